Source: an optimization exercise on an open RTL-to-GDS flow (aim: small area). Production flows keep margins and buffers that such runs may drop. Where RTL was checked, it was by simulation tests only, not by an equivalence proof against the original. The runs stand in the order in which they began. Some may have run side by side, so a run need not build on the results above it, and the first need not be the original design. Not every run is shown, and edits may drop behaviour that the tests do not exercise. For runs 3, 10, 12 and 14 to 16, only the layout was checked, not whether the RTL still works. In runs 23 to 26 the design's own scripts or RTL, not TritonCTS, make the clock network. No driver is modelled on the clock port, so clock power and skew are understated where the tree is cut down; a real chip needs a root buffer or a tree. Power is estimated from default activity; no workload was simulated.

<file path="flow/design.v">
module adder32b (a, b, clk, s);
	input [31:0] a;
	input [31:0] b;
	input clk;
	output [31:0] s;
	assign s = a + b;
endmodule
module counter1 (filesize,enable,pause,clk,count,done);
        input [31:0] filesize;
        input enable, clk, pause;
        output [31:0] count;
        output done;
reg[15:0] cnt;
reg done;
assign count = {16'b0, cnt};
always @(posedge clk)
begin
        if (enable)
        begin
                if (cnt != filesize[15:0] - 16'd1)
                begin
                        if (!pause)
                        begin
                                if (cnt == 0)
                                begin
                                        cnt <= 1;
                                        done <= 0;
                                end else
                                begin
                                        done <= 0;
                                        cnt <= cnt + 1;
                                end
                        end else
                        begin
                                cnt <= cnt;
                                done <= 0;
                        end
                end else
                begin
                        cnt <= cnt;
                        done <= 1;
                end
        end else
        begin
                cnt <= 0;
                done <= 0;
        end
end
endmodule
module filt_address_calc (offset, filesize, enable, pause, clk, addr, done);
	input [31:0] offset, filesize;
	input enable, pause, clk;
	output [31:0] addr;
	output done;
	wire [31:0] count;
	counter1 counter (.filesize(filesize),.enable(enable), .pause(pause), .clk(clk),.count(count), .done(done));
	adder32b adder (.a(offset), .b(count), .clk(clk), .s(addr));
endmodule
module addr_calc_top (offset, filesize, fft_enable, fir_enable, fft_read_pause, fir_read_pause, fft_write_pause, fir_write_pause, clk, addr, fft_read_done, fft_write_done, fir_read_done, fir_write_done);
    input [31:0] offset, filesize;
	input fir_enable, fft_enable, fft_read_pause, fir_read_pause, fft_write_pause, fir_write_pause, clk;
	output [31:0] addr;
	output fft_read_done, fft_write_done, fir_read_done, fir_write_done;
	wire [31:0] fft_read_addr, fft_write_addr, fir_read_addr, fir_write_addr;
	wire [31:0] filesize_plus;
	reg to_fft_go, from_fft_go, to_fir_go, from_fir_go;
assign filesize_plus = filesize + 1 ;
filt_address_calc fft_read_calc (.offset(offset), .filesize(filesize), .enable(fft_enable), .pause(fft_read_pause), .clk(clk), .addr(fft_read_addr), .done(fft_read_done));
filt_address_calc fft_write_calc (.offset(offset), .filesize(filesize), .enable(fft_enable), .pause(fft_write_pause), .clk(clk), .addr(fft_write_addr), .done(fft_write_done));
filt_address_calc fir_read_calc (.offset(offset), .filesize(filesize_plus), .enable(fir_enable), .pause(fir_read_pause), .clk(clk), .addr(fir_read_addr), .done(fir_read_done));
filt_address_calc fir_write_calc (.offset(offset), .filesize(filesize_plus), .enable(fir_enable), .pause(fir_write_pause), .clk(clk), .addr(fir_write_addr), .done(fir_write_done));
always @(*)
begin
	{to_fft_go, from_fft_go, to_fir_go, from_fir_go} = 4'b0000;
	if (fft_enable)
	begin
		case ({fft_read_pause, fft_write_pause})
		2'b01: {to_fft_go, from_fft_go} = 2'b10;
		2'b10: {to_fft_go, from_fft_go} = 2'b01;
		default: {to_fft_go, from_fft_go} = 2'b00;
		endcase
	end
	else if (fir_enable)
	begin
		case ({fir_read_pause, fir_write_pause})
		2'b01: {to_fir_go, from_fir_go} = 2'b10;
		2'b10: {to_fir_go, from_fir_go} = 2'b01;
		default: {to_fir_go, from_fir_go} = 2'b00;
		endcase
	end
end
assign addr = to_fft_go ? fft_read_addr :
              from_fft_go ? fft_write_addr :
              to_fir_go ? fir_read_addr :
              from_fir_go ? fir_write_addr : 32'b0;
endmodule
module pla_top (instruction, fft_read_done, fft_write_done, fir_read_done, fir_write_done, fft_enable, fir_enable, acc_done, clk, reset);
input clk, reset, fft_read_done, fft_write_done, fir_read_done, fir_write_done;
input [31:0] instruction;
output fft_enable, fir_enable, acc_done;
reg fft_enable, fir_enable, acc_done;
reg [31:0] instruction_prev;
reg instruction_valid_reg;
reg acc_done_reg;
wire instruction_changed;
wire fft_finished, fir_finished;
wire instruction_valid;
assign instruction_changed = (instruction != instruction_prev);
assign fft_finished = fft_read_done & fft_write_done;
assign fir_finished = fir_read_done & fir_write_done;
assign instruction_valid = instruction_changed | (instruction_valid_reg & !(fft_finished | fir_finished));
always @(posedge clk)
begin
	instruction_prev <= instruction;
	if (reset)
	begin
		instruction_valid_reg <= 0;
		acc_done_reg <= 0;
	end
	else
	begin
		instruction_valid_reg <= instruction_valid;
		acc_done_reg <= acc_done;
	end
end
always @(*)
begin
	fft_enable = 0;
	fir_enable = 0;
	acc_done = acc_done_reg;
	if (!reset)
	begin
		if (instruction == 2'b01 & instruction_valid == 1)
		begin
			fft_enable = !fft_finished;
			acc_done = fft_finished;
		end
		else if (instruction == 2'b10 & instruction_valid == 1)
		begin
			fir_enable = !fir_finished;
			acc_done = fir_finished;
		end
		if (fft_finished | fir_finished)
			acc_done = 1;
	end
	else
	begin
		acc_done = 0;
	end
end
endmodule
module data_bus_controller (data_bus_in, data_bus_out, fft_data_in, fir_data_in, fft_data_out, fir_data_out, to_fft_empty, to_fft_full, from_fft_empty, from_fft_full, to_fir_empty, to_fir_full, from_fir_empty, from_fir_full, data_to_fft, data_from_fft, data_to_fir, data_from_fir, fft_enable, fir_enable, fft_put_req, fft_get_req, fir_put_req, fir_get_req, ram_read_enable, ram_write_enable, clk, reset);
input [31:0] data_bus_in;
output [31:0] data_bus_out;
input [31:0] fft_data_in, fir_data_in;
input to_fft_empty, to_fft_full, from_fft_empty, from_fft_full, to_fir_empty, to_fir_full, from_fir_empty, from_fir_full, fft_enable, fir_enable, clk, reset;
output [31:0] fft_data_out, fir_data_out;
output data_to_fft, data_from_fft, data_to_fir, data_from_fir, fft_put_req, fft_get_req, fir_put_req, fir_get_req, ram_read_enable, ram_write_enable;
reg data_to_fft, data_from_fft, data_to_fir, data_from_fir, fft_put_req, fft_get_req, fir_put_req, fir_get_req, ram_read_enable, ram_write_enable;
reg fft_to, fft_from, fir_to, fir_from;
always @(*)
begin
	case ({to_fft_empty, to_fft_full, from_fft_empty, from_fft_full})
	4'b0000: {fft_to, fft_from} = 2'b01;
	4'b0001: {fft_to, fft_from} = 2'b01;
	4'b0010: {fft_to, fft_from} = 2'b10;
	4'b0100: {fft_to, fft_from} = 2'b01;
	4'b0101: {fft_to, fft_from} = 2'b01;
	4'b0110: {fft_to, fft_from} = 2'b00;
	4'b1000: {fft_to, fft_from} = 2'b10;
	4'b1001: {fft_to, fft_from} = 2'b01;
	4'b1010: {fft_to, fft_from} = 2'b10;
	default: {fft_to, fft_from} = 2'b00;
	endcase
	case ({to_fir_empty, to_fir_full, from_fir_empty, from_fir_full})
	4'b0000: {fir_to, fir_from} = 2'b01;
	4'b0001: {fir_to, fir_from} = 2'b01;
	4'b0010: {fir_to, fir_from} = 2'b10;
	4'b0100: {fir_to, fir_from} = 2'b01;
	4'b0101: {fir_to, fir_from} = 2'b01;
	4'b0110: {fir_to, fir_from} = 2'b00;
	4'b1000: {fir_to, fir_from} = 2'b10;
	4'b1001: {fir_to, fir_from} = 2'b01;
	4'b1010: {fir_to, fir_from} = 2'b10;
	default: {fir_to, fir_from} = 2'b00;
	endcase
end
always @(*)
begin
	{data_to_fft, data_from_fft, data_to_fir, data_from_fir} = 4'b0000;
	{fft_put_req, fft_get_req, fir_put_req, fir_get_req} = 4'b0000;
	{ram_read_enable, ram_write_enable} = 2'b00;
	if (fft_enable)
	begin
		{data_to_fft, data_from_fft} = {fft_to, fft_from};
		if (data_to_fft == 1)
		begin
			{fft_put_req, fft_get_req} = 2'b10;
			{ram_read_enable, ram_write_enable} = 2'b10;
		end
		else if (data_from_fft == 1)
		begin
			{fft_put_req, fft_get_req} = 2'b01;
			{ram_read_enable, ram_write_enable} = 2'b01;
		end
	end
	else if (fir_enable)
	begin
		{data_to_fir, data_from_fir} = {fir_to, fir_from};
		if (data_to_fir == 1)
		begin
			{fir_put_req, fir_get_req} = 2'b10;
			{ram_read_enable, ram_write_enable} = 2'b10;
		end
		else if (data_from_fir == 1)
		begin
			{fir_put_req, fir_get_req} = 2'b01;
			{ram_read_enable, ram_write_enable} = 2'b01;
		end
	end
end
	assign data_bus_out = data_from_fft ? fft_data_in : (data_from_fir ? fir_data_in : 32'b0);
	assign fft_data_out = (data_to_fft ? data_bus_in : 32'b0);
	assign fir_data_out = (data_to_fir ? data_bus_in : 32'b0);
endmodule
module dc_router_top (clk, reset, instruction, offset, filesize, acc_done, fft_enable, fir_enable, data_bus_in, data_bus_out, fft_data_in, fir_data_in, fft_data_out, fir_data_out, to_fft_empty, to_fft_full, from_fft_empty, from_fft_full, to_fir_empty, to_fir_full, from_fir_empty, from_fir_full, fft_put_req, fft_get_req, fir_put_req, fir_get_req, ram_read_enable, ram_write_enable, addr);
input clk, reset, to_fft_full, to_fft_empty, from_fft_full, from_fft_empty, to_fir_full, to_fir_empty, from_fir_full, from_fir_empty;
input [31:0] instruction, offset, filesize;
input [31:0] fft_data_in, fir_data_in;
output acc_done, fft_enable, fir_enable, fft_put_req, fft_get_req, fir_put_req, fir_get_req, ram_read_enable, ram_write_enable;
output [31:0] addr;
output [31:0] fft_data_out, fir_data_out;
input [31:0] data_bus_in;
output [31:0] data_bus_out;
wire fft_read_pause, fft_write_pause, fir_read_pause, fir_write_pause, data_to_fft, data_from_fft, data_to_fir, data_from_fir, fft_read_done, fft_write_done, fir_read_done, fir_write_done;
wire fft_put_req_reg, fft_get_req_reg, fir_put_req_reg, fir_get_req_reg, ram_read_enable_reg, ram_write_enable_reg;
reg ram_read_enable, ram_write_enable, fft_put_req, fft_get_req, fir_put_req, fir_get_req;
assign fft_read_pause = !data_to_fft;
assign fft_write_pause = !data_from_fft;
assign fir_read_pause = !data_to_fir;
assign fir_write_pause = !data_from_fir;
pla_top pla_top (.instruction(instruction), .fft_read_done(fft_read_done), .fft_write_done(fft_write_done), .fir_read_done(fir_read_done), .fir_write_done(fir_write_done), .fft_enable(fft_enable), .fir_enable(fir_enable), .acc_done(acc_done), .clk(clk), .reset(reset));
addr_calc_top addr_calc (.offset(offset), .filesize(filesize), .fft_enable(fft_enable), .fir_enable(fir_enable), .fft_read_pause(fft_read_pause), .fir_read_pause(fir_read_pause), .fft_write_pause(fft_write_pause), .fir_write_pause(fir_write_pause), .clk(clk), .addr(addr), .fft_read_done(fft_read_done), .fft_write_done(fft_write_done), .fir_read_done(fir_read_done), .fir_write_done(fir_write_done));
data_bus_controller data_cntl (.data_bus_in(data_bus_in), .data_bus_out(data_bus_out), .fft_data_in(fft_data_in), .fir_data_in(fir_data_in), .fft_data_out(fft_data_out), .fir_data_out(fir_data_out), .to_fft_empty(to_fft_empty), .to_fft_full(to_fft_full), .from_fft_empty(from_fft_empty), .from_fft_full(from_fft_full), .to_fir_empty(to_fir_empty), .to_fir_full(to_fir_full), .from_fir_empty(from_fir_empty), .from_fir_full(from_fir_full), .data_to_fft(data_to_fft), .data_from_fft(data_from_fft), .data_to_fir(data_to_fir), .data_from_fir(data_from_fir), .fft_enable(fft_enable), .fir_enable(fir_enable), .fft_put_req(fft_put_req_reg), .fft_get_req(fft_get_req_reg), .fir_put_req(fir_put_req_reg), .fir_get_req(fir_get_req_reg), .ram_read_enable(ram_read_enable_reg), .ram_write_enable(ram_write_enable_reg), .clk(clk), .reset(reset));
always @ (*)
begin
	if (fft_enable & fft_read_done)
	begin
		ram_read_enable = 0;
		ram_write_enable = ram_write_enable_reg;
		fft_put_req = 0;
		fft_get_req = fft_get_req_reg;
		fir_put_req = 0;
		fir_get_req = 0;
	end
	else if (fft_enable & fft_write_done)
	begin
		ram_read_enable = 0;
		ram_write_enable = 0;
		fft_put_req = 0;
		fft_get_req = 0;
		fir_put_req = 0;
		fir_get_req = 0;
	end
	else if (fft_enable & !fft_read_done & !fft_write_done)
	begin
		ram_read_enable = ram_read_enable_reg;
		ram_write_enable = ram_write_enable_reg;
		fft_put_req = fft_put_req_reg;
		fft_get_req = fft_get_req_reg;
		fir_put_req = 0;
		fir_get_req = 0;
	end
	else if (fir_enable & fir_read_done)
	begin
		ram_read_enable = 0;
		ram_write_enable = ram_write_enable_reg;
		fir_put_req = 0;
		fir_get_req = fir_get_req_reg;
		fft_put_req = 0;
		fft_get_req = 0;
	end
	else if (fir_enable & fir_write_done)
	begin
		ram_read_enable = 0;
		ram_write_enable = 0;
		fir_put_req = 0;
		fir_get_req = 0;
		fft_put_req = 0;
		fft_get_req = 0;
	end
	else if (fir_enable & !fir_read_done & !fft_write_done)
	begin
		ram_read_enable = ram_read_enable_reg;
		ram_write_enable = ram_write_enable_reg;
		fir_put_req = fir_put_req_reg;
		fir_get_req = fir_get_req_reg;
		fft_put_req = 0;
		fft_get_req = 0;
	end
	else
	begin
		ram_read_enable = 0;
		ram_write_enable = 0;
		fft_put_req = 0;
		fft_get_req = 0;
		fir_put_req = 0;
		fir_get_req = 0;
	end
end
endmodule
</file>
<file path="flow/run.sh">
#!/bin/bash
# synth_recipe.tcl (not shown) runs the flow's synth.tcl, then flattens the netlist and writes it again
# the make line also repeats each setting of config.mk as NAME=value (left out here)
make -C /OpenROAD-flow-scripts/flow DESIGN_CONFIG=/design/flow/config.mk WORK_HOME=/design/flow/orfs CLKGATE_MAP_FILE= SYNTH_SCRIPT=/design/flow/synth_recipe.tcl finish
</file>
<file path="flow/config.mk">
export PLATFORM = sky130hd
export DESIGN_NAME = dc_router_top
export DESIGN_NICKNAME = dc_router_top
export VERILOG_FILES = /design/flow/design.v
export SDC_FILE = /design/flow/constraint.sdc
export NUM_CORES = 4
export LEC_CHECK = 0
export CAP_MARGIN = 20
export CORE_MARGIN = 2
export CORE_UTILIZATION = 40
export SLEW_MARGIN = 20
</file>
<file path="flow/constraint.sdc">
create_clock -name core_clock -period 10.0 [get_ports {clk}]
set_input_delay 2.0000 -clock core_clock [delete_from_list [all_inputs] [get_ports {clk}]]
set_output_delay 2.0000 -clock core_clock [all_outputs]
set_load 0.01 [all_outputs]
</file>
==> results of run 1 <==
tightest hold or removal path, stage by stage, from the launching register on:
cell and delay [ns]:
dfxtp_1 0.30, o21ai_0 0.10, a31oi_1 0.09
stage by stage:
step / utilization, % / worst slack [ns] / hold WS [ns]
after CTS: 54.1 / 1.73 / 0.535
after global routing: 54.1 / 1.36 / 0.613
after detailed placement: 53.0 / 1.74 / 0.521
after global placement: 53.0 / 1.76 / 0.511
final: 54.1 / 1.69 / 0.541
after floorplan: - / 3.34 / 0.481
cell families after synthesis:
group           after synthesis
buf+inv                     122
flops                       102
fa+ha+maj                    77
simple gates                546
compound gates              413
mux                           6
xor+xnor                    191
worst paths after layout:
check	startpoint	to	slack, ns	depth (start not counted)
worst max-delay path	instruction[23]	addr[27]	1.69	13
worst min-delay path	pla_top.acc_done_reg	pla_top.acc_done_reg	0.54	2
worst max register to register	pla_top.instruction_prev[23]	addr_calc.fft_write_calc.counter.cnt[12]	6.86	10
worst min register to register	pla_top.acc_done_reg	pla_top.acc_done_reg	0.54	2
per-layer routing:
metal	track usage (%)	vias up	part of all wire (%)
li1	-	5917	-
met2	51.5	541	48
met4	12.7	0	3.9
met5	0	-	0
met1	34.9	5572	40
met3	4.77	94	7.5
placed cells by master (no fill, tap or decap), drive strengths merged, types with 16 or more instances in the layout:
master           n
nor3            41
or3             33
dfxtp          102
a22o            35
xnor3           17
ha              73
and2            72
nand4           23
xor2            79
nor2           112
and3            28
inv             42
xnor2           95
nand2           89
o21a            16
a21o            22
clkdlybuf4s50  322
nor4            39
nand3           40
a21oi          129
o21ai           88
area by class of cell:
class,instances,area [um^2],area share [%]
Timing Repair Buffer,337,3340,22.3
Sequential cell,102,2040,13.7
Antenna cell,2,5.00,0.0335
Clock inverter,6,53.8,0.360
Inverter,40,150,1.00
Clock buffer,10,239,1.60
Tap cell,378,473,3.16
Multi-Input combinational cell,1233,8650,57.9
where the power goes:
group | leakage [nW] | internal (mW) | switching, mW
registers | 0.834 | 0.413 | 0.00279
clock network | 0.146 | 0.180 | 0.178
logic | 4.69 | 0.112 | 0.0947
==> run_results.csv, run 1 <==
group,metric,value,unit
cts,cts_tree,"yes",
critical_path,cp.arrival,6.31,ns
global_route,grt_max_degree,53,
timing,finalSetupViolations,0,
synthesis,ys_ff_latch,102,
cells_and_area,stdcell_area,14900,um^2
critical_path,critPathKind,"input pin to output pin",
cts,htree_levels,3,
cells_and_area,regMostFlops,"pla_top.instruction_prev",
timing,finalHoldViolCount,0,
worst_hold_path,hp-class,"flop to flop",
synthesis,async_flop_share,0,%
power,finalPower,0.982,mW
timing,fmax,120,MHz
synthesis,synth_compound_area_share,24.1,%
critical_path,end_kind,"output pin",
floorplan,core,27600,um^2
synthesis,syn-instance-count,1457,
timing,worst_pin_slew,0.893,ns
power,vdd_drop_max,100,uV
critical_path,path_delay_family,"simple AND/OR/NAND/NOR gates",
synthesis,synthFlopType,"dfxtp_1",
place,place.gp.congestion,0.923,
timing,timing.final.crit_share,83.1,%
cts,clk_latency,0.37,ns
cells_and_area,largest_register_ffs,32,
critical_path,required,8.00,ns
detailed_routing,vias,12100,
synthesis,synthXorXnorAreaFrac,17.1,%
floorplan,die_h,171,um
timing,rsz0062_at_grt,"no",
place,place_area,14600,um^2
power,powerDensity,65.7,nW/um^2
detailed_routing,vias_per_cell,5.75,
critical_path,critPathMaxStageDelay,0.64,ns
critical_path,slowest_stage,"clkdlybuf4s50_1",
critical_path,cp-start-kind,"input pin",
synthesis,synth_nets,1736,
timing,maxSlewHeadroom,40.1,%
detailed_routing,drcViolationCount,0,
critical_path,crit_buf_inv,4,
synthesis,yosysUniqueCellTypes,76,
cts,cts_sinks,102,
cells_and_area,syn_to_final_growth,34.1,%
cts,clk_pin_slew,0.08,ns
synthesis,yosysTopAreaCell,"dfxtp_1",
synthesis,synth-simple-area-share,26.7,%
cts,holdBufCountCts,0,
global_route,antenna_found_initial,2,
detailed_routing,first_pass_iters,5,
cells_and_area,final_nets,2002,
floorplan,io_pins,339,
place,dp.cells,2090,
detailed_routing,drtIter0Drc,818,
global_route,grt_pass1_wl,65200,um
cts,clk_path_buf_depth,2,
timing,tns,0,ns
global_route,grt_util_all_layers,29.2,%
critical_path,crit_fanout,47,
place,hpwlAfterDp,35200,um
synthesis,synth_fa_ha_area_share,8.91,%
synthesis,synthMuxAreaShare,0.550,%
flow_run,max_cap_violations,0,
synthesis,ys.warnings.count,5,
timing,period_needed,8.31,ns
synthesis,synth_top_family_by_area,"simple AND/OR/NAND/NOR gates",
global_route,grt_pass1_vias,11400,
cts,cts-buffers-inserted,9,
floorplan,row_count,61,
floorplan,initial_utilization,40.3,%
cells_and_area,drive_gt1_share,3.36,%
cts,cts.repair.resized,0,
cells_and_area,fill_cells,2693,
floorplan,dieWidth,171,um
power,p_leak,5.67,nW
cts,post_cts.repair.setup_buffers,0,
synthesis,avgSynthCellArea,7.65,um^2
detailed_routing,wl,43700,um
cells_and_area,final_cells,2108,
synthesis,synth_edf_count,0,
synthesis,synth_top_area_share,18.3,%
detailed_routing,detail_route.wl_per_cell,20.7,um
synthesis,yosysSeqAreaShare,18.3,%
timing,slew_violations,0,
synthesis,netlist_top_cells_count,"a21oi_1, nor2_1, dfxtp_1, xnor2_1, nand2_1",
critical_path,worstPathCellList,"clkdlybuf4s50_1, nor4_1, nand4_1, nor2_1, o31ai_1, buf_4, nor3_2, buf_4, nand3_1, or3b_2, o21ai_0, a2111oi_0, clkdlybuf4s50_1",
synthesis,syn-cell-area,11100,um^2
cts,cts_root_buf,"clkbuf_16",
synthesis,yosysMostFrequentCell,"a21oi_1",
global_route,grt_overflow,0,
floorplan,die-area,29200,um^2
detailed_routing,ant_nets,0,
status,outcome,"no timing/DRC/antenna violations",
synthesis,synthTopCellsByArea,"dfxtp_1, ha_1, xnor2_1",
timing,fin_skew,0.00920,ns
place,io_buffers,322,
==> inputs of run 2 (changes only) <==
==> flow/design.v (replaced) <==
module dc_router_top (clk, reset, instruction, offset, filesize, acc_done, fft_enable, fir_enable, data_bus_in, data_bus_out, fft_data_in, fir_data_in, fft_data_out, fir_data_out, to_fft_empty, to_fft_full, from_fft_empty, from_fft_full, to_fir_empty, to_fir_full, from_fir_empty, from_fir_full, fft_put_req, fft_get_req, fir_put_req, fir_get_req, ram_read_enable, ram_write_enable, addr);
input clk, reset, to_fft_full, to_fft_empty, from_fft_full, from_fft_empty, to_fir_full, to_fir_empty, from_fir_full, from_fir_empty;
input [31:0] instruction, offset, filesize;
input [31:0] fft_data_in, fir_data_in;
output acc_done, fft_enable, fir_enable, fft_put_req, fft_get_req, fir_put_req, fir_get_req, ram_read_enable, ram_write_enable;
output [31:0] addr;
output [31:0] fft_data_out, fir_data_out;
input [31:0] data_bus_in;
output [31:0] data_bus_out;
reg prev1, prev2;           
reg valid_reg, acc_done_reg;
reg sel_fir_q;              
reg [15:0] rcnt, wcnt;      
reg rdone, wdone;           
wire hi_zero = ~|instruction[31:2];
wire is1 = hi_zero & ~instruction[1] & instruction[0];
wire is2 = hi_zero & instruction[1] & ~instruction[0];
wire fft_read_done  = rdone & ~sel_fir_q;
wire fft_write_done = wdone & ~sel_fir_q;
wire fir_read_done  = rdone & sel_fir_q;
wire fir_write_done = wdone & sel_fir_q;
wire fft_finished = fft_read_done & fft_write_done;
wire fir_finished = fir_read_done & fir_write_done;
wire finished = rdone & wdone;
wire changed = (is1 & ~prev1) | (is2 & ~prev2);
wire valid = changed | (valid_reg & ~finished);
assign fft_enable = ~reset & is1 & valid & ~fft_finished;
assign fir_enable = ~reset & is2 & valid & ~fir_finished;
assign acc_done = ~reset & (finished | (acc_done_reg & ~(valid & (is1 | is2))));
reg fft_to, fft_from, fir_to, fir_from;
always @(*)
begin
	case ({to_fft_empty, to_fft_full, from_fft_empty, from_fft_full})
	4'b0000: {fft_to, fft_from} = 2'b01;
	4'b0001: {fft_to, fft_from} = 2'b01;
	4'b0010: {fft_to, fft_from} = 2'b10;
	4'b0100: {fft_to, fft_from} = 2'b01;
	4'b0101: {fft_to, fft_from} = 2'b01;
	4'b1000: {fft_to, fft_from} = 2'b10;
	4'b1001: {fft_to, fft_from} = 2'b01;
	4'b1010: {fft_to, fft_from} = 2'b10;
	default: {fft_to, fft_from} = 2'b00;
	endcase
	case ({to_fir_empty, to_fir_full, from_fir_empty, from_fir_full})
	4'b0000: {fir_to, fir_from} = 2'b01;
	4'b0001: {fir_to, fir_from} = 2'b01;
	4'b0010: {fir_to, fir_from} = 2'b10;
	4'b0100: {fir_to, fir_from} = 2'b01;
	4'b0101: {fir_to, fir_from} = 2'b01;
	4'b1000: {fir_to, fir_from} = 2'b10;
	4'b1001: {fir_to, fir_from} = 2'b01;
	4'b1010: {fir_to, fir_from} = 2'b10;
	default: {fir_to, fir_from} = 2'b00;
	endcase
end
wire data_to_fft   = fft_enable & fft_to;
wire data_from_fft = fft_enable & fft_from;
wire data_to_fir   = fir_enable & fir_to;
wire data_from_fir = fir_enable & fir_from;
assign fft_put_req = data_to_fft & ~fft_read_done & ~fft_write_done;
assign fft_get_req = data_from_fft & (fft_read_done | ~fft_write_done);
assign fir_put_req = data_to_fir & ~fir_read_done & ~fir_write_done & ~fft_write_done;
assign fir_get_req = data_from_fir & (fir_read_done | (~fir_write_done & ~fft_write_done));
assign ram_read_enable = fft_put_req | fir_put_req;
assign ram_write_enable = fft_get_req | fir_get_req;
assign fft_data_out = data_to_fft ? data_bus_in : 32'b0;
assign fir_data_out = data_to_fir ? data_bus_in : 32'b0;
assign data_bus_out = data_from_fft ? fft_data_in : (data_from_fir ? fir_data_in : 32'b0);
wire enabled = fft_enable | fir_enable;
wire go_read = data_to_fft | data_to_fir;
wire go_write = data_from_fft | data_from_fir;
wire same = ~(fir_enable ^ sel_fir_q);
wire [15:0] rcur = same ? rcnt : 16'b0;
wire [15:0] wcur = same ? wcnt : 16'b0;
wire [15:0] target = filesize[15:0] - {15'b0, fft_enable};
wire req = (rcur == target);
wire weq = (wcur == target);
wire [15:0] cur = go_read ? rcur : wcur;
wire [15:0] inc = cur + 16'd1;
assign addr = (go_read | go_write) ? offset + {16'b0, cur} : 32'b0;
always @(posedge clk)
begin
	prev1 <= is1;
	prev2 <= is2;
	valid_reg <= ~reset & valid;
	acc_done_reg <= acc_done;
	sel_fir_q <= fir_enable;
	rdone <= enabled & req;
	wdone <= enabled & weq;
	rcnt <= ~enabled ? 16'b0 : ((go_read & ~req) ? inc : rcur);
	wcnt <= ~enabled ? 16'b0 : ((go_write & ~weq) ? inc : wcur);
end
endmodule
==> run_results.csv, run 2 <==
group,metric,value,unit
critical_path,reg2reg_to,"rcnt[2]",
floorplan,dieWidth,126,um
timing,worst_slack,0.524,ns
synthesis,syn-instance-count,808,
power,vdd_drop_max,55.6,uV
critical_path,r2r_start,"sel_fir_q",
power,p_leak,3.48,nW
critical_path,required,8.00,ns
floorplan,row_count,44,
cts,clk_pin_slew,0.06,ns
timing,timing.final.crit_share,94.8,%
critical_path,crit_buf_inv,2,
critical_path,end_kind,"output pin",
detailed_routing,wl,26100,um
critical_path,cp-start-kind,"input pin",
synthesis,yosysMostFrequentCell,"nand2_1",
place,io_buffers,322,
critical_path,cp_common_cell,"a21oi_1",
cts,clk_latency,0.29,ns
critical_path,critPathKind,"input pin to output pin",
cells_and_area,syn_to_final_growth,60.0,%
critical_path,reg2regPathDepth,15,
floorplan,io_pins,339,
detailed_routing,drcViolationCount,0,
critical_path,crit_fanout,10,
detailed_routing,vias,7273,
cts,cts_sinks,39,
timing,worst_pin_slew,0.983,ns
cts,htree_levels,2,
cells_and_area,fill_cells,1333,
synthesis,synthMuxAreaShare,4.34,%
global_route,antenna_found_initial,1,
floorplan,die-area,15800,um^2
detailed_routing,first_pass_iters,5,
worst_hold_path,hold_end,"acc_done_reg",
worst_hold_path,hold_depth,2,
global_route,grt_util_all_layers,31.6,%
cells_and_area,layout_common_cells,"clkdlybuf4s50_1, nand2_1, nor2_1",
cells_and_area,layout_commonest_cell,"clkdlybuf4s50_1",
synthesis,synth_edf_count,0,
cts,cts-buffers-inserted,5,
synthesis,syn-cell-area,5930,um^2
cts,clk_path_buf_depth,2,
synthesis,synthFlopType,"dfxtp_1",
cells_and_area,final_nets,1334,
worst_hold_path,holdCritStartpoint,"acc_done_reg",
synthesis,netlist_top_cells_count,"nand2_1, nor2_1, and2_1, a21oi_1, dfxtp_1",
synthesis,synthTopCellsByArea,"dfxtp_1, and2_1, nand2_1",
place,place_ws,0.591,ns
synthesis,yosysTopAreaCell,"dfxtp_1",
flow_run,max_cap_violations,0,
synthesis,synthXorXnorAreaFrac,12.3,%
detailed_routing,detail_route.wl_per_cell,20.2,um
floorplan,initial_utilization,40.8,%
timing,maxSlewHeadroom,34.4,%
synthesis,synth_top_family_by_area,"simple AND/OR/NAND/NOR gates",
critical_path,crit_start,"instruction[1]",
detailed_routing,ant_nets,0,
cells_and_area,reg.largest.list,"rcnt (16), wcnt (16)",
critical_path,worstPathCellList,"clkdlybuf4s50_1, nand2b_1, or4_1, o22ai_1, nand2_1, nand2_1, a21oi_1, ha_1, fa_1, nand3_1, a21oi_1, o21bai_1, a21oi_1, o2111ai_1, a211oi_1, nor2_1, o21ai_0, a21oi_1, clkdlybuf4s50_1",
cts,cts_root_buf,"clkbuf_16",
floorplan,core,14500,um^2
critical_path,critPathMaxStageDelay,0.63,ns
synthesis,synth-simple-area-share,36.6,%
timing,tns,0,ns
timing,fin_skew,0.00444,ns
critical_path,path_delay_family,"compound AO/OA/AOI/OAI gates",
synthesis,synth_nets,1034,
synthesis,synth_top_area_share,13.2,%
cts,post_cts.repair.setup_buffers,0,
critical_path,slowest_stage,"or4_1",
synthesis,ys.warnings.count,1,
synthesis,ys_ff_latch,39,
place,hpwlAfterDp,21100,um
cells_and_area,seqCellArea,781,um^2
synthesis,avgSynthCellArea,7.34,um^2
timing,fmax,106,MHz
timing,rsz0062_at_grt,"no",
synthesis,yosysUniqueCellTypes,86,
global_route,grt_pass1_vias,6912,
worst_hold_path,hp-class,"flop to flop",
detailed_routing,drtIter0Drc,655,
cells_and_area,multi_input_area,4910,um^2
synthesis,synth_fa_ha_area_share,5.19,%
status,outcome,"no timing/DRC/antenna violations",
global_route,grt_overflow,0,
place,place.gp.congestion,0.897,
timing,finalHoldViolCount,0,
cells_and_area,drive_gt1_share,6.13,%
detailed_routing,vias_per_cell,5.62,
power,powerDensity,49.9,nW/um^2
synthesis,async_flop_share,0,%
floorplan,die_h,126,um
cts,cts.repair.resized,0,
global_route,grt_max_degree,36,
timing,period_needed,9.48,ns
cts,cts_tree,"yes",
critical_path,r2r_setup_slack,4.84,ns
timing,slew_violations,0,
global_route,grt_pass1_wl,40000,um
synthesis,yosysSeqAreaShare,13.2,%
synthesis,synth_compound_area_share,23.9,%
cts,holdBufCountCts,0,
critical_path,cp.arrival,7.48,ns
timing,finalSetupViolations,0,
[run 2: changes by cell type in the layout (fill, tap and decap cells not counted), moves of 17 or more]
cell / previous run / this run
a21oi_1: 129 / 39
dfxtp_1: 102 / 39
ha_1: 73 / 23
inv_1: 40 / 13
nand3_1: 40 / 23
nor2_1: 112 / 75
nor4_1: 38 / 16
o21ai_0: 84 / 36
or3_1: 33 / 11
xnor2_1: 95 / 35
xor2_1: 79 / 22
[run 2: layout make-up]
type / instances / share of cell area [%]
Tap cell: 184 / 2.42
Antenna cell: 1 / 0.0264
Inverter: 13 / 0.514
Clock buffer: 6 / 1.46
Clock inverter: 2 / 0.369
Timing Repair Buffer: 338 / 35.2
Sequential cell: 39 / 8.22
Multi-Input combinational cell: 711 / 51.8
[run 2: worst min-delay path: cells and delay by family, from the launching register on]
family / cells / cell delay (ns)
compound gates: 2 / 0.15
flops: 1 / 0.29
[run 2: through the flow]
stage	instance area [um^2]	utilization (%)	total power, mW	std cells	hold WS (ns)
2_1_floorplan	5930	-	0.198	808	0.464
3_3_place_gp	9320	64.1	0.286	1285	0.488
3_5_place_dp	9320	64.1	0.287	1285	0.493
4_1_cts	9490	65.3	0.475	1293	0.501
5_1_grt	9490	65.3	0.490	1293	0.537
6_report	9490	65.3	0.474	1294	0.505
[run 2: metal layers]
layer | global-route usage, % | vias to the layer above | wire length, um
li1 | - | 3556 | -
met1 | 42.7 | 3332 | 11100
met2 | 50.2 | 356 | 11600
met4 | 6.79 | 0 | 442
met3 | 9.56 | 29 | 2910
met5 | 0 | - | 0
[run 2: kinds of logic (layout without fill, tap and decap cells)]
logic type               Yosys count  after routing
AND/OR/NAND/NOR                  404            404
XOR/XNOR                          67             67
adder cells (fa/ha/maj)           24             24
AO/OA/AOI/OAI                    192            192
other                              0              1
buffers and inverters             58            359
multiplexers                      24             24
flip-flops                        39             39
[run 2: worst max path at each step]
stage | slack (ns) | cells past startpoint | to
after floorplan | 1.89 | 18 | addr[25]
after global placement | 0.60 | 19 | addr[28]
after detailed placement | 0.59 | 19 | addr[22]
after CTS | 0.55 | 19 | addr[28]
after global routing | 0.01 | 19 | addr[24]
final | 0.52 | 19 | addr[28]
[run 2: where the power goes]
| group | switching (mW) | internal, mW |
|---|---|---|
| clock network | 0.0647 | 0.124 |
| registers | 0.0000000000160 | 0.155 |
| logic | 0.0457 | 0.0841 |
| total | 0.110 | 0.364 |
==> inputs of run 3 (changes only) <==
--- a/flow/design.v
+++ b/flow/design.v
@@ -70,14 +70,21 @@
 wire go_read = data_to_fft | data_to_fir;
 wire go_write = data_from_fft | data_from_fir;
 wire same = ~(fir_enable ^ sel_fir_q);
-wire [15:0] rcur = same ? rcnt : 16'b0;
-wire [15:0] wcur = same ? wcnt : 16'b0;
 wire [15:0] target = filesize[15:0] - {15'b0, fft_enable};
-wire req = (rcur == target);
-wire weq = (wcur == target);
-wire [15:0] cur = go_read ? rcur : wcur;
+wire target_zero = ~|target;
+wire req = same ? (rcnt == target) : target_zero;
+wire weq = same ? (wcnt == target) : target_zero;
+wire sel_r = go_read & same;
+wire sel_w = go_write & same;
+wire [15:0] cur = ({16{sel_r}} & rcnt) | ({16{sel_w}} & wcnt);
 wire [15:0] inc = cur + 16'd1;
-assign addr = (go_read | go_write) ? offset + {16'b0, cur} : 32'b0;
+wire inc_r = go_read & ~req;
+wire inc_w = go_write & ~weq;
+wire keep_r = enabled & same & ~inc_r;
+wire keep_w = enabled & same & ~inc_w;
+wire go = go_read | go_write;
+wire [31:0] offset_g = offset & {32{go}};
+assign addr = offset_g + {16'b0, cur};
 always @(posedge clk)
 begin
 	prev1 <= is1;
@@ -87,7 +94,7 @@
 	sel_fir_q <= fir_enable;
 	rdone <= enabled & req;
 	wdone <= enabled & weq;
-	rcnt <= ~enabled ? 16'b0 : ((go_read & ~req) ? inc : rcur);
-	wcnt <= ~enabled ? 16'b0 : ((go_write & ~weq) ? inc : wcur);
+	rcnt <= ({16{inc_r}} & inc) | ({16{keep_r}} & rcnt);
+	wcnt <= ({16{inc_w}} & inc) | ({16{keep_w}} & wcnt);
 end
 endmodule
==> flow/flow/run.sh (new file) <==
#!/bin/bash
# Standard layout, with the smallest buffer on the ports instead of the
# default delay buffer. Each step's output goes to a log file of its own.
set -euo pipefail
bash standard.sh synth > synth.log 2>&1
bash standard.sh "BUFFER_PORTS_ARGS=-buffer_cell sky130_fd_sc_hd__buf_1" finish > finish.log 2>&1
==> flow/standard.sh (new file) <==
#!/bin/bash
# synth_recipe.tcl (not shown) runs the flow's synth.tcl, then flattens the netlist and writes it again
# the make line also repeats each setting of config.mk as NAME=value (left out here)
make -C /OpenROAD-flow-scripts/flow DESIGN_CONFIG=/design/flow/config.mk WORK_HOME=/design/flow/orfs CLKGATE_MAP_FILE= SYNTH_SCRIPT=/design/flow/synth_recipe.tcl "${@:-finish}"
--- a/flow/config.mk
+++ b/flow/config.mk
@@ -5,6 +5,7 @@
 export SDC_FILE = /design/flow/constraint.sdc
 export NUM_CORES = 4
 export LEC_CHECK = 0
+export ABC_AREA = 1
 export CAP_MARGIN = 20
 export CORE_MARGIN = 2
 export CORE_UTILIZATION = 40
removed: flow/run.sh
==> run_results.csv, run 3 <==
group,metric,value,unit
detailed_routing,vias_per_cell,4.90,
critical_path,crit_fanout,33,
critical_path,cp-start-kind,"input pin",
synthesis,synthXorXnorAreaFrac,9.65,%
synthesis,synth_compound_area_share,7.34,%
synthesis,synth-simple-area-share,50.2,%
detailed_routing,vias,6979,
timing,fin_skew,0.00570,ns
cells_and_area,fill_cells,1479,
timing,timing.final.crit_share,89.8,%
global_route,grt_pass1_vias,6118,
power,finalPower,0.413,mW
cells_and_area,reg.largest.list,"rcnt (16), wcnt (16)",
cts,cts-buffers-inserted,5,
critical_path,cp_common_cell,"nand2_1",
synthesis,yosysUniqueCellTypes,44,
floorplan,io_pins,339,
critical_path,reg2regPathDepth,23,
synthesis,syn-instance-count,944,
synthesis,yosysMostFrequentCell,"nand2_1",
cts,post_cts.repair.setup_buffers,0,
synthesis,synthFlopType,"dfxtp_1",
floorplan,core,12700,um^2
global_route,grt_overflow,0,
floorplan,row_count,41,
worst_hold_path,hold_depth,2,
critical_path,crit_buf_inv,4,
synthesis,synth_top_family_by_area,"simple AND/OR/NAND/NOR gates",
timing,finalSetupViolations,0,
flow_run,max_cap_violations,0,
synthesis,ys.warnings.count,1,
cts,htree_levels,2,
cts,cts_root_buf,"clkbuf_16",
detailed_routing,wl,22400,um
critical_path,crit_cells,28,
cells_and_area,layout_commonest_cell,"buf_1",
detailed_routing,detail_route.wl_per_cell,15.7,um
synthesis,yosysSeqAreaShare,14.9,%
timing,period_needed,8.98,ns
power,p_leak,3.26,nW
critical_path,required,8.00,ns
cells_and_area,layout_common_cells,"buf_1, nand2_1, nor2_1",
place,place.gp.congestion,0.943,
synthesis,synth_top_area_share,17.8,%
detailed_routing,drcViolationCount,0,
power,powerDensity,61.3,nW/um^2
global_route,grt_pass1_wl,33600,um
synthesis,synth_fa_ha_area_share,4.91,%
status,outcome,"no timing/DRC/antenna violations",
global_route,grt_max_degree,35,
critical_path,critPathMaxStageDelay,0.49,ns
critical_path,end_kind,"output pin",
cts,clk_pin_slew,0.06,ns
synthesis,avgSynthCellArea,5.57,um^2
timing,maxSlewHeadroom,35.0,%
floorplan,die_h,119,um
critical_path,slowest_stage,"nand2_2",
timing,whs,0.460,ns
cts,clk_path_buf_depth,2,
detailed_routing,ant_nets,0,
synthesis,ys_ff_latch,39,
timing,tns,0,ns
synthesis,synth_nets,1166,
critical_path,cp.arrival,6.98,ns
place,hpwlAfterDp,18800,um
detailed_routing,first_pass_iters,5,
synthesis,synth_edf_count,0,
synthesis,async_flop_share,0,%
floorplan,die-area,14100,um^2
cts,holdBufCountCts,0,
timing,finalHoldViolCount,0,
synthesis,netlist_top_cells_count,"nand2_1, nor2_1, inv_1, nand3_1, xor2_1",
synthesis,synthTopCellsByArea,"nand2_1, dfxtp_1, nor2_1",
cts,cts_tree,"yes",
timing,fmax,111,MHz
floorplan,dieWidth,119,um
place,io_buffers,322,
cts,cts_sinks,39,
critical_path,path_delay_family,"simple AND/OR/NAND/NOR gates",
global_route,grt_util_all_layers,30.3,%
cells_and_area,syn_to_final_growth,28.3,%
synthesis,syn-cell-area,5250,um^2
cts,clk_latency,0.29,ns
cells_and_area,final_nets,1472,
cts,cts.repair.resized,0,
power,vdd_drop_max,54.2,uV
worst_hold_path,hp-class,"flop to flop",
global_route,antenna_found_initial,2,
timing,rsz0062_at_grt,"no",
synthesis,synthMuxAreaShare,0,%
synthesis,yosysTopAreaCell,"nand2_1",
cells_and_area,drive_gt1_share,5.04,%
timing,slew_violations,0,
detailed_routing,drtIter0Drc,466,
critical_path,critPathKind,"input pin to output pin",
floorplan,initial_utilization,41.3,%
timing,worst_pin_slew,0.974,ns
-- run 3: cell types whose count changed after synthesis, moves of 33 or more --
| cell | before | now |
|---|---|---|
| nor2_1 | 76 | 163 |
| a22o_1 | 33 | 0 |
| nand2_1 | 89 | 249 |
| nand3_1 | 23 | 100 |
| inv_1 | 13 | 138 |
| and2_1 | 69 | 0 |
-- run 3: report_power, final --
group / internal (mW) / total [mW] / switching, mW
combinational: 0.0253 / 0.0652 / 0.0398
clock: 0.124 / 0.193 / 0.0684
sequential: 0.155 / 0.155 / 0.00000000000314
total: 0.305 / 0.413 / 0.108
-- run 3: worst paths after layout --
path / from / endpoint / slack (ns)
setup reg to reg: rdone / wcnt[11] / 6.02
setup / recovery: instruction[17] / addr[30] / 1.02
hold reg to reg: rcnt[15] / rcnt[15] / 0.46
hold / removal: rcnt[15] / rcnt[15] / 0.46
-- run 3: through the flow --
step           area, um^2  cells  setup slack (ns)  utilization [%]
2_1_floorplan        5250    944              2.18                -
3_3_place_gp         6560   1415              1.07             51.6
3_5_place_dp         6560   1415              1.09             51.6
4_1_cts              6740   1423              1.06             53.0
5_1_grt              6740   1425             0.407             53.0
6_report             6740   1425              1.02             53.0
-- run 3: cells by family (layout without fill, tap and decap cells) --
kind of cell,count (synthesis),in the layout
buf+inv,173,480
other cells,0,2
compound gates,67,67
flops,39,39
simple gates,588,588
xor+xnor,57,57
fa+ha+maj,20,20
-- run 3: routing by layer --
| metal | wire [um] | vias to the layer above | GRT usage [%] |
|---|---|---|---|
| li1 | - | 3564 | - |
| met1 | 9240 | 3078 | 39.2 |
| met2 | 10400 | 295 | 48.3 |
| met3 | 2080 | 40 | 8.25 |
| met4 | 606 | 2 | 9.38 |
| met5 | 72 | - | 4.04 |
-- run 3: final cells by class --
cell class	count	area, um^2	area share, %
Antenna cell	2	5.00	0.0742
Inverter	147	552	8.18
Tap cell	172	215	3.19
Timing Repair Buffer	325	1230	18.3
Multi-Input combinational cell	732	3780	56.1
Clock buffer	6	139	2.06
Clock inverter	2	35.0	0.520
Sequential cell	39	781	11.6
-- run 3: worst register-to-register path: cells and delay by family, from the launching register on --
kind | cells | cell delay (ns)
adders and majority gates | 2 | 0.42
xor gates and xnor gates | 2 | 0.44
and+or+nand+nor | 16 | 2.17
buffers and inverters | 3 | 0.52
DFF | 1 | 0.33
==> inputs of run 4 (changes only) <==
--- a/flow/design.v
+++ b/flow/design.v
@@ -69,22 +69,34 @@
 wire enabled = fft_enable | fir_enable;
 wire go_read = data_to_fft | data_to_fir;
 wire go_write = data_from_fft | data_from_fir;
-wire same = ~(fir_enable ^ sel_fir_q);
-wire [15:0] target = filesize[15:0] - {15'b0, fft_enable};
+wire go = go_read | go_write;
+wire same = is1 ^ sel_fir_q;
+wire dir_read = sel_fir_q ? fir_to : fft_to;
+wire [15:0] sel_cnt = dir_read ? rcnt : wcnt;
+wire [15:0] target = filesize[15:0] - {15'b0, is1};
 wire target_zero = ~|target;
 wire req = same ? (rcnt == target) : target_zero;
 wire weq = same ? (wcnt == target) : target_zero;
-wire sel_r = go_read & same;
-wire sel_w = go_write & same;
-wire [15:0] cur = ({16{sel_r}} & rcnt) | ({16{sel_w}} & wcnt);
-wire [15:0] inc = cur + 16'd1;
+wire [15:0] inc = same ? sel_cnt + 16'd1 : 16'd1;
 wire inc_r = go_read & ~req;
 wire inc_w = go_write & ~weq;
 wire keep_r = enabled & same & ~inc_r;
 wire keep_w = enabled & same & ~inc_w;
-wire go = go_read | go_write;
-wire [31:0] offset_g = offset & {32{go}};
-assign addr = offset_g + {16'b0, cur};
+wire [16:0] sum_lo = {1'b0, offset[15:0]} + {1'b0, sel_cnt};
+wire carry = same & sum_lo[16];
+wire [15:0] prop;
+genvar i;
+generate
+	for (i = 0; i < 16; i = i + 1) begin : g_prop
+		if (i == 0) begin : g0
+			assign prop[i] = carry;
+		end else begin : gi
+			assign prop[i] = carry & (&offset[15+i:16]);
+		end
+	end
+endgenerate
+wire [15:0] sum_hi = offset[31:16] ^ prop;
+assign addr = go ? {sum_hi, same ? sum_lo[15:0] : offset[15:0]} : 32'b0;
 always @(posedge clk)
 begin
 	prev1 <= is1;
==> flow/flow/run.sh (replaced) <==
#!/bin/bash
# Standard synthesis; then the combinational logic re-mapped for area by ABC
# with a few scripts, keeping the smallest netlist whose pre-layout timing
# has some slack left (flip-flops untouched); then the standard layout with
# the smallest buffer on the ports. Each tool run logs to a file of its own.
set -euo pipefail
HERE=$(pwd)
PLAT=$FLOW_HOME/platforms/$FLOW_PLATFORM
RES=$HERE/orfs/results/$FLOW_PLATFORM/dc_router_top/base
YOSYS=$FLOW_HOME/../tools/install/yosys/bin/yosys
export LIB=$PLAT/lib/sky130_fd_sc_hd__tt_025C_1v80.lib
export TECH_LEF=$PLAT/lef/sky130_fd_sc_hd.tlef
export SC_LEF=$PLAT/lef/sky130_fd_sc_hd_merged.lef
export TOP=$FLOW_TOP
export SDC=$HERE/constraint.sdc
export DONT_USE=$(awk '/^export DONT_USE_CELLS/{f=1} f{print} f && !/\\$/{f=0}' $PLAT/config.mk | sed 's/export DONT_USE_CELLS *+\?= *//' | tr -d '\\' | tr '\n' ' ')
MARGIN=0.4

bash standard.sh synth > synth.log 2>&1
cp $RES/1_2_yosys.v $HERE/std_synth.v

mkdir -p $HERE/resynth
best=""; best_area=""; best_slack=""
for s in $HERE/flow/abc_*.script; do
  n=$(basename $s .script)
  IN_V=$HERE/std_synth.v OUT_V=$HERE/resynth/$n.v ABC_SCRIPT=$s STAT=$HERE/resynth/$n.stat \
    $YOSYS -c $HERE/flow/resynth.tcl > $HERE/resynth_$n.log 2>&1 || continue
  NET=$HERE/resynth/$n.v openroad -no_init -exit $HERE/flow/sta.tcl > $HERE/sta_$n.log 2>&1 || continue
  area=$(sed -n 's/.*Chip area for module .*: *//p' $HERE/resynth/$n.stat | head -1)
  slack=$(sed -n 's/^SLACK *//p' $HERE/sta_$n.log | tail -1)
  echo "$n area $area slack $slack" >> $HERE/resynth_choice.txt
  if [[ -z "$best" ]] || python3 -c "
import sys
a,s,ba,bs,m=map(float,sys.argv[1:])
ok,bok=s>=m,bs>=m
sys.exit(0 if (ok and (not bok or a<ba)) or (not ok and not bok and s>bs) else 1)" "$area" "$slack" "$best_area" "$best_slack" "$MARGIN"; then
    best=$n; best_area=$area; best_slack=$slack
  fi
done
echo "chosen $best area $best_area slack $best_slack" >> $HERE/resynth_choice.txt
if [[ -n "$best" ]]; then
  cp $HERE/resynth/$best.v $RES/1_2_yosys.v
  rm -f $RES/1_synth.odb $RES/1_synth.sdc
fi
bash standard.sh "BUFFER_PORTS_ARGS=-buffer_cell sky130_fd_sc_hd__buf_1" finish > finish.log 2>&1
==> flow/flow/abc_a3.script (new file) <==
strash
dch
amap
==> flow/flow/abc_c1.script (new file) <==
strash
balance; rewrite; refactor; balance; rewrite; rewrite -z; balance; refactor -z; rewrite -z; balance
dch -f
amap
==> flow/flow/abc_c4.script (new file) <==
strash
dch
amap
topo
mfs2
strash
dch
amap
topo
mfs2
strash
dch
amap
==> flow/flow/abc_c5.script (new file) <==
strash
dch -f
amap
topo
mfs2
strash
dch -f
amap
topo
mfs2
strash
dch -f
amap
==> flow/flow/abc_c6.script (new file) <==
strash
balance; rewrite; refactor; balance; rewrite; rewrite -z; balance; refactor -z; rewrite -z; balance
dch
amap
topo
mfs2
strash
dch
amap
topo
mfs2
strash
dch
amap
==> flow/flow/abc_c7.script (new file) <==
strash
dch
amap
topo
mfs2 -W 8 -M 5000
strash
dch
amap
topo
mfs2 -W 8 -M 5000
strash
dch
amap
topo
mfs2 -W 8 -M 5000
strash
dch
amap
==> flow/flow/resynth.tcl (new file) <==
# Re-map the standard synthesis's combinational logic for area. The flip-flops
# are kept as they are (same cells, same instance names).
set lib $::env(LIB)
yosys read_liberty -overwrite -ignore_miss_func $lib
yosys blackbox sky130_fd_sc_hd__df* sky130_fd_sc_hd__sdf* sky130_fd_sc_hd__edf* sky130_fd_sc_hd__dl*
yosys read_verilog $::env(IN_V)
yosys hierarchy -top $::env(TOP)
yosys flatten
yosys opt -purge
set du {}
foreach c $::env(DONT_USE) { lappend du -dont_use $c }
yosys abc -liberty $lib {*}$du -script $::env(ABC_SCRIPT)
yosys opt_clean -purge
yosys hilomap -singleton -hicell sky130_fd_sc_hd__conb_1 HI -locell sky130_fd_sc_hd__conb_1 LO
yosys splitnets
yosys opt_clean -purge
yosys insbuf -buf sky130_fd_sc_hd__buf_1 A X
yosys tee -o $::env(STAT) stat -liberty $lib
yosys write_verilog -noattr -noexpr -nohex -nodec $::env(OUT_V)
==> flow/flow/sta.tcl (new file) <==
# Quick pre-layout timing of a candidate netlist (no wires; ports driven and
# loaded through the smallest buffer, as the layout will be).
read_lef $::env(TECH_LEF)
read_lef $::env(SC_LEF)
read_liberty $::env(LIB)
read_verilog $::env(NET)
link_design $::env(TOP)
read_sdc $::env(SDC)
set_driving_cell -lib_cell sky130_fd_sc_hd__buf_1 [delete_from_list [all_inputs] [get_ports clk]]
set_load [expr 0.01 + [[get_lib_pins sky130_fd_sc_hd__buf_1/A] capacitance]] [all_outputs]
report_checks -path_delay max -fields {fanout cap slew}
puts "SLACK [sta::worst_slack -max]"
--- a/flow/config.mk
+++ b/flow/config.mk
@@ -9,4 +9,7 @@
 export CAP_MARGIN = 20
 export CORE_MARGIN = 2
 export CORE_UTILIZATION = 40
+export CTS_BUF_LIST = sky130_fd_sc_hd__clkbuf_8
+export CTS_CLUSTER_DIAMETER = 200
+export CTS_CLUSTER_SIZE = 40
 export SLEW_MARGIN = 20
==> run_results.csv, run 4 <==
group,metric,value,unit
critical_path,slowest_stage,"nand2_2",
floorplan,initial_utilization,40.7,%
power,finalPower,0.439,mW
synthesis,synth_top_area_share,18.2,%
critical_path,cp-start-kind,"input pin",
cts,cts.repair.resized,0,
power,p_leak,3.57,nW
global_route,grt_pass1_wl,35200,um
cts,cts_sinks,39,
critical_path,cp.arrival,6.22,ns
synthesis,syn-instance-count,1101,
timing,fmax,122,MHz
status,outcome,"no timing/DRC/antenna violations",
critical_path,path_delay_family,"simple AND/OR/NAND/NOR gates",
worst_hold_path,holdCritStartpoint,"rcnt[5]",
synthesis,synth_edf_count,0,
cts,cts_root_buf,"clkbuf_8",
critical_path,critPathKind,"input pin to output pin",
critical_path,end_kind,"output pin",
timing,maxSlewHeadroom,31.4,%
detailed_routing,vias_per_cell,4.92,
synthesis,synth_nets,1324,
cells_and_area,reg.largest.list,"rcnt (16), wcnt (16)",
cells_and_area,layout_common_cells,"buf_1, nand2_1, nor2_1",
cells_and_area,multi_input_area,4560,um^2
synthesis,async_flop_share,0,%
cts,clk_latency,0.31,ns
flow_run,max_cap_violations,0,
floorplan,row_count,45,
cts,clk_path_buf_depth,2,
timing,finalSetupViolations,0,
detailed_routing,vias,7795,
cells_and_area,fill_cells,1704,
global_route,grt_overflow,0,
cts,holdBufCountCts,0,
detailed_routing,wl,23800,um
synthesis,ys.warnings.count,1,
critical_path,required,8.00,ns
cts,clk_pin_slew,0.09,ns
synthesis,syn-cell-area,6160,um^2
critical_path,critPathMaxStageDelay,0.50,ns
worst_hold_path,hp-class,"flop to flop",
synthesis,avgSynthCellArea,5.59,um^2
timing,rsz0062_at_grt,"no",
place,hpwlAfterDp,19300,um
synthesis,yosysSeqAreaShare,12.7,%
cts,post_cts.repair.setup_buffers,0,
floorplan,io_pins,339,
place,io_buffers,322,
floorplan,dieWidth,128,um
cts,cts-buffers-inserted,5,
cells_and_area,final_nets,1616,
floorplan,core,15100,um^2
floorplan,die_h,128,um
critical_path,crit_buf_inv,5,
synthesis,synthTopCellsByArea,"nand2_1, dfxtp_1, nor2_1",
synthesis,yosysUniqueCellTypes,51,
cells_and_area,seqCellArea,781,um^2
detailed_routing,drtIter0Drc,343,
timing,worst_pin_slew,1.03,ns
detailed_routing,ant_nets,0,
detailed_routing,wl_met3,2060,um
critical_path,cp_common_cell,"nand2_1",
synthesis,yosysTopAreaCell,"nand2_1",
cts,cts_tree,"yes",
detailed_routing,drcViolationCount,0,
synthesis,synthFlopType,"dfxtp_1",
critical_path,worstPathCellList,"buf_1, nor2_1, nor3_4, nand2_1, nand2_2, nand2_1, o21ai_2, ha_1, inv_1, fa_1, inv_1, nand3_1, nand2_1, nand3_1, nand2_1, nand3_1, a21oi_2, nand2_1, nor3_4, nand4_1, nand2_1, inv_1, nor2_1, buf_1",
detailed_routing,wl_met2,10700,um
global_route,antenna_found_initial,3,
floorplan,die-area,16400,um^2
critical_path,crit_start,"to_fft_empty",
timing,timing.final.crit_share,82.2,%
detailed_routing,detail_route.wl_per_cell,15.0,um
critical_path,r2r_start,"sel_fir_q",
cells_and_area,layout_commonest_cell,"buf_1",
timing,fin_skew,0.0135,ns
place,place.gp.congestion,0.915,
detailed_routing,routed.top_layer,"met5",
timing,slew_violations,0,
timing,tns,0,ns
cells_and_area,postLayoutCoreUtil,49.8,%
detailed_routing,first_pass_iters,5,
cells_and_area,drive_gt1_share,7.32,%
global_route,grt_pass1_vias,6797,
power,powerDensity,58.3,nW/um^2
global_route,grt_util_all_layers,27.2,%
synthesis,ys_ff_latch,39,
cells_and_area,syn_to_final_growth,22.4,%
cts,htree_levels,2,
timing,period_needed,8.22,ns
synthesis,netlist_top_cells_count,"nand2_1, nor2_1, inv_1, nand3_1, nand4_1",
critical_path,crit_fanout,21,
global_route,grt_max_degree,38,
timing,finalHoldViolCount,0,
detailed_routing,wl_met1,10200,um
power,vdd_drop_max,45.2,uV
synthesis,yosysMostFrequentCell,"nand2_1",
run 4: cell types whose count changed after synthesis, sizes merged, moves of 5 or more:
cell / before / now
xor2: 41 / 17
o22ai: 8 / 2
nand2: 265 / 307
nand3b: 3 / 8
nor3: 6 / 14
nand3: 104 / 126
o21ai: 25 / 41
a21oi: 23 / 37
inv: 145 / 161
nand4: 24 / 44
nor2: 176 / 211
buf: 13 / 25
run 4: per-stage QoR:
| stage | cell area (um^2) | hold slack [ns] | cells | worst slack (ns) |
|---|---|---|---|---|
| after floorplan | 6160 | 0.437 | 1101 | 3.22 |
| after global placement | 7380 | 0.449 | 1573 | 1.81 |
| after detailed placement | 7390 | 0.454 | 1574 | 1.76 |
| after CTS | 7530 | 0.467 | 1582 | 1.75 |
| after global routing | 7540 | 0.493 | 1582 | 1.29 |
| final | 7540 | 0.464 | 1583 | 1.78 |
run 4: path summary, 6_finish.rpt:
kind,to,slack (ns),cells after the start
max reg2reg,wcnt[10],6.90,13
min,rcnt[5],0.46,2
max,addr[30],1.78,24
min reg2reg,rcnt[5],0.46,2
run 4: logic make-up (layout without fill, tap and decap cells):
kind of cell	Yosys count	after routing	share of synthesized area, %
AO/OA/AOI/OAI	89	89	8.39
buffers and inverters	199	492	13.4
adder cells (fa/ha/maj)	21	21	4.39
multiplexers	2	2	0.325
AND/OR/NAND/NOR	722	722	55.8
other	0	1	0
flip-flops	39	39	12.7
XOR/XNOR	29	29	5.04
run 4: cell type report:
class	instances	area share, %
tap	188	3.12
inverter	161	8.02
multi-input combinational	863	60.5
sequential	39	10.4
antenna	1	0.0332
clock buffer	5	0.913
timing repair buffer	323	16.2
clock inverter	3	0.896
run 4: layer usage:
layer,GRT usage (%),up-vias
li1,-,4078
met1,34.9,3374
met2,43.5,299
met3,6.93,38
met4,11.2,6
met5,0,-
run 4: where the power goes:
group	leakage, nW	switching, mW	total (mW)	internal (mW)
clock network	0.0644	0.0641	0.164	0.0996
registers	0.314	0.00000000000274	0.155	0.155
logic	3.19	0.0747	0.120	0.0458
total	3.57	0.139	0.439	0.300
run 4: worst register-to-register path: stages, from the launching register on:
cell	delay, ns
dfxtp_1	0.47
inv_2	0.10
nand2_1	0.40
nand2_2	0.42
o21ai_2	0.40
ha_1	0.25
inv_1	0.07
nor2_2	0.24
nand4_1	0.14
nand2_1	0.07
inv_1	0.04
nor2_1	0.24
nand4_1	0.14
nand2_1	0.10
==> inputs of run 5 (changes only) <==
--- a/flow/flow/sta.tcl
+++ b/flow/flow/sta.tcl
@@ -7,6 +7,6 @@
 link_design $::env(TOP)
 read_sdc $::env(SDC)
 set_driving_cell -lib_cell sky130_fd_sc_hd__buf_1 [delete_from_list [all_inputs] [get_ports clk]]
-set_load [expr 0.01 + [[get_lib_pins sky130_fd_sc_hd__buf_1/A] capacitance]] [all_outputs]
+set_load 0.012 [all_outputs]
 report_checks -path_delay max -fields {fanout cap slew}
 puts "SLACK [sta::worst_slack -max]"
==> run_results.csv, run 5 <==
group,metric,value,unit
cts,clk_latency,0.31,ns
cts,clk_pin_slew,0.08,ns
place,hpwlAfterDp,18900,um
timing,worst_pin_slew,0.881,ns
critical_path,cp.arrival,6.56,ns
floorplan,core,10300,um^2
cells_and_area,layout_common_cells,"buf_1, nor2_1, clkinv_1",
timing,finalSetupViolations,0,
cts,cts.repair.resized,0,
detailed_routing,vias,6603,
cells_and_area,syn_to_final_growth,38.2,%
floorplan,io_pins,339,
synthesis,ys.warnings.count,1,
floorplan,dieWidth,107,um
status,outcome,"no timing/DRC/antenna violations",
global_route,grt_pass1_vias,5664,
detailed_routing,drcViolationCount,0,
cells_and_area,layout_commonest_cell,"buf_1",
cts,post_cts.repair.setup_buffers,0,
global_route,grt_max_degree,35,
place,io_buffers,322,
floorplan,die-area,11400,um^2
cells_and_area,stdcell_area,5840,um^2
worst_hold_path,hp-class,"flop to flop",
critical_path,critPathKind,"input pin to output pin",
timing,tns,0,ns
timing,fmax,117,MHz
cts,cts-buffers-inserted,5,
power,vdd_drop_max,47.1,uV
critical_path,cp-endpoint,"addr[27]",
cts,cts_root_buf,"clkbuf_8",
critical_path,crit_fanout,17,
detailed_routing,vias_per_cell,5.61,
power,powerDensity,65.7,nW/um^2
critical_path,required,8.00,ns
critical_path,crit_start,"from_fft_full",
detailed_routing,ant_nets,0,
global_route,antenna_found_initial,3,
synthesis,syn-cell-area,4230,um^2
detailed_routing,wl,22200,um
floorplan,die_h,107,um
detailed_routing,drtIter0Drc,667,
critical_path,reg2reg_to,"wcnt[15]",
cells_and_area,drive_gt1_share,2.40,%
critical_path,end_kind,"output pin",
cts,htree_levels,2,
synthesis,syn-instance-count,697,
cts,cts_sinks,39,
critical_path,r2r_start,"sel_fir_q",
cts,holdBufCountCts,0,
timing,finalHoldViolCount,0,
floorplan,row_count,37,
flow_run,max_cap_violations,0,
cells_and_area,reg.largest.list,"rcnt (16), wcnt (16)",
critical_path,cp-start-kind,"input pin",
detailed_routing,first_pass_iters,5,
global_route,grt_overflow,0,
critical_path,reg2regPathDepth,19,
timing,fin_skew,0.00540,ns
synthesis,avgSynthCellArea,6.06,um^2
timing,rsz0062_at_grt,"no",
synthesis,synth_nets,899,
cells_and_area,postLayoutCoreUtil,56.8,%
power,p_leak,1.86,nW
global_route,grt_util_all_layers,37.4,%
place,place_area,5720,um^2
timing,period_needed,8.56,ns
cells_and_area,final_nets,1241,
cts,cts_tree,"yes",
cts,clk_path_buf_depth,2,
floorplan,initial_utilization,41.1,%
timing,slew_violations,0,
critical_path,r2r_setup_slack,5.52,ns
place,place.gp.congestion,1.06,
timing,maxSlewHeadroom,40.9,%
detailed_routing,detail_route.wl_per_cell,18.9,um
timing,timing.final.crit_share,85.6,%
global_route,grt_pass1_wl,32000,um
[run 5: area by class of cell]
cell class                 instances  area (um^2)
antenna                            2         5.00
clock buffer                       5         68.8
clock inverter                     3         43.8
fill                            1147         4440
inverter                         116          435
multi-input combinational        542         3030
sequential                        39          781
tap                              136          170
timing repair buffer             335         1310
[run 5: how the worst min path moves through the flow]
stage | start | end | slack, ns | depth (start not counted)
2_1_floorplan | wcnt[0] | wcnt[0] | 0.48 | 2
3_3_place_gp | acc_done_reg | acc_done_reg | 0.46 | 2
3_5_place_dp | acc_done_reg | acc_done_reg | 0.46 | 2
4_1_cts | acc_done_reg | acc_done_reg | 0.48 | 2
5_1_grt | acc_done_reg | acc_done_reg | 0.50 | 2
6_report | acc_done_reg | acc_done_reg | 0.49 | 2
[run 5: stage by stage]
stage / hold WS, ns / setup WS (ns) / cells / power [mW]
after global routing: 0.497 / 0.841 / 1176 / 0.403
after CTS: 0.475 / 1.52 / 1176 / 0.382
after global placement: 0.459 / 1.59 / 1168 / 0.247
after detailed placement: 0.462 / 1.53 / 1168 / 0.247
after floorplan: 0.477 / 0.948 / 697 / 0.198
final: 0.486 / 1.44 / 1178 / 0.384
[run 5: report_power, final]
| group | switching [mW] | total (mW) | leakage [nW] | internal [mW] |
|---|---|---|---|---|
| Combinational | 0.0571 | 0.0907 | 1.49 | 0.0336 |
| Clock | 0.0636 | 0.138 | 0.0581 | 0.0744 |
| Sequential | 0.00000000000269 | 0.155 | 0.314 | 0.155 |
[run 5: metal layers]
| layer | global-route usage (%) | vias to the layer above | routed length (um) |
|---|---|---|---|
| met1 | 43.6 | 2992 | 8430 |
| met4 | 12.7 | 2 | 814 |
| met2 | 63.8 | 329 | 10300 |
| met5 | 0 | - | 11 |
| met3 | 12.8 | 45 | 2640 |
| li1 | - | 3235 | - |
[run 5: critical path: stages]
cell      delay [ns]
buf_1           0.08
nor2_1          0.09
o21ai_0         0.24
o22ai_2         0.23
buf_4           0.29
clkinv_1        0.10
buf_4           0.21
o22ai_1         0.24
clkinv_1        0.18
a21oi_1         0.22
nor2_1          0.07
nand2_1         0.09
nand3_1         0.08
o21ai_0         0.17
clkinv_1        0.17
a21oi_1         0.38
nor3_1          0.08
o41ai_1         0.51
nor3_1          0.19
nand4b_1        0.22
clkinv_1        0.13
and3_1          0.19
nor3_1          0.19
buf_1           0.20
==> inputs of run 6 (changes only) <==
--- a/flow/design.v
+++ b/flow/design.v
@@ -82,21 +82,8 @@
 wire inc_w = go_write & ~weq;
 wire keep_r = enabled & same & ~inc_r;
 wire keep_w = enabled & same & ~inc_w;
-wire [16:0] sum_lo = {1'b0, offset[15:0]} + {1'b0, sel_cnt};
-wire carry = same & sum_lo[16];
-wire [15:0] prop;
-genvar i;
-generate
-	for (i = 0; i < 16; i = i + 1) begin : g_prop
-		if (i == 0) begin : g0
-			assign prop[i] = carry;
-		end else begin : gi
-			assign prop[i] = carry & (&offset[15+i:16]);
-		end
-	end
-endgenerate
-wire [15:0] sum_hi = offset[31:16] ^ prop;
-assign addr = go ? {sum_hi, same ? sum_lo[15:0] : offset[15:0]} : 32'b0;
+wire [31:0] sum = offset + {16'b0, sel_cnt};
+assign addr = go ? (same ? sum : offset) : 32'b0;
 always @(posedge clk)
 begin
 	prev1 <= is1;
==> flow/flow/run.sh (replaced) <==
#!/bin/bash
# Standard synthesis, then the combinational logic re-mapped for area (flip-flops
# untouched), then the standard layout with the smallest buffer on the ports.
# Each tool's output goes to a log file of its own in this folder.
set -euo pipefail
HERE=$(pwd)
RES=$HERE/orfs/results/$FLOW_PLATFORM/dc_router_top/base
bash standard.sh synth > synth.log 2>&1
cp $RES/1_2_yosys.v $HERE/std_synth.v
DONT_USE=$(awk '/^export DONT_USE_CELLS/{f=1} f{print} f && !/\\$/{f=0}' $FLOW_HOME/platforms/$FLOW_PLATFORM/config.mk | sed 's/export DONT_USE_CELLS *+\?= *//' | tr -d '\\' | tr '\n' ' ')
LIB=$FLOW_HOME/platforms/$FLOW_PLATFORM/lib/sky130_fd_sc_hd__tt_025C_1v80.lib \
IN_V=$HERE/std_synth.v OUT_V=$RES/1_2_yosys.v TOP=$FLOW_TOP \
ABC_SCRIPT=$HERE/flow/area.abc STAT=$HERE/resynth_stat.txt DONT_USE="$DONT_USE" \
  $FLOW_HOME/../tools/install/yosys/bin/yosys -c $HERE/flow/resynth.tcl > resynth.log 2>&1
rm -f $RES/1_synth.odb $RES/1_synth.sdc
bash standard.sh "BUFFER_PORTS_ARGS=-buffer_cell sky130_fd_sc_hd__buf_1" finish > finish.log 2>&1
==> flow/flow/area.abc (new file) <==
strash
dch
amap
removed: flow/flow/abc_a3.script
removed: flow/flow/abc_c1.script
removed: flow/flow/abc_c4.script
removed: flow/flow/abc_c5.script
removed: flow/flow/abc_c6.script
removed: flow/flow/abc_c7.script
removed: flow/flow/sta.tcl
==> run_results.csv, run 6 <==
group,metric,value,unit
status,outcome,"no timing/DRC/antenna violations",
cts,cts_tree,"yes",
cts,post_cts.repair.setup_buffers,0,
floorplan,row_count,37,
power,powerDensity,59.2,nW/um^2
floorplan,initial_utilization,41.3,%
global_route,grt_max_degree,36,
timing,timing.final.crit_share,92.8,%
critical_path,critPathMaxStageDelay,0.36,ns
power,vdd_drop_max,39.9,uV
floorplan,dieWidth,107,um
cells_and_area,layout_commonest_cell,"buf_1",
timing,slew_violations,0,
synthesis,syn-cell-area,4280,um^2
power,p_leak,1.79,nW
floorplan,die_h,107,um
critical_path,crit_fanout,17,
place,hpwlAfterDp,17200,um
cells_and_area,multi_input_area,3060,um^2
place,io_buffers,322,
detailed_routing,detail_route.wl_per_cell,17.7,um
cells_and_area,fill_cells,1166,
global_route,grt_util_all_layers,34.9,%
floorplan,core,10400,um^2
detailed_routing,drcViolationCount,0,
cts,cts_root_buf,"clkbuf_8",
cts,clk_pin_slew,0.08,ns
cts,cts_sinks,39,
cts,clk_latency,0.30,ns
floorplan,die-area,11500,um^2
timing,period_needed,9.28,ns
critical_path,cp_common_cell,"nor2_1",
global_route,antenna_found_initial,2,
cells_and_area,syn_to_final_growth,37.3,%
cts,htree_levels,2,
timing,finalHoldViolCount,0,
timing,fin_skew,0.00435,ns
detailed_routing,wl,20900,um
critical_path,cp-start-kind,"input pin",
flow_run,max_cap_violations,0,
synthesis,synth_nets,901,
worst_hold_path,hp-class,"flop to flop",
cts,holdBufCountCts,0,
synthesis,avgSynthCellArea,6.12,um^2
timing,rsz0062_at_grt,"no",
global_route,grt_overflow,0,
detailed_routing,vias,6570,
timing,maxSlewHeadroom,44.2,%
detailed_routing,first_pass_iters,5,
detailed_routing,drtIter0Drc,677,
cts,cts-buffers-inserted,5,
synthesis,ys.warnings.count,1,
critical_path,critPathKind,"input pin to output pin",
timing,worst_pin_slew,0.831,ns
place,place.gp.congestion,1.01,
global_route,grt_pass1_vias,5527,
cells_and_area,reg.largest.list,"rcnt (16), wcnt (16)",
critical_path,slowest_stage,"or3_1",
place,place_ws,0.571,ns
timing,whs,0.476,ns
global_route,grt_pass1_wl,31200,um
detailed_routing,vias_per_cell,5.56,
cells_and_area,layout_common_cells,"buf_1, nor2_1, clkinv_1",
timing,worst_slack,0.715,ns
cells_and_area,seqCellArea,781,um^2
cells_and_area,final_nets,1243,
timing,finalSetupViolations,0,
timing,tns,0,ns
cts,clk_path_buf_depth,2,
cells_and_area,drive_gt1_share,2.50,%
timing,fmax,108,MHz
critical_path,required,8.00,ns
critical_path,cp.arrival,7.28,ns
critical_path,end_kind,"output pin",
detailed_routing,ant_nets,0,
floorplan,io_pins,339,
synthesis,syn-instance-count,699,
-- run 6: metal layers --
layer | wire length, um | share of wire [%] | vias up | track usage (%)
li1 | - | - | 3264 | -
met1 | 9190 | 44 | 2950 | 49.9
met2 | 9350 | 45 | 324 | 53.8
met3 | 1750 | 8.4 | 32 | 4.78
met4 | 629 | 3.0 | 0 | 11.6
met5 | 0 | 0 | - | 0
-- run 6: metrics by stage --
| step | instance area [um^2] | utilization (%) | cells | total power [mW] |
|---|---|---|---|---|
| global placement | 5770 | 55.7 | 1170 | 0.243 |
| finish | 5870 | 56.6 | 1181 | 0.348 |
| detailed placement | 5770 | 55.7 | 1170 | 0.243 |
| CTS | 5850 | 56.4 | 1178 | 0.347 |
| global route | 5870 | 56.6 | 1180 | 0.368 |
| floorplan | 4280 | - | 699 | 0.198 |
-- run 6: worst max-delay path: cells and delay by family --
| family | cells | cell delay (ns) |
|---|---|---|
| AND/OR/NAND/NOR | 14 | 2.45 |
| AO/OA/AOI/OAI | 12 | 2.29 |
| buffers and inverters | 3 | 0.55 |
-- run 6: path summary, 6_finish.rpt --
path                   from           end  slack, ns  cells past startpoint
max          from_fir_empty      addr[31]       0.72                     29
min            acc_done_reg  acc_done_reg       0.48                      2
max reg2reg       sel_fir_q      wcnt[15]       5.83                     20
min reg2reg    acc_done_reg  acc_done_reg       0.48                      2
-- run 6: what timing repair did --
item,CTS,global route
gates resized for setup,0,3
endpoints found under the setup margin,0,3
hold endpoints to repair,0,0
-- run 6: where the power goes --
part	internal, mW	total, mW	switching [mW]
Combinational	0.0325	0.0866	0.0541
Sequential	0.155	0.155	0.00000000000291
Clock	0.0470	0.106	0.0591
-- run 6: area by class of cell --
cell class                 count  share of cell area (%)
antenna                        3                   0.128
clock buffer                   5                    1.17
clock inverter                 3                   0.213
inverter                     124                    7.93
multi-input combinational    536                    52.1
sequential                    39                    13.3
tap                          136                    2.90
timing repair buffer         335                    22.2
==> inputs of run 7 (changes only) <==
--- a/flow/design.v
+++ b/flow/design.v
@@ -82,8 +82,21 @@
 wire inc_w = go_write & ~weq;
 wire keep_r = enabled & same & ~inc_r;
 wire keep_w = enabled & same & ~inc_w;
-wire [31:0] sum = offset + {16'b0, sel_cnt};
-assign addr = go ? (same ? sum : offset) : 32'b0;
+wire [16:0] sum_lo = {1'b0, offset[15:0]} + {1'b0, sel_cnt};
+wire carry = same & sum_lo[16];
+wire [15:0] prop;
+genvar i;
+generate
+	for (i = 0; i < 16; i = i + 1) begin : g_prop
+		if (i == 0) begin : g0
+			assign prop[i] = carry;
+		end else begin : gi
+			assign prop[i] = carry & (&offset[15+i:16]);
+		end
+	end
+endgenerate
+wire [15:0] sum_hi = offset[31:16] ^ prop;
+assign addr = go ? {sum_hi, same ? sum_lo[15:0] : offset[15:0]} : 32'b0;
 always @(posedge clk)
 begin
 	prev1 <= is1;
==> flow/flow/run.sh (replaced) <==
#!/bin/bash
# Standard synthesis; then the combinational logic re-mapped for area by ABC
# with a few scripts, keeping the smallest netlist whose pre-layout timing
# has some slack left (flip-flops untouched); then the standard layout with
# the smallest buffer on the ports. Each tool run logs to a file of its own.
set -euo pipefail
HERE=$(pwd)
PLAT=$FLOW_HOME/platforms/$FLOW_PLATFORM
RES=$HERE/orfs/results/$FLOW_PLATFORM/dc_router_top/base
YOSYS=$FLOW_HOME/../tools/install/yosys/bin/yosys
export LIB=$PLAT/lib/sky130_fd_sc_hd__tt_025C_1v80.lib
export TECH_LEF=$PLAT/lef/sky130_fd_sc_hd.tlef
export SC_LEF=$PLAT/lef/sky130_fd_sc_hd_merged.lef
export TOP=$FLOW_TOP
export SDC=$HERE/constraint.sdc
export DONT_USE=$(awk '/^export DONT_USE_CELLS/{f=1} f{print} f && !/\\$/{f=0}' $PLAT/config.mk | sed 's/export DONT_USE_CELLS *+\?= *//' | tr -d '\\' | tr '\n' ' ')
MARGIN=0.1

bash standard.sh synth > synth.log 2>&1
cp $RES/1_2_yosys.v $HERE/std_synth.v

mkdir -p $HERE/resynth
best=""; best_area=""; best_slack=""
for s in $HERE/flow/abc_*.script; do
  n=$(basename $s .script)
  IN_V=$HERE/std_synth.v OUT_V=$HERE/resynth/$n.v ABC_SCRIPT=$s STAT=$HERE/resynth/$n.stat \
    $YOSYS -c $HERE/flow/resynth.tcl > $HERE/resynth_$n.log 2>&1 || continue
  NET=$HERE/resynth/$n.v openroad -no_init -exit $HERE/flow/sta.tcl > $HERE/sta_$n.log 2>&1 || continue
  area=$(sed -n 's/.*Chip area for module .*: *//p' $HERE/resynth/$n.stat | head -1)
  slack=$(sed -n 's/^SLACK *//p' $HERE/sta_$n.log | tail -1)
  echo "$n area $area slack $slack" >> $HERE/resynth_choice.txt
  if [[ -z "$best" ]] || python3 -c "
import sys
a,s,ba,bs,m=map(float,sys.argv[1:])
ok,bok=s>=m,bs>=m
sys.exit(0 if (ok and (not bok or a<ba)) or (not ok and not bok and s>bs) else 1)" "$area" "$slack" "$best_area" "$best_slack" "$MARGIN"; then
    best=$n; best_area=$area; best_slack=$slack
  fi
done
echo "chosen $best area $best_area slack $best_slack" >> $HERE/resynth_choice.txt
if [[ -n "$best" ]]; then
  cp $HERE/resynth/$best.v $RES/1_2_yosys.v
  rm -f $RES/1_synth.odb $RES/1_synth.sdc
fi
bash standard.sh "BUFFER_PORTS_ARGS=-buffer_cell sky130_fd_sc_hd__buf_1" finish > finish.log 2>&1
==> flow/flow/abc_a3.script (new file) <==
strash
dch
amap
==> flow/flow/abc_c1.script (new file) <==
strash
balance; rewrite; refactor; balance; rewrite; rewrite -z; balance; refactor -z; rewrite -z; balance
dch -f
amap
==> flow/flow/abc_c4.script (new file) <==
strash
dch
amap
topo
mfs2
strash
dch
amap
topo
mfs2
strash
dch
amap
==> flow/flow/abc_c5.script (new file) <==
strash
dch -f
amap
topo
mfs2
strash
dch -f
amap
topo
mfs2
strash
dch -f
amap
==> flow/flow/abc_c6.script (new file) <==
strash
balance; rewrite; refactor; balance; rewrite; rewrite -z; balance; refactor -z; rewrite -z; balance
dch
amap
topo
mfs2
strash
dch
amap
topo
mfs2
strash
dch
amap
==> flow/flow/abc_c7.script (new file) <==
strash
dch
amap
topo
mfs2 -W 8 -M 5000
strash
dch
amap
topo
mfs2 -W 8 -M 5000
strash
dch
amap
topo
mfs2 -W 8 -M 5000
strash
dch
amap
==> flow/flow/abc_f1.script (new file) <==
strash
dch
amap
topo
mfs3 -a
strash
dch
amap
==> flow/flow/abc_f3.script (new file) <==
strash
dc2
dch
amap
topo
mfs2
strash
dc2
dch
amap
==> flow/flow/abc_f4.script (new file) <==
strash
dch -x
amap -F 2 -A 4
topo
mfs2
strash
dch -x
amap
==> flow/flow/abc_f5.script (new file) <==
strash
dch
amap
topo
mfs2
strash
dch
amap
topo
mfs2
strash
dch
amap
topo
mfs2
strash
dch
amap
topo
mfs2
strash
dch
amap
==> flow/flow/sta.tcl (new file) <==
# Quick pre-layout timing of a candidate netlist (no wires; ports driven and
# loaded through the smallest buffer, as the layout will be).
read_lef $::env(TECH_LEF)
read_lef $::env(SC_LEF)
read_liberty $::env(LIB)
read_verilog $::env(NET)
link_design $::env(TOP)
read_sdc $::env(SDC)
set_driving_cell -lib_cell sky130_fd_sc_hd__buf_1 [delete_from_list [all_inputs] [get_ports clk]]
set_load 0.012 [all_outputs]
report_checks -path_delay max -fields {fanout cap slew}
puts "SLACK [sta::worst_slack -max]"
removed: flow/flow/area.abc
==> run_results.csv, run 7 <==
group,metric,value,unit
flow_run,max_cap_violations,0,
detailed_routing,drcViolationCount,0,
cells_and_area,reg.largest.list,"rcnt (16), wcnt (16)",
worst_hold_path,holdCritStartpoint,"wcnt[2]",
cells_and_area,antennaDiodeCount,0,
critical_path,cp-start-kind,"input pin",
place,hpwlAfterDp,17600,um
floorplan,core,9330,um^2
floorplan,dieWidth,103,um
cts,holdBufCountCts,0,
cells_and_area,final_cells,1105,
critical_path,end_kind,"output pin",
critical_path,crit_buf_inv,3,
critical_path,reg2regPathDepth,20,
detailed_routing,wl,21100,um
status,outcome,"no timing/DRC/antenna violations",
cts,cts_tree,"yes",
critical_path,required,8.00,ns
place,place.gp.congestion,1.06,
timing,finalSetupViolations,0,
cts,clk_pin_slew,0.08,ns
critical_path,r2r_setup_slack,5.22,ns
critical_path,reg2reg_to,"rcnt[11]",
timing,maxSlewHeadroom,44.2,%
timing,worst_slack,0.584,ns
floorplan,die_h,103,um
global_route,grt_max_degree,35,
global_route,grt_overflow,0,
timing,timing.final.crit_share,94.2,%
cells_and_area,final_nets,1177,
timing,period_needed,9.42,ns
synthesis,syn-instance-count,632,
cells_and_area,drive_gt1_share,3.79,%
timing,slew_violations,0,
timing,finalHoldViolCount,0,
timing,rsz0062_at_grt,"no",
timing,worst_pin_slew,0.837,ns
timing,fmax,106,MHz
global_route,grt_util_all_layers,38.4,%
cts,clk_path_buf_depth,2,
worst_hold_path,hold_depth,2,
cells_and_area,layout_common_cells,"buf_1, nor2_1, clkinv_1",
place,place_ws,0.0421,ns
cts,cts_sinks,39,
worst_hold_path,hp-class,"flop to flop",
critical_path,critPathMaxStageDelay,0.39,ns
place,io_buffers,322,
synthesis,ys.warnings.count,1,
synthesis,syn-cell-area,3890,um^2
cells_and_area,syn_to_final_growth,42.5,%
power,powerDensity,66.1,nW/um^2
cts,cts-buffers-inserted,5,
cts,cts_root_buf,"clkbuf_8",
detailed_routing,vias,6266,
cells_and_area,layout_commonest_cell,"buf_1",
global_route,antenna_found_initial,0,
timing,tns,0,ns
critical_path,critPathKind,"input pin to output pin",
floorplan,row_count,35,
detailed_routing,vias_per_cell,5.67,
timing,fin_skew,0.00934,ns
global_route,grt_pass1_wl,30200,um
detailed_routing,first_pass_iters,6,
worst_hold_path,hold_end,"wcnt[2]",
synthesis,synth_nets,834,
global_route,grt_pass1_vias,5512,
synthesis,avgSynthCellArea,6.15,um^2
critical_path,slowest_stage,"or3_1",
place,dp.cells,1094,
critical_path,path_delay_family,"simple AND/OR/NAND/NOR gates",
cts,clk_latency,0.29,ns
critical_path,cp.arrival,7.42,ns
critical_path,r2r_start,"sel_fir_q",
floorplan,die-area,10500,um^2
power,p_leak,1.75,nW
detailed_routing,drtIter0Drc,545,
floorplan,initial_utilization,41.7,%
floorplan,io_pins,339,
power,vdd_drop_max,49.8,uV
detailed_routing,detail_route.wl_per_cell,19.1,um
detailed_routing,ant_nets,0,
critical_path,crit_fanout,16,
cts,htree_levels,2,
power,finalPower,0.366,mW
critical_path,cp_common_cell,"and3_1",
-- run 7: worst register-to-register path: stages, from the launching register on --
cell       delay, ns
dfxtp_1         0.40
clkinv_1        0.16
o22ai_1         0.11
buf_4           0.27
clkinv_1        0.13
o2111ai_1       0.12
a221oi_1        0.25
o221ai_1        0.17
a221oi_1        0.23
o221ai_1        0.16
a2111oi_0       0.47
o21ai_0         0.15
a2111oi_0       0.33
o221a_1         0.25
o221a_1         0.17
o221ai_1        0.11
nand2b_1        0.16
nor2b_1         0.14
o21ai_0         0.12
nand2b_1        0.49
o22ai_1         0.32
-- run 7: worst max path at each step --
stage | cells after the start | startpoint | slack, ns | end
3_5_place_dp | 28 | to_fir_empty | 0.04 | addr[30]
3_3_place_gp | 28 | to_fir_empty | 0.15 | addr[30]
6_report | 28 | to_fir_empty | 0.58 | addr[30]
2_1_floorplan | 25 | to_fir_full | 0.50 | addr[31]
4_1_cts | 28 | to_fir_empty | 0.03 | addr[30]
5_1_grt | 30 | to_fir_empty | 0.07 | addr[30]
-- run 7: report_power, final --
part,internal [mW],switching (mW)
Sequential,0.155,0.00000000000217
Clock,0.0628,0.0598
Combinational,0.0323,0.0560
Total,0.250,0.116
-- run 7: per-layer routing --
| metal | global-route usage [%] | share of wire [%] | wire length [um] |
|---|---|---|---|
| met3 | 16.9 | 15 | 3160 |
| met5 | 4.81 | 0.31 | 65 |
| met4 | 9.95 | 2.2 | 469 |
| met2 | 54.7 | 42 | 8840 |
| met1 | 52.5 | 41 | 8580 |
-- run 7: area by class of cell --
class	count	area, um^2
timing repair buffer	336	1330
fill	1010	3790
clock buffer	7	96.3
inverter	114	428
multi-input combinational	479	2740
tap	129	161
sequential	39	781
clock inverter	1	7.51
-- run 7: repair_timing --
| action | 4_1_cts | 5_1_grt |
|---|---|---|
| setup endpoints to repair | 0 | 5 |
| resized for setup | 0 | 14 |
| buffers inserted | 0 | 3 |
-- run 7: through the flow --
step | area, um^2 | hold WS (ns) | util, %
2_1_floorplan | 3890 | 0.459 | -
3_3_place_gp | 5370 | 0.470 | 57.5
3_5_place_dp | 5370 | 0.482 | 57.5
4_1_cts | 5470 | 0.496 | 58.6
5_1_grt | 5540 | 0.509 | 59.4
6_report | 5540 | 0.493 | 59.4
==> inputs of run 8 (changes only) <==
--- a/flow/flow/run.sh
+++ b/flow/flow/run.sh
@@ -42,4 +42,6 @@
   cp $HERE/resynth/$best.v $RES/1_2_yosys.v
   rm -f $RES/1_synth.odb $RES/1_synth.sdc
 fi
-bash standard.sh "BUFFER_PORTS_ARGS=-buffer_cell sky130_fd_sc_hd__buf_1" finish > finish.log 2>&1
+bash standard.sh "BUFFER_PORTS_ARGS=-buffer_cell sky130_fd_sc_hd__buf_1" \
+  "CTS_ARGS=-sink_clustering_enable -repair_clock_nets -dont_use_dummy_load -buf_list sky130_fd_sc_hd__clkbuf_8 -sink_clustering_size 40 -sink_clustering_max_diameter 200" \
+  finish > finish.log 2>&1
==> flow/config.mk (replaced) <==
export PLATFORM = sky130hd
export DESIGN_NAME = dc_router_top
export DESIGN_NICKNAME = dc_router_top
export VERILOG_FILES = /design/flow/design.v
export SDC_FILE = /design/flow/constraint.sdc
export NUM_CORES = 4
export LEC_CHECK = 0
export ABC_AREA = 1
export CAP_MARGIN = 5
export CORE_MARGIN = 2
export CORE_UTILIZATION = 40
export SLEW_MARGIN = 5
==> run_results.csv, run 8 <==
group,metric,value,unit
status,outcome,"no timing/DRC/antenna violations",
critical_path,cp.arrival,7.45,ns
critical_path,reg2reg_to,"rcnt[11]",
synthesis,synth_nets,834,
detailed_routing,first_pass_iters,7,
synthesis,syn-cell-area,3890,um^2
detailed_routing,drcViolationCount,0,
place,place_area,5370,um^2
cells_and_area,fill_cells,1014,
timing,timing.final.crit_share,94.5,%
cts,cts_root_buf,"clkbuf_8",
cts,cts_sinks,39,
cells_and_area,drive_gt1_share,3.49,%
power,vdd_drop_max,44.7,uV
critical_path,crit_fanout,16,
place,io_buffers,322,
cells_and_area,stdcell_area,5510,um^2
worst_hold_path,holdCritStartpoint,"wcnt[2]",
timing,period_needed,9.45,ns
worst_hold_path,hold_end,"wcnt[2]",
global_route,antenna_found_initial,0,
flow_run,max_cap_violations,0,
critical_path,reg2regPathDepth,20,
place,place_ws,0.0421,ns
floorplan,die_h,103,um
floorplan,die-area,10500,um^2
cells_and_area,antennaDiodeCount,0,
timing,tns,0,ns
cts,clk_latency,0.29,ns
critical_path,cp-start-kind,"input pin",
cells_and_area,reg.largest.list,"rcnt (16), wcnt (16)",
cts,clk_pin_slew,0.07,ns
place,place.gp.congestion,1.06,
critical_path,critPathMaxStageDelay,0.39,ns
cts,clk_path_buf_depth,2,
cts,cts_tree,"yes",
cells_and_area,layout_commonest_cell,"buf_1",
critical_path,r2r_setup_slack,5.18,ns
floorplan,io_pins,339,
detailed_routing,wl,21100,um
power,p_leak,1.73,nW
cts,cts-buffers-inserted,5,
critical_path,cp_common_cell,"and3_1",
synthesis,avgSynthCellArea,6.15,um^2
cells_and_area,layout_common_cells,"buf_1, nor2_1, clkinv_1",
synthesis,ys.warnings.count,1,
timing,finalHoldViolCount,0,
timing,worst_pin_slew,0.855,ns
cts,htree_levels,2,
timing,slew_violations,0,
floorplan,dieWidth,103,um
global_route,grt_overflow,0,
cells_and_area,final_nets,1177,
critical_path,required,8.00,ns
critical_path,path_delay_family,"simple AND/OR/NAND/NOR gates",
detailed_routing,ant_nets,0,
detailed_routing,detail_route.wl_per_cell,19.1,um
critical_path,critPathKind,"input pin to output pin",
power,powerDensity,62.0,nW/um^2
critical_path,end_kind,"output pin",
timing,fin_skew,0.0191,ns
global_route,grt_pass1_vias,5509,
global_route,grt_max_degree,35,
critical_path,crit_buf_inv,3,
timing,rsz0062_at_grt,"no",
timing,whs,0.492,ns
detailed_routing,vias,6322,
detailed_routing,drtIter0Drc,515,
floorplan,core,9330,um^2
cells_and_area,syn_to_final_growth,41.6,%
critical_path,r2r_start,"sel_fir_q",
floorplan,initial_utilization,41.7,%
place,hpwlAfterDp,17600,um
timing,fmax,106,MHz
power,finalPower,0.342,mW
global_route,grt_util_all_layers,38.2,%
worst_hold_path,hp-class,"flop to flop",
timing,worst_slack,0.550,ns
critical_path,crit_start,"to_fir_empty",
floorplan,row_count,35,
critical_path,slowest_stage,"or3_1",
detailed_routing,vias_per_cell,5.74,
timing,finalSetupViolations,0,
worst_hold_path,hold_depth,2,
synthesis,syn-instance-count,632,
timing,maxSlewHeadroom,42.6,%
global_route,grt_pass1_wl,30100,um
## run 8: metrics by stage
stage / util (%) / std cells
6_report: 59.0 / 1102
5_1_grt: 59.0 / 1102
3_3_place_gp: 57.5 / 1094
2_1_floorplan: - / 632
3_5_place_dp: 57.5 / 1094
4_1_cts: 58.3 / 1099
## run 8: per-layer routing
metal / part of all wire, % / vias to the layer above / track usage, %
met3: 15 / 37 / 17.2
met4: 2.1 / 2 / 9.64
li1: - / 2990 / -
met5: 0.31 / - / 4.81
met2: 42 / 372 / 54.8
met1: 41 / 2921 / 51.9
## run 8: how the worst max path moves through the flow
stage	end	slack, ns	cells past startpoint
after floorplan	addr[31]	0.50	25
after global placement	addr[30]	0.15	28
after detailed placement	addr[30]	0.04	28
after CTS	addr[30]	0.03	28
after global routing	addr[30]	0.08	30
final	addr[30]	0.55	28
## run 8: worst register-to-register path, delay by kind of cell (launching register included)
kind / cells / cell delay (ns)
buffers and inverters: 3 / 0.56
DFF: 1 / 0.39
AOI/OAI and AO/OA: 14 / 2.99
and+or+nand+nor: 3 / 0.79
## run 8: power by group
part           internal, mW  total [mW]    switching [mW]  leakage [nW]
Clock                0.0450      0.0982            0.0531        0.0359
Combinational        0.0323      0.0883            0.0560          1.38
Sequential            0.155       0.155  0.00000000000211         0.314
## run 8: area by class of cell
class | count | area [um^2] | area share (%)
Timing Repair Buffer | 336 | 1330 | 24.1
Clock buffer | 5 | 68.8 | 1.25
Inverter | 114 | 428 | 7.77
Sequential cell | 39 | 781 | 14.2
Tap cell | 129 | 161 | 2.93
Multi-Input combinational cell | 479 | 2740 | 49.8
## run 8: repair_timing
item / CTS / global route
resized for setup: 0 / 14
buffers inserted: 0 / 3
endpoints found under the setup margin: 0 / 5
hold buffers: 0 / 0
==> inputs of run 9 (changes only) <==
--- a/flow/flow/run.sh
+++ b/flow/flow/run.sh
@@ -43,5 +43,5 @@
   rm -f $RES/1_synth.odb $RES/1_synth.sdc
 fi
 bash standard.sh "BUFFER_PORTS_ARGS=-buffer_cell sky130_fd_sc_hd__buf_1" \
-  "CTS_ARGS=-sink_clustering_enable -repair_clock_nets -dont_use_dummy_load -buf_list sky130_fd_sc_hd__clkbuf_8 -sink_clustering_size 40 -sink_clustering_max_diameter 200" \
+  "CTS_ARGS=-sink_clustering_enable -repair_clock_nets -dont_use_dummy_load -buf_list {sky130_fd_sc_hd__clkbuf_4 sky130_fd_sc_hd__clkbuf_8} -sink_clustering_size 40 -sink_clustering_max_diameter 200" \
   finish > finish.log 2>&1
--- a/flow/config.mk
+++ b/flow/config.mk
@@ -6,7 +6,10 @@
 export NUM_CORES = 4
 export LEC_CHECK = 0
 export ABC_AREA = 1
-export CAP_MARGIN = 5
+export CAP_MARGIN = 20
 export CORE_MARGIN = 2
 export CORE_UTILIZATION = 40
-export SLEW_MARGIN = 5
+export CTS_BUF_LIST = sky130_fd_sc_hd__clkbuf_8
+export CTS_CLUSTER_DIAMETER = 200
+export CTS_CLUSTER_SIZE = 40
+export SLEW_MARGIN = 20
==> run_results.csv, run 9 <==
group,metric,value,unit
status,outcome,"no timing/DRC/antenna violations",
critical_path,crit_fanout,16,
timing,timing.final.crit_share,94.5,%
cts,cts_sinks,39,
critical_path,cp-start-kind,"input pin",
timing,fin_skew,0.0191,ns
cts,clk_path_buf_depth,2,
detailed_routing,drtIter0Drc,515,
detailed_routing,first_pass_iters,7,
floorplan,core,9330,um^2
global_route,grt_max_degree,35,
critical_path,end_kind,"output pin",
power,powerDensity,62.0,nW/um^2
detailed_routing,vias_per_cell,5.74,
critical_path,required,8.00,ns
power,finalPower,0.342,mW
cts,holdBufCountCts,0,
timing,period_needed,9.45,ns
global_route,grt_use_met3,17.2,%
critical_path,r2r_start,"sel_fir_q",
floorplan,dieWidth,103,um
timing,maxSlewHeadroom,42.6,%
critical_path,critPathKind,"input pin to output pin",
place,hpwlAfterDp,17600,um
place,place_area,5370,um^2
global_route,busiest_layer,"met2",
global_route,antenna_found_initial,0,
floorplan,die-area,10500,um^2
worst_hold_path,holdCritStartpoint,"wcnt[2]",
global_route,grt_pass1_wl,30100,um
worst_hold_path,hp-class,"flop to flop",
timing,rsz0062_at_grt,"no",
floorplan,initial_utilization,41.7,%
cells_and_area,layout_common_cells,"buf_1, nor2_1, clkinv_1",
place,dp.cells,1094,
global_route,grt_util_all_layers,38.2,%
timing,finalSetupViolations,0,
cells_and_area,antennaDiodeCount,0,
detailed_routing,ant_nets,0,
critical_path,crit_start,"to_fir_empty",
timing,whs,0.492,ns
detailed_routing,drcViolationCount,0,
synthesis,ys.warnings.count,1,
global_route,grtUsageMet1,51.9,%
floorplan,io_pins,339,
timing,slew_violations,0,
cts,cts-buffers-inserted,5,
flow_run,max_cap_violations,0,
cells_and_area,layout_commonest_cell,"buf_1",
cts,cts_tree,"yes",
cells_and_area,final_cells,1102,
global_route,grt.met2_usage,54.8,%
synthesis,syn-cell-area,3890,um^2
floorplan,die_h,103,um
cts,clk_latency,0.29,ns
power,p_leak,1.73,nW
place,io_buffers,322,
cts,cts_root_buf,"clkbuf_8",
synthesis,syn-instance-count,632,
cts,clk_pin_slew,0.07,ns
timing,worst_pin_slew,0.855,ns
power,vdd_drop_max,44.7,uV
synthesis,synth_nets,834,
timing,fmax,106,MHz
floorplan,row_count,35,
cells_and_area,stdcell_area,5510,um^2
global_route,grt_overflow,0,
detailed_routing,wl,21100,um
timing,finalHoldViolCount,0,
detailed_routing,detail_route.wl_per_cell,19.1,um
critical_path,cp.arrival,7.45,ns
detailed_routing,vias,6322,
synthesis,avgSynthCellArea,6.15,um^2
timing,tns,0,ns
cells_and_area,syn_to_final_growth,41.6,%
cells_and_area,drive_gt1_share,3.49,%
cells_and_area,final_nets,1177,
global_route,grt_pass1_vias,5509,
cts,htree_levels,2,
place,place.gp.congestion,1.06,
cells_and_area,reg.largest.list,"rcnt (16), wcnt (16)",
-- run 9: worst paths after layout --
check	endpoint	slack, ns	cells after the start
max reg2reg	rcnt[11]	5.18	20
max	addr[30]	0.55	28
min	wcnt[2]	0.49	2
min reg2reg	wcnt[2]	0.49	2
-- run 9: area by class of cell --
class | count | area [um^2]
fillers | 1014 | 3820
well taps | 129 | 161
inverters | 114 | 428
multi-input cells | 479 | 2740
clock buffers | 5 | 68.8
repair buffers | 336 | 1330
flip-flops and latches | 39 | 781
-- run 9: per-stage QoR --
| step | setup WS, ns | utilization [%] |
|---|---|---|
| 6_report | 0.550 | 59.0 |
| 5_1_grt | 0.0754 | 59.0 |
| 4_1_cts | 0.0252 | 58.3 |
| 3_5_place_dp | 0.0421 | 57.5 |
| 3_3_place_gp | 0.151 | 57.5 |
| 2_1_floorplan | 0.505 | - |
-- run 9: what timing repair did --
| item | in CTS | in global routing |
|---|---|---|
| endpoints found under the setup margin | 0 | 5 |
| hold endpoints to repair | 0 | 0 |
| buffers inserted | 0 | 3 |
| resized for setup | 0 | 14 |
-- run 9: report_power, final --
part / switching (mW) / internal [mW] / leakage, nW
clock: 0.0531 / 0.0450 / 0.0359
combinational: 0.0560 / 0.0323 / 1.38
sequential: 0.00000000000211 / 0.155 / 0.314
total: 0.109 / 0.233 / 1.73
-- run 9: critical path: stages --
cell	delay, ns
buf_1	0.15
nor2_1	0.07
or3_1	0.39
o22ai_4	0.18
buf_12	0.18
o22ai_1	0.13
o21ai_0	0.31
o21a_1	0.21
a21oi_1	0.10
nor2_1	0.10
nor2_1	0.09
nor3_2	0.15
nor3_1	0.10
nor4_2	0.33
nor2_2	0.11
nor4_2	0.21
nor4_1	0.11
a311oi_1	0.37
and3_1	0.25
and3_1	0.20
and3_1	0.20
and3_1	0.20
and3_1	0.21
and3_4	0.24
and3_2	0.24
nor2_1	0.06
a211oi_2	0.34
clkbuf_2	0.20
-- run 9: per-layer routing --
metal  up-vias  part of all wire [%]
li1       2990                     -
met1      2921                    41
met2       372                    42
met3        37                    15
met4         2                   2.1
met5         -                  0.31
==> inputs of run 10 (changes only) <==
--- a/flow/design.v
+++ b/flow/design.v
@@ -84,18 +84,8 @@
 wire keep_w = enabled & same & ~inc_w;
 wire [16:0] sum_lo = {1'b0, offset[15:0]} + {1'b0, sel_cnt};
 wire carry = same & sum_lo[16];
-wire [15:0] prop;
-genvar i;
-generate
-	for (i = 0; i < 16; i = i + 1) begin : g_prop
-		if (i == 0) begin : g0
-			assign prop[i] = carry;
-		end else begin : gi
-			assign prop[i] = carry & (&offset[15+i:16]);
-		end
-	end
-endgenerate
-wire [15:0] sum_hi = offset[31:16] ^ prop;
+wire [15:0] hi_inc = offset[31:16] + 16'd1;
+wire [15:0] sum_hi = carry ? hi_inc : offset[31:16];
 assign addr = go ? {sum_hi, same ? sum_lo[15:0] : offset[15:0]} : 32'b0;
 always @(posedge clk)
 begin
--- a/flow/flow/run.sh
+++ b/flow/flow/run.sh
@@ -43,5 +43,5 @@
   rm -f $RES/1_synth.odb $RES/1_synth.sdc
 fi
 bash standard.sh "BUFFER_PORTS_ARGS=-buffer_cell sky130_fd_sc_hd__buf_1" \
-  "CTS_ARGS=-sink_clustering_enable -repair_clock_nets -dont_use_dummy_load -buf_list {sky130_fd_sc_hd__clkbuf_4 sky130_fd_sc_hd__clkbuf_8} -sink_clustering_size 40 -sink_clustering_max_diameter 200" \
+  "CTS_ARGS=-sink_clustering_enable -repair_clock_nets -dont_use_dummy_load -buf_list sky130_fd_sc_hd__clkbuf_8 -sink_clustering_size 40 -sink_clustering_max_diameter 200" \
   finish > finish.log 2>&1
==> run_results.csv, run 10 <==
group,metric,value,unit
detailed_routing,ant_nets,0,
floorplan,row_count,36,
detailed_routing,first_pass_iters,5,
synthesis,syn-instance-count,632,
power,powerDensity,60.6,nW/um^2
floorplan,die-area,10600,um^2
worst_hold_path,hp-class,"flop to flop",
cts,clk_latency,0.30,ns
detailed_routing,drtIter0Drc,427,
timing,finalHoldViolCount,0,
place,place_ws,0.177,ns
timing,maxSlewHeadroom,18.5,%
critical_path,end_kind,"output pin",
global_route,grt_overflow,0,
place,place.gp.congestion,0.948,
cts,cts_root_buf,"clkbuf_8",
cts,cts-buffers-inserted,5,
power,vdd_drop_max,47.1,uV
cells_and_area,final_nets,1175,
cells_and_area,final_cells,1112,
critical_path,required,8.00,ns
floorplan,io_pins,339,
detailed_routing,detail_route.wl_per_cell,18.1,um
detailed_routing,wl,20100,um
critical_path,cp.arrival,7.53,ns
cells_and_area,syn_to_final_growth,41.0,%
timing,timing.final.crit_share,95.3,%
cts,clk_pin_slew,0.08,ns
timing,period_needed,9.53,ns
synthesis,synth_nets,834,
critical_path,critPathMaxStageDelay,0.37,ns
cells_and_area,layout_commonest_cell,"buf_1",
cts,cts_tree,"yes",
global_route,antenna_found_initial,8,
floorplan,core,9640,um^2
cells_and_area,drive_gt1_share,2.78,%
synthesis,ys.warnings.count,1,
timing,fin_skew,0.0182,ns
power,p_leak,1.71,nW
global_route,grt_util_all_layers,35.3,%
timing,whs,0.508,ns
synthesis,avgSynthCellArea,6.20,um^2
cells_and_area,reg.largest.list,"rcnt (16), wcnt (16)",
cells_and_area,stdcell_area,5530,um^2
timing,slew_violations,0,
place,io_buffers,322,
critical_path,cp-start-kind,"input pin",
timing,worst_pin_slew,1.21,ns
detailed_routing,vias_per_cell,5.67,
timing,fmax,105,MHz
floorplan,dieWidth,103,um
critical_path,crit_buf_inv,6,
cts,htree_levels,2,
power,finalPower,0.335,mW
place,place_area,5370,um^2
timing,tns,0,ns
critical_path,path_delay_family,"simple AND/OR/NAND/NOR gates",
critical_path,crit_fanout,6,
flow_run,max_cap_violations,0,
status,outcome,"no timing/DRC/antenna violations",
global_route,grt_pass1_wl,27900,um
place,hpwlAfterDp,16700,um
cells_and_area,layout_common_cells,"buf_1, nor2_1, clkinv_1",
cells_and_area,postLayoutCoreUtil,57.3,%
critical_path,slowest_stage,"or3_1",
timing,finalSetupViolations,0,
synthesis,syn-cell-area,3920,um^2
cts,cts_sinks,39,
cts,clk_path_buf_depth,2,
place,dp.cells,1095,
detailed_routing,drcViolationCount,0,
timing,worst_slack,0.470,ns
critical_path,critPathKind,"input pin to output pin",
floorplan,initial_utilization,40.7,%
global_route,grt_max_degree,35,
critical_path,cp_common_cell,"and3_1",
floorplan,die_h,103,um
cts,holdBufCountCts,0,
global_route,grt_pass1_vias,5419,
detailed_routing,vias,6309,
==> run 10: routing by layer <==
metal	track usage, %	part of all wire (%)	vias up
met5	0	0.080	-
met4	21.4	5.0	2
met3	9.08	10	53
met2	58.7	48	334
met1	40.7	37	2899
li1	-	-	3021
==> run 10: tightest hold or removal path, stage by stage, from the launching register on <==
cell      delay, ns
dfxtp_1        0.33
clkinv_1       0.06
o32ai_1        0.07
==> run 10: repair_timing <==
item | CTS | global route
resized for setup | 0 | 8
setup buffers | 0 | 4
endpoints found under the setup margin | 0 | 6
==> run 10: worst paths after layout <==
path	start	end	slack (ns)	cells past startpoint
hold reg to reg	rcnt[13]	rcnt[13]	0.51	2
hold / removal	rcnt[13]	rcnt[13]	0.51	2
setup / recovery	from_fir_empty	addr[31]	0.47	33
setup reg to reg	sel_fir_q	rcnt[5]	5.18	16
==> run 10: final cells by class <==
class	count	area, um^2
sequential	39	781
timing repair buffer	334	1300
tap	133	166
antenna	8	20.0
clock buffer	5	68.8
multi-input combinational	469	2720
inverter	124	465
fill	1057	4110
==> run 10: power breakdown <==
group          internal [mW]    switching (mW)
Sequential             0.155  0.00000000000233
Combinational         0.0320            0.0497
Clock                 0.0450            0.0528
==> inputs of run 11 (changes only) <==
--- a/flow/design.v
+++ b/flow/design.v
@@ -84,8 +84,18 @@
 wire keep_w = enabled & same & ~inc_w;
 wire [16:0] sum_lo = {1'b0, offset[15:0]} + {1'b0, sel_cnt};
 wire carry = same & sum_lo[16];
-wire [15:0] hi_inc = offset[31:16] + 16'd1;
-wire [15:0] sum_hi = carry ? hi_inc : offset[31:16];
+wire [15:0] prop;
+genvar i;
+generate
+	for (i = 0; i < 16; i = i + 1) begin : g_prop
+		if (i == 0) begin : g0
+			assign prop[i] = carry;
+		end else begin : gi
+			assign prop[i] = carry & (&offset[15+i:16]);
+		end
+	end
+endgenerate
+wire [15:0] sum_hi = offset[31:16] ^ prop;
 assign addr = go ? {sum_hi, same ? sum_lo[15:0] : offset[15:0]} : 32'b0;
 always @(posedge clk)
 begin
==> run_results.csv, run 11 <==
group,metric,value,unit
critical_path,required,8.00,ns
timing,rsz0062_at_grt,"no",
cts,htree_levels,2,
critical_path,end_kind,"output pin",
floorplan,io_pins,339,
detailed_routing,wl_met3,3110,um
place,io_buffers,322,
cells_and_area,final_nets,1177,
detailed_routing,drtIter0Drc,515,
timing,fin_skew,0.0191,ns
cells_and_area,final_cells,1102,
place,hpwlAfterDp,17600,um
timing,maxSlewHeadroom,42.6,%
detailed_routing,wl,21100,um
floorplan,dieWidth,103,um
timing,tns,0,ns
cells_and_area,layout_common_cells,"buf_1, nor2_1, clkinv_1",
timing,finalHoldViolCount,0,
detailed_routing,routed.top_layer,"met5",
detailed_routing,drcViolationCount,0,
power,vdd_drop_max,44.7,uV
power,swShare,31.9,%
floorplan,core,9330,um^2
critical_path,cp.arrival,7.45,ns
place,dp.cells,1094,
timing,worst_pin_slew,0.855,ns
cts,cts_tree,"yes",
power,powerDensity,62.0,nW/um^2
timing,period_needed,9.45,ns
power,p_clk_share,28.7,%
flow_run,max_cap_violations,0,
cells_and_area,reg.largest.list,"rcnt (16), wcnt (16)",
floorplan,die_h,103,um
cells_and_area,syn_to_final_growth,41.6,%
global_route,grt_pass1_vias,5509,
cts,clk_path_buf_depth,2,
power,seq_power_share,45.4,%
timing,fmax,106,MHz
critical_path,slowest_stage,"or3_1",
global_route,antenna_found_initial,0,
timing,timing.final.crit_share,94.5,%
synthesis,ys.warnings.count,1,
cts,clk_latency,0.29,ns
global_route,grt_max_degree,35,
detailed_routing,first_pass_iters,7,
detailed_routing,vias_per_cell,5.74,
cells_and_area,fill_cells,1014,
place,place.gp.congestion,1.06,
power,finalPower,0.342,mW
global_route,grt_util_all_layers,38.2,%
critical_path,crit_fanout,16,
critical_path,crit_buf_inv,3,
cts,cts-buffers-inserted,5,
synthesis,syn-instance-count,632,
cts,cts_sinks,39,
critical_path,cp-start-kind,"input pin",
global_route,grt_overflow,0,
global_route,grt_pass1_wl,30100,um
critical_path,cp_common_cell,"and3_1",
power,p_leak,1.73,nW
cts,holdBufCountCts,0,
detailed_routing,wl_met1,8650,um
synthesis,avgSynthCellArea,6.15,um^2
status,outcome,"no timing/DRC/antenna violations",
cts,cts_root_buf,"clkbuf_8",
detailed_routing,vias,6322,
cts,clk_pin_slew,0.07,ns
synthesis,syn-cell-area,3890,um^2
timing,slew_violations,0,
floorplan,die-area,10500,um^2
cells_and_area,antennaDiodeCount,0,
detailed_routing,wl_met2,8830,um
critical_path,critPathMaxStageDelay,0.39,ns
detailed_routing,detail_route.wl_per_cell,19.1,um
cells_and_area,drive_gt1_share,3.49,%
synthesis,synth_nets,834,
power,combinationalPowerShare,25.8,%
critical_path,critPathKind,"input pin to output pin",
floorplan,row_count,35,
critical_path,path_delay_family,"simple AND/OR/NAND/NOR gates",
power,p_sw,0.109,mW
worst_hold_path,hp-class,"flop to flop",
timing,finalSetupViolations,0,
power,p_int,0.233,mW
floorplan,initial_utilization,41.7,%
cells_and_area,layout_commonest_cell,"buf_1",
detailed_routing,ant_nets,0,
run 11: cell types whose count changed in the layout (fill, tap and decap cells not counted), moves of 3 or more:
cell,change
o32ai_1,-31
o22ai_1,+20
clkinv_1,-11
o21ai_0,+11
diode_2,-8
a31oi_1,-5
and3_1,+3
nor2b_1,+3
nor4_1,-3
o22ai_2,-3
run 11: worst min-delay path: cells and delay by family, from the launching register on:
kind	cells	cell delay (ns)
DFF	1	0.33
buffers and inverters	1	0.06
AOI/OAI and AO/OA	1	0.06
run 11: worst paths after layout:
check | start | to | slack (ns) | cells after the start
worst max-delay path | to_fir_empty | addr[30] | 0.55 | 28
worst min-delay path | wcnt[2] | wcnt[2] | 0.49 | 2
worst max register to register | sel_fir_q | rcnt[11] | 5.18 | 20
worst min register to register | wcnt[2] | wcnt[2] | 0.49 | 2
run 11: stage by stage:
stage	setup WS, ns	cell area [um^2]	utilization (%)	hold slack [ns]
final	0.550	5510	59.0	0.492
after global routing	0.0754	5510	59.0	0.508
after CTS	0.0252	5440	58.3	0.494
after detailed placement	0.0421	5370	57.5	0.482
after global placement	0.151	5370	57.5	0.470
after floorplan	0.505	3890	-	0.459
run 11: cell type report:
class	instances	area, um^2	area share (%)
multi-input combinational	479	2740	49.8
timing repair buffer	336	1330	24.1
sequential	39	781	14.2
inverter	114	428	7.77
tap	129	161	2.93
clock buffer	5	68.8	1.25
run 11: layer usage:
metal | vias up | GRT usage, %
li1 | 2990 | -
met1 | 2921 | 51.9
met2 | 372 | 54.8
met3 | 37 | 17.2
met4 | 2 | 9.64
met5 | - | 4.81
run 11: power by group through the flow:
stage          Clock, mW  Sequential [mW]  Combinational, mW
6_report          0.0982            0.155             0.0883
5_1_grt            0.103            0.155             0.0967
4_1_cts           0.0983            0.155             0.0837
3_5_place_dp           0            0.159             0.0832
3_3_place_gp           0            0.159             0.0817
2_1_floorplan          0            0.159             0.0355
run 11: what timing repair did:
action | in CTS | in global routing
resized for setup | 0 | 14
setup endpoints to repair | 0 | 5
buffers inserted | 0 | 3
==> inputs of run 12 (changes only) <==
--- a/flow/design.v
+++ b/flow/design.v
@@ -70,10 +70,11 @@
 wire go_read = data_to_fft | data_to_fir;
 wire go_write = data_from_fft | data_from_fir;
 wire go = go_read | go_write;
-wire same = is1 ^ sel_fir_q;
+wire ins_fft = instruction[0];
+wire same = ins_fft ^ sel_fir_q;
 wire dir_read = sel_fir_q ? fir_to : fft_to;
 wire [15:0] sel_cnt = dir_read ? rcnt : wcnt;
-wire [15:0] target = filesize[15:0] - {15'b0, is1};
+wire [15:0] target = filesize[15:0] - {15'b0, ins_fft};
 wire target_zero = ~|target;
 wire req = same ? (rcnt == target) : target_zero;
 wire weq = same ? (wcnt == target) : target_zero;
@@ -82,21 +83,22 @@
 wire inc_w = go_write & ~weq;
 wire keep_r = enabled & same & ~inc_r;
 wire keep_w = enabled & same & ~inc_w;
-wire [16:0] sum_lo = {1'b0, offset[15:0]} + {1'b0, sel_cnt};
-wire carry = same & sum_lo[16];
-wire [15:0] prop;
+wire [15:0] cnt_g = same ? sel_cnt : 16'b0;
+wire [16:0] cy;
+wire [16:0] hc;
+assign cy[0] = 1'b0;
+assign hc[0] = cy[16];
 genvar i;
 generate
-	for (i = 0; i < 16; i = i + 1) begin : g_prop
-		if (i == 0) begin : g0
-			assign prop[i] = carry;
-		end else begin : gi
-			assign prop[i] = carry & (&offset[15+i:16]);
-		end
+	for (i = 0; i < 16; i = i + 1) begin : g_lo
+		assign cy[i+1] = (offset[i] & cnt_g[i]) | (cy[i] & (offset[i] | cnt_g[i]));
+		assign addr[i] = go & (offset[i] ^ cnt_g[i] ^ cy[i]);
+	end
+	for (i = 0; i < 16; i = i + 1) begin : g_hi
+		assign hc[i+1] = hc[i] & offset[16+i];
+		assign addr[16+i] = go & (offset[16+i] ^ hc[i]);
 	end
 endgenerate
-wire [15:0] sum_hi = offset[31:16] ^ prop;
-assign addr = go ? {sum_hi, same ? sum_lo[15:0] : offset[15:0]} : 32'b0;
 always @(posedge clk)
 begin
 	prev1 <= is1;
--- a/flow/flow/run.sh
+++ b/flow/flow/run.sh
@@ -14,7 +14,7 @@
 export TOP=$FLOW_TOP
 export SDC=$HERE/constraint.sdc
 export DONT_USE=$(awk '/^export DONT_USE_CELLS/{f=1} f{print} f && !/\\$/{f=0}' $PLAT/config.mk | sed 's/export DONT_USE_CELLS *+\?= *//' | tr -d '\\' | tr '\n' ' ')
-MARGIN=0.1
+MARGIN=-0.5
 
 bash standard.sh synth > synth.log 2>&1
 cp $RES/1_2_yosys.v $HERE/std_synth.v
==> run_results.csv, run 12 <==
group,metric,value,unit
critical_path,end_kind,"output pin",
synthesis,avgSynthCellArea,5.97,um^2
cells_and_area,final_nets,1179,
synthesis,ys.warnings.count,1,
critical_path,crit_fanout,4,
power,p_int,0.235,mW
power,p_leak,1.81,nW
floorplan,die-area,10100,um^2
cells_and_area,stdcell_area,5470,um^2
cells_and_area,layout_common_cells,"buf_1, nor2_1, clkinv_1",
cts,cts_sinks,39,
timing,maxSlewHeadroom,29.0,%
critical_path,cp-start-kind,"input pin",
place,hpwlAfterDp,17100,um
timing,fin_skew,0.0108,ns
detailed_routing,vias_per_cell,5.69,
cells_and_area,reg.largest.list,"rcnt (16), wcnt (16)",
timing,worst_pin_slew,1.06,ns
global_route,grt_max_degree,35,
global_route,grt_pass1_vias,5323,
worst_hold_path,hp-class,"flop to flop",
power,combinationalPowerShare,26.1,%
floorplan,row_count,35,
cts,clk_pin_slew,0.07,ns
floorplan,io_pins,339,
place,io_buffers,322,
synthesis,syn-instance-count,622,
cts,cts_root_buf,"clkbuf_8",
cells_and_area,layout_commonest_cell,"buf_1",
timing,finalSetupViolations,0,
timing,slew_violations,0,
cts,clk_path_buf_depth,2,
power,p_sw,0.108,mW
timing,period_needed,9.55,ns
power,powerDensity,62.6,nW/um^2
timing,fmax,105,MHz
critical_path,critPathKind,"input pin to output pin",
flow_run,max_cap_violations,0,
place,place_area,5250,um^2
critical_path,path_delay_family,"simple AND/OR/NAND/NOR gates",
global_route,antenna_found_initial,2,
global_route,grt_use_met3,13.4,%
detailed_routing,vias,6195,
critical_path,cp.arrival,7.55,ns
cts,cts_tree,"yes",
critical_path,required,8.00,ns
detailed_routing,first_pass_iters,5,
power,vdd_drop_max,50.9,uV
cells_and_area,drive_gt1_share,6.46,%
cells_and_area,syn_to_final_growth,47.3,%
cts,holdBufCountCts,0,
cts,htree_levels,2,
detailed_routing,drcViolationCount,0,
floorplan,die_h,100,um
global_route,busiest_layer,"met2",
timing,whs,0.500,ns
global_route,grt.met2_usage,56.5,%
power,p_clk_share,28.6,%
synthesis,synth_nets,824,
global_route,grt_pass1_wl,28900,um
global_route,grt_util_all_layers,37.8,%
critical_path,cp_common_cell,"nor2_1",
critical_path,crit_buf_inv,3,
detailed_routing,drtIter0Drc,501,
critical_path,slowest_stage,"nor3_1",
detailed_routing,detail_route.wl_per_cell,18.8,um
cts,clk_latency,0.29,ns
critical_path,critPathMaxStageDelay,0.30,ns
global_route,grtUsageMet1,52.6,%
global_route,grt_overflow,0,
detailed_routing,ant_nets,0,
place,place.gp.congestion,1.01,
timing,finalHoldViolCount,0,
power,swShare,31.5,%
floorplan,initial_utilization,40.8,%
floorplan,core,9110,um^2
floorplan,dieWidth,100,um
synthesis,syn-cell-area,3710,um^2
timing,timing.final.crit_share,95.5,%
detailed_routing,wl,20500,um
power,seq_power_share,45.3,%
cts,cts-buffers-inserted,5,
status,outcome,"no timing/DRC/antenna violations",
-- run 12: area by class of cell --
type | count | area (um^2)
fillers | 991 | 3640
well taps | 111 | 139
diodes | 3 | 7.51
flip-flops and latches | 39 | 781
clock buffers | 5 | 68.8
inverters | 122 | 459
repair buffers | 348 | 1410
multi-input cells | 461 | 2610
-- run 12: repair_timing --
action / 4_1_cts / 5_1_grt
resized for setup: 7 / 34
endpoints found under the setup margin: 4 / 12
pin swaps: 2 / 8
buffers inserted: 1 / 3
-- run 12: power by group through the flow --
stage	sequential, mW	clock (mW)	combinational (mW)
after floorplan	0.159	0	0.0351
after global placement	0.159	0	0.0812
after detailed placement	0.159	0	0.0831
after CTS	0.155	0.0966	0.0843
after global routing	0.155	0.102	0.0981
final	0.155	0.0981	0.0893
-- run 12: tightest hold or removal path, cell delays in order (launching register included) --
cell,delay (ns)
dfxtp_1,0.33
clkinv_1,0.05
o22ai_1,0.07
-- run 12: worst paths after layout --
check | cells after the start | end | from | slack [ns]
min | 2 | rcnt[4] | rcnt[4] | 0.50
min reg2reg | 2 | rcnt[4] | rcnt[4] | 0.50
max | 44 | addr[28] | to_fir_full | 0.45
max reg2reg | 18 | wcnt[6] | sel_fir_q | 4.73
-- run 12: routing by layer --
layer  vias up  wire [um]
met5         -          0
met4         0        436
met3        41       2680
met2       367       8750
met1      2846       8590
li1       2941          -
-- run 12: per-stage QoR --
stage / utilization [%] / total power, mW / TNS (ns) / worst slack (ns) / instances
after floorplan: - / 0.194 / 0 / 0.0492 / 622
final: 60.1 / 0.343 / 0 / 0.453 / 1089
after CTS: 58.7 / 0.336 / 0 / 0.0205 / 1083
after global routing: 60.0 / 0.355 / -0.132 / -0.0662 / 1088
after detailed placement: 57.6 / 0.242 / -0.271 / -0.124 / 1077
after global placement: 57.6 / 0.240 / 0 / 0.0650 / 1077
==> inputs of run 13 (changes only) <==
--- a/flow/design.v
+++ b/flow/design.v
@@ -78,12 +78,12 @@
 wire target_zero = ~|target;
 wire req = same ? (rcnt == target) : target_zero;
 wire weq = same ? (wcnt == target) : target_zero;
-wire [15:0] inc = same ? sel_cnt + 16'd1 : 16'd1;
 wire inc_r = go_read & ~req;
 wire inc_w = go_write & ~weq;
 wire keep_r = enabled & same & ~inc_r;
 wire keep_w = enabled & same & ~inc_w;
 wire [15:0] cnt_g = same ? sel_cnt : 16'b0;
+wire [15:0] inc = cnt_g + 16'd1;
 wire [16:0] cy;
 wire [16:0] hc;
 assign cy[0] = 1'b0;
==> flow/flow/run.sh (replaced) <==
#!/bin/bash
set -euo pipefail
HERE=$(pwd)
PLAT=$FLOW_HOME/platforms/$FLOW_PLATFORM
RES=$HERE/orfs/results/$FLOW_PLATFORM/dc_router_top/base
export YOSYS=$FLOW_HOME/../tools/install/yosys/bin/yosys
export LIB=$PLAT/lib/sky130_fd_sc_hd__tt_025C_1v80.lib
export TECH_LEF=$PLAT/lef/sky130_fd_sc_hd.tlef
export SC_LEF=$PLAT/lef/sky130_fd_sc_hd_merged.lef
export TOP=$FLOW_TOP
export SDC=$HERE/constraint.sdc
export DONT_USE=$(awk '/^export DONT_USE_CELLS/{f=1} f{print} f && !/\\$/{f=0}' $PLAT/config.mk | sed 's/export DONT_USE_CELLS *+\?= *//' | tr -d '\\' | tr '\n' ' ')

bash standard.sh synth > synth.log 2>&1
cp $RES/1_2_yosys.v $HERE/std_synth.v

mkdir -p $HERE/resynth $HERE/abcpool
python3 $HERE/flow/abc_pool.py $HERE/abcpool
ls $HERE/abcpool/*.abc | xargs -P ${NUM_CORES:-4} -I{} bash $HERE/flow/try_one.sh {} $HERE > $HERE/resynth_results.txt 2> $HERE/resynth_errors.log || true
best=$(awk '$2 > 0 && $3 > -90 { d = 0.2 - $3; if (d < 0) d = 0; c = $2 + 400 * d; print c, $1, $2, $3 }' $HERE/resynth_results.txt | sort -n | head -1)
echo "chosen: $best" > $HERE/resynth_choice.txt
n=$(echo "$best" | awk '{print $2}')
if [[ -n "$n" ]]; then
  cp $HERE/resynth/$n.v $RES/1_2_yosys.v
  rm -f $RES/1_synth.odb $RES/1_synth.sdc
fi
bash standard.sh "BUFFER_PORTS_ARGS=-buffer_cell sky130_fd_sc_hd__buf_1" \
  "CTS_ARGS=-sink_clustering_enable -repair_clock_nets -dont_use_dummy_load -buf_list sky130_fd_sc_hd__clkbuf_8 -sink_clustering_size 40 -sink_clustering_max_diameter 200" \
  finish > finish.log 2>&1
==> flow/flow/abc_pool.py (new file) <==
# Writes the ABC scripts that the flow tries when re-mapping the logic for area:
# combinations of pre-optimisation, choice computation and amap/mfs passes.
import sys, os
out = sys.argv[1]
os.makedirs(out, exist_ok=True)
pre = ["strash", "strash\ndc2",
       "strash\nbalance\nrewrite\nrefactor\nbalance\nrewrite\nrewrite -z\nbalance\nrefactor -z\nrewrite -z\nbalance",
       "strash\ndrw\ndrf\ndc2", "strash\nifraig\ndc2"]
ch = ["dch", "dch -f", "dch -p"]
post = ["", "topo\nmfs2\nstrash\n{ch}\namap", "topo\nmfs2\nstrash\ndc2\n{ch}\namap",
        "topo\nmfs3\nstrash\n{ch}\namap",
        "topo\nmfs2\nstrash\n{ch}\namap\ntopo\nmfs2\nstrash\n{ch}\namap"]
n = 0
for p in pre:
    for c in ch:
        for q in post:
            n += 1
            s = p + "\n" + c + "\namap\n" + (q.format(ch=c) + "\n" if q else "")
            with open(os.path.join(out, "s%02d.abc" % n), "w") as f:
                f.write(s)
==> flow/flow/try_one.sh (new file) <==
#!/bin/bash
# Re-map the standard netlist with one ABC script and time it; prints
# "name area slack". Logs go to resynth/NAME.*.log.
s=$1; HERE=$2
n=$(basename $s .abc)
R=$HERE/resynth
IN_V=$HERE/std_synth.v OUT_V=$R/$n.v ABC_SCRIPT=$s STAT=$R/$n.stat \
  timeout 300 $YOSYS -c $HERE/flow/resynth.tcl > $R/$n.yosys.log 2>&1 || { echo "$n 0 -99"; exit 0; }
NET=$R/$n.v timeout 300 openroad -no_init -exit $HERE/flow/sta.tcl > $R/$n.sta.log 2>&1 || { echo "$n 0 -99"; exit 0; }
a=$(sed -n 's/.*Chip area for module .*: *//p' $R/$n.stat | head -1)
sl=$(sed -n 's/^SLACK *//p' $R/$n.sta.log | tail -1)
echo "$n ${a:-0} ${sl:--99}"
removed: flow/flow/abc_a3.script
removed: flow/flow/abc_c1.script
removed: flow/flow/abc_c4.script
removed: flow/flow/abc_c5.script
removed: flow/flow/abc_c6.script
removed: flow/flow/abc_c7.script
removed: flow/flow/abc_f1.script
removed: flow/flow/abc_f3.script
removed: flow/flow/abc_f4.script
removed: flow/flow/abc_f5.script
==> run_results.csv, run 13 <==
group,metric,value,unit
timing,worst_pin_slew,0.866,ns
cells_and_area,reg.largest.list,"rcnt (16), wcnt (16)",
timing,maxSlewHeadroom,41.9,%
cts,cts_sinks,39,
detailed_routing,ant_nets,0,
critical_path,required,8.00,ns
cts,cts_tree,"yes",
global_route,grt_overflow,0,
critical_path,end_kind,"output pin",
detailed_routing,drcViolationCount,0,
floorplan,io_pins,339,
cts,cts_root_buf,"clkbuf_8",
cells_and_area,layout_commonest_cell,"buf_1",
detailed_routing,detail_route.wl_per_cell,18.4,um
synthesis,syn-cell-area,3790,um^2
detailed_routing,wl,20200,um
flow_run,max_cap_violations,0,
global_route,grt_pass1_vias,5359,
cells_and_area,final_nets,1172,
synthesis,avgSynthCellArea,6.02,um^2
critical_path,critPathMaxStageDelay,0.27,ns
cts,htree_levels,2,
power,vdd_drop_max,73.6,uV
cts,clk_latency,0.30,ns
detailed_routing,vias,5998,
critical_path,cp-start-kind,"input pin",
worst_hold_path,hp-class,"flop to flop",
cts,clk_pin_slew,0.07,ns
global_route,antenna_found_initial,1,
place,place.gp.congestion,0.966,
floorplan,die-area,10300,um^2
cts,cts-buffers-inserted,5,
timing,tns,0,ns
place,hpwlAfterDp,17100,um
synthesis,syn-instance-count,630,
global_route,grt_pass1_wl,28800,um
cells_and_area,layout_common_cells,"buf_1, clkinv_1, nor2_1",
status,outcome,"no timing/DRC/antenna violations",
synthesis,synth_nets,832,
floorplan,die_h,101,um
power,p_leak,1.65,nW
critical_path,cp_common_cell,"nand2_1",
critical_path,crit_fanout,5,
floorplan,initial_utilization,41.0,%
critical_path,cp.arrival,7.44,ns
cts,clk_path_buf_depth,2,
cells_and_area,drive_gt1_share,3.00,%
place,io_buffers,322,
timing,period_needed,9.44,ns
floorplan,core,9240,um^2
global_route,grt_max_degree,35,
synthesis,ys.warnings.count,1,
critical_path,slowest_stage,"o221ai_1",
floorplan,row_count,35,
floorplan,dieWidth,101,um
timing,fmax,106,MHz
timing,rsz0062_at_grt,"no",
detailed_routing,drtIter0Drc,450,
timing,timing.final.crit_share,94.4,%
power,powerDensity,63.1,nW/um^2
critical_path,path_delay_family,"compound AO/OA/AOI/OAI gates",
detailed_routing,first_pass_iters,5,
critical_path,critPathKind,"input pin to output pin",
timing,slew_violations,0,
timing,finalSetupViolations,0,
critical_path,crit_buf_inv,2,
timing,finalHoldViolCount,0,
detailed_routing,vias_per_cell,5.46,
cells_and_area,syn_to_final_growth,41.9,%
timing,fin_skew,0.0182,ns
cells_and_area,postLayoutCoreUtil,58.2,%
global_route,grt_util_all_layers,37.0,%
-- run 13: changes by cell type in the layout (fill, tap and decap cells not counted), sizes merged, moves of 8 or more --
| cell | change |
|---|---|
| o22ai | -22 |
| o21ai | +14 |
| and3 | -9 |
| a211oi | +8 |
| nor2 | -11 |
| nor4 | -8 |
| buf | -14 |
| o221ai | +17 |
| clkinv | +28 |
-- run 13: worst min-delay path: stages, from the launching register on --
cell      delay [ns]
dfxtp_1         0.33
clkinv_1        0.06
o22ai_1         0.06
-- run 13: repair_timing --
| item | in CTS | in global routing |
|---|---|---|
| gates resized for setup | 0 | 13 |
| setup endpoints to repair | 0 | 10 |
| buffers inserted | 0 | 1 |
| hold buffers | 0 | 0 |
-- run 13: final timing paths --
check	startpoint	end	slack [ns]	depth (start not counted)
min	wcnt[2]	wcnt[2]	0.50	2
max	to_fft_full	addr[31]	0.56	30
min reg2reg	wcnt[2]	wcnt[2]	0.50	2
max reg2reg	sel_fir_q	wcnt[15]	4.79	34
-- run 13: per-stage QoR --
stage / total power [mW] / worst slack (ns) / instance area [um^2] / hold WS, ns / instances
final: 0.339 / 0.556 / 5380 / 0.496 / 1098
after global routing: 0.356 / 0.0387 / 5380 / 0.517 / 1098
after CTS: 0.337 / 0.153 / 5320 / 0.493 / 1096
after detailed placement: 0.239 / 0.185 / 5250 / 0.483 / 1091
after global placement: 0.237 / 0.362 / 5250 / 0.475 / 1091
after floorplan: 0.194 / 0.672 / 3790 / 0.460 / 630
-- run 13: metal layers --
metal  vias to the layer above  GRT usage, %  share of wire [%]
met2                       334          56.0                 43
met1                      2687          50.9                 44
met5                         -             0                  0
met3                        45          8.42                9.7
li1                       2932             -                  -
met4                         0          15.3                4.1
-- run 13: final cells by class --
cell class                 count  area (um^2)
antenna                        1         2.50
clock buffer                   5         68.8
fill                         992         3860
inverter                     149          559
multi-input combinational    442         2520
sequential                    39          781
tap                          129          161
timing repair buffer         333         1290
-- run 13: power by group --
group | leakage, nW | switching (mW) | internal (mW)
registers | 0.314 | 0.00000000000263 | 0.155
logic | 1.30 | 0.0528 | 0.0316
clock network | 0.0360 | 0.0545 | 0.0451
==> inputs of run 14 (changes only) <==
--- a/flow/design.v
+++ b/flow/design.v
@@ -78,14 +78,14 @@
 wire target_zero = ~|target;
 wire req = same ? (rcnt == target) : target_zero;
 wire weq = same ? (wcnt == target) : target_zero;
+wire [15:0] inc = same ? sel_cnt + 16'd1 : 16'd1;
 wire inc_r = go_read & ~req;
 wire inc_w = go_write & ~weq;
 wire keep_r = enabled & same & ~inc_r;
 wire keep_w = enabled & same & ~inc_w;
 wire [15:0] cnt_g = same ? sel_cnt : 16'b0;
-wire [15:0] inc = cnt_g + 16'd1;
 wire [16:0] cy;
-wire [16:0] hc;
+wire [0:0] hc;
 assign cy[0] = 1'b0;
 assign hc[0] = cy[16];
 genvar i;
@@ -94,11 +94,9 @@
 		assign cy[i+1] = (offset[i] & cnt_g[i]) | (cy[i] & (offset[i] | cnt_g[i]));
 		assign addr[i] = go & (offset[i] ^ cnt_g[i] ^ cy[i]);
 	end
-	for (i = 0; i < 16; i = i + 1) begin : g_hi
-		assign hc[i+1] = hc[i] & offset[16+i];
-		assign addr[16+i] = go & (offset[16+i] ^ hc[i]);
-	end
 endgenerate
+wire [15:0] hi_inc = offset[31:16] + 16'd1;
+assign addr[31:16] = go ? (hc[0] ? hi_inc : offset[31:16]) : 16'b0;
 always @(posedge clk)
 begin
 	prev1 <= is1;
==> run_results.csv, run 14 <==
group,metric,value,unit
cells_and_area,drive_gt1_share,3.60,%
timing,finalSetupViolations,0,
timing,period_needed,9.37,ns
timing,fin_skew,0.0126,ns
detailed_routing,wl_met3,2150,um
worst_hold_path,hp-class,"flop to flop",
floorplan,dieWidth,101,um
floorplan,io_pins,339,
cts,holdBufCountCts,0,
detailed_routing,routed.top_layer,"met4",
cts,cts_sinks,39,
cts,clk_latency,0.30,ns
flow_run,max_cap_violations,0,
timing,whs,0.499,ns
timing,finalHoldViolCount,0,
floorplan,row_count,35,
place,hpwlAfterDp,16500,um
critical_path,cp-start-kind,"input pin",
synthesis,syn-instance-count,629,
power,powerDensity,62.7,nW/um^2
critical_path,critPathMaxStageDelay,0.32,ns
global_route,grt_util_all_layers,36.7,%
detailed_routing,first_pass_iters,5,
synthesis,synth_nets,831,
critical_path,end_kind,"output pin",
detailed_routing,vias,6066,
floorplan,initial_utilization,41.0,%
critical_path,crit_fanout,6,
detailed_routing,wl_met2,8740,um
synthesis,avgSynthCellArea,5.99,um^2
critical_path,cp.arrival,7.37,ns
global_route,antenna_found_initial,1,
place,io_buffers,322,
status,outcome,"no timing/DRC/antenna violations",
detailed_routing,drtIter0Drc,453,
cells_and_area,reg.largest.list,"rcnt (16), wcnt (16)",
cts,cts_tree,"yes",
detailed_routing,wl_met1,8290,um
timing,tns,0,ns
cts,htree_levels,2,
power,p_leak,1.72,nW
floorplan,die-area,10200,um^2
cells_and_area,final_cells,1083,
critical_path,critPathKind,"input pin to output pin",
detailed_routing,drcViolationCount,0,
cells_and_area,layout_common_cells,"buf_1, nor2_1, clkinv_1",
global_route,grt_pass1_vias,5309,
place,place.gp.congestion,1.06,
power,finalPower,0.336,mW
cells_and_area,syn_to_final_growth,42.3,%
place,place_ws,0.0175,ns
timing,slew_violations,0,
timing,timing.final.crit_share,93.7,%
synthesis,syn-cell-area,3770,um^2
detailed_routing,ant_nets,0,
timing,fmax,107,MHz
global_route,grt_overflow,0,
cells_and_area,final_nets,1175,
cts,clk_pin_slew,0.08,ns
global_route,grt_max_degree,35,
detailed_routing,wl,19600,um
timing,worst_slack,0.632,ns
floorplan,core,9200,um^2
floorplan,die_h,101,um
cells_and_area,layout_commonest_cell,"buf_1",
detailed_routing,vias_per_cell,5.60,
cts,cts-buffers-inserted,5,
place,dp.cells,1075,
cts,clk_path_buf_depth,2,
global_route,grt_pass1_wl,28600,um
cts,cts_root_buf,"clkbuf_8",
critical_path,slowest_stage,"o22ai_2",
power,vdd_drop_max,46.7,uV
detailed_routing,detail_route.wl_per_cell,18.1,um
critical_path,required,8.00,ns
synthesis,ys.warnings.count,1,
timing,maxSlewHeadroom,44.9,%
timing,worst_pin_slew,0.826,ns
run 14: cell types whose count changed in the layout (fill, tap and decap cells not counted), moves of 5 or more:
cell	previous run	this run
nand2_1	23	31
o22ai_1	45	69
clkinv_1	149	120
a221oi_1	7	2
or4_1	7	0
o21ai_0	41	34
nor2_1	147	162
nor4_1	4	11
and2_0	1	6
o221ai_1	25	6
run 14: worst paths after layout:
check | start | to | slack, ns | cells past startpoint
min reg2reg | rcnt[4] | rcnt[4] | 0.50 | 2
max reg2reg | sel_fir_q | wcnt[2] | 5.25 | 18
max | to_fft_full | addr[29] | 0.63 | 34
min | rcnt[4] | rcnt[4] | 0.50 | 2
run 14: cell type report:
class / count / area, um^2
clock buffer: 5 / 68.8
fill: 1009 / 3830
multi-input combinational: 469 / 2590
antenna: 1 / 2.50
inverter: 121 / 455
timing repair buffer: 337 / 1320
tap: 111 / 139
sequential: 39 / 781
run 14: timing repair:
item,4_1_cts,5_1_grt
resized for setup,1,11
endpoints found under the setup margin,2,13
pin swaps,0,3
setup buffers,0,2
run 14: power breakdown:
group,internal (mW),switching [mW],leakage [nW],total (mW)
Clock,0.0451,0.0551,0.0360,0.100
Sequential,0.155,0.00000000000283,0.314,0.155
Combinational,0.0311,0.0500,1.37,0.0811
run 14: worst max-delay path: cells and delay by family:
kind            cells  cell delay, ns
simple gates       17            2.56
compound gates     14            2.27
buf+inv             3            0.53
run 14: per-layer routing:
| metal | global-route usage, % | up-vias |
|---|---|---|
| met4 | 10.2 | 0 |
| met2 | 56.7 | 361 |
| li1 | - | 2936 |
| met5 | 0 | - |
| met1 | 51.2 | 2733 |
| met3 | 8.11 | 36 |
run 14: stage by stage:
stage	area (um^2)	util, %
4_1_cts	5310	57.7
3_5_place_dp	5240	56.9
5_1_grt	5360	58.3
2_1_floorplan	3770	-
3_3_place_gp	5240	56.9
6_report	5360	58.3
==> inputs of run 15 (changes only) <==
--- a/flow/config.mk
+++ b/flow/config.mk
@@ -8,8 +8,5 @@
 export ABC_AREA = 1
 export CAP_MARGIN = 20
 export CORE_MARGIN = 2
-export CORE_UTILIZATION = 40
-export CTS_BUF_LIST = sky130_fd_sc_hd__clkbuf_8
-export CTS_CLUSTER_DIAMETER = 200
-export CTS_CLUSTER_SIZE = 40
+export CORE_UTILIZATION = 60
 export SLEW_MARGIN = 20
==> run_results.csv, run 15 <==
group,metric,value,unit
floorplan,dieWidth,83.2,um
synthesis,syn-instance-count,629,
synthesis,avgSynthCellArea,5.99,um^2
floorplan,initial_utilization,62.9,%
status,failed_stage,"3_2_place_iop",
status,outcome,"aborted with a tool error",
synthesis,ys.warnings.count,1,
floorplan,row_count,28,
synthesis,syn-cell-area,3770,um^2
floorplan,die_h,83.2,um
status,error_line,"[ERROR PPL-0024] Number of IO pins (339) exceeds maximum number of available positions (292). Increase the die perimeter from 332.96um to 461.04um.",
synthesis,synth_nets,831,
==> inputs of run 16 (changes only) <==
--- a/flow/flow/run.sh
+++ b/flow/flow/run.sh
@@ -24,6 +24,9 @@
   cp $HERE/resynth/$n.v $RES/1_2_yosys.v
   rm -f $RES/1_synth.odb $RES/1_synth.sdc
 fi
-bash standard.sh "BUFFER_PORTS_ARGS=-buffer_cell sky130_fd_sc_hd__buf_1" \
+# The resizer's repair buffers: at most buf_2 (the platform's don't-use list
+# plus the larger plain buffers).
+LAYOUT_DONT_USE="$DONT_USE sky130_fd_sc_hd__buf_4 sky130_fd_sc_hd__buf_6 sky130_fd_sc_hd__buf_8 sky130_fd_sc_hd__buf_12 sky130_fd_sc_hd__buf_16"
+bash standard.sh "BUFFER_PORTS_ARGS=-buffer_cell sky130_fd_sc_hd__buf_1" "DONT_USE_CELLS=$LAYOUT_DONT_USE" \
   "CTS_ARGS=-sink_clustering_enable -repair_clock_nets -dont_use_dummy_load -buf_list sky130_fd_sc_hd__clkbuf_8 -sink_clustering_size 40 -sink_clustering_max_diameter 200" \
   finish > finish.log 2>&1
--- a/flow/config.mk
+++ b/flow/config.mk
@@ -8,5 +8,8 @@
 export ABC_AREA = 1
 export CAP_MARGIN = 20
 export CORE_MARGIN = 2
-export CORE_UTILIZATION = 60
+export CORE_UTILIZATION = 40
+export CTS_BUF_LIST = sky130_fd_sc_hd__clkbuf_8
+export CTS_CLUSTER_DIAMETER = 200
+export CTS_CLUSTER_SIZE = 40
 export SLEW_MARGIN = 20
==> run_results.csv, run 16 <==
group,metric,value,unit
status,outcome,"no timing/DRC/antenna violations",
detailed_routing,wl,19600,um
cells_and_area,final_cells,1086,
place,place_ws,0.0465,ns
place,io_buffers,322,
global_route,grt_pass1_wl,28300,um
place,dp.cells,1078,
power,combinationalPowerShare,23.9,%
timing,maxSlewHeadroom,38.4,%
flow_run,max_cap_violations,0,
detailed_routing,ant_nets,0,
critical_path,required,8.00,ns
global_route,grt_max_degree,35,
global_route,grt_util_all_layers,36.3,%
power,powerDensity,62.3,nW/um^2
detailed_routing,detail_route.wl_per_cell,18.1,um
floorplan,core,9200,um^2
cts,cts_sinks,39,
critical_path,cp.arrival,7.42,ns
power,p_leak,1.74,nW
power,seq_power_share,46.3,%
cells_and_area,syn_to_final_growth,42.6,%
cts,cts_tree,"yes",
timing,finalSetupViolations,0,
timing,timing.final.crit_share,94.2,%
power,swShare,31.1,%
synthesis,ys.warnings.count,1,
power,p_int,0.231,mW
critical_path,cp_common_cell,"nor2_1",
global_route,antenna_found_initial,0,
timing,finalHoldViolCount,0,
timing,worst_pin_slew,0.924,ns
synthesis,synth_nets,831,
critical_path,path_delay_family,"compound AO/OA/AOI/OAI gates",
synthesis,avgSynthCellArea,5.99,um^2
synthesis,syn-cell-area,3770,um^2
cells_and_area,reg.largest.list,"rcnt (16), wcnt (16)",
critical_path,critPathKind,"input pin to output pin",
cts,holdBufCountCts,0,
critical_path,end_kind,"output pin",
power,p_clk_share,29.8,%
cts,htree_levels,2,
timing,tns,0,ns
critical_path,critPathMaxStageDelay,0.40,ns
cts,cts_root_buf,"clkbuf_8",
detailed_routing,vias,6054,
synthesis,syn-instance-count,629,
power,p_sw,0.104,mW
detailed_routing,drtIter0Drc,390,
timing,fin_skew,0.0218,ns
cts,clk_path_buf_depth,2,
floorplan,initial_utilization,41.0,%
timing,period_needed,9.42,ns
cells_and_area,drive_gt1_share,2.16,%
cells_and_area,layout_common_cells,"buf_1, nor2_1, clkinv_1",
timing,fmax,106,MHz
critical_path,slowest_stage,"o22ai_2",
critical_path,cp-start-kind,"input pin",
critical_path,crit_buf_inv,4,
global_route,grt_pass1_vias,5397,
floorplan,die-area,10200,um^2
worst_hold_path,hp-class,"flop to flop",
place,hpwlAfterDp,16500,um
power,vdd_drop_max,57.2,uV
cells_and_area,final_nets,1178,
detailed_routing,vias_per_cell,5.57,
floorplan,die_h,101,um
detailed_routing,first_pass_iters,7,
cts,clk_pin_slew,0.06,ns
critical_path,crit_fanout,11,
timing,slew_violations,0,
cells_and_area,layout_commonest_cell,"buf_1",
cts,clk_latency,0.30,ns
timing,worst_slack,0.576,ns
place,place.gp.congestion,1.01,
floorplan,io_pins,339,
cts,cts-buffers-inserted,5,
floorplan,row_count,35,
floorplan,dieWidth,101,um
detailed_routing,drcViolationCount,0,
global_route,grt_overflow,0,
==> run 16: path summary, 6_finish.rpt <==
check / start / to / slack [ns] / cells past startpoint
worst max-delay path: to_fft_full / addr[31] / 0.58 / 32
worst min-delay path: rcnt[15] / rcnt[15] / 0.50 / 2
worst max register to register: wcnt[0] / wcnt[2] / 5.22 / 18
worst min register to register: rcnt[15] / rcnt[15] / 0.50 / 2
==> run 16: power by group through the flow <==
stage               registers (mW)  logic [mW]  clock network, mW
finish                       0.155      0.0799             0.0998
global route                 0.155      0.0886              0.105
CTS                          0.155      0.0772             0.0985
detailed placement           0.159      0.0766                  0
global placement             0.159      0.0752                  0
floorplan                    0.159      0.0318                  0
==> run 16: cell type report <==
cell class,count,area (um^2)
multi-input combinational,469,2580
clock buffer,5,68.8
timing repair buffer,340,1350
inverter,121,454
sequential,39,781
fill,1018,3820
tap,111,139
antenna,1,2.50
==> run 16: what timing repair did <==
action / CTS / global route
gates resized for setup: 0 / 9
setup buffers: 0 / 2
setup endpoints to repair: 0 / 13
==> run 16: metrics by stage <==
stage	total power [mW]	util (%)	hold WS [ns]	cell area [um^2]
after detailed placement	0.235	57.4	0.485	5280
after global routing	0.349	58.4	0.511	5370
after global placement	0.234	57.4	0.473	5280
after CTS	0.331	58.1	0.495	5350
after floorplan	0.191	-	0.460	3770
final	0.335	58.4	0.495	5370
==> run 16: metal layers <==
metal	global-route usage, %	up-vias	part of all wire, %
met1	48.6	2743	41
met5	0	-	0
met2	56.3	349	44
met3	12.1	29	12
li1	-	2933	-
met4	8.63	0	1.9
==> run 16: worst reg2reg max path: stages, from the launching register on <==
cell and delay (ns):
dfxtp_1 0.37, clkinv_1 0.11, a222oi_1 0.26, o21ai_0 0.13
nor4_1 0.33, o221ai_1 0.20, a2111oi_0 0.40, o221ai_1 0.21
nor3_1 0.25, o221ai_1 0.15, a221oi_1 0.25, o221a_1 0.23
o221a_1 0.17, o221ai_1 0.11, a221o_1 0.27, nor2b_1 0.14
o21ai_0 0.11, dlygate4sd1_1 0.71, o22ai_1 0.23
==> inputs of run 17 (changes only) <==
--- a/flow/design.v
+++ b/flow/design.v
@@ -75,7 +75,7 @@
 wire dir_read = sel_fir_q ? fir_to : fft_to;
 wire [15:0] sel_cnt = dir_read ? rcnt : wcnt;
 wire [15:0] target = filesize[15:0] - {15'b0, ins_fft};
-wire target_zero = ~|target;
+wire target_zero = ins_fft ? (filesize[15:0] == 16'd1) : (filesize[15:0] == 16'd0);
 wire req = same ? (rcnt == target) : target_zero;
 wire weq = same ? (wcnt == target) : target_zero;
 wire [15:0] inc = same ? sel_cnt + 16'd1 : 16'd1;
--- a/flow/flow/run.sh
+++ b/flow/flow/run.sh
@@ -24,9 +24,6 @@
   cp $HERE/resynth/$n.v $RES/1_2_yosys.v
   rm -f $RES/1_synth.odb $RES/1_synth.sdc
 fi
-# The resizer's repair buffers: at most buf_2 (the platform's don't-use list
-# plus the larger plain buffers).
-LAYOUT_DONT_USE="$DONT_USE sky130_fd_sc_hd__buf_4 sky130_fd_sc_hd__buf_6 sky130_fd_sc_hd__buf_8 sky130_fd_sc_hd__buf_12 sky130_fd_sc_hd__buf_16"
-bash standard.sh "BUFFER_PORTS_ARGS=-buffer_cell sky130_fd_sc_hd__buf_1" "DONT_USE_CELLS=$LAYOUT_DONT_USE" \
+bash standard.sh "BUFFER_PORTS_ARGS=-buffer_cell sky130_fd_sc_hd__buf_1" \
   "CTS_ARGS=-sink_clustering_enable -repair_clock_nets -dont_use_dummy_load -buf_list sky130_fd_sc_hd__clkbuf_8 -sink_clustering_size 40 -sink_clustering_max_diameter 200" \
   finish > finish.log 2>&1
==> run_results.csv, run 17 <==
group,metric,value,unit
timing,slew_violations,0,
status,outcome,"no timing/DRC/antenna violations",
cts,clk_latency,0.30,ns
cells_and_area,fill_cells,945,
cells_and_area,final_cells,1069,
cells_and_area,layout_common_cells,"buf_1, nor2_1, clkinv_1",
detailed_routing,drtIter0Drc,386,
power,p_leak,1.74,nW
detailed_routing,detail_route.wl_per_cell,18.5,um
cells_and_area,stdcell_area,5320,um^2
critical_path,slowest_stage,"o22ai_1",
power,powerDensity,63.8,nW/um^2
cts,cts_root_buf,"clkbuf_8",
synthesis,synth_nets,816,
critical_path,critPathKind,"input pin to output pin",
global_route,grt_pass1_vias,5241,
critical_path,critPathMaxStageDelay,0.30,ns
floorplan,die_h,100,um
timing,fin_skew,0.0155,ns
detailed_routing,vias_per_cell,5.71,
cts,clk_pin_slew,0.08,ns
critical_path,cp_common_cell,"nor2_1",
detailed_routing,vias,6106,
synthesis,syn-instance-count,614,
global_route,grt_util_all_layers,37.3,%
cells_and_area,reg.largest.list,"rcnt (16), wcnt (16)",
cells_and_area,antennaDiodeCount,0,
cts,holdBufCountCts,0,
global_route,grt_max_degree,36,
detailed_routing,drcViolationCount,0,
timing,tns,0,ns
detailed_routing,wl,19800,um
timing,finalHoldViolCount,0,
synthesis,ys.warnings.count,1,
critical_path,end_kind,"output pin",
cells_and_area,drive_gt1_share,4.28,%
detailed_routing,ant_nets,0,
floorplan,io_pins,339,
cells_and_area,final_nets,1162,
cts,cts-buffers-inserted,5,
floorplan,core,9110,um^2
flow_run,max_cap_violations,0,
global_route,grt_pass1_wl,28700,um
global_route,antenna_found_initial,0,
synthesis,syn-cell-area,3690,um^2
timing,period_needed,9.58,ns
cts,cts_sinks,39,
detailed_routing,first_pass_iters,5,
floorplan,dieWidth,100,um
timing,whs,0.496,ns
cts,htree_levels,2,
place,place.gp.congestion,1.01,
synthesis,avgSynthCellArea,6.01,um^2
global_route,grt_overflow,0,
timing,timing.final.crit_share,95.8,%
place,dp.cells,1061,
power,vdd_drop_max,38.9,uV
floorplan,initial_utilization,40.5,%
timing,fmax,104,MHz
critical_path,cp.arrival,7.58,ns
timing,finalSetupViolations,0,
timing,worst_pin_slew,0.838,ns
critical_path,cp-start-kind,"input pin",
worst_hold_path,hp-class,"flop to flop",
place,hpwlAfterDp,16300,um
place,io_buffers,322,
critical_path,required,8.00,ns
place,place_area,5170,um^2
cts,clk_path_buf_depth,2,
floorplan,row_count,35,
cells_and_area,syn_to_final_growth,44.1,%
floorplan,die-area,10000,um^2
critical_path,crit_fanout,6,
cells_and_area,layout_commonest_cell,"buf_1",
cts,cts_tree,"yes",
timing,maxSlewHeadroom,44.2,%
-- run 17: final timing paths --
check              start        to  slack (ns)  cells past startpoint
max reg2reg    sel_fir_q   wcnt[0]        5.05                     18
min reg2reg      wcnt[6]   wcnt[6]        0.50                      2
min              wcnt[6]   wcnt[6]        0.50                      2
max          to_fft_full  addr[29]        0.42                     34
-- run 17: worst max-delay path, delay by kind of cell --
family          cells  cell delay [ns]
compound gates     14             2.48
buf+inv             3             0.53
simple gates       17             2.56
-- run 17: per-layer routing --
| layer | vias to the layer above | part of all wire [%] | GRT usage (%) | wire [um] |
|---|---|---|---|---|
| met5 | - | 0 | 0 | 0 |
| met4 | 0 | 2.6 | 10.5 | 508 |
| met3 | 39 | 11 | 9.75 | 2170 |
| met2 | 368 | 44 | 56.5 | 8770 |
| met1 | 2805 | 42 | 52.4 | 8360 |
| li1 | 2894 | - | - | - |
-- run 17: report_power, final --
part / internal, mW / switching (mW) / total (mW) / leakage (nW)
registers: 0.155 / 0.00000000000252 / 0.155 / 0.314
logic: 0.0313 / 0.0521 / 0.0833 / 1.39
clock network: 0.0451 / 0.0556 / 0.101 / 0.0359
total: 0.232 / 0.108 / 0.339 / 1.74
-- run 17: layout make-up --
cell class | count | area (um^2) | area share [%]
Multi-Input combinational cell | 472 | 2610 | 49.0
Timing Repair Buffer | 339 | 1340 | 25.1
Sequential cell | 39 | 781 | 14.7
Inverter | 103 | 387 | 7.27
Tap cell | 111 | 139 | 2.61
Clock buffer | 5 | 68.8 | 1.29
-- run 17: metrics by stage --
stage	setup slack [ns]	utilization [%]	power [mW]
after global placement	0.102	56.7	0.236
after floorplan	0.145	-	0.191
after CTS	0.0297	57.6	0.334
final	0.416	58.4	0.339
after global routing	-0.0592	58.4	0.353
after detailed placement	-0.112	56.7	0.238
-- run 17: repair_timing --
action,CTS,global route
resized for setup,2,15
setup buffers,0,3
endpoints found under the setup margin,3,10
pin swaps,0,3
==> inputs of run 18 (changes only) <==
--- a/flow/flow/run.sh
+++ b/flow/flow/run.sh
@@ -24,6 +24,6 @@
   cp $HERE/resynth/$n.v $RES/1_2_yosys.v
   rm -f $RES/1_synth.odb $RES/1_synth.sdc
 fi
-bash standard.sh "BUFFER_PORTS_ARGS=-buffer_cell sky130_fd_sc_hd__buf_1" \
+bash standard.sh "BUFFER_PORTS_ARGS=-buffer_cell sky130_fd_sc_hd__buf_1" "RECOVER_POWER=100" \
   "CTS_ARGS=-sink_clustering_enable -repair_clock_nets -dont_use_dummy_load -buf_list sky130_fd_sc_hd__clkbuf_8 -sink_clustering_size 40 -sink_clustering_max_diameter 200" \
   finish > finish.log 2>&1
==> run_results.csv, run 18 <==
group,metric,value,unit
cts,clk_pin_slew,0.06,ns
power,p_leak,1.72,nW
floorplan,io_pins,339,
cts,htree_levels,2,
timing,maxSlewHeadroom,-1.33,%
cells_and_area,final_nets,1162,
cts,cts_root_buf,"clkbuf_8",
timing,finalSetupViolations,0,
critical_path,critPathKind,"input pin to output pin",
critical_path,cp.arrival,7.59,ns
flow_run,max_cap_violations,1,
global_route,grt_overflow,0,
power,powerDensity,64.1,nW/um^2
place,io_buffers,322,
synthesis,syn-cell-area,3690,um^2
cts,cts_tree,"yes",
timing,fin_skew,0.0155,ns
power,vdd_drop_max,39.3,uV
cells_and_area,antennaDiodeCount,0,
global_route,grt_pass1_wl,28700,um
global_route,grt_max_degree,36,
critical_path,end_kind,"output pin",
timing,tns,0,ns
critical_path,required,8.00,ns
place,place.gp.congestion,1.01,
cells_and_area,syn_to_final_growth,43.2,%
detailed_routing,first_pass_iters,6,
detailed_routing,drtIter0Drc,450,
detailed_routing,drcViolationCount,0,
place,hpwlAfterDp,16300,um
timing,worst_slack,0.411,ns
floorplan,die-area,10000,um^2
cts,clk_latency,0.30,ns
cts,clk_path_buf_depth,2,
critical_path,critPathMaxStageDelay,0.34,ns
global_route,grt_pass1_vias,5241,
cells_and_area,drive_gt1_share,3.55,%
cells_and_area,layout_common_cells,"buf_1, nor2_1, clkinv_1",
timing,period_needed,9.59,ns
floorplan,initial_utilization,40.5,%
timing,fmax,104,MHz
synthesis,synth_nets,816,
floorplan,core,9110,um^2
cells_and_area,final_cells,1069,
detailed_routing,vias,6075,
timing,worst_pin_slew,1.52,ns
floorplan,dieWidth,100,um
detailed_routing,ant_nets,0,
worst_hold_path,hp-class,"flop to flop",
place,place_area,5170,um^2
detailed_routing,vias_per_cell,5.68,
global_route,antenna_found_initial,0,
cts,cts-buffers-inserted,5,
critical_path,cp-start-kind,"input pin",
floorplan,die_h,100,um
global_route,grt_util_all_layers,37.3,%
synthesis,syn-instance-count,614,
detailed_routing,wl,19900,um
timing,timing.final.crit_share,95.9,%
status,failed_checks,"capacitance limit, slew limit",
timing,slew_violations,33,
critical_path,crit_fanout,6,
cells_and_area,stdcell_area,5290,um^2
critical_path,slowest_stage,"o22ai_1",
place,dp.cells,1061,
cells_and_area,layout_commonest_cell,"buf_1",
cells_and_area,reg.largest.list,"rcnt (16), wcnt (16)",
place,place_ws,-0.112,ns
synthesis,avgSynthCellArea,6.01,um^2
detailed_routing,detail_route.wl_per_cell,18.6,um
synthesis,ys.warnings.count,1,
cts,cts_sinks,39,
floorplan,row_count,35,
status,outcome,"finished with violations",
timing,finalHoldViolCount,0,
critical_path,cp_common_cell,"nor2_1",
cells_and_area,postLayoutCoreUtil,58.1,%
cells_and_area,fill_cells,951,
## run 18: what timing repair did
action | in CTS | in global routing
hold buffers | 0 | 0
pin swaps | 0 | 3
setup endpoints to repair | 3 | 10
resized for setup | 2 | 15
setup buffers | 0 | 3
## run 18: metrics by stage
step | hold slack, ns | power [mW]
2_1_floorplan | 0.459 | 0.191
6_report | 0.497 | 0.339
4_1_cts | 0.493 | 0.334
3_3_place_gp | 0.474 | 0.236
5_1_grt | 0.515 | 0.353
3_5_place_dp | 0.480 | 0.238
## run 18: power breakdown
group	total, mW	leakage (nW)	internal [mW]	switching [mW]
clock network	0.101	0.0359	0.0451	0.0556
logic	0.0832	1.37	0.0313	0.0519
registers	0.155	0.314	0.155	0.00000000000253
## run 18: worst paths after layout
check              to        start  slack [ns]  cells past startpoint
max          addr[29]  to_fft_full        0.41                     34
min reg2reg   wcnt[4]      wcnt[4]        0.50                      2
max reg2reg   wcnt[0]    sel_fir_q        4.99                     18
min           wcnt[4]      wcnt[4]        0.50                      2
## run 18: area by class of cell
type	instances	area [um^2]	area share, %
Timing Repair Buffer	339	1320	24.9
Multi-Input combinational cell	472	2600	49.1
Inverter	103	387	7.31
Clock buffer	5	68.8	1.30
Sequential cell	39	781	14.8
Tap cell	111	139	2.63
## run 18: critical path: cells and delay by family
kind | cells | cell delay [ns]
AO/OA/AOI/OAI | 14 | 2.51
buffers and inverters | 3 | 0.54
AND/OR/NAND/NOR | 17 | 2.51
## run 18: layer usage
layer | vias up | global-route usage [%] | wire, um
li1 | 2884 | - | -
met1 | 2792 | 52.4 | 8320
met2 | 355 | 56.5 | 8790
met3 | 44 | 9.75 | 2240
met4 | 0 | 10.5 | 512
met5 | - | 0 | 0
==> inputs of run 19 (changes only) <==
--- a/flow/flow/run.sh
+++ b/flow/flow/run.sh
@@ -24,6 +24,6 @@
   cp $HERE/resynth/$n.v $RES/1_2_yosys.v
   rm -f $RES/1_synth.odb $RES/1_synth.sdc
 fi
-bash standard.sh "BUFFER_PORTS_ARGS=-buffer_cell sky130_fd_sc_hd__buf_1" "RECOVER_POWER=100" \
+bash standard.sh "BUFFER_PORTS_ARGS=-buffer_cell sky130_fd_sc_hd__buf_1" "RECOVER_POWER=25" \
   "CTS_ARGS=-sink_clustering_enable -repair_clock_nets -dont_use_dummy_load -buf_list sky130_fd_sc_hd__clkbuf_8 -sink_clustering_size 40 -sink_clustering_max_diameter 200" \
   finish > finish.log 2>&1
==> run_results.csv, run 19 <==
group,metric,value,unit
detailed_routing,first_pass_iters,5,
cts,cts_root_buf,"clkbuf_8",
critical_path,cp.arrival,7.58,ns
power,powerDensity,63.8,nW/um^2
place,place_ws,-0.112,ns
floorplan,die_h,100,um
critical_path,reg2regPathDepth,18,
global_route,grt_max_degree,36,
cts,clk_latency,0.30,ns
global_route,grt_pass1_vias,5241,
global_route,grt_overflow,0,
power,p_leak,1.73,nW
floorplan,io_pins,339,
cts,cts-buffers-inserted,5,
timing,slew_violations,0,
timing,period_needed,9.58,ns
synthesis,syn-instance-count,614,
cells_and_area,reg.largest.list,"rcnt (16), wcnt (16)",
floorplan,dieWidth,100,um
place,dp.cells,1061,
cells_and_area,drive_gt1_share,4.07,%
timing,whs,0.497,ns
power,swShare,31.7,%
global_route,grt_util_all_layers,37.3,%
timing,timing.final.crit_share,95.8,%
flow_run,max_cap_violations,0,
detailed_routing,wl,19800,um
place,io_buffers,322,
global_route,antenna_found_initial,0,
critical_path,required,8.00,ns
power,seq_power_share,45.8,%
detailed_routing,vias,6087,
cells_and_area,layout_commonest_cell,"buf_1",
cts,cts_tree,"yes",
status,outcome,"no timing/DRC/antenna violations",
critical_path,cp_common_cell,"nor2_1",
floorplan,row_count,35,
synthesis,synth_nets,816,
critical_path,critPathKind,"input pin to output pin",
floorplan,die-area,10000,um^2
critical_path,reg2reg_to,"wcnt[2]",
detailed_routing,drtIter0Drc,398,
cells_and_area,syn_to_final_growth,43.8,%
timing,worst_slack,0.422,ns
detailed_routing,vias_per_cell,5.69,
worst_hold_path,hp-class,"flop to flop",
place,place_area,5170,um^2
cts,htree_levels,2,
synthesis,ys.warnings.count,1,
cells_and_area,stdcell_area,5310,um^2
worst_hold_path,hold_end,"wcnt[6]",
power,p_int,0.232,mW
detailed_routing,detail_route.wl_per_cell,18.5,um
detailed_routing,ant_nets,0,
cells_and_area,final_nets,1162,
place,place.gp.congestion,1.01,
timing,worst_pin_slew,1.38,ns
worst_hold_path,holdCritStartpoint,"wcnt[6]",
cts,clk_pin_slew,0.08,ns
global_route,grt_pass1_wl,28700,um
power,combinationalPowerShare,24.5,%
power,vdd_drop_max,39.1,uV
synthesis,syn-cell-area,3690,um^2
synthesis,avgSynthCellArea,6.01,um^2
critical_path,end_kind,"output pin",
critical_path,cp-start-kind,"input pin",
cells_and_area,postLayoutCoreUtil,58.3,%
critical_path,r2r_start,"sel_fir_q",
critical_path,slowest_stage,"o22ai_1",
timing,maxSlewHeadroom,7.96,%
timing,fmax,104,MHz
cts,clk_path_buf_depth,2,
power,p_sw,0.107,mW
power,p_clk_share,29.7,%
floorplan,core,9110,um^2
cts,cts_sinks,39,
timing,finalHoldViolCount,0,
cells_and_area,layout_common_cells,"buf_1, nor2_1, clkinv_1",
timing,fin_skew,0.0138,ns
critical_path,crit_fanout,6,
place,hpwlAfterDp,16300,um
worst_hold_path,hold_depth,2,
cells_and_area,final_cells,1069,
timing,finalSetupViolations,0,
critical_path,critPathMaxStageDelay,0.30,ns
detailed_routing,drcViolationCount,0,
cells_and_area,antennaDiodeCount,0,
floorplan,initial_utilization,40.5,%
critical_path,r2r_setup_slack,5.04,ns
[run 19: cell count changes in the layout (fill, tap and decap cells not counted)]
cell / delta
buf_1: +1
buf_4: +4
clkbuf_1: -5
nor4_1: -1
nor4_2: +1
[run 19: metrics by stage]
step | TNS (ns) | power [mW]
2_1_floorplan | 0 | 0.191
3_3_place_gp | 0 | 0.236
3_5_place_dp | -0.241 | 0.238
4_1_cts | 0 | 0.334
5_1_grt | -0.0845 | 0.353
6_report | 0 | 0.339
[run 19: metal layers]
layer	track usage [%]	routed length, um
met2	56.5	8730
met4	10.5	519
met3	9.75	2150
met5	0	0
met1	52.4	8380
[run 19: what timing repair did]
item                                   4_1_cts  5_1_grt
hold buffers                                 0        0
resized for setup                            2       15
setup buffers                                0        3
setup endpoints to repair                    3       10
endpoints found under the hold margin        0        0
pin swaps                                    0        3
[run 19: cell type report]
class,instances,area [um^2]
Sequential cell,39,781
Inverter,103,387
Clock buffer,5,68.8
Multi-Input combinational cell,472,2600
Timing Repair Buffer,339,1330
Fill cell,948,3800
Tap cell,111,139
[run 19: worst max path at each step]
| stage | to | startpoint | depth (start not counted) |
|---|---|---|---|
| 5_1_grt | addr[31] | to_fft_full | 34 |
| 4_1_cts | addr[31] | to_fft_full | 35 |
| 3_5_place_dp | addr[31] | to_fft_full | 35 |
| 6_report | addr[29] | to_fft_full | 34 |
| 2_1_floorplan | addr[31] | to_fft_full | 31 |
| 3_3_place_gp | addr[31] | to_fft_full | 35 |
[run 19: power by group through the flow]
stage | Combinational [mW] | Clock, mW | Sequential (mW)
3_3_place_gp | 0.0772 | 0 | 0.159
2_1_floorplan | 0.0319 | 0 | 0.159
6_report | 0.0831 | 0.101 | 0.155
4_1_cts | 0.0796 | 0.0997 | 0.155
3_5_place_dp | 0.0789 | 0 | 0.159
5_1_grt | 0.0911 | 0.107 | 0.155
[run 19: worst max-delay path, delay by kind of cell]
kind | cells | cell delay [ns]
simple gates | 17 | 2.55
buf+inv | 3 | 0.53
compound gates | 14 | 2.47
==> inputs of run 20 (changes only) <==
--- a/flow/flow/run.sh
+++ b/flow/flow/run.sh
@@ -24,6 +24,6 @@
   cp $HERE/resynth/$n.v $RES/1_2_yosys.v
   rm -f $RES/1_synth.odb $RES/1_synth.sdc
 fi
-bash standard.sh "BUFFER_PORTS_ARGS=-buffer_cell sky130_fd_sc_hd__buf_1" "RECOVER_POWER=25" \
+bash standard.sh "BUFFER_PORTS_ARGS=-buffer_cell sky130_fd_sc_hd__buf_1" "RECOVER_POWER=50" \
   "CTS_ARGS=-sink_clustering_enable -repair_clock_nets -dont_use_dummy_load -buf_list sky130_fd_sc_hd__clkbuf_8 -sink_clustering_size 40 -sink_clustering_max_diameter 200" \
   finish > finish.log 2>&1
==> run_results.csv, run 20 <==
group,metric,value,unit
status,outcome,"finished with violations",
status,failed_checks,"capacitance limit, slew limit",
cells_and_area,syn_to_final_growth,43.6,%
floorplan,core,9110,um^2
cts,clk_latency,0.30,ns
power,combinationalPowerShare,24.6,%
timing,period_needed,9.60,ns
critical_path,path_delay_family,"simple AND/OR/NAND/NOR gates",
critical_path,crit_fanout,6,
power,finalPower,0.339,mW
synthesis,avgSynthCellArea,6.01,um^2
synthesis,ys.warnings.count,1,
global_route,antenna_found_initial,0,
critical_path,required,8.00,ns
floorplan,die_h,100,um
timing,finalSetupViolations,0,
synthesis,syn-cell-area,3690,um^2
detailed_routing,ant_nets,0,
power,powerDensity,63.9,nW/um^2
floorplan,row_count,35,
power,vdd_drop_max,39.0,uV
cells_and_area,stdcell_area,5300,um^2
detailed_routing,first_pass_iters,5,
cts,cts_tree,"yes",
power,swShare,31.7,%
synthesis,syn-instance-count,614,
power,p_leak,1.73,nW
critical_path,cp_common_cell,"nor2_1",
floorplan,die-area,10000,um^2
place,dp.cells,1061,
critical_path,critPathMaxStageDelay,0.30,ns
cells_and_area,antennaDiodeCount,0,
cells_and_area,fill_cells,950,
timing,maxSlewHeadroom,-2.07,%
place,io_buffers,322,
power,p_sw,0.107,mW
cells_and_area,drive_gt1_share,3.86,%
timing,worst_pin_slew,1.53,ns
detailed_routing,vias,6102,
detailed_routing,drtIter0Drc,394,
floorplan,dieWidth,100,um
place,place.gp.congestion,1.01,
timing,slew_violations,33,
cells_and_area,final_nets,1162,
global_route,grt_pass1_vias,5241,
synthesis,synth_nets,816,
global_route,grt_util_all_layers,37.3,%
power,p_clk_share,29.6,%
critical_path,crit_buf_inv,3,
place,hpwlAfterDp,16300,um
timing,finalHoldViolCount,0,
cts,cts_sinks,39,
detailed_routing,detail_route.wl_per_cell,18.5,um
timing,tns,0,ns
global_route,grt_max_degree,36,
worst_hold_path,hp-class,"flop to flop",
timing,fmax,104,MHz
floorplan,initial_utilization,40.5,%
detailed_routing,wl,19800,um
detailed_routing,vias_per_cell,5.71,
cells_and_area,final_cells,1069,
cells_and_area,reg.largest.list,"rcnt (16), wcnt (16)",
global_route,grt_overflow,0,
floorplan,io_pins,339,
cts,clk_pin_slew,0.08,ns
cells_and_area,layout_common_cells,"buf_1, nor2_1, clkinv_1",
detailed_routing,drcViolationCount,0,
cts,cts_root_buf,"clkbuf_8",
place,place_area,5170,um^2
cts,cts-buffers-inserted,5,
critical_path,critPathKind,"input pin to output pin",
cells_and_area,layout_commonest_cell,"buf_1",
cts,htree_levels,2,
critical_path,end_kind,"output pin",
critical_path,slowest_stage,"o22ai_1",
timing,fin_skew,0.0140,ns
global_route,grt_pass1_wl,28700,um
timing,timing.final.crit_share,96.0,%
cts,clk_path_buf_depth,2,
critical_path,cp.arrival,7.60,ns
critical_path,cp-start-kind,"input pin",
flow_run,max_cap_violations,1,
power,seq_power_share,45.8,%
power,p_int,0.231,mW
cells_and_area,postLayoutCoreUtil,58.2,%
## run 20: worst register-to-register path: stages, from the launching register on
cell and delay [ns]:
dfxtp_1 0.46, clkinv_1 0.23, o22ai_2 0.20, clkinv_1 0.16, buf_4 0.23, a2111oi_0 0.42
o221ai_1 0.23, a221o_1 0.31, a221oi_1 0.30, o221ai_1 0.20, a221oi_1 0.25, o2111ai_1 0.19
a221oi_1 0.26, o221ai_1 0.18, a211o_1 0.24, nor2b_1 0.14, o21ai_0 0.12, nand2b_1 0.50
o22ai_1 0.29
## run 20: power groups by stage
stage | clock network [mW] | logic (mW) | registers [mW]
floorplan | 0 | 0.0319 | 0.159
global placement | 0 | 0.0772 | 0.159
detailed placement | 0 | 0.0789 | 0.159
CTS | 0.0997 | 0.0796 | 0.155
global route | 0.107 | 0.0911 | 0.155
finish | 0.100 | 0.0833 | 0.155
## run 20: final cells by class
cell class              count  area [um^2]  share of cell area [%]
inverters                 103          387                    7.29
multi-input cells         472         2600                    49.1
well taps                 111          139                    2.62
flip-flops and latches     39          781                    14.7
clock buffers               5         68.8                    1.30
repair buffers            339         1330                    25.0
## run 20: path summary, 6_finish.rpt
| check | from | end | slack (ns) | cells after the start |
|---|---|---|---|---|
| max reg2reg | sel_fir_q | wcnt[0] | 5.01 | 18 |
| min reg2reg | wcnt[6] | wcnt[6] | 0.50 | 2 |
| max | to_fft_full | addr[29] | 0.40 | 34 |
| min | wcnt[6] | wcnt[6] | 0.50 | 2 |
## run 20: stage by stage
step | setup slack (ns) | hold slack, ns
6_report | 0.399 | 0.496
5_1_grt | -0.0592 | 0.515
4_1_cts | 0.0297 | 0.493
3_5_place_dp | -0.112 | 0.480
3_3_place_gp | 0.102 | 0.474
2_1_floorplan | 0.145 | 0.459
## run 20: per-layer routing
layer | part of all wire (%) | vias up | global-route usage [%]
met2 | 44 | 386 | 56.5
met4 | 2.8 | 0 | 10.5
met3 | 12 | 44 | 9.75
li1 | - | 2887 | -
met5 | 0 | - | 0
met1 | 42 | 2785 | 52.4
## run 20: timing repair
action | 4_1_cts | 5_1_grt
setup endpoints to repair | 3 | 10
gates resized for setup | 2 | 15
setup buffers | 0 | 3
hold endpoints to repair | 0 | 0
pin swaps | 0 | 3
hold buffers | 0 | 0
==> inputs of run 21 (changes only) <==
--- a/flow/flow/run.sh
+++ b/flow/flow/run.sh
@@ -24,6 +24,6 @@
   cp $HERE/resynth/$n.v $RES/1_2_yosys.v
   rm -f $RES/1_synth.odb $RES/1_synth.sdc
 fi
-bash standard.sh "BUFFER_PORTS_ARGS=-buffer_cell sky130_fd_sc_hd__buf_1" "RECOVER_POWER=50" \
+bash standard.sh "BUFFER_PORTS_ARGS=-buffer_cell sky130_fd_sc_hd__buf_1" "RECOVER_POWER=25" \
   "CTS_ARGS=-sink_clustering_enable -repair_clock_nets -dont_use_dummy_load -buf_list sky130_fd_sc_hd__clkbuf_8 -sink_clustering_size 40 -sink_clustering_max_diameter 200" \
   finish > finish.log 2>&1
==> run_results.csv, run 21 <==
group,metric,value,unit
global_route,grt_overflow,0,
timing,fmax,104,MHz
floorplan,die-area,10000,um^2
critical_path,crit_fanout,6,
place,hpwlAfterDp,16300,um
critical_path,slowest_stage,"o22ai_1",
floorplan,io_pins,339,
floorplan,dieWidth,100,um
timing,worst_pin_slew,1.38,ns
floorplan,initial_utilization,40.5,%
critical_path,cp-start-kind,"input pin",
timing,slew_violations,0,
cells_and_area,drive_gt1_share,4.07,%
cells_and_area,final_nets,1162,
cells_and_area,layout_common_cells,"buf_1, nor2_1, clkinv_1",
cells_and_area,reg.largest.list,"rcnt (16), wcnt (16)",
global_route,grt_util_all_layers,37.3,%
timing,tns,0,ns
floorplan,die_h,100,um
timing,timing.final.crit_share,95.8,%
critical_path,path_delay_family,"simple AND/OR/NAND/NOR gates",
flow_run,max_cap_violations,0,
critical_path,cp_common_cell,"nor2_1",
cts,clk_latency,0.30,ns
power,p_leak,1.73,nW
critical_path,critPathMaxStageDelay,0.30,ns
cells_and_area,syn_to_final_growth,43.8,%
global_route,grt_max_degree,36,
cells_and_area,layout_commonest_cell,"buf_1",
cts,clk_pin_slew,0.08,ns
synthesis,avgSynthCellArea,6.01,um^2
cts,htree_levels,2,
detailed_routing,vias,6087,
detailed_routing,drtIter0Drc,398,
global_route,grt_pass1_wl,28700,um
cts,cts_root_buf,"clkbuf_8",
critical_path,required,8.00,ns
worst_hold_path,hp-class,"flop to flop",
synthesis,ys.warnings.count,1,
detailed_routing,vias_per_cell,5.69,
timing,fin_skew,0.0138,ns
cells_and_area,antennaDiodeCount,0,
detailed_routing,first_pass_iters,5,
synthesis,syn-instance-count,614,
cts,cts_tree,"yes",
global_route,grt_pass1_vias,5241,
detailed_routing,wl,19800,um
detailed_routing,detail_route.wl_per_cell,18.5,um
cells_and_area,stdcell_area,5310,um^2
floorplan,core,9110,um^2
timing,maxSlewHeadroom,7.96,%
timing,finalHoldViolCount,0,
place,io_buffers,322,
critical_path,critPathKind,"input pin to output pin",
cts,cts-buffers-inserted,5,
synthesis,syn-cell-area,3690,um^2
cts,cts_sinks,39,
power,powerDensity,63.8,nW/um^2
timing,period_needed,9.58,ns
floorplan,row_count,35,
cells_and_area,fill_cells,948,
power,vdd_drop_max,39.1,uV
detailed_routing,ant_nets,0,
cts,holdBufCountCts,0,
critical_path,crit_buf_inv,3,
cts,clk_path_buf_depth,2,
global_route,antenna_found_initial,0,
place,place_area,5170,um^2
synthesis,synth_nets,816,
critical_path,cp.arrival,7.58,ns
status,outcome,"no timing/DRC/antenna violations",
critical_path,end_kind,"output pin",
place,place.gp.congestion,1.01,
timing,finalSetupViolations,0,
detailed_routing,drcViolationCount,0,
[run 21: cell count changes in the layout (fill, tap and decap cells not counted)]
cell / before / now
clkbuf_1: 3 / 1
buf_4: 14 / 16
[run 21: worst paths after layout]
check,start,endpoint,slack [ns],cells past startpoint
setup reg to reg,sel_fir_q,wcnt[2],5.04,18
hold reg to reg,wcnt[6],wcnt[6],0.50,2
setup / recovery,to_fft_full,addr[29],0.42,34
hold / removal,wcnt[6],wcnt[6],0.50,2
[run 21: through the flow]
step	hold WS, ns	power [mW]	util (%)	cells	worst slack [ns]
final	0.497	0.339	58.3	1069	0.422
after global routing	0.515	0.353	58.3	1069	-0.0592
after CTS	0.493	0.334	57.6	1066	0.0297
after detailed placement	0.480	0.238	56.7	1061	-0.112
after global placement	0.474	0.236	56.7	1061	0.102
after floorplan	0.459	0.191	-	614	0.145
[run 21: layout make-up]
type / instances / area [um^2] / area share (%)
Clock buffer: 5 / 68.8 / 1.30
Inverter: 103 / 387 / 7.28
Multi-Input combinational cell: 472 / 2600 / 49.0
Sequential cell: 39 / 781 / 14.7
Tap cell: 111 / 139 / 2.62
Timing Repair Buffer: 339 / 1330 / 25.1
[run 21: what timing repair did]
item,CTS,global route
pin swaps,0,3
buffers inserted,0,3
endpoints found under the setup margin,3,10
resized for setup,2,15
[run 21: layer usage]
layer / up-vias / GRT usage (%) / part of all wire (%) / routed length [um]
met4: 0 / 10.5 / 2.6 / 519
met3: 41 / 9.75 / 11 / 2150
met1: 2796 / 52.4 / 42 / 8380
met5: - / 0 / 0 / 0
met2: 364 / 56.5 / 44 / 8730
li1: 2886 / - / - / -
[run 21: power by group]
group / leakage [nW] / switching, mW / internal [mW]
combinational: 1.38 / 0.0518 / 0.0313
sequential: 0.314 / 0.00000000000266 / 0.155
clock: 0.0359 / 0.0555 / 0.0451
total: 1.73 / 0.107 / 0.232
[run 21: worst reg2reg max path: stages (launching register included)]
cell       delay, ns
dfxtp_1         0.46
clkinv_1        0.23
o22ai_2         0.19
clkinv_1        0.16
buf_4           0.23
a2111oi_0       0.41
o221ai_1        0.22
a221o_1         0.30
a221oi_1        0.30
o221ai_1        0.20
a221oi_1        0.25
o2111ai_1       0.19
a221oi_1        0.26
o221ai_1        0.18
a211o_1         0.24
nor2b_1         0.13
o21ai_0         0.11
nand2b_1        0.50
o22ai_1         0.29
==> inputs of run 22 (changes only) <==
--- a/flow/config.mk
+++ b/flow/config.mk
@@ -8,7 +8,7 @@
 export ABC_AREA = 1
 export CAP_MARGIN = 20
 export CORE_MARGIN = 2
-export CORE_UTILIZATION = 40
+export CORE_UTILIZATION = 50
 export CTS_BUF_LIST = sky130_fd_sc_hd__clkbuf_8
 export CTS_CLUSTER_DIAMETER = 200
 export CTS_CLUSTER_SIZE = 40
==> run_results.csv, run 22 <==
group,metric,value,unit
status,outcome,"aborted with a tool error",
status,failed_stage,"3_2_place_iop",
status,error_line,"[ERROR PPL-0024] Number of IO pins (339) exceeds maximum number of available positions (316). Increase the die perimeter from 359.74um to 461.04um.",
synthesis,avgSynthCellArea,6.01,um^2
floorplan,initial_utilization,51.2,%
synthesis,syn-cell-area,3690,um^2
synthesis,ys.warnings.count,1,
floorplan,row_count,31,
floorplan,die_h,89.9,um
synthesis,syn-instance-count,614,
synthesis,synth_nets,816,
floorplan,dieWidth,89.9,um
==> inputs of run 23 (changes only) <==
--- a/flow/flow/run.sh
+++ b/flow/flow/run.sh
@@ -25,5 +25,5 @@
   rm -f $RES/1_synth.odb $RES/1_synth.sdc
 fi
 bash standard.sh "BUFFER_PORTS_ARGS=-buffer_cell sky130_fd_sc_hd__buf_1" "RECOVER_POWER=25" \
-  "CTS_ARGS=-sink_clustering_enable -repair_clock_nets -dont_use_dummy_load -buf_list sky130_fd_sc_hd__clkbuf_8 -sink_clustering_size 40 -sink_clustering_max_diameter 200" \
+  "PRE_CTS_TCL=$HERE/flow/cts_pre.tcl" \
   finish > finish.log 2>&1
==> flow/flow/cts_pre.tcl (new file) <==
rename clock_tree_synthesis orfs_clock_tree_synthesis
proc clock_tree_synthesis { args } {
  set block [ord::get_db_block]
  set dbu [$block getDbUnitsPerMicron]
  set net [$block findNet clk]
  set sinks {}
  set sx 0.0
  set sy 0.0
  foreach pin [get_pins -of_objects [get_nets clk]] {
    set loc [[[sta::sta_to_db_pin $pin] getInst] getLocation]
    set x [expr { double([lindex $loc 0]) / $dbu }]
    set y [expr { double([lindex $loc 1]) / $dbu }]
    lappend sinks [list $pin $x $y]
    set sx [expr { $sx + $x }]
    set sy [expr { $sy + $y }]
  }
  set n [llength $sinks]
  set cx [expr { $sx / $n }]
  set cy [expr { $sy / $n }]
  foreach q {0 1 2 3} {
    set pins($q) {}
    set qx($q) 0.0
    set qy($q) 0.0
  }
  foreach s $sinks {
    lassign $s pin x y
    set q [expr { ($x >= $cx ? 1 : 0) + ($y >= $cy ? 2 : 0) }]
    lappend pins($q) $pin
    set qx($q) [expr { $qx($q) + $x }]
    set qy($q) [expr { $qy($q) + $y }]
  }
  foreach q {0 1 2 3} {
    set k [llength $pins($q)]
    if { $k == 0 } { continue }
    set x [expr { $qx($q) / $k }]
    set y [expr { $qy($q) / $k }]
    # clkbuf_4 for up to 8 flip-flops, else clkbuf_8, to keep their clock pins' slew low
    set cell [expr { $k <= 8 ? "sky130_fd_sc_hd__clkbuf_4" : "sky130_fd_sc_hd__clkbuf_8" }]
    puts "Custom clock tree: $cell at ($x, $y) for $k sinks"
    insert_buffer -buffer_cell $cell -net clk -load_pins $pins($q) \
      -location [list $x $y] -buffer_name clkbuf_q$q -net_name clknet_q$q
  }
  foreach it [$net getITerms] {
    foreach bit [[$it getInst] getITerms] {
      set bnet [$bit getNet]
      if { $bnet ne "NULL" && [$bnet getSigType] eq "SIGNAL" } { $bnet setSigType CLOCK }
    }
  }
  set_propagated_clock [all_clocks]
}
--- a/flow/config.mk
+++ b/flow/config.mk
@@ -8,7 +8,7 @@
 export ABC_AREA = 1
 export CAP_MARGIN = 20
 export CORE_MARGIN = 2
-export CORE_UTILIZATION = 50
+export CORE_UTILIZATION = 40
 export CTS_BUF_LIST = sky130_fd_sc_hd__clkbuf_8
 export CTS_CLUSTER_DIAMETER = 200
 export CTS_CLUSTER_SIZE = 40
==> run_results.csv, run 23 <==
group,metric,value,unit
critical_path,critPathMaxStageDelay,0.30,ns
critical_path,cp.arrival,7.60,ns
synthesis,avgSynthCellArea,6.01,um^2
power,powerDensity,60.2,nW/um^2
detailed_routing,drtIter0Drc,427,
floorplan,core,9110,um^2
detailed_routing,drcViolationCount,0,
timing,tns,0,ns
timing,fin_skew,0.00561,ns
cells_and_area,fill_cells,950,
power,finalPower,0.319,mW
floorplan,row_count,35,
detailed_routing,wl,19700,um
synthesis,ys.warnings.count,1,
worst_hold_path,hp-class,"flop to flop",
cells_and_area,layout_commonest_cell,"buf_1",
status,outcome,"no timing/DRC/antenna violations",
detailed_routing,detail_route.wl_per_cell,18.4,um
timing,slew_violations,0,
timing,finalHoldViolCount,0,
power,p_leak,1.73,nW
place,place.gp.congestion,1.01,
floorplan,die_h,100,um
global_route,grt_pass1_wl,28600,um
place,dp.cells,1061,
critical_path,cp-start-kind,"input pin",
detailed_routing,ant_nets,0,
timing,period_needed,9.60,ns
timing,fmax,104,MHz
floorplan,initial_utilization,40.5,%
cts,clk_pin_slew,0.07,ns
global_route,grt_max_degree,36,
timing,timing.final.crit_share,96.0,%
cells_and_area,syn_to_final_growth,43.4,%
global_route,grt_util_all_layers,36.5,%
synthesis,syn-cell-area,3690,um^2
detailed_routing,vias,6047,
critical_path,slowest_stage,"o22ai_1",
floorplan,die-area,10000,um^2
critical_path,end_kind,"output pin",
cells_and_area,final_nets,1161,
critical_path,critPathKind,"input pin to output pin",
cells_and_area,postLayoutCoreUtil,58.1,%
critical_path,required,8.00,ns
cts,clk_latency,0.14,ns
synthesis,syn-instance-count,614,
cts,holdBufCountCts,0,
timing,worst_slack,0.395,ns
cells_and_area,antennaDiodeCount,0,
timing,maxSlewHeadroom,9.38,%
power,vdd_drop_max,36.2,uV
flow_run,max_cap_violations,0,
floorplan,dieWidth,100,um
global_route,grt_pass1_vias,5233,
place,io_buffers,322,
place,place_area,5170,um^2
timing,whs,0.495,ns
floorplan,io_pins,339,
critical_path,crit_fanout,6,
global_route,antenna_found_initial,0,
timing,worst_pin_slew,1.36,ns
detailed_routing,vias_per_cell,5.66,
cells_and_area,layout_common_cells,"buf_1, nor2_1, clkinv_1",
timing,finalSetupViolations,0,
cells_and_area,reg.largest.list,"rcnt (16), wcnt (16)",
cells_and_area,final_cells,1068,
place,place_ws,-0.112,ns
detailed_routing,first_pass_iters,5,
synthesis,synth_nets,816,
cells_and_area,drive_gt1_share,3.97,%
global_route,grt_overflow,0,
cells_and_area,stdcell_area,5300,um^2
place,hpwlAfterDp,16300,um
critical_path,cp_common_cell,"nor2_1",
## run 23: cell type report, clock buffers not listed
| class | count | area (um^2) | area share [%] |
|---|---|---|---|
| inverters | 103 | 387 | 7.30 |
| multi-input cells | 472 | 2600 | 49.1 |
| flip-flops and latches | 39 | 781 | 14.7 |
| well taps | 111 | 139 | 2.62 |
| repair buffers | 339 | 1330 | 25.2 |
## run 23: timing repair
item,in CTS,in global routing
buffers inserted,0,3
pin swaps,0,3
setup endpoints to repair,3,10
resized for setup,2,15
## run 23: worst max-delay path: cells and delay by family
family	cells	cell delay (ns)
simple gates	17	2.56
compound gates	14	2.46
buf+inv	3	0.55
## run 23: path summary, 6_finish.rpt
check | from | endpoint | slack [ns] | cells after the start
setup / recovery | to_fft_full | addr[29] | 0.40 | 34
hold / removal | wcnt[6] | wcnt[6] | 0.49 | 2
setup reg to reg | sel_fir_q | wcnt[0] | 5.03 | 18
hold reg to reg | wcnt[6] | wcnt[6] | 0.49 | 2
## run 23: layer usage
layer / wire length (um) / vias up / global-route usage, %
li1: - / 2886 / -
met1: 8250 / 2772 / 52.2
met2: 8560 / 347 / 55.7
met3: 2200 / 42 / 7.52
met4: 653 / 0 / 10.1
met5: 0 / - / 0
## run 23: power breakdown
| part | switching, mW | internal (mW) | leakage (nW) | total, mW |
|---|---|---|---|---|
| sequential | 0.00000000000255 | 0.155 | 0.314 | 0.155 |
| clock | 0.0436 | 0.0365 | 0.0288 | 0.0802 |
| combinational | 0.0520 | 0.0313 | 1.38 | 0.0833 |
==> inputs of run 24 (changes only) <==
--- a/flow/flow/cts_pre.tcl
+++ b/flow/flow/cts_pre.tcl
@@ -34,8 +34,8 @@
     if { $k == 0 } { continue }
     set x [expr { $qx($q) / $k }]
     set y [expr { $qy($q) / $k }]
-    # clkbuf_4 for up to 8 flip-flops, else clkbuf_8, to keep their clock pins' slew low
-    set cell [expr { $k <= 8 ? "sky130_fd_sc_hd__clkbuf_4" : "sky130_fd_sc_hd__clkbuf_8" }]
+    # clkbuf_4 for up to 9 flip-flops, else clkbuf_8, to keep their clock pins' slew low
+    set cell [expr { $k <= 9 ? "sky130_fd_sc_hd__clkbuf_4" : "sky130_fd_sc_hd__clkbuf_8" }]
     puts "Custom clock tree: $cell at ($x, $y) for $k sinks"
     insert_buffer -buffer_cell $cell -net clk -load_pins $pins($q) \
       -location [list $x $y] -buffer_name clkbuf_q$q -net_name clknet_q$q
==> run_results.csv, run 24 <==
group,metric,value,unit
status,outcome,"no timing/DRC/antenna violations",
cells_and_area,fill_cells,953,
global_route,grt.met2_usage,55.1,%
cells_and_area,syn_to_final_growth,43.1,%
power,powerDensity,58.7,nW/um^2
synthesis,ys.warnings.count,1,
critical_path,critPathMaxStageDelay,0.30,ns
critical_path,end_kind,"output pin",
place,io_buffers,322,
cts,clk_pin_slew,0.08,ns
detailed_routing,ant_nets,0,
global_route,grt_util_all_layers,36.5,%
synthesis,syn-instance-count,614,
detailed_routing,first_pass_iters,5,
global_route,busiest_layer,"met2",
floorplan,die_h,100,um
critical_path,slowest_stage,"o22ai_1",
cells_and_area,antennaDiodeCount,0,
critical_path,crit_fanout,6,
cells_and_area,reg.largest.list,"rcnt (16), wcnt (16)",
synthesis,syn-cell-area,3690,um^2
cells_and_area,layout_commonest_cell,"buf_1",
detailed_routing,vias_per_cell,5.66,
flow_run,max_cap_violations,0,
timing,worst_pin_slew,1.36,ns
worst_hold_path,hold_end,"wcnt[6]",
timing,period_needed,9.59,ns
floorplan,die-area,10000,um^2
timing,finalSetupViolations,0,
cells_and_area,drive_gt1_share,3.97,%
detailed_routing,vias,6044,
critical_path,required,8.00,ns
power,vdd_drop_max,36.3,uV
critical_path,cp.arrival,7.59,ns
global_route,grt_pass1_vias,5233,
critical_path,r2r_start,"sel_fir_q",
detailed_routing,drtIter0Drc,404,
worst_hold_path,holdCritStartpoint,"wcnt[6]",
critical_path,reg2reg_to,"wcnt[12]",
global_route,grt_pass1_wl,28600,um
synthesis,avgSynthCellArea,6.01,um^2
timing,timing.final.crit_share,95.9,%
detailed_routing,wl,19700,um
timing,finalHoldViolCount,0,
floorplan,io_pins,339,
power,p_leak,1.72,nW
place,place.gp.congestion,1.01,
timing,slew_violations,0,
floorplan,core,9110,um^2
critical_path,cp_common_cell,"nor2_1",
critical_path,r2r_setup_slack,4.96,ns
detailed_routing,detail_route.wl_per_cell,18.4,um
global_route,grt_max_degree,36,
timing,tns,0,ns
floorplan,row_count,35,
cells_and_area,postLayoutCoreUtil,58.0,%
global_route,grt_overflow,0,
cts,clk_latency,0.17,ns
floorplan,initial_utilization,40.5,%
critical_path,cp-start-kind,"input pin",
timing,maxSlewHeadroom,9.51,%
synthesis,synth_nets,816,
worst_hold_path,hp-class,"flop to flop",
worst_hold_path,hold_depth,2,
global_route,grtUsageMet1,51.8,%
critical_path,reg2regPathDepth,18,
floorplan,dieWidth,100,um
critical_path,critPathKind,"input pin to output pin",
timing,fin_skew,0.0356,ns
cells_and_area,final_nets,1161,
timing,fmax,104,MHz
detailed_routing,drcViolationCount,0,
global_route,grt_use_met3,8.15,%
global_route,antenna_found_initial,0,
place,hpwlAfterDp,16300,um
cells_and_area,layout_common_cells,"buf_1, nor2_1, clkinv_1",
==> run 24: metal layers <==
layer | vias to the layer above | share of wire [%]
met4 | 0 | 3.7
met2 | 356 | 43
li1 | 2888 | -
met5 | - | 0
met3 | 49 | 11
met1 | 2751 | 42
==> run 24: critical path, delay by kind of cell <==
kind | cells | cell delay [ns]
and+or+nand+nor | 17 | 2.55
AOI/OAI and AO/OA | 14 | 2.47
buffers and inverters | 3 | 0.54
==> run 24: worst max-delay path by stage <==
stage,from,end
final,to_fft_full,addr[29]
after global placement,to_fft_full,addr[31]
after detailed placement,to_fft_full,addr[31]
after floorplan,to_fft_full,addr[31]
after global routing,to_fft_full,addr[31]
after CTS,to_fft_full,addr[31]
==> run 24: power by group <==
| part | internal, mW | switching, mW |
|---|---|---|
| registers | 0.155 | 0.00000000000250 |
| clock network | 0.0279 | 0.0438 |
| logic | 0.0313 | 0.0520 |
| total | 0.214 | 0.0959 |
==> run 24: layout make-up, clock buffers not listed <==
type | instances | area [um^2] | share of cell area, %
Inverter | 103 | 387 | 7.32
Sequential cell | 39 | 781 | 14.8
Tap cell | 111 | 139 | 2.63
Multi-Input combinational cell | 472 | 2600 | 49.3
Timing Repair Buffer | 339 | 1330 | 25.2
==> run 24: through the flow <==
stage               hold slack [ns]  worst slack [ns]  area (um^2)  instances  power (mW)
floorplan                     0.459             0.145         3700        614       0.191
global placement              0.474             0.102         5170       1061       0.236
detailed placement            0.480            -0.112         5170       1061       0.238
CTS                           0.493            0.0297         5220       1065       0.305
global route                  0.514           -0.0593         5280       1068       0.323
finish                        0.495             0.413         5280       1068       0.310
==> run 24: timing repair <==
action | CTS | global route
endpoints found under the hold margin | 0 | 0
gates resized for setup | 2 | 15
hold buffers | 0 | 0
buffers inserted | 0 | 3
pin swaps | 0 | 3
endpoints found under the setup margin | 3 | 10
==> inputs of run 25 (changes only) <==
--- a/flow/flow/run.sh
+++ b/flow/flow/run.sh
@@ -24,6 +24,6 @@
   cp $HERE/resynth/$n.v $RES/1_2_yosys.v
   rm -f $RES/1_synth.odb $RES/1_synth.sdc
 fi
-bash standard.sh "BUFFER_PORTS_ARGS=-buffer_cell sky130_fd_sc_hd__buf_1" "RECOVER_POWER=25" \
+bash standard.sh "BUFFER_PORTS_ARGS=-buffer_cell sky130_fd_sc_hd__buf_1" "RECOVER_POWER=35" \
   "PRE_CTS_TCL=$HERE/flow/cts_pre.tcl" \
   finish > finish.log 2>&1
==> run_results.csv, run 25 <==
group,metric,value,unit
timing,finalSetupViolations,0,
power,p_leak,1.72,nW
critical_path,required,8.00,ns
critical_path,cp.arrival,7.59,ns
power,vdd_drop_max,36.3,uV
critical_path,crit_fanout,6,
floorplan,die_h,100,um
timing,fmax,104,MHz
global_route,grt_overflow,0,
timing,slew_violations,33,
floorplan,io_pins,339,
floorplan,core,9110,um^2
cells_and_area,stdcell_area,5280,um^2
floorplan,row_count,35,
cts,clk_pin_slew,0.08,ns
cts,holdBufCountCts,0,
global_route,antenna_found_initial,0,
cells_and_area,layout_common_cells,"buf_1, nor2_1, clkinv_1",
detailed_routing,vias_per_cell,5.66,
timing,worst_slack,0.414,ns
critical_path,slowest_stage,"o22ai_1",
timing,timing.final.crit_share,95.9,%
synthesis,synth_nets,816,
global_route,grt_max_degree,36,
cells_and_area,reg.largest.list,"rcnt (16), wcnt (16)",
place,place.gp.congestion,1.01,
detailed_routing,vias,6049,
detailed_routing,detail_route.wl_per_cell,18.4,um
timing,maxSlewHeadroom,-2.08,%
timing,finalHoldViolCount,0,
synthesis,avgSynthCellArea,6.01,um^2
detailed_routing,first_pass_iters,5,
global_route,grt_pass1_wl,28600,um
global_route,grt_pass1_vias,5233,
cells_and_area,antennaDiodeCount,0,
detailed_routing,wl,19700,um
cells_and_area,final_nets,1161,
timing,whs,0.495,ns
detailed_routing,ant_nets,0,
cells_and_area,drive_gt1_share,3.87,%
cells_and_area,syn_to_final_growth,43.0,%
synthesis,syn-instance-count,614,
worst_hold_path,hp-class,"flop to flop",
status,failed_checks,"capacitance limit, slew limit",
critical_path,critPathKind,"input pin to output pin",
synthesis,syn-cell-area,3690,um^2
place,place_area,5170,um^2
cts,clk_latency,0.17,ns
timing,worst_pin_slew,1.53,ns
critical_path,cp-start-kind,"input pin",
cells_and_area,layout_commonest_cell,"buf_1",
critical_path,path_delay_family,"simple AND/OR/NAND/NOR gates",
critical_path,cp_common_cell,"nor2_1",
critical_path,critPathMaxStageDelay,0.30,ns
synthesis,ys.warnings.count,1,
floorplan,die-area,10000,um^2
place,hpwlAfterDp,16300,um
place,io_buffers,322,
floorplan,dieWidth,100,um
global_route,grt_util_all_layers,36.5,%
floorplan,initial_utilization,40.5,%
timing,fin_skew,0.0354,ns
power,powerDensity,58.8,nW/um^2
critical_path,crit_buf_inv,3,
flow_run,max_cap_violations,1,
status,outcome,"finished with violations",
detailed_routing,drcViolationCount,0,
detailed_routing,drtIter0Drc,408,
critical_path,end_kind,"output pin",
timing,period_needed,9.59,ns
place,place_ws,-0.112,ns
run 25: repair_timing:
action,4_1_cts,5_1_grt
gates resized for setup,2,15
buffers inserted,0,3
endpoints found under the setup margin,3,10
pin swaps,0,3
cloned,0,0
run 25: path summary, 6_finish.rpt:
kind / start / end / slack [ns] / cells after the start
worst max register to register: sel_fir_q / wcnt[12] / 4.96 / 18
worst min register to register: wcnt[6] / wcnt[6] / 0.49 / 2
worst min-delay path: wcnt[6] / wcnt[6] / 0.49 / 2
worst max-delay path: to_fft_full / addr[29] / 0.41 / 34
run 25: per-stage QoR:
stage          total power [mW]  TNS, ns  util [%]  instances
2_1_floorplan             0.191        0         -        614
3_3_place_gp              0.236        0      56.7       1061
3_5_place_dp              0.238   -0.241      56.7       1061
4_1_cts                   0.305        0      57.3       1065
5_1_grt                   0.323  -0.0846      58.0       1068
6_report                  0.310        0      58.0       1068
run 25: layout make-up, clock buffers not listed:
cell class | count | area (um^2)
fill | 954 | 3830
multi-input combinational | 472 | 2600
tap | 111 | 139
inverter | 103 | 387
sequential | 39 | 781
timing repair buffer | 339 | 1330
run 25: report_power, final:
part	internal, mW	switching (mW)
Sequential	0.155	0.00000000000252
Combinational	0.0313	0.0519
Clock	0.0279	0.0440
Total	0.214	0.0959
run 25: routing by layer:
layer	wire length [um]	part of all wire [%]	vias to the layer above	track usage, %
met5	0	0	-	0
met4	742	3.8	0	11.5
met3	2120	11	49	8.15
met2	8500	43	363	55.1
met1	8310	42	2751	51.8
li1	-	-	2886	-
run 25: worst register-to-register path: stages, from the launching register on:
cell,delay [ns]
dfxtp_1,0.48
clkinv_1,0.23
o22ai_2,0.19
clkinv_1,0.16
buf_4,0.23
a2111oi_0,0.41
o221ai_1,0.23
a221o_1,0.31
a221oi_1,0.33
o221ai_1,0.20
a221oi_1,0.25
o2111ai_1,0.19
a221oi_1,0.26
o221ai_1,0.18
a211o_1,0.24
nor2b_1,0.13
o21ai_0,0.12
nand2b_1,0.50
o22ai_1,0.28
==> inputs of run 26 (changes only) <==
--- a/flow/flow/run.sh
+++ b/flow/flow/run.sh
@@ -24,6 +24,6 @@
   cp $HERE/resynth/$n.v $RES/1_2_yosys.v
   rm -f $RES/1_synth.odb $RES/1_synth.sdc
 fi
-bash standard.sh "BUFFER_PORTS_ARGS=-buffer_cell sky130_fd_sc_hd__buf_1" "RECOVER_POWER=35" \
+bash standard.sh "BUFFER_PORTS_ARGS=-buffer_cell sky130_fd_sc_hd__buf_1" "RECOVER_POWER=25" \
   "PRE_CTS_TCL=$HERE/flow/cts_pre.tcl" \
   finish > finish.log 2>&1
--- a/flow/config.mk
+++ b/flow/config.mk
@@ -12,4 +12,5 @@
 export CTS_BUF_LIST = sky130_fd_sc_hd__clkbuf_8
 export CTS_CLUSTER_DIAMETER = 200
 export CTS_CLUSTER_SIZE = 40
+export GPL_TIMING_DRIVEN = 0
 export SLEW_MARGIN = 20
==> run_results.csv, run 26 <==
group,metric,value,unit
critical_path,slowest_stage,"and4_1",
critical_path,cp-start-kind,"input pin",
cts,clk_latency,0.14,ns
floorplan,core,9110,um^2
cells_and_area,final_cells,1069,
place,io_buffers,322,
cells_and_area,fill_cells,957,
cells_and_area,postLayoutCoreUtil,58.5,%
global_route,grt_max_degree,34,
detailed_routing,drcViolationCount,0,
cells_and_area,layout_common_cells,"buf_1, nor2_1, clkinv_1",
power,powerDensity,58.9,nW/um^2
detailed_routing,vias_per_cell,5.68,
floorplan,initial_utilization,40.5,%
cells_and_area,seqCellArea,781,um^2
timing,slew_violations,0,
timing,tns,0,ns
cells_and_area,drive_gt1_share,4.29,%
global_route,antenna_found_initial,3,
critical_path,end_kind,"output pin",
timing,worst_pin_slew,1.34,ns
detailed_routing,drtIter0Drc,451,
critical_path,critPathMaxStageDelay,0.27,ns
critical_path,critPathKind,"input pin to output pin",
critical_path,crit_fanout,8,
timing,finalHoldViolCount,0,
timing,period_needed,9.53,ns
detailed_routing,wl,19800,um
timing,fmax,105,MHz
global_route,grt_pass1_wl,28800,um
cells_and_area,syn_to_final_growth,44.4,%
global_route,grt_pass1_vias,5228,
synthesis,syn-cell-area,3690,um^2
timing,fin_skew,0.00923,ns
detailed_routing,detail_route.wl_per_cell,18.6,um
power,p_leak,1.74,nW
power,finalPower,0.314,mW
floorplan,row_count,35,
synthesis,ys.warnings.count,1,
floorplan,dieWidth,100,um
synthesis,syn-instance-count,614,
place,hpwlAfterDp,16500,um
flow_run,max_cap_violations,0,
timing,timing.final.crit_share,95.3,%
timing,finalSetupViolations,0,
status,outcome,"no timing/DRC/antenna violations",
cells_and_area,reg.largest.list,"rcnt (16), wcnt (16)",
synthesis,avgSynthCellArea,6.01,um^2
global_route,grt_overflow,0,
worst_hold_path,hp-class,"flop to flop",
cells_and_area,layout_commonest_cell,"buf_1",
place,dp.cells,1057,
floorplan,io_pins,339,
cells_and_area,final_nets,1160,
global_route,grt_util_all_layers,37.1,%
detailed_routing,first_pass_iters,5,
timing,maxSlewHeadroom,10.0,%
detailed_routing,vias,6074,
floorplan,die-area,10000,um^2
cts,clk_pin_slew,0.08,ns
power,vdd_drop_max,47.3,uV
synthesis,synth_nets,816,
critical_path,cp.arrival,7.53,ns
critical_path,required,8.00,ns
cts,holdBufCountCts,0,
place,place.gp.congestion,1.04,
detailed_routing,ant_nets,0,
cells_and_area,multi_input_area,2630,um^2
floorplan,die_h,100,um
-- run 26: final timing paths --
kind	startpoint	to	slack [ns]	cells past startpoint
worst max-delay path	to_fft_full	addr[30]	0.47	34
worst min-delay path	rcnt[12]	rcnt[12]	0.49	2
worst max register to register	sel_fir_q	wcnt[0]	4.17	17
worst min register to register	rcnt[12]	rcnt[12]	0.49	2
-- run 26: layer usage --
layer,GRT usage (%),routed length [um],vias up,part of all wire [%]
met5,0,15,-,0.076
met4,9.27,486,2,2.5
met3,6.55,2140,31,11
met2,58.3,8800,354,44
met1,52.9,8390,2789,42
li1,-,-,2898,-
-- run 26: critical path, delay by kind of cell --
kind | cells | cell delay, ns
simple gates | 16 | 2.76
compound gates | 15 | 2.31
buf+inv | 3 | 0.48
-- run 26: metrics by stage --
step                      setup slack [ns]  area, um^2  hold slack, ns
final                                0.469        5330           0.494
after global routing              -0.00656        5330           0.513
after CTS                           0.0438        5280           0.491
after detailed placement             -1.64        5160           0.479
after global placement               -1.86        5050           0.473
after floorplan                      0.145        3700           0.459
-- run 26: layout make-up, clock buffers not listed --
cell class                      instances  share of cell area [%]
Antenna cell                            2                  0.0939
Tap cell                              111                    2.60
Timing Repair Buffer                  337                    25.1
Sequential cell                        39                    14.6
Multi-Input combinational cell        473                    49.2
Inverter                              103                    7.46
-- run 26: power breakdown --
part             switching [mW]  total [mW]  internal, mW
combinational            0.0532      0.0845        0.0313
sequential     0.00000000000231       0.155         0.155
clock                    0.0423      0.0746        0.0322
-- run 26: what timing repair did --
action	in CTS	in global routing
resized for setup	13	11
setup endpoints to repair	17	10
cloned	1	0
buffers inserted	2	3
pin swaps	2	4

==> static timing again, ports no longer ideal <==
The results above use ideal ports. As a check the final layouts listed here were re-extracted and re-timed, cells and wires unchanged.
Step 1 (the two cells are an assumption about what drives the block):
set clk [get_ports {clk}]
set_driving_cell -lib_cell sky130_fd_sc_hd__clkbuf_16 $clk
set_driving_cell -lib_cell sky130_fd_sc_hd__buf_2 [delete_from_list [all_inputs] $clk]
Step 2 moves the port delays by t, midway between the first and last clock arrival at a register: inputs arrive t later, outputs are due t later. That takes back most of the time a late clock gives input paths.
a / b / c = ideal ports / drivers / drivers and shift; a / b = the first two.
| run | t (ns) | setup WS [ns] | hold slack, ns | worst setup path after step 2 | pins driven straight from the clock port |
|---|---|---|---|---|---|
| run 1 | 0.419 | 1.689 / 1.669 / 1.669 | 0.541 / 0.541 / 0.541 | input to output | 1 |
| run 2 | 0.334 | 0.524 / 0.495 / 0.495 | 0.505 / 0.505 / 0.505 | input to output | 1 |
| run 3 | 0.324 | 1.017 / 0.990 / 0.990 | 0.460 / 0.460 / 0.460 | input to output | 1 |
| run 4 | 0.338 | 1.778 / 1.752 / 1.752 | 0.464 / 0.464 / 0.464 | input to output | 1 |
| run 5 | 0.336 | 1.442 / 1.421 / 1.421 | 0.486 / 0.486 / 0.486 | input to output | 1 |
| run 6 | 0.328 | 0.715 / 0.692 / 0.692 | 0.476 / 0.476 / 0.476 | input to output | 1 |
| run 7 | 0.325 | 0.584 / 0.552 / 0.552 | 0.493 / 0.493 / 0.493 | input to output | 1 |
| run 8 | 0.320 | 0.550 / 0.517 / 0.517 | 0.492 / 0.492 / 0.492 | input to output | 1 |
| run 9 | 0.320 | 0.550 / 0.517 / 0.517 | 0.492 / 0.492 / 0.492 | input to output | 1 |
| run 10 | 0.322 | 0.470 / 0.406 / 0.406 | 0.508 / 0.508 / 0.508 | input to output | 1 |
| run 11 | 0.320 | 0.550 / 0.517 / 0.517 | 0.492 / 0.492 / 0.492 | input to output | 1 |
| run 12 | 0.308 | 0.453 / 0.422 / 0.422 | 0.500 / 0.500 / 0.500 | input to output | 1 |
| run 13 | 0.319 | 0.556 / 0.535 / 0.535 | 0.496 / 0.496 / 0.496 | input to output | 1 |
| run 14 | 0.325 | 0.632 / 0.609 / 0.609 | 0.499 / 0.499 / 0.499 | input to output | 1 |
| run 16 | 0.320 | 0.576 / 0.552 / 0.552 | 0.495 / 0.495 / 0.495 | input to output | 1 |
| run 17 | 0.329 | 0.416 / 0.386 / 0.386 | 0.496 / 0.496 / 0.496 | input to output | 1 |
| run 18 | 0.329 | 0.411 / 0.382 / 0.382 | 0.497 / 0.497 / 0.497 | input to output | 1 |
| run 19 | 0.329 | 0.422 / 0.392 / 0.392 | 0.497 / 0.497 / 0.497 | input to output | 1 |
| run 20 | 0.328 | 0.399 / 0.369 / 0.369 | 0.496 / 0.496 / 0.496 | input to output | 1 |
| run 21 | 0.329 | 0.422 / 0.392 / 0.392 | 0.497 / 0.497 / 0.497 | input to output | 1 |
| run 23 | 0.193 | 0.395 / 0.366 / 0.366 | 0.495 / 0.495 / 0.495 | input to output | 4 |
| run 24 | 0.208 | 0.413 / 0.383 / 0.383 | 0.495 / 0.495 / 0.495 | input to output | 4 |
| run 25 | 0.208 | 0.414 / 0.385 / 0.385 | 0.495 / 0.495 / 0.495 | input to output | 4 |
| run 26 | 0.201 | 0.469 / 0.442 / 0.442 | 0.494 / 0.494 / 0.494 | input to output | 4 |
The setup slack of run 10, which loses most, moves by -0.064 ns with the drivers and by -0.064 ns with both steps.
